What follows belongs to an exercise in optimizing a design on an open flow for small area; a production flow would make more cautious choices. RTL that was checked went through simulation tests only; none was proved equivalent to the original. The runs stand in the order in which they began. Some may have run side by side, so a run need not build on the results above it, and the first need not be the original design. Not every run is shown, and edits may drop behaviour that the tests do not exercise. The RTL of runs 15, 17 and 24 was laid out without a check of its function. No activity file was given, so power comes from the tool's default toggle rates. The flow treats the clock pin as an ideal source, which a real chip does not have.

==> design.v <==
module ospi_flash(
    input wire clk,
    output wire [7:0] OSPI_IO_out,
    output wire OSPI_IO_oe,
    input wire OSPI_CS,
    input wire reset_n,
    input wire write_enable,
    input wire read_enable,
    input wire erase_enable,
    input wire [7:0] data_in,
    input wire [23:0] address,
    output reg [7:0] data_out,
    input wire HOLD_N,
    input wire [1:0] mode 
);
    reg [7:0] memory [0:255];
    reg hold_active;  
    reg [7:0] ospi_io_out;  
    always @(posedge clk or negedge reset_n) begin
        if (!reset_n) begin
            data_out <= 8'hFF;  
            hold_active <= 1'b0;  
        end else begin
            if (!HOLD_N) begin
                hold_active <= 1'b1;  
            end else begin
                hold_active <= 1'b0;  
            end
            if (!hold_active) begin
                if (write_enable && !OSPI_CS) begin
                    memory[address[7:0]] <= data_in;  
                end
                if (read_enable && !OSPI_CS) begin
                    data_out <= memory[address[7:0]];  
                end
                if (erase_enable && !OSPI_CS) begin
                    memory[address[7:0]] <= 8'hFF;  
                end
            end
        end
    end
    always @(*) begin
        if (!hold_active && read_enable && !OSPI_CS) begin
            case (mode)
                2'b00: begin  
                    ospi_io_out = memory[address[7:0]];
                end
                2'b01: begin  
                    ospi_io_out[7:4] = memory[address[7:0]][3:0];  
                    ospi_io_out[3:0] = memory[address[7:0]][7:4];
                end
                2'b10: begin  
                    ospi_io_out[7:6] = memory[address[7:0]][1:0];  
                    ospi_io_out[5:4] = memory[address[7:0]][3:2];
                    ospi_io_out[3:2] = memory[address[7:0]][5:4];
                    ospi_io_out[1:0] = memory[address[7:0]][7:6];
                end
                2'b11: begin  
                    ospi_io_out = {memory[address[7:0]][0], memory[address[7:0]][1], memory[address[7:0]][2], memory[address[7:0]][3], memory[address[7:0]][4], memory[address[7:0]][5], memory[address[7:0]][6], memory[address[7:0]][7]};
                end
                default: begin
                    ospi_io_out = 8'h00;
                end
            endcase
        end else begin
            ospi_io_out = 8'h00;
        end
    end
    assign OSPI_IO_oe = !(OSPI_CS || hold_active) && !hold_active && read_enable && !OSPI_CS;
    assign OSPI_IO_out = ospi_io_out;
endmodule
==> run.sh <==
#!/bin/bash
# synth_recipe.tcl (not shown) runs the flow's synth.tcl, then flattens the netlist and writes it again
# the make line also repeats each setting of config.mk as NAME=value (left out here)
make -C /OpenROAD-flow-scripts/flow DESIGN_CONFIG=/design/flow/config.mk WORK_HOME=/design/flow/orfs CLKGATE_MAP_FILE= SYNTH_SCRIPT=/design/flow/synth_recipe.tcl finish
==> config.mk <==
export PLATFORM = sky130hd
export DESIGN_NAME = ospi_flash
export DESIGN_NICKNAME = ospi_flash
export VERILOG_FILES = /design/flow/design.v
export SDC_FILE = /design/flow/constraint.sdc
export NUM_CORES = 8
export LEC_CHECK = 0
export CAP_MARGIN = 40
export CORE_MARGIN = 2
export CORE_UTILIZATION = 35
export SLEW_MARGIN = 40
==> constraint.sdc <==
create_clock -name core_clock -period 14.0 [get_ports {clk}]
set_input_delay 2.8000 -clock core_clock [delete_from_list [all_inputs] [get_ports {clk}]]
set_output_delay 2.8000 -clock core_clock [all_outputs]
set_load 0.01 [all_outputs]
==> results.toml, run 1 <==
[outcome]
outcome = "complete, no violations"

[global_routing]
grt_max_degree = 147
grt_overflow = 0
grt_use_total = 0.518
antenna_found_initial = 154
grt_pass1_wl_microns = 971000
first_global_vias = 83500

[drt]
met1_length_microns = 267000
wire_per_inst_microns = 61.2
wl_met2_microns = 300000
routed.top_layer = "met5"
viasPerCell = 7.77
antenna_left = 0
drc_errors = 0
wl_microns = 783000
wl_met3_microns = 133000
drtIter0Drc = 22800
drtPass1Iterations = 9
via_count = 99300

[place]
dp_hpwl_microns = 566000
dp_slack_ns = 2.49
portBuffers = 41
gp_congestion = 1.14

[hold_path]
hold_path.class = "flip-flop to flip-flop"
hold_depth = 2
hold_end = "data_out[7]"
min_from = "data_out[7]"

[synthesis]
yosysTopAreaCell = "edfxtp_1"
synth_cell_types = 86
synthTopCellsByCount = "2,048 x edfxtp_1, 1,384 x a22o_1, 1,072 x nor2_1, 848 x a21oi_1, 648 x a22oi_1"
synthArstFlopShare = 0.00438
ys_dominant_reg_cell = "edfxtp_1"
synth-edff-count = 2048
synth_top_area_frac = 0.612
synth_fp_nets = 8501
synth-seq-area-share = 0.614
avgSynthCellArea_sq_um = 11.9
synth_most_common_cell = "edfxtp_1"
ys_top_cells_by_area = "edfxtp_1 61%, a22o_1 12%, a22oi_1 4.8%"
yosys_warnings = 2
ys_ff_latch = 2057
syn_inst = 8460
netlist_area_sq_mm = 0.100

[timing]
hold_violations = 0
report.final.slew_viol_count = 0
relSlewSlack = 0.204
rsz0062_at_grt = "no"
timing.setup.tns_ns = 0
setup_violations = 0
fmax_ghz = 0.0835
finalWorstSetupSlack_ns = 2.03
min_period_ns = 11.97
skew_ns = 0.0571
fin_crit_sh = 0.855
worst_pin_slew_ns = 1.18

[clocking]
cts_buffers = 244
cts_hold_buf = 0
clock-root-buffer = "clkbuf_16"
cts_htree_levels = 4
cts-resized-gates = 0
clockBufferDepth = 4
cts_setup_buffers = 0
cts_tree = "built"
clkTransAtPathRegs_ns = 0.06
cts.sink_count = 2057
clk_latency_ns = 1.00

[floorplan]
die_w_microns = 540
fp.coreArea_sq_mm = 0.285
io_pins = 58
row_count = 196
initial_core_util = 0.352
die_h_microns = 540
die-area_sq_mm = 0.291

[setup_path]
reg2reg_from = "memory[134][1]"
crit_path_end_kind = "output port"
cp_data_arrival_time_ns = 9.17
ff2ff_setup_slack_ns = 9.49
cp_max_fo = 43
critPathRequiredTime_ns = 11.20
reg2reg_depth = 9
timing.rr.end = "data_out[1]"
cp-start-kind = "primary input"
critPathKind = "primary input to output port"

[cells_and_area]
layout.nets = 8701
drive_gt1_frac = 0.155
fillers = 27000
syn2layout_area_growth_pct = 17.6

[run]
drv_cap = 0

[power_and_ir_drop]
powerDensity_mw_per_mm2 = 129
max-vdd-ir-drop_mv = 0.113
power.leakage_nw = 41.7
stage by stage:
stage	hold slack, ns	instance area, sq um	instances	utilization	total power [mW]
final	0.527	118000	12800	0.414	15.2
after global routing	0.565	118000	12600	0.413	15.3
after CTS	0.525	117000	12600	0.411	15.0
after detailed placement	0.513	110000	12200	0.385	8.65
after global placement	0.507	108000	12100	0.380	8.62
after floorplan	0.506	100000	8460	-	8.11
worst max-delay path, stage by stage:
cell	delay, ns
buf_4	0.58
buf_4	0.59
or4b_2	0.27
buf_12	0.28
nor2_1	0.33
buf_4	0.31
a22oi_1	0.21
nand3_1	0.57
or4_1	0.82
nor4_1	0.79
nand4_1	0.24
buf_4	0.26
nor2_1	0.18
o22ai_1	0.14
clkdlybuf4s50_1	0.50
cell type report:
cell class / instances / area [sq um] / share of cell area
clock buffer: 311 / 6470 / 0.0548
sequential: 2057 / 61700 / 0.522
multi-input combinational: 5585 / 36700 / 0.311
antenna: 157 / 393 / 0.00332
timing repair buffer: 764 / 6960 / 0.0589
clock inverter: 141 / 1130 / 0.00955
tap: 3762 / 4710 / 0.0398
inverter: 8 / 32.5 / 0.000275
layer usage:
layer / up-vias / global-route usage
met4: 42 / 0.437
met5: - / 0.00575
met1: 50500 / 0.610
li1: 34700 / -
met2: 11500 / 0.679
met3: 2637 / 0.282
flip-flops by register name (all words and copies together), names as in the netlist:
| name | cells |
|---|---|
| hold_active | 1 |
| data_out | 8 |
| memory | 2048 |
how the worst max path moves through the flow:
stage	start	endpoint	slack, ns
2_1_floorplan	reset_n	memory[0][0]	-19.77
3_3_place_gp	address[6]	OSPI_IO_out[4]	2.27
3_5_place_dp	address[6]	OSPI_IO_out[0]	2.49
4_1_cts	address[6]	OSPI_IO_out[0]	2.48
5_1_grt	address[6]	OSPI_IO_out[0]	2.36
6_report	address[6]	OSPI_IO_out[0]	2.03
cells in the final DEF, fill, tap and decap left out, types with 59 or more instances in the layout:
master     count
clkbuf_1      59
nand4_1      106
nor2_1      1013
a22o_1      1384
nand3_1      166
nand2_1      365
nor3_1       254
a21oi_1      838
edfxtp_1    2048
o22ai_1       79
diode_2      157
a22oi_1      635
clkinv_1      69
buf_4        617
clkbuf_16    247
logic make-up (layout without fill, tap and decap cells):
family	Yosys count	in the layout	share of synthesized area
muxes	46	46	0.00496
AOI/OAI and AO/OA	3218	3218	0.238
and+or+nand+nor	2321	2321	0.108
buffers and inverters	818	1224	0.0347
other	0	157	0
DFF	2057	2057	0.614
power by group:
part | internal [mW] | leakage [nW] | switching (mW)
sequential | 7.06 | 19.3 | 0.240
combinational | 0.338 | 18.6 | 1.03
clock | 3.57 | 3.73 | 2.96
==> run 2: changes to the inputs <==
==> design.v (replaced) <==
module ospi_flash(
    input wire clk,
    output wire [7:0] OSPI_IO_out,
    output wire OSPI_IO_oe,
    input wire OSPI_CS,
    input wire reset_n,
    input wire write_enable,
    input wire read_enable,
    input wire erase_enable,
    input wire [7:0] data_in,
    input wire [23:0] address,
    output reg [7:0] data_out,
    input wire HOLD_N,
    input wire [1:0] mode
);
    reg hold_active;
    reg ph;                        
    reg [7:0] st [0:255];          
    wire [7:0] a = address[7:0];
    wire act = !hold_active && !OSPI_CS;
    wire we  = reset_n && act && (write_enable || erase_enable);
    wire [7:0] wd = we ? ((erase_enable ? 8'hFF : data_in) ^ {8{ph}}) : 8'hFF;
    wire [15:0] pa, pb, pan, pbwn;
    genvar i, j, b;
    generate
        for (i = 0; i < 16; i = i + 1) begin : g_pre
            assign pa[i]   = (a[3:0] == i);
            assign pb[i]   = (a[7:4] == i);
            assign pan[i]  = ~pa[i];
            assign pbwn[i] = ~(we & pb[i]);
        end
    endgenerate
    wire [255:0] sn, w;
    wire [7:0] nx [0:255];
    wire [7:0] hit [0:127];
    generate
        for (j = 0; j < 16; j = j + 1) begin : g_hi
            for (i = 0; i < 16; i = i + 1) begin : g_lo
                localparam integer R = 16 * j + i;
                ospi_nand2 u_sn (.a(pa[i]), .b(pb[j]), .y(sn[R]));
                ospi_nor2  u_w  (.a(pan[i]), .b(pbwn[j]), .y(w[R]));
                for (b = 0; b < 8; b = b + 1) begin : g_bit
                    ospi_oai22 u_nx (.a1(st[R][b]), .a2(w[R]), .b1(wd[b]), .b2(sn[R]), .y(nx[R][b]));
                end
                always @(posedge clk)
                    st[R] <= nx[R];
            end
        end
        for (i = 0; i < 128; i = i + 1) begin : g_pair
            for (b = 0; b < 8; b = b + 1) begin : g_bit
                ospi_oai22 u_hit (.a1(st[2*i][b]), .a2(sn[2*i]), .b1(st[2*i+1][b]), .b2(sn[2*i+1]), .y(hit[i][b]));
            end
        end
    endgenerate
    wire [7:0] l2 [0:7];
    wire [7:0] sel;
    generate
        for (b = 0; b < 8; b = b + 1) begin : g_or
            for (i = 0; i < 8; i = i + 1) begin : g_l2
                ospi_or16 u (.x({hit[16*i+15][b], hit[16*i+14][b], hit[16*i+13][b], hit[16*i+12][b],
                                 hit[16*i+11][b], hit[16*i+10][b], hit[16*i+9][b],  hit[16*i+8][b],
                                 hit[16*i+7][b],  hit[16*i+6][b],  hit[16*i+5][b],  hit[16*i+4][b],
                                 hit[16*i+3][b],  hit[16*i+2][b],  hit[16*i+1][b],  hit[16*i][b]}),
                             .y(l2[i][b]));
            end
            ospi_or8 u_l3 (.x({l2[7][b], l2[6][b], l2[5][b], l2[4][b], l2[3][b], l2[2][b], l2[1][b], l2[0][b]}),
                           .y(sel[b]));
        end
    endgenerate
    wire [7:0] d = sel ^ {8{~ph}};
    always @(posedge clk)
        ph <= ~ph;
    always @(posedge clk or negedge reset_n) begin
        if (!reset_n) begin
            data_out <= 8'hFF;
            hold_active <= 1'b0;
        end else begin
            hold_active <= !HOLD_N;
            if (act && read_enable)
                data_out <= d;
        end
    end
    assign OSPI_IO_oe = act && read_enable;
    reg [7:0] perm;
    always @(*) begin
        case (mode)
            2'b00: perm = d;
            2'b01: perm = {d[3:0], d[7:4]};
            2'b10: perm = {d[1:0], d[3:2], d[5:4], d[7:6]};
            default: perm = {d[0], d[1], d[2], d[3], d[4], d[5], d[6], d[7]};
        endcase
    end
    assign OSPI_IO_out = OSPI_IO_oe ? perm : 8'h00;
endmodule
module ospi_oai22(input wire a1, input wire a2, input wire b1, input wire b2, output wire y);
    assign y = ~((a1 | a2) & (b1 | b2));
endmodule
module ospi_nand2(input wire a, input wire b, output wire y);
    assign y = ~(a & b);
endmodule
module ospi_nor2(input wire a, input wire b, output wire y);
    assign y = ~(a | b);
endmodule
module ospi_or16(input wire [15:0] x, output wire y);
    assign y = |x;
endmodule
module ospi_or8(input wire [7:0] x, output wire y);
    assign y = |x;
endmodule
--- a/config.mk
+++ b/config.mk
@@ -7,5 +7,7 @@
 export LEC_CHECK = 0
 export CAP_MARGIN = 40
 export CORE_MARGIN = 2
-export CORE_UTILIZATION = 35
+export CORE_UTILIZATION = 60
 export SLEW_MARGIN = 40
+export SYNTH_HIERARCHICAL = 1
+export SYNTH_MINIMUM_KEEP_SIZE = 0
==> results.toml, run 2 <==
[outcome]
outcome = "complete, no violations"

[cells_and_area]
fin_cells = 8062
largest_reg_flops = 2048
layout_commonest_cell = "o22ai_1"
seq_area_sq_mm = 0.0413
final_cell_mix = "3,072 x o22ai_1, 2,049 x dfxtp_1, 269 x nand2_1, 269 x nor2_1, 261 x nor4_1"
drive_gt1_frac = 0.0726
multi_input_area_sq_mm = 0.0246
syn2layout_area_growth_pct = 15.5
fillers = 8287
layout.nets = 6527

[clocking]
cts.sink_count = 2058
cts_buffers = 194
cts_tree = "built"
clock-root-buffer = "clkbuf_16"
cts_htree_levels = 4
cts_setup_buffers = 0
cts-resized-gates = 0
clk_latency_ns = 0.80
clkTransAtPathRegs_ns = 0.06
clockBufferDepth = 3
cts_hold_buf = 0

[synthesis]
syn_inst = 6161
ys_top_cells_by_area = "dfxtp_1 62%, o22ai_1 29%, nor4_1 2.6%"
synth_cell_types = 28
synth-seq-area-share = 0.628
synthArstFlopShare = 0.00437
synth-edff-count = 0
avgSynthCellArea_sq_um = 10.7
synth_most_common_cell = "o22ai_1"
ys_dominant_reg_cell = "dfxtp_1"
yosysTopAreaCell = "dfxtp_1"
ys_ff_latch = 2058
netlist_area_sq_mm = 0.0657
synth_top_area_frac = 0.624
yosys_warnings = 9
synth_fp_nets = 6202
synthTopCellsByCount = "3,072 x o22ai_1, 2,049 x dfxtp_1, 278 x nor2_1, 276 x nand2_1, 274 x nor4_1"

[timing]
timing.setup.tns_ns = 0
worst_pin_slew_ns = 0.922
min_period_ns = 11.51
fin_hold_ws_ns = 0.441
fin_crit_sh = 0.822
hold_violations = 0
skew_ns = 0.0217
relSlewSlack = 0.384
report.final.slew_viol_count = 0
setup_violations = 0
rsz0062_at_grt = "no"
fmax_ghz = 0.0869

[drt]
wl_microns = 223000
antenna_left = 0
wire_per_inst_microns = 27.7
drc_errors = 0
drtPass1Iterations = 6
drtIter0Drc = 7068
via_count = 59100
viasPerCell = 7.34

[setup_path]
critPathMaxStageDelay_ns = 0.92
cp_max_fo = 16
ff2ff_setup_slack_ns = 10.94
cp-start-kind = "primary input"
crit_end = "OSPI_IO_out[5]"
reg2reg_from = "st[86][3]"
reg2reg_depth = 8
slowest_stage = "clkdlybuf4s50_1"
critPathKind = "primary input to output port"
critPathRequiredTime_ns = 11.20
crit_path_end_kind = "output port"
cp_data_arrival_time_ns = 8.71
cp-startpoint = "address[2]"
timing.rr.end = "data_out[3]"
path_cells = "clkdlybuf4s50_1 > nand2b_1 > nor2_4 > buf_4 > nand2_1 > o22ai_1 > nor4_1 > nand4_1 > nor4_1 > buf_4 > nand2_1 > mux4_2 > mux2i_1 > clkdlybuf4s50_1"

[floorplan]
die-area_sq_mm = 0.112
die_w_microns = 335
io_pins = 58
initial_core_util = 0.604
fp.coreArea_sq_mm = 0.109
die_h_microns = 335
row_count = 121

[power_and_ir_drop]
power.share.clock = 0.455
p_switching_mw = 2.49
power.leakage_nw = 28.8
seqPwrFrac = 0.512
powerDensity_mw_per_mm2 = 155
max-vdd-ir-drop_mv = 0.132
internal_power_mw = 9.24
p_sw_frac = 0.212
combinationalPowerShare = 0.033

[hold_path]
hold_depth = 1
hold_path.class = "flip-flop to flip-flop"

[place]
portBuffers = 41
dp_hpwl_microns = 139000
gp_congestion = 0.903
placed_cells = 7702

[global_routing]
grt_overflow = 0
antenna_found_initial = 9
grt_max_degree = 145
grt_use_total = 0.381
first_global_vias = 53200
grt_pass1_wl_microns = 330000

[run]
drv_cap = 0
[run 2: cell types whose count changed in the layout (fill, tap and decap cells not counted), sizes merged, moves of 160 or more]
cell / before / now
a21oi: 848 / 0
buf: 725 / 110
edfxtp: 2048 / 0
a22oi: 648 / 0
nor2: 1080 / 278
dfxtp: 0 / 2049
nand3: 166 / 6
a22o: 1384 / 0
o22ai: 88 / 3072
nor3: 294 / 20
nor4: 58 / 274
[run 2: logic make-up (layout without fill, tap and decap cells)]
kind of cell              count (synthesis)  after routing  synth area share
AOI/OAI and AO/OA                      3089           3089             0.294
DFF                                    2058           2058             0.628
and+or+nand+nor                         956            956            0.0696
buffers and inverters                    26            508           0.00173
muxes                                    24             24           0.00533
xor gates and xnor gates                  8              8           0.00107
other                                     0              5                 0
[run 2: final cells by class]
cell class                      count  area share
Inverter                            4    0.000198
Clock buffer                      297      0.0776
Clock inverter                     56     0.00859
Timing Repair Buffer              151      0.0219
Tap cell                         1414      0.0233
Sequential cell                  2058       0.543
Multi-Input combinational cell   4077       0.325
Antenna cell                        5    0.000165
[run 2: how the worst min path moves through the flow]
stage	start	endpoint	slack, ns
final	st[217][7]	st[217][7]	0.44
after global placement	st[137][4]	st[137][4]	0.43
after floorplan	st[101][0]	st[101][0]	0.42
after detailed placement	st[197][2]	st[197][2]	0.44
after global routing	st[111][2]	st[111][2]	0.45
after CTS	st[239][1]	st[239][1]	0.45
[run 2: Yosys stat by module, one instance, submodules excluded]
module	flops+latches	copies in the design	cell area (sq um)
ospi_flash	2058	1	42400
ospi_or16	0	64	31.3
ospi_or8	0	8	16.3
ospi_oai22	0	3072	6.26
ospi_nand2	0	256	3.75
ospi_nor2	0	256	3.75
[run 2: critical path: cells and delay by family]
family	cells	cell delay, ns
buf+inv	4	2.02
compound gates	1	0.24
simple gates	7	2.90
mux	2	0.70
[run 2: metrics by stage]
step	utilization	area, sq um	total power, mW	worst slack [ns]
2_1_floorplan	-	65700	6.32	1.33
3_3_place_gp	0.632	68600	6.48	2.72
3_5_place_dp	0.637	69300	6.50	2.72
4_1_cts	0.697	75800	11.8	2.67
5_1_grt	0.698	75900	12.0	2.47
6_report	0.698	75900	11.7	2.49
[run 2: power by group through the flow]
stage / clock network (mW) / logic [mW] / registers [mW]
5_1_grt: 5.62 / 0.391 / 6.01
2_1_floorplan: 0 / 0.190 / 6.13
4_1_cts: 5.38 / 0.367 / 6.01
3_3_place_gp: 0 / 0.354 / 6.13
6_report: 5.35 / 0.383 / 6.01
3_5_place_dp: 0 / 0.365 / 6.13
[run 2: metal layers]
| layer | global-route usage | vias to the layer above | wire length (microns) |
|---|---|---|---|
| met2 | 0.556 | 3064 | 95600 |
| met5 | 0 | - | 46 |
| met4 | 0.197 | 8 | 12600 |
| met3 | 0.0884 | 629 | 23200 |
| met1 | 0.528 | 28700 | 91700 |
| li1 | - | 26800 | - |
==> run 3: changes to the inputs <==
--- a/config.mk
+++ b/config.mk
@@ -7,7 +7,8 @@
 export LEC_CHECK = 0
 export CAP_MARGIN = 40
 export CORE_MARGIN = 2
-export CORE_UTILIZATION = 60
+export CORE_UTILIZATION = 75
+export PLACE_DENSITY = 0.85
 export SLEW_MARGIN = 40
 export SYNTH_HIERARCHICAL = 1
 export SYNTH_MINIMUM_KEEP_SIZE = 0
==> results.toml, run 3 <==
[outcome]
outcome = "complete, no violations"

[place]
portBuffers = 41
gp_congestion = 0.940
dpl-instance-area_sq_mm = 0.0686
placed_cells = 7429
dp_hpwl_microns = 131000

[synthesis]
synth_most_common_cell = "o22ai_1"
ys_top_cells_by_area = "dfxtp_1 62%, o22ai_1 29%, nor4_1 2.6%"
ys_ff_latch = 2058
synth_cell_types = 28
yosysTopAreaCell = "dfxtp_1"
synth-seq-area-share = 0.628
netlist_area_sq_mm = 0.0657
synth-edff-count = 0
synthArstFlopShare = 0.00437
ys_dominant_reg_cell = "dfxtp_1"
synth_fp_nets = 6202
synthTopCellsByCount = "3,072 x o22ai_1, 2,049 x dfxtp_1, 278 x nor2_1, 276 x nand2_1, 274 x nor4_1"
synth_top_area_frac = 0.624
syn_inst = 6161
avgSynthCellArea_sq_um = 10.7
yosys_warnings = 9

[drt]
wl_microns = 223000
drtPass1Iterations = 9
via_count = 62100
wire_per_inst_microns = 28.7
drc_errors = 0
viasPerCell = 7.99
drtIter0Drc = 9329
antenna_left = 0

[timing]
fin_crit_sh = 0.860
report.final.slew_viol_count = 0
rsz0062_at_grt = "no"
relSlewSlack = 0.347
timing.setup.tns_ns = 0
hold_violations = 0
worst_pin_slew_ns = 0.970
setup_violations = 0
skew_ns = 0.0151
min_period_ns = 12.04
fmax_ghz = 0.0830

[cells_and_area]
fillers = 4471
drive_gt1_frac = 0.0679
fin_area_sq_mm = 0.0750
largest_reg_flops = 2048
fin_cells = 7777
layout.nets = 6505
syn2layout_area_growth_pct = 14.2
layout_commonest_cell = "o22ai_1"
final_cell_mix = "3,072 x o22ai_1, 2,049 x dfxtp_1, 274 x nand2_1"

[hold_path]
hold_path.class = "flip-flop to flip-flop"

[setup_path]
critPathKind = "primary input to output port"
cp_max_fo = 16
critPathRequiredTime_ns = 11.20
cp-start-kind = "primary input"
cp_data_arrival_time_ns = 9.24
crit_path_end_kind = "output port"

[clocking]
cts-resized-gates = 0
cts.sink_count = 2058
clkTransAtPathRegs_ns = 0.06
clk_latency_ns = 0.79
cts_tree = "built"
cts_buffers = 185
cts_hold_buf = 0
cts_setup_buffers = 0
cts_htree_levels = 4
clockBufferDepth = 3
clock-root-buffer = "clkbuf_16"

[power_and_ir_drop]
p_sw_frac = 0.212
power_mw = 11.6
p_switching_mw = 2.46
power.leakage_nw = 28.4
combinationalPowerShare = 0.033
powerDensity_mw_per_mm2 = 154
max-vdd-ir-drop_mv = 0.171
seqPwrFrac = 0.519
power.share.clock = 0.448
internal_power_mw = 9.13

[global_routing]
first_global_vias = 57700
grt_max_degree = 179
antenna_found_initial = 14
grt_overflow = 0
grt_pass1_wl_microns = 334000
grt_use_total = 0.474

[floorplan]
die-area_sq_mm = 0.0900
die_w_microns = 300
io_pins = 58
initial_core_util = 0.757
die_h_microns = 300
fp.coreArea_sq_mm = 0.0868
row_count = 108

[run]
drv_cap = 0
## run 3: layer usage
layer | part of all wire | wire length (microns) | track usage | up-vias
li1 | - | - | - | 26700
met1 | 0.35 | 78700 | 0.607 | 29500
met2 | 0.42 | 94600 | 0.691 | 4765
met3 | 0.14 | 31900 | 0.140 | 1204
met4 | 0.080 | 17900 | 0.334 | 16
met5 | 0.00049 | 109 | 0 | -
## run 3: final timing paths
kind | cells after the start | from | to | slack, ns
max | 13 | address[2] | OSPI_IO_out[1] | 1.96
min | 1 | st[88][7] | st[88][7] | 0.44
max reg2reg | 7 | st[117][6] | data_out[6] | 10.48
min reg2reg | 1 | st[88][7] | st[88][7] | 0.44
max in group asynchronous | 1 | reset_n | data_out[3] | 11.35
min in group asynchronous | 1 | reset_n | hold_active | 2.32
## run 3: worst max-delay path: stages
cell and delay, ns:
clkdlybuf4s50_1 0.98, nand2b_1 0.45, nor2_4 0.19, buf_4 0.32
nand2_1 0.49, o22ai_1 0.21, nor4_1 0.72, nand4_1 0.45
nor4_2 0.81, nand2_1 0.44, mux4_2 0.60, mux2i_1 0.18
clkdlybuf4s50_1 0.56
## run 3: area by class of cell
cell class	instances	area (sq um)	share of cell area
diodes	11	27.5	0.000367
clock buffers	290	5690	0.0759
clock inverters	44	594	0.00792
inverters	4	15.0	0.000200
multi-input cells	4077	24600	0.329
flip-flops and latches	2058	41300	0.550
well taps	1155	1450	0.0193
repair buffers	138	1330	0.0178
## run 3: modules after synthesis (local to each module, per instance)
module	cell area, sq um	cells inside	flops+latches	copies in the design
ospi_nor2	3.75	1	0	256
ospi_or8	16.3	3	0	8
ospi_oai22	6.26	1	0	3072
ospi_flash	42400	2233	2058	1
ospi_or16	31.3	5	0	64
ospi_nand2	3.75	1	0	256
## run 3: logic make-up after synthesis
group | share of synthesized area
mux | 0.00533
simple gates | 0.0696
flops | 0.628
xor+xnor | 0.00107
compound gates | 0.294
buf+inv | 0.00173
## run 3: power by group through the flow
stage / sequential, mW / clock (mW) / combinational (mW)
floorplan: 6.13 / 0 / 0.190
global placement: 6.13 / 0 / 0.335
detailed placement: 6.14 / 0 / 0.350
CTS: 6.01 / 5.17 / 0.355
global route: 6.02 / 5.42 / 0.381
finish: 6.01 / 5.20 / 0.382
## run 3: per-stage QoR
stage / worst slack, ns / hold WS [ns] / util
2_1_floorplan: 1.33 / 0.422 / -
3_3_place_gp: 2.32 / 0.430 / 0.787
3_5_place_dp: 2.51 / 0.438 / 0.791
4_1_cts: 2.41 / 0.445 / 0.863
5_1_grt: 2.07 / 0.450 / 0.864
6_report: 1.96 / 0.443 / 0.865
==> run 4: changes to the inputs <==
--- a/config.mk
+++ b/config.mk
@@ -8,6 +8,7 @@
 export CAP_MARGIN = 40
 export CORE_MARGIN = 2
 export CORE_UTILIZATION = 75
+export CTS_BUF_LIST = sky130_fd_sc_hd__clkbuf_4 sky130_fd_sc_hd__clkbuf_8
 export PLACE_DENSITY = 0.85
 export SLEW_MARGIN = 40
 export SYNTH_HIERARCHICAL = 1
==> results.toml, run 4 <==
[synthesis]
synth_top_area_frac = 0.624
ys_dominant_reg_cell = "dfxtp_1"
synth_cell_types = 28
synthTopCellsByCount = "3,072 x o22ai_1, 2,049 x dfxtp_1, 278 x nor2_1, 276 x nand2_1, 274 x nor4_1"
syn_inst = 6161
yosysTopAreaCell = "dfxtp_1"
ys_ff_latch = 2058
synth_most_common_cell = "o22ai_1"
synth-edff-count = 0
synth-seq-area-share = 0.628
yosys_warnings = 9
netlist_area_sq_mm = 0.0657
synth_fp_nets = 6202
synthArstFlopShare = 0.00437
ys_top_cells_by_area = "dfxtp_1 62%, o22ai_1 29%, nor4_1 2.6%"
avgSynthCellArea_sq_um = 10.7

[place]
gp_congestion = 0.940
dp_hpwl_microns = 131000
portBuffers = 41

[floorplan]
initial_core_util = 0.757
die_w_microns = 300
row_count = 108
io_pins = 58
fp.coreArea_sq_mm = 0.0868
die_h_microns = 300
die-area_sq_mm = 0.0900

[setup_path]
cp_data_arrival_time_ns = 9.17
cp_max_fo = 16
cp-start-kind = "primary input"
critPathRequiredTime_ns = 11.20
slowest_stage = "clkdlybuf4s50_1"
critPathMaxStageDelay_ns = 0.97
cp.buffers_inverters = 3
crit_path_end_kind = "output port"
crit_family = "simple AND/OR/NAND/NOR gates"
ff2ff_setup_slack_ns = 10.45
path_cells = "clkdlybuf4s50_1 > nand2b_1 > nor2_4 > buf_4 > nand2_1 > o22ai_1 > nor4_1 > nand4_1 > nor4_2 > nand2_1 > mux4_2 > mux2i_1 > clkdlybuf4s50_1"
critPathKind = "primary input to output port"

[clocking]
cts_setup_buffers = 0
cts-resized-gates = 0
cts_tree = "built"
clk_latency_ns = 0.95
cts_buffers = 313
cts_htree_levels = 5
cts.sink_count = 2058
clkTransAtPathRegs_ns = 0.06
cts_hold_buf = 0
clock-root-buffer = "clkbuf_8"
clockBufferDepth = 4

[timing]
fin_crit_sh = 0.855
skew_ns = 0.0292
report.final.slew_viol_count = 0
worst_pin_slew_ns = 1.02
relSlewSlack = 0.318
timing.setup.tns_ns = 0
setup_violations = 0
hold_violations = 0
min_period_ns = 11.97
fmax_ghz = 0.0836
rsz0062_at_grt = "no"
fin_hold_ws_ns = 0.443

[cells_and_area]
layout_commonest_cell = "o22ai_1"
postLayoutCoreUtil = 0.866
layout.nets = 6632
largest_reg_flops = 2048
final_cell_mix = "3,072 x o22ai_1, 2,049 x dfxtp_1, 390 x clkbuf_8"
fillers = 4525
syn2layout_area_growth_pct = 14.3
drive_gt1_frac = 0.101

[drt]
drtIter0Drc = 8756
wire_per_inst_microns = 27.7
via_count = 62300
drc_errors = 0
antenna_left = 0
drtPass1Iterations = 14
viasPerCell = 7.82
wl_microns = 221000

[power_and_ir_drop]
max-vdd-ir-drop_mv = 0.191
power.leakage_nw = 28.7
powerDensity_mw_per_mm2 = 152

[global_routing]
antenna_found_initial = 15
grt_use_total = 0.470
grt_max_degree = 179
grt_pass1_wl_microns = 332000
grt_overflow = 0
first_global_vias = 57900

[outcome]
outcome = "complete, no violations"

[hold_path]
hold_path.class = "flip-flop to flip-flop"

[run]
drv_cap = 0
-- run 4: worst reg2reg max path: stages (launching register included) --
cell and delay (ns):
dfxtp_1 0.33, o22ai_1 0.11, nor4_1 0.78, nand4_1 0.37
nor4_2 0.93, nand2_1 0.43, xnor2_1 0.23, mux2_1 0.30
-- run 4: modules after synthesis, one instance, submodules excluded --
module	copies in the design	flip-flops and latches	cells inside
ospi_nor2	256	0	1
ospi_or8	8	0	3
ospi_nand2	256	0	1
ospi_flash	1	2058	2233
ospi_or16	64	0	5
ospi_oai22	3072	0	1
-- run 4: kinds of logic (layout without fill, tap and decap cells) --
kind of cell           count (synthesis)  count (layout)  share of synthesized area
buffers and inverters                 26             670                    0.00173
XOR/XNOR                               8               8                    0.00107
flip-flops                          2058            2058                      0.628
AO/OA/AOI/OAI                       3089            3089                      0.294
multiplexers                          24              24                    0.00533
other                                  0               9                          0
AND/OR/NAND/NOR                      956             956                     0.0696
-- run 4: power breakdown --
part	internal (mW)	switching [mW]	leakage (nW)
logic	0.135	0.244	6.42
clock network	2.83	2.22	3.43
registers	5.96	0.0533	18.8
total	8.93	2.52	28.7
-- run 4: per-stage QoR --
| stage | worst slack [ns] | area [sq um] | cells | total power [mW] |
|---|---|---|---|---|
| floorplan | 1.33 | 65700 | 6161 | 6.32 |
| global placement | 2.32 | 68300 | 7410 | 6.46 |
| detailed placement | 2.51 | 68600 | 7429 | 6.49 |
| CTS | 2.48 | 75000 | 7958 | 11.4 |
| global route | 2.12 | 75100 | 7963 | 11.7 |
| finish | 2.03 | 75100 | 7969 | 11.4 |
-- run 4: metal layers --
metal,routed length [microns],up-vias,global-route usage
met4,17500,18,0.335
met1,79400,29500,0.602
li1,-,27000,-
met2,93500,4644,0.679
met3,30600,1166,0.144
met5,118,-,0
-- run 4: final timing paths --
path	from	depth (start not counted)	to
max in group asynchronous	reset_n	1	data_out[1]
min in group asynchronous	reset_n	1	hold_active
worst max-delay path	address[2]	13	OSPI_IO_out[0]
worst max register to register	st[214][7]	7	data_out[7]
worst min register to register	st[115][6]	1	st[115][6]
worst min-delay path	st[115][6]	1	st[115][6]
-- run 4: area by class of cell --
class / instances / area (sq um) / share of cell area
tap: 1155 / 1450 / 0.0192
antenna: 9 / 22.5 / 0.000300
timing repair buffer: 137 / 1310 / 0.0175
sequential: 2058 / 41300 / 0.549
clock buffer: 496 / 6160 / 0.0821
clock inverter: 33 / 264 / 0.00351
multi-input combinational: 4077 / 24600 / 0.328
inverter: 4 / 15.0 / 0.000200
==> run 5: changes to the inputs <==
--- a/config.mk
+++ b/config.mk
@@ -8,7 +8,9 @@
 export CAP_MARGIN = 40
 export CORE_MARGIN = 2
 export CORE_UTILIZATION = 75
-export CTS_BUF_LIST = sky130_fd_sc_hd__clkbuf_4 sky130_fd_sc_hd__clkbuf_8
+export CTS_BUF_LIST = sky130_fd_sc_hd__clkbuf_8
+export CTS_CLUSTER_DIAMETER = 60
+export CTS_CLUSTER_SIZE = 20
 export PLACE_DENSITY = 0.85
 export SLEW_MARGIN = 40
 export SYNTH_HIERARCHICAL = 1
==> results.toml, run 5 <==
[timing]
rsz0062_at_grt = "no"
fin_crit_sh = 0.855
skew_ns = 0.0313
worst_pin_slew_ns = 0.976
min_period_ns = 11.97
fmax_ghz = 0.0836
report.final.slew_viol_count = 0
hold_violations = 0
finalWorstSetupSlack_ns = 2.03
setup_violations = 0
fin_hold_ws_ns = 0.450
timing.setup.tns_ns = 0
relSlewSlack = 0.344

[cells_and_area]
postLayoutCoreUtil = 0.817
fin_area_sq_mm = 0.0709
syn2layout_area_growth_pct = 7.92
layout.nets = 6441
fin_cells = 7608
drive_gt1_frac = 0.0501
fillers = 5348
largest_reg_flops = 2048
final_cell_mix = "3,072 x o22ai_1, 2,049 x dfxtp_1, 274 x nand2_1"
layout_commonest_cell = "o22ai_1"

[setup_path]
cp-start-kind = "primary input"
reg2reg_from = "st[117][6]"
slowest_stage = "clkdlybuf4s50_1"
crit_path_end_kind = "output port"
cp.buffers_inverters = 3
critPathMaxStageDelay_ns = 0.97
timing.rr.end = "data_out[6]"
cp_data_arrival_time_ns = 9.17
ff2ff_setup_slack_ns = 10.48
critPathKind = "primary input to output port"
cp_max_fo = 16
path_cells = "clkdlybuf4s50_1 > nand2b_1 > nor2_4 > buf_4 > nand2_1 > o22ai_1 > nor4_1 > nand4_1 > nor4_2 > nand2_1 > mux4_2 > mux2i_1 > clkdlybuf4s50_1"
critPathRequiredTime_ns = 11.20
crit_family = "simple AND/OR/NAND/NOR gates"
reg2reg_depth = 7

[clocking]
cts-resized-gates = 0
cts.sink_count = 2058
clk_latency_ns = 0.86
cts_buffers = 120
clock-root-buffer = "clkbuf_8"
clockBufferDepth = 3
cts_setup_buffers = 0
cts_htree_levels = 3
cts_tree = "built"
clkTransAtPathRegs_ns = 0.11
cts_hold_buf = 0

[power_and_ir_drop]
power_mw = 9.14
powerDensity_mw_per_mm2 = 129
max-vdd-ir-drop_mv = 0.114
power.leakage_nw = 26.4

[place]
dp_slack_ns = 2.51
dpl-instance-area_sq_mm = 0.0686
portBuffers = 41
placed_cells = 7429
dp_hpwl_microns = 131000
gp_congestion = 0.940

[drt]
wire_per_inst_microns = 27.5
drc_errors = 0
wl_microns = 209000
drtIter0Drc = 8271
drtPass1Iterations = 9
via_count = 59500
antenna_left = 0
viasPerCell = 7.82

[floorplan]
io_pins = 58
die_w_microns = 300
die-area_sq_mm = 0.0900
initial_core_util = 0.757
row_count = 108
die_h_microns = 300
fp.coreArea_sq_mm = 0.0868

[synthesis]
syn_inst = 6161
yosys_warnings = 9
ys_top_cells_by_area = "dfxtp_1 62%, o22ai_1 29%, nor4_1 2.6%"
synthArstFlopShare = 0.00437
yosysTopAreaCell = "dfxtp_1"
synthTopCellsByCount = "3,072 x o22ai_1, 2,049 x dfxtp_1, 278 x nor2_1, 276 x nand2_1, 274 x nor4_1"
ys_dominant_reg_cell = "dfxtp_1"
synth_most_common_cell = "o22ai_1"
avgSynthCellArea_sq_um = 10.7
ys_ff_latch = 2058
synth_fp_nets = 6202
synth_cell_types = 28
synth-seq-area-share = 0.628
netlist_area_sq_mm = 0.0657
synth-edff-count = 0
synth_top_area_frac = 0.624

[hold_path]
hold_path.class = "flip-flop to flip-flop"
hold_end = "st[75][6]"
min_from = "st[75][6]"
hold_depth = 1

[global_routing]
grt_overflow = 0
antenna_found_initial = 10
grt_pass1_wl_microns = 314000
first_global_vias = 54100
grt_use_total = 0.445
grt_max_degree = 179

[outcome]
outcome = "complete, no violations"

[run]
drv_cap = 0
## run 5: per-layer routing
layer | vias to the layer above | track usage | part of all wire
met5 | - | 0 | 0.00022
met4 | 6 | 0.267 | 0.072
met3 | 915 | 0.119 | 0.13
met2 | 3958 | 0.650 | 0.42
met1 | 28200 | 0.595 | 0.37
li1 | 26400 | - | -
## run 5: kinds of logic after synthesis
| family | Yosys count | synth area share |
|---|---|---|
| AO/OA/AOI/OAI | 3089 | 0.294 |
| flip-flops | 2058 | 0.628 |
| AND/OR/NAND/NOR | 956 | 0.0696 |
| buffers and inverters | 26 | 0.00173 |
| multiplexers | 24 | 0.00533 |
| XOR/XNOR | 8 | 0.00107 |
## run 5: layout make-up
type	instances	area, sq um	area share
Sequential cell	2058	41300	0.582
Multi-Input combinational cell	4077	24600	0.347
Clock buffer	135	1860	0.0262
Tap cell	1155	1450	0.0204
Timing Repair Buffer	139	1350	0.0190
Clock inverter	37	359	0.00506
Inverter	4	15.0	0.000212
Antenna cell	3	7.51	0.000106
## run 5: power breakdown
part           total, mW  switching (mW)  leakage (nW)  internal [mW]
clock               2.76            1.78          1.15          0.978
combinational      0.374           0.239          6.44          0.134
sequential          6.01          0.0514          18.8           5.95
total               9.14            2.07          26.4           7.07
## run 5: how the worst max path moves through the flow
stage | from | to | slack [ns] | depth (start not counted)
floorplan | erase_enable | st[0][0] | 1.33 | 5
global placement | address[2] | OSPI_IO_out[1] | 2.32 | 13
detailed placement | address[2] | OSPI_IO_out[0] | 2.51 | 13
CTS | address[0] | OSPI_IO_out[0] | 2.49 | 13
global route | address[2] | OSPI_IO_out[0] | 2.10 | 13
finish | address[2] | OSPI_IO_out[0] | 2.03 | 13
## run 5: modules after synthesis (local to each module, per instance)
module      times used  area [sq um]  flip-flops and latches  cells
ospi_oai22        3072          6.26                       0      1
ospi_or8             8          16.3                       0      3
ospi_nor2          256          3.75                       0      1
ospi_flash           1         42400                    2058   2233
ospi_nand2         256          3.75                       0      1
ospi_or16           64          31.3                       0      5
## run 5: worst register-to-register path, stage by stage (launching register included)
cell     delay [ns]
dfxtp_1        0.36
o22ai_1        0.10
nor4_1         0.62
nand4_1        0.52
nor4_2         0.91
nand2_1        0.43
xnor2_1        0.24
mux2_2         0.27
==> run 6: changes to the inputs <==
--- a/config.mk
+++ b/config.mk
@@ -8,8 +8,8 @@
 export CAP_MARGIN = 40
 export CORE_MARGIN = 2
 export CORE_UTILIZATION = 75
-export CTS_BUF_LIST = sky130_fd_sc_hd__clkbuf_8
-export CTS_CLUSTER_DIAMETER = 60
+export CTS_BUF_LIST = sky130_fd_sc_hd__clkbuf_16
+export CTS_CLUSTER_DIAMETER = 50
 export CTS_CLUSTER_SIZE = 20
 export PLACE_DENSITY = 0.85
 export SLEW_MARGIN = 40
==> results.toml, run 6 <==
[synthesis]
synthTopCellsByCount = "3,072 x o22ai_1, 2,049 x dfxtp_1, 278 x nor2_1, 276 x nand2_1, 274 x nor4_1"
yosysTopAreaCell = "dfxtp_1"
netlist_area_sq_mm = 0.0657
synth-edff-count = 0
synthArstFlopShare = 0.00437
avgSynthCellArea_sq_um = 10.7
ys_ff_latch = 2058
ys_top_cells_by_area = "dfxtp_1 62%, o22ai_1 29%, nor4_1 2.6%"
ys_dominant_reg_cell = "dfxtp_1"
synth-seq-area-share = 0.628
syn_inst = 6161
yosys_warnings = 9
synth_most_common_cell = "o22ai_1"
synth_cell_types = 28
synth_top_area_frac = 0.624
synth_fp_nets = 6202

[timing]
timing.setup.tns_ns = 0
hold_violations = 0
setup_violations = 0
rsz0062_at_grt = "no"
fin_hold_ws_ns = 0.445
fin_crit_sh = 0.855
skew_ns = 0.0178
report.final.slew_viol_count = 0
finalWorstSetupSlack_ns = 2.03
fmax_ghz = 0.0835
relSlewSlack = 0.355
worst_pin_slew_ns = 0.959
min_period_ns = 11.97

[cells_and_area]
syn2layout_area_growth_pct = 12.3
final_cell_mix = "3,072 x o22ai_1, 2,049 x dfxtp_1, 274 x nand2_1"
layout_commonest_cell = "o22ai_1"
layout.nets = 6464
fin_cells = 7698
largest_reg_flops = 2048
fillers = 4773
drive_gt1_frac = 0.0602

[clocking]
clock-root-buffer = "clkbuf_16"
clkTransAtPathRegs_ns = 0.08
clockBufferDepth = 3
cts_buffers = 143
clk_latency_ns = 0.77
cts-resized-gates = 0
cts_htree_levels = 4
cts_hold_buf = 0
cts.sink_count = 2058
cts_setup_buffers = 0
cts_tree = "built"

[setup_path]
crit_path_end_kind = "output port"
cp-start-kind = "primary input"
path_cells = "clkdlybuf4s50_1 > nand2b_1 > nor2_4 > buf_4 > nand2_1 > o22ai_1 > nor4_1 > nand4_1 > nor4_2 > nand2_1 > mux4_2 > mux2i_1 > clkdlybuf4s50_1"
slowest_stage = "clkdlybuf4s50_1"
cp_max_fo = 16
timing.rr.end = "data_out[2]"
reg2reg_from = "st[88][2]"
critPathRequiredTime_ns = 11.20
cp_data_arrival_time_ns = 9.17
critPathMaxStageDelay_ns = 0.98
reg2reg_depth = 7
critPathKind = "primary input to output port"
ff2ff_setup_slack_ns = 10.57

[hold_path]
hold_path.class = "flip-flop to flip-flop"
hold_end = "st[153][6]"
hold_depth = 1
min_from = "st[153][6]"

[global_routing]
antenna_found_initial = 12
first_global_vias = 56200
grt_max_degree = 179
grt_pass1_wl_microns = 326000
grt_use_total = 0.463
grt_overflow = 0

[floorplan]
die_w_microns = 300
io_pins = 58
die-area_sq_mm = 0.0900
row_count = 108
initial_core_util = 0.757
die_h_microns = 300
fp.coreArea_sq_mm = 0.0868

[drt]
viasPerCell = 7.95
wl_microns = 219000
drtIter0Drc = 8686
wire_per_inst_microns = 28.5
via_count = 61200
drtPass1Iterations = 9
antenna_left = 0
drc_errors = 0

[place]
dp_slack_ns = 2.51
gp_congestion = 0.940
portBuffers = 41
dp_hpwl_microns = 131000
placed_cells = 7429

[outcome]
outcome = "complete, no violations"

[power_and_ir_drop]
power.leakage_nw = 27.8
powerDensity_mw_per_mm2 = 148
max-vdd-ir-drop_mv = 0.152
power_mw = 10.9

[run]
drv_cap = 0
[run 6: layer usage]
layer | wire (microns) | track usage | part of all wire
met4 | 16900 | 0.309 | 0.077
met1 | 78400 | 0.596 | 0.36
met2 | 93300 | 0.674 | 0.43
met3 | 30700 | 0.146 | 0.14
met5 | 55 | 0 | 0.00025
[run 6: logic make-up (layout without fill, tap and decap cells)]
kind of cell,Yosys count,after routing,share of synthesized area
other,0,10,0
muxes,24,24,0.00533
AOI/OAI and AO/OA,3089,3089,0.294
xor gates and xnor gates,8,8,0.00107
buffers and inverters,26,398,0.00173
and+or+nand+nor,956,956,0.0696
DFF,2058,2058,0.628
[run 6: worst max-delay path by stage]
stage | endpoint | cells after the start | start
5_1_grt | OSPI_IO_out[6] | 13 | address[2]
3_3_place_gp | OSPI_IO_out[1] | 13 | address[2]
3_5_place_dp | OSPI_IO_out[0] | 13 | address[2]
2_1_floorplan | st[0][0] | 5 | erase_enable
4_1_cts | OSPI_IO_out[0] | 13 | address[2]
6_report | OSPI_IO_out[5] | 13 | address[2]
[run 6: modules after synthesis, one instance, submodules excluded]
| module | area (sq um) | cells | flip-flops and latches |
|---|---|---|---|
| ospi_flash | 42400 | 2233 | 2058 |
| ospi_nand2 | 3.75 | 1 | 0 |
| ospi_nor2 | 3.75 | 1 | 0 |
| ospi_oai22 | 6.26 | 1 | 0 |
| ospi_or16 | 31.3 | 5 | 0 |
| ospi_or8 | 16.3 | 3 | 0 |
[run 6: cell type report]
class                           count  area [sq um]  area share
Clock inverter                    100          1160      0.0157
Multi-Input combinational cell   4077         24600       0.334
Clock buffer                      155          3880      0.0526
Tap cell                         1155          1450      0.0196
Sequential cell                  2058         41300       0.559
Timing Repair Buffer              139          1350      0.0184
Inverter                            4          15.0    0.000204
Antenna cell                       10          25.0    0.000339
[run 6: where the power goes]
part	leakage (nW)	internal (mW)	switching, mW
combinational	6.44	0.135	0.244
sequential	18.8	5.95	0.0533
clock	2.49	2.41	2.11
total	27.8	8.50	2.41
[run 6: worst max-delay path: cells and delay by family]
family / cells / cell delay, ns
compound gates: 1 / 0.22
buf+inv: 3 / 1.88
mux: 2 / 0.78
simple gates: 7 / 3.46
[run 6: stage by stage]
stage	area (sq um)	util
floorplan	65700	-
global placement	68300	0.787
detailed placement	68600	0.791
CTS	73600	0.849
global route	73800	0.850
finish	73800	0.850
==> run 7: changes to the inputs <==
--- a/config.mk
+++ b/config.mk
@@ -10,7 +10,7 @@
 export CORE_UTILIZATION = 75
 export CTS_BUF_LIST = sky130_fd_sc_hd__clkbuf_16
 export CTS_CLUSTER_DIAMETER = 50
-export CTS_CLUSTER_SIZE = 20
+export CTS_CLUSTER_SIZE = 30
 export PLACE_DENSITY = 0.85
 export SLEW_MARGIN = 40
 export SYNTH_HIERARCHICAL = 1
==> results.toml, run 7 <==
[cells_and_area]
postLayoutCoreUtil = 0.851
drive_gt1_frac = 0.0634
fin_area_sq_mm = 0.0738
largest_reg_flops = 2048
layout.nets = 6462
final_cell_mix = "3,072 x o22ai_1, 2,049 x dfxtp_1, 274 x nand2_1"
syn2layout_area_growth_pct = 12.3
fillers = 4768
layout_commonest_cell = "o22ai_1"

[global_routing]
antenna_found_initial = 10
grt_overflow = 0
grt_use_total = 0.464
grt_max_degree = 179
grt_pass1_wl_microns = 327000
first_global_vias = 55900

[hold_path]
hold_depth = 1
hold_end = "st[178][0]"
min_from = "st[178][0]"
hold_path.class = "flip-flop to flip-flop"

[synthesis]
ys_dominant_reg_cell = "dfxtp_1"
synth_compound_area_frac = 0.294
synth_top_area_frac = 0.624
netlist_area_sq_mm = 0.0657
synth_cell_types = 28
synth_top_family_by_area = "compound AO/OA/AOI/OAI gates"
synth-seq-area-share = 0.628
synthTopCellsByCount = "3,072 x o22ai_1, 2,049 x dfxtp_1, 278 x nor2_1, 276 x nand2_1, 274 x nor4_1"
yosys_warnings = 9
synth_fp_nets = 6202
yosysTopAreaCell = "dfxtp_1"
ys_top_cells_by_area = "dfxtp_1 62%, o22ai_1 29%, nor4_1 2.6%"
synth_adder_area_share = 0
synthMuxAreaShare = 0.00533
synth-edff-count = 0
synthXorXnorAreaFrac = 0.00107
ys_ff_latch = 2058
synthArstFlopShare = 0.00437
synthSimpleGateAreaFrac = 0.0696
avgSynthCellArea_sq_um = 10.7
synth_most_common_cell = "o22ai_1"
syn_inst = 6161

[power_and_ir_drop]
max-vdd-ir-drop_mv = 0.158
power.leakage_nw = 27.8
powerDensity_mw_per_mm2 = 147

[timing]
relSlewSlack = 0.361
setup_violations = 0
report.final.slew_viol_count = 0
min_period_ns = 11.89
fin_crit_sh = 0.850
fmax_ghz = 0.0841
fin_hold_ws_ns = 0.445
worst_pin_slew_ns = 0.950
timing.setup.tns_ns = 0
skew_ns = 0.0251
hold_violations = 0
rsz0062_at_grt = "no"

[outcome]
outcome = "complete, no violations"

[drt]
drtPass1Iterations = 9
via_count = 61400
drtIter0Drc = 8922
wire_per_inst_microns = 28.4
antenna_left = 0
drc_errors = 0
viasPerCell = 7.96
wl_microns = 219000

[setup_path]
critPathKind = "primary input to output port"
crit_path_end_kind = "output port"
reg2reg_depth = 7
cp_max_fo = 16
path_cells = "clkdlybuf4s50_1 > nand2b_1 > nor2_4 > buf_4 > nand2_1 > o22ai_1 > nor4_1 > nand4_1 > nor4_2 > nand2_1 > mux4_2 > mux2i_1 > clkdlybuf4s50_1"
timing.rr.end = "data_out[7]"
reg2reg_from = "st[214][7]"
critPathRequiredTime_ns = 11.20
crit_family = "simple AND/OR/NAND/NOR gates"
critPathMaxStageDelay_ns = 0.97
cp.buffers_inverters = 3
slowest_stage = "clkdlybuf4s50_1"
cp_data_arrival_time_ns = 9.09
cp-start-kind = "primary input"
ff2ff_setup_slack_ns = 10.58

[floorplan]
row_count = 108
die-area_sq_mm = 0.0900
io_pins = 58
initial_core_util = 0.757
fp.coreArea_sq_mm = 0.0868
die_h_microns = 300
die_w_microns = 300

[run]
drv_cap = 0

[place]
portBuffers = 41
gp_congestion = 0.940
dp_hpwl_microns = 131000
dpl-instance-area_sq_mm = 0.0686

[clocking]
cts_setup_buffers = 0
cts_hold_buf = 0
clockBufferDepth = 3
clkTransAtPathRegs_ns = 0.08
cts_buffers = 142
cts.sink_count = 2058
cts-resized-gates = 0
clk_latency_ns = 0.79
cts_htree_levels = 4
cts_tree = "built"
clock-root-buffer = "clkbuf_16"
[run 7: changes by cell type in the layout (fill, tap and decap cells not counted), moves of 3 or more]
cell / previous run / this run
bufinv_16: 20 / 9
clkinv_1: 10 / 5
clkinv_2: 17 / 8
clkinv_4: 7 / 16
clkinv_8: 4 / 12
diode_2: 10 / 13
inv_1: 15 / 6
inv_12: 1 / 4
inv_6: 14 / 30
inv_8: 4 / 11
[run 7: routing by layer]
metal | GRT usage | vias up | share of wire
met3 | 0.134 | 1033 | 0.13
met1 | 0.603 | 29400 | 0.36
met5 | 0 | - | 0.00042
li1 | - | 26600 | -
met4 | 0.307 | 10 | 0.077
met2 | 0.679 | 4325 | 0.43
[run 7: report_power, final]
part | internal (mW) | total, mW | switching, mW
registers | 5.95 | 6.00 | 0.0533
clock network | 2.26 | 4.49 | 2.23
logic | 0.134 | 0.380 | 0.245
total | 8.34 | 10.9 | 2.53
[run 7: how the worst max path moves through the flow]
stage,start,slack [ns],cells after the start,to
floorplan,erase_enable,1.33,5,st[0][0]
global placement,address[2],2.32,13,OSPI_IO_out[1]
detailed placement,address[2],2.51,13,OSPI_IO_out[0]
CTS,address[2],2.49,13,OSPI_IO_out[0]
global route,address[2],2.09,13,OSPI_IO_out[4]
finish,address[2],2.11,13,OSPI_IO_out[4]
[run 7: final cells by class]
cell class                      count  area [sq um]  share of cell area
Timing Repair Buffer              138          1330              0.0181
Clock inverter                    111          1250              0.0169
Sequential cell                  2058         41300               0.559
Clock buffer                      153          3830              0.0519
Multi-Input combinational cell   4077         24600               0.334
Antenna cell                       13          32.5            0.000441
Tap cell                         1155          1450              0.0196
Inverter                            4          15.0            0.000203
[run 7: cells by family (layout without fill, tap and decap cells)]
family	after synthesis	after routing
other	0	13
muxes	24	24
and+or+nand+nor	956	956
xor gates and xnor gates	8	8
AOI/OAI and AO/OA	3089	3089
DFF	2058	2058
buffers and inverters	26	406
[run 7: modules after synthesis (local to each module, per instance)]
| module | cells inside | flip-flops and latches |
|---|---|---|
| ospi_flash | 2233 | 2058 |
| ospi_or16 | 5 | 0 |
| ospi_or8 | 3 | 0 |
| ospi_oai22 | 1 | 0 |
| ospi_nand2 | 1 | 0 |
| ospi_nor2 | 1 | 0 |
[run 7: through the flow]
| stage | cells | total power [mW] | setup slack (ns) |
|---|---|---|---|
| after floorplan | 6161 | 6.32 | 1.33 |
| after global placement | 7410 | 6.46 | 2.32 |
| after detailed placement | 7429 | 6.49 | 2.51 |
| after CTS | 7693 | 10.8 | 2.49 |
| after global routing | 7699 | 11.1 | 2.09 |
| final | 7709 | 10.9 | 2.11 |
[run 7: worst reg2reg max path: stages, from the launching register on]
cell,delay [ns]
dfxtp_1,0.34
o22ai_1,0.10
nor4_1,0.78
nand4_1,0.35
nor4_2,0.85
nand2_1,0.41
xnor2_1,0.22
mux2_1,0.31
==> run 8: changes to the inputs <==
--- a/config.mk
+++ b/config.mk
@@ -9,8 +9,8 @@
 export CORE_MARGIN = 2
 export CORE_UTILIZATION = 75
 export CTS_BUF_LIST = sky130_fd_sc_hd__clkbuf_16
-export CTS_CLUSTER_DIAMETER = 50
-export CTS_CLUSTER_SIZE = 30
+export CTS_CLUSTER_DIAMETER = 60
+export CTS_CLUSTER_SIZE = 40
 export PLACE_DENSITY = 0.85
 export SLEW_MARGIN = 40
 export SYNTH_HIERARCHICAL = 1
==> results.toml, run 8 <==
[clocking]
cts_hold_buf = 0
clockBufferDepth = 3
clock-root-buffer = "clkbuf_16"
cts.sink_count = 2058
cts-resized-gates = 0
cts_htree_levels = 3
clkTransAtPathRegs_ns = 0.09
cts_buffers = 111
cts_tree = "built"
cts_setup_buffers = 0
clk_latency_ns = 0.76

[drt]
drtIter0Drc = 8694
wl_microns = 217000
drc_errors = 0
drtPass1Iterations = 9
antenna_left = 0
wire_per_inst_microns = 28.4
via_count = 60900
viasPerCell = 7.96

[floorplan]
io_pins = 58
initial_core_util = 0.757
die_h_microns = 300
row_count = 108
fp.coreArea_sq_mm = 0.0868
die_w_microns = 300
die-area_sq_mm = 0.0900

[cells_and_area]
largest_reg_flops = 2048
fin_area_sq_mm = 0.0731
layout_commonest_cell = "o22ai_1"
layout.nets = 6432
drive_gt1_frac = 0.0570
final_cell_mix = "3,072 x o22ai_1, 2,049 x dfxtp_1, 274 x nand2_1"
syn2layout_area_growth_pct = 11.3

[setup_path]
slowest_stage = "clkdlybuf4s50_1"
crit_path_end_kind = "output port"
path_cells = "clkdlybuf4s50_1 > nand2b_1 > nor2_4 > buf_4 > nand2_1 > o22ai_1 > nor4_1 > nand4_1 > nor4_2 > nand2_1 > mux4_2 > mux2i_1 > clkdlybuf4s50_1"
critPathMaxStageDelay_ns = 0.98
cp-start-kind = "primary input"
critPathKind = "primary input to output port"
reg2reg_from = "st[215][7]"
timing.rr.end = "data_out[7]"
ff2ff_setup_slack_ns = 10.52
reg2reg_depth = 7
cp_max_fo = 16
cp_data_arrival_time_ns = 9.09
critPathRequiredTime_ns = 11.20
crit_family = "simple AND/OR/NAND/NOR gates"
cp.buffers_inverters = 3

[timing]
min_period_ns = 11.89
finalWorstSetupSlack_ns = 2.11
fmax_ghz = 0.0841
rsz0062_at_grt = "no"
fin_crit_sh = 0.850
setup_violations = 0
report.final.slew_viol_count = 0
skew_ns = 0.0264
hold_violations = 0
relSlewSlack = 0.352
worst_pin_slew_ns = 0.964
timing.setup.tns_ns = 0

[place]
gp_congestion = 0.940
dp_slack_ns = 2.51
portBuffers = 41
dp_hpwl_microns = 131000
dpl-instance-area_sq_mm = 0.0686

[global_routing]
grt_max_degree = 179
grt_use_total = 0.459
grt_pass1_wl_microns = 324000
grt_use_met3 = 0.124
grt_overflow = 0
grt_busiest_layer = "met2"
met2_usage = 0.671
grtUsageMet1 = 0.605
first_global_vias = 55500
antenna_found_initial = 8

[power_and_ir_drop]
max-vdd-ir-drop_mv = 0.147
powerDensity_mw_per_mm2 = 143
power_mw = 10.5
power.share.clock = 0.391
p_switching_mw = 2.64
p_sw_frac = 0.252
seqPwrFrac = 0.573
internal_power_mw = 7.84
power.leakage_nw = 27.4
combinationalPowerShare = 0.036

[synthesis]
synth-edff-count = 0
ys_dominant_reg_cell = "dfxtp_1"
ys_ff_latch = 2058
synthArstFlopShare = 0.00437
synth_top_area_frac = 0.624
synth_fp_nets = 6202
ys_top_cells_by_area = "dfxtp_1 62%, o22ai_1 29%, nor4_1 2.6%"
yosys_warnings = 9
synthTopCellsByCount = "3,072 x o22ai_1, 2,049 x dfxtp_1, 278 x nor2_1, 276 x nand2_1, 274 x nor4_1"
synth_cell_types = 28
netlist_area_sq_mm = 0.0657
syn_inst = 6161
synth_most_common_cell = "o22ai_1"
synth-seq-area-share = 0.628
avgSynthCellArea_sq_um = 10.7
yosysTopAreaCell = "dfxtp_1"

[hold_path]
hold_end = "st[39][2]"
hold_path.class = "flip-flop to flip-flop"
min_from = "st[39][2]"
hold_depth = 1

[outcome]
outcome = "complete, no violations"

[run]
drv_cap = 0
run 8: cell counts after synthesis:
No cell type changed its count.
run 8: power groups by stage:
stage | clock (mW) | combinational, mW | sequential (mW)
after global routing | 4.31 | 0.380 | 6.02
final | 4.10 | 0.378 | 6.01
after floorplan | 0 | 0.190 | 6.13
after detailed placement | 0 | 0.350 | 6.14
after global placement | 0 | 0.335 | 6.13
after CTS | 4.08 | 0.353 | 6.00
run 8: how the worst max path moves through the flow:
stage,from,slack [ns],depth (start not counted),endpoint
floorplan,erase_enable,1.33,5,st[0][0]
global placement,address[2],2.32,13,OSPI_IO_out[1]
detailed placement,address[2],2.51,13,OSPI_IO_out[0]
CTS,address[0],2.47,13,OSPI_IO_out[0]
global route,address[2],2.11,13,OSPI_IO_out[0]
finish,address[3],2.11,13,OSPI_IO_out[0]
run 8: layout make-up:
| class | instances | area, sq um |
|---|---|---|
| sequential | 2058 | 41300 |
| multi-input combinational | 4077 | 24600 |
| fill | 4863 | 13600 |
| clock buffer | 112 | 2800 |
| clock inverter | 100 | 1600 |
| tap | 1155 | 1450 |
| timing repair buffer | 139 | 1350 |
| antenna | 10 | 25.0 |
| inverter | 4 | 15.0 |
run 8: cells by family after synthesis:
kind of cell,after synthesis,synth area share
AO/OA/AOI/OAI,3089,0.294
XOR/XNOR,8,0.00107
flip-flops,2058,0.628
buffers and inverters,26,0.00173
AND/OR/NAND/NOR,956,0.0696
multiplexers,24,0.00533
run 8: per-stage QoR:
stage               hold WS (ns)  std cells   util
finish                     0.448       7655  0.843
global route               0.457       7647  0.843
CTS                        0.451       7641  0.841
detailed placement         0.438       7429  0.791
global placement           0.430       7410  0.787
floorplan                  0.422       6161      -
run 8: worst register-to-register path: cells and delay by family (launching register included):
family                    cells  cell delay, ns
DFF                           1            0.36
xor gates and xnor gates      1            0.22
AOI/OAI and AO/OA             1            0.11
and+or+nand+nor               4            2.42
muxes                         1            0.31
run 8: per-layer routing:
layer  wire [microns]  share of wire  vias to the layer above
met5               26        0.00012                        -
met2            92300           0.43                     4326
met1            78800           0.36                    29000
met3            28900           0.13                     1038
li1                 -              -                    26500
met4            17100          0.079                        4
run 8: modules after synthesis (local to each module, per instance):
module	flops+latches	area [sq um]	cells
ospi_nor2	0	3.75	1
ospi_flash	2058	42400	2233
ospi_or8	0	16.3	3
ospi_or16	0	31.3	5
ospi_nand2	0	3.75	1
ospi_oai22	0	6.26	1
==> run 9: changes to the inputs <==
--- a/config.mk
+++ b/config.mk
@@ -9,8 +9,8 @@
 export CORE_MARGIN = 2
 export CORE_UTILIZATION = 75
 export CTS_BUF_LIST = sky130_fd_sc_hd__clkbuf_16
-export CTS_CLUSTER_DIAMETER = 60
-export CTS_CLUSTER_SIZE = 40
+export CTS_CLUSTER_DIAMETER = 40
+export CTS_CLUSTER_SIZE = 25
 export PLACE_DENSITY = 0.85
 export SLEW_MARGIN = 40
 export SYNTH_HIERARCHICAL = 1
==> results.toml, run 9 <==
[drt]
wl_microns = 221000
via_count = 61700
wire_per_inst_microns = 28.4
drtPass1Iterations = 8
drc_errors = 0
viasPerCell = 7.94
drtIter0Drc = 8973
antenna_left = 0

[global_routing]
antenna_found_initial = 13
grt_max_degree = 179
grt_overflow = 0
grt_pass1_wl_microns = 331000
grt_use_total = 0.470
first_global_vias = 56400

[cells_and_area]
fillers = 4593
layout_commonest_cell = "o22ai_1"
layout.nets = 6495
largest_reg_flops = 2048
drive_gt1_frac = 0.0702
seq_area_sq_mm = 0.0413
final_cell_mix = "3,072 x o22ai_1, 2,049 x dfxtp_1, 274 x nand2_1"
multi_input_area_sq_mm = 0.0246
syn2layout_area_growth_pct = 13.7

[synthesis]
synth_cell_types = 28
synthTopCellsByCount = "3,072 x o22ai_1, 2,049 x dfxtp_1, 278 x nor2_1, 276 x nand2_1, 274 x nor4_1"
yosysTopAreaCell = "dfxtp_1"
syn_inst = 6161
netlist_area_sq_mm = 0.0657
synth_most_common_cell = "o22ai_1"
synth_top_area_frac = 0.624
ys_dominant_reg_cell = "dfxtp_1"
ys_ff_latch = 2058
synth-edff-count = 0
synthArstFlopShare = 0.00437
ys_top_cells_by_area = "dfxtp_1 62%, o22ai_1 29%, nor4_1 2.6%"
avgSynthCellArea_sq_um = 10.7
synth_fp_nets = 6202
synth-seq-area-share = 0.628
yosys_warnings = 9

[timing]
timing.setup.tns_ns = 0
skew_ns = 0.0304
worst_pin_slew_ns = 0.958
fin_crit_sh = 0.852
rsz0062_at_grt = "no"
report.final.slew_viol_count = 0
fmax_ghz = 0.0839
fin_hold_ws_ns = 0.444
relSlewSlack = 0.356
min_period_ns = 11.92
setup_violations = 0
hold_violations = 0

[place]
dp_hpwl_microns = 131000
gp_congestion = 0.940
portBuffers = 41

[setup_path]
cp_data_arrival_time_ns = 9.12
path_cells = "clkdlybuf4s50_1 > nand2b_1 > nor2_4 > buf_4 > nand2_1 > o22ai_1 > nor4_1 > nand4_1 > nor4_2 > nand2_1 > mux4_2 > mux2i_1 > clkdlybuf4s50_1"
critPathKind = "primary input to output port"
cp.buffers_inverters = 3
slowest_stage = "clkdlybuf4s50_1"
critPathMaxStageDelay_ns = 0.98
crit_family = "simple AND/OR/NAND/NOR gates"
cp_max_fo = 16
cp-start-kind = "primary input"
crit_path_end_kind = "output port"
critPathRequiredTime_ns = 11.20

[floorplan]
io_pins = 58
row_count = 108
fp.coreArea_sq_mm = 0.0868
die_w_microns = 300
die-area_sq_mm = 0.0900
die_h_microns = 300
initial_core_util = 0.757

[clocking]
cts_htree_levels = 4
clock-root-buffer = "clkbuf_16"
cts_buffers = 174
clockBufferDepth = 3
cts_setup_buffers = 0
clkTransAtPathRegs_ns = 0.07
cts_tree = "built"
cts-resized-gates = 0
cts.sink_count = 2058
cts_hold_buf = 0
clk_latency_ns = 0.80

[run]
drv_cap = 0

[hold_path]
hold_path.class = "flip-flop to flip-flop"

[outcome]
outcome = "complete, no violations"

[power_and_ir_drop]
max-vdd-ir-drop_mv = 0.143
power.leakage_nw = 28.2
power_mw = 11.4
powerDensity_mw_per_mm2 = 152
==> run 9: cell counts after synthesis <==
Identical to the previous run, type by type.
==> run 9: area by class of cell <==
type / count / share of cell area
Sequential cell: 2058 / 0.552
Multi-Input combinational cell: 4077 / 0.330
Inverter: 4 / 0.000201
Antenna cell: 11 / 0.000369
Clock buffer: 175 / 0.0586
Tap cell: 1155 / 0.0193
Timing Repair Buffer: 139 / 0.0181
Clock inverter: 155 / 0.0214
==> run 9: stage by stage <==
stage          std cells  setup WS, ns  utilization  cell area (sq um)
2_1_floorplan       6161          1.33            -              65700
6_report            7774          2.08        0.861              74700
4_1_cts             7759          2.48        0.859              74600
3_5_place_dp        7429          2.51        0.791              68600
3_3_place_gp        7410          2.32        0.787              68300
5_1_grt             7765          2.17        0.861              74700
==> run 9: final timing paths <==
kind | from | endpoint | slack [ns] | depth (start not counted)
worst max-delay path | address[2] | OSPI_IO_out[0] | 2.08 | 13
worst min-delay path | st[153][6] | st[153][6] | 0.44 | 1
worst max register to register | st[105][6] | data_out[6] | 10.47 | 7
worst min register to register | st[153][6] | st[153][6] | 0.44 | 1
max in group asynchronous | reset_n | data_out[7] | 11.34 | 1
min in group asynchronous | reset_n | hold_active | 2.33 | 1
==> run 9: layer usage <==
layer  vias up  GRT usage  wire [microns]
met2      4642      0.685           94100
met4        12      0.318           17100
met3      1100      0.139           30400
met1     29200      0.608           79400
met5         -          0              85
li1      26700          -               -
==> run 9: worst register-to-register path, cell delays in order (launching register included) <==
cell     delay (ns)
dfxtp_1        0.35
o22ai_1        0.12
nor4_1         0.59
nand4_1        0.45
nor4_2         0.92
nand2_1        0.45
xnor2_1        0.28
mux2_2         0.30
==> run 9: where the power goes <==
| part | switching, mW | leakage, nW | internal, mW |
|---|---|---|---|
| Clock | 2.39 | 2.91 | 2.61 |
| Combinational | 0.247 | 6.44 | 0.134 |
| Sequential | 0.0537 | 18.8 | 5.95 |
| Total | 2.69 | 28.2 | 8.69 |
==> run 9: per-module statistics from Yosys (local to each module, per instance) <==
module      cells inside  times used  area [sq um]  flip-flops and latches
ospi_flash          2233           1         42400                    2058
ospi_nand2             1         256          3.75                       0
ospi_nor2              1         256          3.75                       0
ospi_oai22             1        3072          6.26                       0
ospi_or16              5          64          31.3                       0
ospi_or8               3           8          16.3                       0
==> run 9: logic make-up after synthesis <==
logic type             synth area share
AO/OA/AOI/OAI                     0.294
XOR/XNOR                        0.00107
flip-flops                        0.628
multiplexers                    0.00533
buffers and inverters           0.00173
AND/OR/NAND/NOR                  0.0696
==> run 10: changes to the inputs <==
==> flow/run.sh (new file) <==
#!/bin/bash
# The standard layout, with two changes: port buffers use the smallest
# buffer cell, and clock tree synthesis inserts no dummy loads.
set -euo pipefail
export BUFFER_PORTS_ARGS="-buffer_cell sky130_fd_sc_hd__buf_1"
export CTS_ARGS="-sink_clustering_enable -repair_clock_nets -dont_use_dummy_load -buf_list sky130_fd_sc_hd__clkbuf_16 -sink_clustering_size 30 -sink_clustering_max_diameter 60"
bash standard.sh > standard.log 2>&1
==> standard.sh (new file) <==
#!/bin/bash
# synth_recipe.tcl (not shown) runs the flow's synth.tcl, then flattens the netlist and writes it again
# the make line also repeats each setting of config.mk as NAME=value (left out here)
make -C /OpenROAD-flow-scripts/flow DESIGN_CONFIG=/design/flow/config.mk WORK_HOME=/design/flow/orfs CLKGATE_MAP_FILE= SYNTH_SCRIPT=/design/flow/synth_recipe.tcl "${@:-finish}"
--- a/config.mk
+++ b/config.mk
@@ -9,8 +9,8 @@
 export CORE_MARGIN = 2
 export CORE_UTILIZATION = 75
 export CTS_BUF_LIST = sky130_fd_sc_hd__clkbuf_16
-export CTS_CLUSTER_DIAMETER = 40
-export CTS_CLUSTER_SIZE = 25
+export CTS_CLUSTER_DIAMETER = 80
+export CTS_CLUSTER_SIZE = 30
 export PLACE_DENSITY = 0.85
 export SLEW_MARGIN = 40
 export SYNTH_HIERARCHICAL = 1
removed: run.sh
==> results.toml, run 10 <==
[synthesis]
ys_dominant_reg_cell = "dfxtp_1"
syn_inst = 6161
synth-seq-area-share = 0.628
netlist_area_sq_mm = 0.0657
synth-edff-count = 0
synth_adder_area_share = 0
synthSimpleGateAreaFrac = 0.0696
synthXorXnorAreaFrac = 0.00107
ys_top_cells_by_area = "dfxtp_1 62%, o22ai_1 29%, nor4_1 2.6%"
synth_top_area_frac = 0.624
yosys_warnings = 9
synth_cell_types = 28
synthTopCellsByCount = "3,072 x o22ai_1, 2,049 x dfxtp_1, 278 x nor2_1, 276 x nand2_1, 274 x nor4_1"
synth_compound_area_frac = 0.294
avgSynthCellArea_sq_um = 10.7
yosysTopAreaCell = "dfxtp_1"
ys_ff_latch = 2058
synth_most_common_cell = "o22ai_1"
synthArstFlopShare = 0.00437
synth_top_family_by_area = "compound AO/OA/AOI/OAI gates"
synthMuxAreaShare = 0.00533
synth_fp_nets = 6202

[global_routing]
first_global_vias = 54700
grt_overflow = 0
grt_max_degree = 167
grt_pass1_wl_microns = 318000
grt_use_total = 0.452
antenna_found_initial = 12

[run]
drv_cap = 0

[power_and_ir_drop]
p_sw_frac = 0.217
p_switching_mw = 2.06
max-vdd-ir-drop_mv = 0.120
combinationalPowerShare = 0.038
internal_power_mw = 7.45
power.leakage_nw = 26.5
seqPwrFrac = 0.631
power.share.clock = 0.331
powerDensity_mw_per_mm2 = 134

[place]
portBuffers = 41
placed_cells = 7424
gp_congestion = 0.950
dp_hpwl_microns = 131000

[cells_and_area]
final_cell_mix = "3,072 x o22ai_1, 2,049 x dfxtp_1, 273 x nand2_1"
layout_commonest_cell = "o22ai_1"
drive_gt1_frac = 0.0423
layout.nets = 6428
fin_cells = 7551
syn2layout_area_growth_pct = 8.39
largest_reg_flops = 2048

[timing]
timing.setup.tns_ns = 0
fmax_ghz = 0.0908
rsz0062_at_grt = "no"
hold_violations = 0
relSlewSlack = 0.284
skew_ns = 0.0644
fin_hold_ws_ns = 0.444
min_period_ns = 11.01
worst_pin_slew_ns = 1.07
fin_crit_sh = 0.786
setup_violations = 0
report.final.slew_viol_count = 0

[clocking]
cts_buffers = 109
cts_htree_levels = 3
clk_latency_ns = 0.72
cts-resized-gates = 0
clkTransAtPathRegs_ns = 0.06
cts_tree = "built"
clock-root-buffer = "clkbuf_16"
cts.sink_count = 2058
clockBufferDepth = 3
cts_setup_buffers = 0
cts_hold_buf = 0

[setup_path]
cp_data_arrival_time_ns = 8.21
cp_max_fo = 16
cp-start-kind = "primary input"
critPathKind = "primary input to output port"
critPathRequiredTime_ns = 11.20
ff2ff_setup_slack_ns = 10.32
crit_path_end_kind = "output port"

[hold_path]
hold_path.class = "flip-flop to flip-flop"

[drt]
wire_per_inst_microns = 28.2
drtIter0Drc = 8602
drtPass1Iterations = 6
wl_microns = 213000
viasPerCell = 7.98
antenna_left = 0
via_count = 60300
drc_errors = 0

[outcome]
outcome = "complete, no violations"

[floorplan]
die-area_sq_mm = 0.0900
initial_core_util = 0.757
fp.coreArea_sq_mm = 0.0868
die_w_microns = 300
die_h_microns = 300
io_pins = 58
row_count = 108
[run 10: changes by cell type in the layout (fill, tap and decap cells not counted), sizes merged]
cell           previous run  this run
inv                      69         4
clkinvlp                 20         0
buf                      98       132
clkinv                   59         0
clkdlybuf4s50            41         0
bufinv                   11         0
clkbuf                  175       114
[run 10: final cells by class]
type	count	area [sq um]
Sequential cell	2058	41300
Multi-Input combinational cell	4077	24600
Fill cell	5324	15500
Clock buffer	109	2730
Tap cell	1155	1450
Timing Repair Buffer	137	1120
Antenna cell	11	27.5
Inverter	4	15.0
[run 10: worst max-delay path: stages]
cell and delay [ns]:
clkbuf_2 0.35, nand2b_1 0.42, nor3_4 0.19, buf_4 0.30, nand2_1 0.48, o22ai_1 0.21, nor4_1 0.62, nand4_1 0.43
nor4_2 0.98, nand2_1 0.44, mux4_2 0.60, mux2i_1 0.18, buf_1 0.17
[run 10: kinds of logic (layout without fill, tap and decap cells)]
| kind of cell | after synthesis | in the layout |
|---|---|---|
| compound gates | 3089 | 3089 |
| xor+xnor | 8 | 8 |
| other cells | 0 | 11 |
| buf+inv | 26 | 250 |
| simple gates | 956 | 956 |
| flops | 2058 | 2058 |
| mux | 24 | 24 |
[run 10: through the flow]
| stage | setup WS, ns | utilization | instance area, sq um | total power, mW |
|---|---|---|---|---|
| after floorplan | 1.33 | - | 65700 | 6.32 |
| after global placement | 3.03 | 0.783 | 67900 | 6.45 |
| after detailed placement | 3.11 | 0.787 | 68300 | 6.47 |
| after CTS | 3.10 | 0.819 | 71000 | 9.47 |
| after global routing | 3.08 | 0.821 | 71200 | 9.72 |
| final | 2.99 | 0.821 | 71200 | 9.51 |
[run 10: routing by layer]
layer  global-route usage  part of all wire  vias to the layer above
li1                     -                 -                    26400
met1                0.594              0.36                    28700
met2                0.669              0.43                     4132
met3                0.117              0.13                      993
met4                0.291             0.075                       12
met5                    0           0.00039                        -
[run 10: final timing paths]
| path | startpoint | end | cells past startpoint |
|---|---|---|---|
| hold reg to reg | st[237][4] | st[237][4] | 1 |
| min in group asynchronous | reset_n | hold_active | 1 |
| setup / recovery | address[0] | OSPI_IO_out[4] | 13 |
| setup reg to reg | ph | st[197][4] | 7 |
| hold / removal | st[237][4] | st[237][4] | 1 |
| max in group asynchronous | reset_n | data_out[5] | 1 |
[run 10: power by group through the flow]
stage	logic (mW)	clock network, mW	registers [mW]
2_1_floorplan	0.190	0	6.13
3_3_place_gp	0.319	0	6.13
3_5_place_dp	0.335	0	6.14
4_1_cts	0.336	3.13	6.00
5_1_grt	0.364	3.34	6.01
6_report	0.360	3.15	6.00
[run 10: Yosys stat by module, one instance, submodules excluded]
module | times used | area [sq um] | cells
ospi_flash | 1 | 42400 | 2233
ospi_or16 | 64 | 31.3 | 5
ospi_or8 | 8 | 16.3 | 3
ospi_oai22 | 3072 | 6.26 | 1
ospi_nand2 | 256 | 3.75 | 1
ospi_nor2 | 256 | 3.75 | 1
==> run 11: changes to the inputs <==
==> flow/run.sh (replaced) <==
#!/bin/bash
# The standard layout, with two changes: port buffers use the smallest
# buffer cell, and clock tree synthesis inserts no dummy loads.
set -euo pipefail
export BUFFER_PORTS_ARGS="-buffer_cell sky130_fd_sc_hd__buf_1"
export CTS_ARGS="-sink_clustering_enable -repair_clock_nets -dont_use_dummy_load -buf_list sky130_fd_sc_hd__clkbuf_8 -sink_clustering_size 20 -sink_clustering_max_diameter 60"
bash standard.sh > standard.log 2>&1
==> results.toml, run 11 <==
[outcome]
outcome = "complete, no violations"

[global_routing]
grt_overflow = 0
grt_max_degree = 167
grt_use_total = 0.447
first_global_vias = 54000
antenna_found_initial = 15
grt_pass1_wl_microns = 314000

[place]
portBuffers = 41
gp_congestion = 0.950
dpl-instance-area_sq_mm = 0.0683
dp_hpwl_microns = 131000

[clocking]
clkTransAtPathRegs_ns = 0.08
cts_htree_levels = 3
clock-root-buffer = "clkbuf_8"
cts_setup_buffers = 0
cts_buffers = 120
cts_tree = "built"
cts-resized-gates = 0
clockBufferDepth = 3
clk_latency_ns = 0.84
cts_hold_buf = 0
cts.sink_count = 2058

[run]
drv_cap = 0

[timing]
rsz0062_at_grt = "no"
hold_violations = 0
setup_violations = 0
timing.setup.tns_ns = 0
fin_crit_sh = 0.781
fmax_ghz = 0.0914
skew_ns = 0.0499
worst_pin_slew_ns = 1.04
report.final.slew_viol_count = 0
relSlewSlack = 0.306
fin_hold_ws_ns = 0.448
min_period_ns = 10.94

[power_and_ir_drop]
powerDensity_mw_per_mm2 = 126
power.leakage_nw = 26.0
max-vdd-ir-drop_mv = 0.107

[cells_and_area]
layout.nets = 6436
fillers = 5597
layout_commonest_cell = "o22ai_1"
final_cell_mix = "3,072 x o22ai_1, 2,049 x dfxtp_1, 274 x nand2_1"
drive_gt1_frac = 0.0430
fin_area_sq_mm = 0.0701
multi_input_area_sq_mm = 0.0246
seq_area_sq_mm = 0.0413
syn2layout_area_growth_pct = 6.70
largest_reg_flops = 2048
postLayoutCoreUtil = 0.808

[drt]
antenna_left = 0
drc_errors = 0
drtIter0Drc = 8489
wl_microns = 210000
via_count = 59700
drtPass1Iterations = 8
viasPerCell = 7.90
wire_per_inst_microns = 27.8

[setup_path]
cp_data_arrival_time_ns = 8.14
cp.buffers_inverters = 3
slowest_stage = "nor4_1"
cp_common_cell = "nand2_1"
crit_family = "simple AND/OR/NAND/NOR gates"
crit_path_end_kind = "output port"
critPathKind = "primary input to output port"
path_cells = "clkbuf_2 > nand2b_1 > nor3_2 > buf_4 > nand2_1 > o22ai_1 > nor4_1 > nand4_1 > nor4_2 > nand2_1 > mux4_2 > mux2i_1 > buf_1"
critPathMaxStageDelay_ns = 0.78
cp-start-kind = "primary input"
ff2ff_setup_slack_ns = 10.37
critPathRequiredTime_ns = 11.20
cp_max_fo = 16

[synthesis]
synth_cell_types = 28
syn_inst = 6161
yosysTopAreaCell = "dfxtp_1"
netlist_area_sq_mm = 0.0657
avgSynthCellArea_sq_um = 10.7
ys_dominant_reg_cell = "dfxtp_1"
synth-seq-area-share = 0.628
synth-edff-count = 0
synth_most_common_cell = "o22ai_1"
yosys_warnings = 9
ys_top_cells_by_area = "dfxtp_1 62%, o22ai_1 29%, nor4_1 2.6%"
synthTopCellsByCount = "3,072 x o22ai_1, 2,049 x dfxtp_1, 278 x nor2_1, 276 x nand2_1, 274 x nor4_1"
ys_ff_latch = 2058
synth_fp_nets = 6202
synth_top_area_frac = 0.624
synthArstFlopShare = 0.00437

[hold_path]
hold_path.class = "flip-flop to flip-flop"

[floorplan]
die-area_sq_mm = 0.0900
initial_core_util = 0.757
row_count = 108
die_w_microns = 300
fp.coreArea_sq_mm = 0.0868
die_h_microns = 300
io_pins = 58
run 11: cell counts after synthesis:
Identical to the previous run, type by type.
run 11: worst paths after layout:
check / from / endpoint / cells after the start
worst max-delay path: address[2] / OSPI_IO_out[5] / 13
worst min-delay path: st[24][6] / st[24][6] / 1
worst max register to register: ph / st[197][4] / 7
worst min register to register: st[24][6] / st[24][6] / 1
max in group asynchronous: reset_n / data_out[1] / 1
min in group asynchronous: reset_n / hold_active / 1
run 11: per-layer routing:
| layer | up-vias | track usage | part of all wire |
|---|---|---|---|
| met2 | 3965 | 0.661 | 0.43 |
| met5 | - | 0 | 0.00031 |
| li1 | 26400 | - | - |
| met1 | 28400 | 0.601 | 0.37 |
| met4 | 6 | 0.267 | 0.073 |
| met3 | 976 | 0.105 | 0.13 |
run 11: where the power goes:
group	internal, mW	switching (mW)	total, mW
sequential	5.95	0.0514	6.00
clock	0.768	1.70	2.47
combinational	0.121	0.239	0.359
total	6.84	1.99	8.83
run 11: kinds of logic after synthesis:
kind of cell           after synthesis  share of synthesized area
AO/OA/AOI/OAI                     3089                      0.294
flip-flops                        2058                      0.628
AND/OR/NAND/NOR                    956                     0.0696
buffers and inverters               26                    0.00173
multiplexers                        24                    0.00533
XOR/XNOR                             8                    0.00107
run 11: final cells by class:
| class | instances | area share |
|---|---|---|
| Sequential cell | 2058 | 0.588 |
| Multi-Input combinational cell | 4077 | 0.351 |
| Timing Repair Buffer | 134 | 0.0156 |
| Tap cell | 1155 | 0.0206 |
| Antenna cell | 15 | 0.000535 |
| Inverter | 4 | 0.000214 |
| Clock buffer | 120 | 0.0236 |
run 11: through the flow:
step	instances	setup WS [ns]	power (mW)
after CTS	7544	3.10	8.79
after global routing	7552	3.11	9.04
after floorplan	6161	1.33	6.32
after detailed placement	7424	3.11	6.47
final	7563	3.06	8.83
after global placement	7403	3.03	6.45
run 11: modules after synthesis, one instance, submodules excluded:
module	cells inside	flip-flops and latches	times used
ospi_flash	2233	2058	1
ospi_or8	3	0	8
ospi_nand2	1	0	256
ospi_oai22	1	0	3072
ospi_nor2	1	0	256
ospi_or16	5	0	64
==> run 12: changes to the inputs <==
==> flow/run.sh (replaced) <==
#!/bin/bash
# The standard layout, with two changes: port buffers use the smallest
# buffer cell, and clock tree synthesis inserts no dummy loads.
set -euo pipefail
export BUFFER_PORTS_ARGS="-buffer_cell sky130_fd_sc_hd__buf_1"
export CTS_ARGS="-sink_clustering_enable -repair_clock_nets -dont_use_dummy_load -buf_list sky130_fd_sc_hd__clkbuf_16 -sink_clustering_size 30 -sink_clustering_max_diameter 80"
bash standard.sh > standard.log 2>&1
==> results.toml, run 12 <==
[global_routing]
antenna_found_initial = 17
grt_pass1_wl_microns = 315000
grt_max_degree = 167
grt_overflow = 0
grt_use_total = 0.448
first_global_vias = 54200

[synthesis]
synth_top_area_frac = 0.624
synth_cell_types = 28
yosys_warnings = 9
synth_most_common_cell = "o22ai_1"
ys_top_cells_by_area = "dfxtp_1 62%, o22ai_1 29%, nor4_1 2.6%"
netlist_area_sq_mm = 0.0657
syn_inst = 6161
yosysTopAreaCell = "dfxtp_1"
ys_ff_latch = 2058
synth-edff-count = 0
synth_fp_nets = 6202
avgSynthCellArea_sq_um = 10.7
synthArstFlopShare = 0.00437
synthTopCellsByCount = "3,072 x o22ai_1, 2,049 x dfxtp_1, 278 x nor2_1, 276 x nand2_1, 274 x nor4_1"
ys_dominant_reg_cell = "dfxtp_1"
synth-seq-area-share = 0.628

[hold_path]
hold_path.class = "flip-flop to flip-flop"
hold_depth = 1
min_from = "st[129][3]"
hold_end = "st[129][3]"

[setup_path]
critPathMaxStageDelay_ns = 0.80
cp-start-kind = "primary input"
reg2reg_depth = 7
critPathKind = "primary input to output port"
cp_common_cell = "nand2_1"
path_cells = "clkbuf_2 > nand2b_1 > nor3_2 > buf_4 > nand2_1 > o22ai_1 > nor4_1 > nand4_1 > nor4_2 > nand2_1 > mux4_2 > mux2i_1 > buf_1"
reg2reg_from = "ph"
crit_path_end_kind = "output port"
critPathRequiredTime_ns = 11.20
ff2ff_setup_slack_ns = 10.36
cp_data_arrival_time_ns = 8.15
cp_max_fo = 16
slowest_stage = "nor4_1"
timing.rr.end = "st[197][4]"

[clocking]
cts_buffers = 78
cts.sink_count = 2058
cts_htree_levels = 3
cts_setup_buffers = 0
clk_latency_ns = 0.69
clkTransAtPathRegs_ns = 0.07
cts_tree = "built"
cts_hold_buf = 0
clock-root-buffer = "clkbuf_16"
clockBufferDepth = 3
cts-resized-gates = 0

[floorplan]
row_count = 108
die_h_microns = 300
initial_core_util = 0.757
io_pins = 58
die-area_sq_mm = 0.0900
fp.coreArea_sq_mm = 0.0868
die_w_microns = 300

[drt]
wl_microns = 211000
wl_met3_microns = 26500
routed.top_layer = "met5"
drc_errors = 0
wire_per_inst_microns = 28.0
via_count = 59700
met1_length_microns = 77700
drtIter0Drc = 8152
antenna_left = 0
viasPerCell = 7.93
wl_met2_microns = 90500
drtPass1Iterations = 8

[timing]
worst_pin_slew_ns = 1.04
setup_violations = 0
timing.setup.tns_ns = 0
relSlewSlack = 0.302
hold_violations = 0
report.final.slew_viol_count = 0
fmax_ghz = 0.0913
min_period_ns = 10.95
fin_crit_sh = 0.782
skew_ns = 0.0326
rsz0062_at_grt = "no"

[cells_and_area]
fin_cells = 7525
largest_reg_flops = 2048
postLayoutCoreUtil = 0.812
layout.nets = 6396
layout_commonest_cell = "o22ai_1"
syn2layout_area_growth_pct = 7.25
final_cell_mix = "3,072 x o22ai_1, 2,049 x dfxtp_1, 272 x nand2_1"
drive_gt1_frac = 0.0375

[run]
drv_cap = 0

[outcome]
outcome = "complete, no violations"

[place]
placed_cells = 7424
dp_hpwl_microns = 131000
gp_congestion = 0.950
portBuffers = 41

[power_and_ir_drop]
p_sw_frac = 0.219
max-vdd-ir-drop_mv = 0.142
power.leakage_nw = 26.2
seqPwrFrac = 0.662
power.share.clock = 0.299
internal_power_mw = 7.09
combinationalPowerShare = 0.040
powerDensity_mw_per_mm2 = 129
p_switching_mw = 1.99
[run 12: cell types whose count changed in the layout (fill, tap and decap cells not counted)]
cell / before / now
nor4_2: 6 / 8
nand2_2: 0 / 2
clkbuf_16: 0 / 78
clkbuf_2: 4 / 3
nand2_1: 274 / 272
buf_16: 6 / 7
diode_2: 15 / 17
buf_1: 37 / 38
buf_4: 66 / 67
nor4_1: 267 / 265
clkbuf_8: 121 / 1
[run 12: critical path, delay by kind of cell]
kind | cells | cell delay (ns)
simple gates | 7 | 3.50
buf+inv | 3 | 0.84
mux | 2 | 0.76
compound gates | 1 | 0.19
[run 12: layout make-up]
cell class	instances	area [sq um]
Fill cell	5460	16300
Multi-Input combinational cell	4077	24600
Clock buffer	78	1950
Sequential cell	2058	41300
Inverter	4	15.0
Tap cell	1155	1450
Antenna cell	17	42.5
Timing Repair Buffer	136	1130
[run 12: cells by family after synthesis]
kind of cell	synth area share
muxes	0.00533
buffers and inverters	0.00173
DFF	0.628
and+or+nand+nor	0.0696
AOI/OAI and AO/OA	0.294
xor gates and xnor gates	0.00107
[run 12: how the worst max path moves through the flow]
stage / startpoint / end / slack [ns] / depth (start not counted)
2_1_floorplan: erase_enable / st[0][0] / 1.33 / 5
3_3_place_gp: address[0] / OSPI_IO_out[7] / 3.03 / 13
3_5_place_dp: address[2] / OSPI_IO_out[5] / 3.11 / 13
4_1_cts: address[2] / OSPI_IO_out[5] / 3.09 / 13
5_1_grt: address[0] / OSPI_IO_out[4] / 3.07 / 13
6_report: address[2] / OSPI_IO_out[5] / 3.05 / 13
[run 12: per-stage QoR]
| stage | setup WS [ns] | instance area [sq um] | hold WS [ns] | power (mW) |
|---|---|---|---|---|
| after floorplan | 1.33 | 65700 | 0.422 | 6.32 |
| after global placement | 3.03 | 67900 | 0.429 | 6.45 |
| after detailed placement | 3.11 | 68300 | 0.438 | 6.47 |
| after CTS | 3.09 | 70300 | 0.448 | 9.04 |
| after global routing | 3.07 | 70400 | 0.457 | 9.28 |
| final | 3.05 | 70500 | 0.447 | 9.08 |
[run 12: metal layers]
metal,up-vias,GRT usage
met3,982,0.121
met5,-,0
met4,20,0.290
li1,26300,-
met1,28500,0.591
met2,3881,0.654
[run 12: per-module statistics from Yosys (local to each module, per instance)]
module / times used / area [sq um] / cells / flops+latches
ospi_nor2: 256 / 3.75 / 1 / 0
ospi_nand2: 256 / 3.75 / 1 / 0
ospi_or16: 64 / 31.3 / 5 / 0
ospi_flash: 1 / 42400 / 2233 / 2058
ospi_oai22: 3072 / 6.26 / 1 / 0
ospi_or8: 8 / 16.3 / 3 / 0
[run 12: power groups by stage]
| stage | sequential [mW] | combinational [mW] | clock, mW |
|---|---|---|---|
| global placement | 6.13 | 0.319 | 0 |
| detailed placement | 6.14 | 0.335 | 0 |
| finish | 6.00 | 0.360 | 2.71 |
| CTS | 6.00 | 0.336 | 2.70 |
| floorplan | 6.13 | 0.190 | 0 |
| global route | 6.02 | 0.365 | 2.90 |
==> run 13: changes to the inputs <==
==> run.sh (new file) <==
#!/bin/bash
# synth_recipe.tcl (not shown) runs the flow's synth.tcl, then flattens the netlist and writes it again
# the make line also repeats each setting of config.mk as NAME=value (left out here)
make -C /OpenROAD-flow-scripts/flow DESIGN_CONFIG=/design/flow/config.mk WORK_HOME=/design/flow/orfs CLKGATE_MAP_FILE= SYNTH_SCRIPT=/design/flow/synth_recipe.tcl finish
removed: flow/run.sh
removed: standard.sh
==> results.toml, run 13 <==
[run]
drv_cap = 0

[drt]
drtPass1Iterations = 9
wire_per_inst_microns = 27.9
wl_microns = 210000
viasPerCell = 7.92
drc_errors = 0
antenna_left = 0
drtIter0Drc = 8001
via_count = 59600

[floorplan]
die_h_microns = 300
die-area_sq_mm = 0.0900
row_count = 108
die_w_microns = 300
fp.coreArea_sq_mm = 0.0868
initial_core_util = 0.757
io_pins = 58

[synthesis]
yosysTopAreaCell = "dfxtp_1"
ys_dominant_reg_cell = "dfxtp_1"
synth-edff-count = 0
synthTopCellsByCount = "3,072 x o22ai_1, 2,049 x dfxtp_1, 278 x nor2_1, 276 x nand2_1, 274 x nor4_1"
ys_ff_latch = 2058
yosys_warnings = 9
syn_inst = 6161
avgSynthCellArea_sq_um = 10.7
ys_top_cells_by_area = "dfxtp_1 62%, o22ai_1 29%, nor4_1 2.6%"
synth_top_area_frac = 0.624
synth-seq-area-share = 0.628
synthArstFlopShare = 0.00437
synth_most_common_cell = "o22ai_1"
synth_fp_nets = 6202
netlist_area_sq_mm = 0.0657
synth_cell_types = 28

[clocking]
cts-resized-gates = 0
cts.sink_count = 2058
clkTransAtPathRegs_ns = 0.10
clk_latency_ns = 0.70
clock-root-buffer = "clkbuf_16"
cts_htree_levels = 3
cts_tree = "built"
clockBufferDepth = 3
cts_hold_buf = 0
cts_setup_buffers = 0
cts_buffers = 78

[cells_and_area]
seq_area_sq_mm = 0.0413
largest_reg_flops = 2048
fin_cells = 7527
drive_gt1_frac = 0.0382
layout.nets = 6397
postLayoutCoreUtil = 0.816
layout_commonest_cell = "o22ai_1"
final_cell_mix = "3,072 x o22ai_1, 2,049 x dfxtp_1, 274 x nand2_1"
multi_input_area_sq_mm = 0.0246
fillers = 5345
syn2layout_area_growth_pct = 7.69

[setup_path]
critPathKind = "primary input to output port"
cp-start-kind = "primary input"
cp_max_fo = 16
reg2reg_depth = 7
critPathRequiredTime_ns = 11.20
crit_path_end_kind = "output port"
cp_data_arrival_time_ns = 9.13

[timing]
fin_crit_sh = 0.852
worst_pin_slew_ns = 0.925
fmax_ghz = 0.0838
hold_violations = 0
min_period_ns = 11.93
timing.setup.tns_ns = 0
setup_violations = 0
report.final.slew_viol_count = 0
fin_hold_ws_ns = 0.449
rsz0062_at_grt = "no"
skew_ns = 0.0303
relSlewSlack = 0.378

[place]
portBuffers = 41
dp_hpwl_microns = 131000
placed_cells = 7429
gp_congestion = 0.940

[global_routing]
first_global_vias = 54000
grt_pass1_wl_microns = 315000
antenna_found_initial = 9
grt_max_degree = 179
grt_overflow = 0
grt_use_total = 0.446

[hold_path]
hold_depth = 1
hold_path.class = "flip-flop to flip-flop"

[power_and_ir_drop]
max-vdd-ir-drop_mv = 0.131
power.leakage_nw = 26.3
powerDensity_mw_per_mm2 = 129

[outcome]
outcome = "complete, no violations"
run 13: cell counts after synthesis:
Identical to the previous run, type by type.
run 13: final timing paths:
check / endpoint / slack (ns) / start
worst max register to register: data_out[3] / 10.60 / st[214][3]
min in group asynchronous: hold_active / 2.38 / reset_n
worst min-delay path: st[163][0] / 0.45 / st[163][0]
worst min register to register: st[163][0] / 0.45 / st[163][0]
max in group asynchronous: data_out[1] / 11.29 / reset_n
worst max-delay path: OSPI_IO_out[1] / 2.07 / address[2]
run 13: metrics by stage:
step           instance area (sq um)  setup WS (ns)  power [mW]
2_1_floorplan                  65700           1.33        6.32
3_3_place_gp                   68300           2.32        6.46
6_report                       70800           2.07        9.15
5_1_grt                        70700           2.09        9.36
3_5_place_dp                   68600           2.51        6.49
4_1_cts                        70700           2.48        9.11
run 13: power by group:
group | internal, mW | switching [mW] | total (mW)
clock | 1.04 | 1.73 | 2.77
combinational | 0.135 | 0.240 | 0.375
sequential | 5.95 | 0.0519 | 6.01
run 13: area by class of cell:
type / instances / share of cell area
sequential: 2058 / 0.583
multi-input combinational: 4077 / 0.348
clock buffer: 80 / 0.0283
tap: 1155 / 0.0204
timing repair buffer: 137 / 0.0186
clock inverter: 7 / 0.000937
antenna: 9 / 0.000318
inverter: 4 / 0.000212
run 13: kinds of logic (layout without fill, tap and decap cells):
group | Yosys count | after routing | synth area share
AOI/OAI and AO/OA | 3089 | 3089 | 0.294
xor gates and xnor gates | 8 | 8 | 0.00107
buffers and inverters | 26 | 228 | 0.00173
DFF | 2058 | 2058 | 0.628
muxes | 24 | 24 | 0.00533
other | 0 | 9 | 0
and+or+nand+nor | 956 | 956 | 0.0696
run 13: critical path, cell delays in order:
cell and delay [ns]:
clkdlybuf4s50_1 0.99, nand2b_1 0.43, nor2_4 0.19, buf_4 0.32, nand2_1 0.50, o22ai_1 0.21
nor4_1 0.69, nand4_1 0.44, nor4_2 0.79, nand2_1 0.42, mux4_2 0.59, mux2i_1 0.18
clkdlybuf4s50_1 0.56
run 13: metal layers:
layer  track usage  part of all wire  wire, microns  vias up
met3         0.123              0.13          27900      875
met5             0           0.00018             37        -
met1         0.595              0.37          77900    28400
li1              -                 -              -    26400
met4         0.270             0.069          14600        6
met2         0.651              0.43          89800     3952
run 13: modules after synthesis (local to each module, per instance):
module,flip-flops and latches,cells
ospi_nor2,0,1
ospi_or8,0,3
ospi_flash,2058,2233
ospi_or16,0,5
ospi_oai22,0,1
ospi_nand2,0,1
==> run 14: changes to the inputs <==
--- a/config.mk
+++ b/config.mk
@@ -11,6 +11,7 @@
 export CTS_BUF_LIST = sky130_fd_sc_hd__clkbuf_16
 export CTS_CLUSTER_DIAMETER = 80
 export CTS_CLUSTER_SIZE = 30
+export GPL_TIMING_DRIVEN = 0
 export PLACE_DENSITY = 0.85
 export SLEW_MARGIN = 40
 export SYNTH_HIERARCHICAL = 1
==> results.toml, run 14 <==
[global_routing]
grt_pass1_wl_microns = 338000
grt_use_total = 0.481
grt_overflow = 0
first_global_vias = 57700
antenna_found_initial = 13
grt_max_degree = 32

[setup_path]
crit_path_end_kind = "output port"
crit_end = "OSPI_IO_out[1]"
timing.rr.end = "st[213][5]"
cp-start-kind = "primary input"
critPathRequiredTime_ns = 11.20
ff2ff_setup_slack_ns = 9.66
reg2reg_from = "hold_active"
cp_max_fo = 16
cp-startpoint = "address[1]"
reg2reg_depth = 14
cp_data_arrival_time_ns = 9.52
critPathKind = "primary input to output port"

[clocking]
clockBufferDepth = 3
cts_buffers = 78
cts_hold_buf = 0
cts.sink_count = 2058
clock-root-buffer = "clkbuf_16"
clkTransAtPathRegs_ns = 0.10
clk_latency_ns = 0.69
cts-resized-gates = 0
cts_htree_levels = 3
cts_setup_buffers = 0
cts_tree = "built"

[cells_and_area]
final_cell_mix = "3,072 x o22ai_1, 2,049 x dfxtp_1, 347 x buf_2"
syn2layout_area_growth_pct = 11.2
layout.nets = 6781
layout_commonest_cell = "o22ai_1"
fillers = 4992
drive_gt1_frac = 0.0935
fin_cells = 7921
largest_reg_flops = 2048

[synthesis]
synth-seq-area-share = 0.628
synthArstFlopShare = 0.00437
yosysTopAreaCell = "dfxtp_1"
avgSynthCellArea_sq_um = 10.7
synth_top_area_frac = 0.624
synth_cell_types = 28
netlist_area_sq_mm = 0.0657
synth-edff-count = 0
ys_dominant_reg_cell = "dfxtp_1"
syn_inst = 6161
synth_fp_nets = 6202
synth_most_common_cell = "o22ai_1"
yosys_warnings = 9
ys_ff_latch = 2058
ys_top_cells_by_area = "dfxtp_1 62%, o22ai_1 29%, nor4_1 2.6%"
synthTopCellsByCount = "3,072 x o22ai_1, 2,049 x dfxtp_1, 278 x nor2_1, 276 x nand2_1, 274 x nor4_1"

[floorplan]
die-area_sq_mm = 0.0900
row_count = 108
die_h_microns = 300
die_w_microns = 300
io_pins = 58
initial_core_util = 0.757
fp.coreArea_sq_mm = 0.0868

[timing]
min_period_ns = 12.32
timing.setup.tns_ns = 0
fmax_ghz = 0.0812
setup_violations = 0
fin_hold_ws_ns = 0.449
report.final.slew_viol_count = 0
rsz0062_at_grt = "no"
finalWorstSetupSlack_ns = 1.68
fin_crit_sh = 0.880
relSlewSlack = 0.298
hold_violations = 0
skew_ns = 0.0205
worst_pin_slew_ns = 1.04

[place]
dp_hpwl_microns = 156000
portBuffers = 38
placed_cells = 7815
gp_congestion = 0.914
dp_slack_ns = 2.29

[drt]
met1_length_microns = 79900
wl_met2_microns = 94000
routed.top_layer = "met5"
wl_microns = 225000
wl_met3_microns = 32600
wire_per_inst_microns = 28.5
viasPerCell = 7.91
via_count = 62700
drtPass1Iterations = 9
drtIter0Drc = 9375
antenna_left = 0
drc_errors = 0

[hold_path]
min_from = "st[18][4]"
hold_depth = 1
hold_path.class = "flip-flop to flip-flop"

[power_and_ir_drop]
powerDensity_mw_per_mm2 = 126
power_mw = 9.20
max-vdd-ir-drop_mv = 0.124
power.leakage_nw = 27.4

[outcome]
outcome = "complete, no violations"

[run]
drv_cap = 0
-- run 14: cell types whose count changed in the layout (fill, tap and decap cells not counted), sizes merged --
cell           delta
buf             +374
clkbuf           +13
diode            +10
clkdlybuf4s50     -3
-- run 14: cell families (layout without fill, tap and decap cells) --
group	after synthesis	count (layout)	synth area share
compound gates	3089	3089	0.294
xor+xnor	8	8	0.00107
simple gates	956	956	0.0696
buf+inv	26	612	0.00173
other cells	0	19	0
mux	24	24	0.00533
flops	2058	2058	0.628
-- run 14: worst max-delay path, stage by stage --
cell,delay [ns]
clkdlybuf4s50_1,0.63
clkbuf_1,0.71
nor3_2,0.31
buf_4,0.26
buf_2,0.17
buf_4,0.19
nand2_1,0.40
o22ai_1,0.18
nor4_1,0.60
nand4_1,0.39
nor4_2,0.98
nand2_1,0.46
mux4_2,0.62
mux2i_1,0.21
clkdlybuf4s50_1,0.58
-- run 14: cell type report --
class	count	area [sq um]	share of cell area
antenna	19	47.5	0.000651
buffer	22	100	0.00137
clock buffer	80	2000	0.0274
clock inverter	7	66.3	0.000908
inverter	4	20.0	0.000274
multi-input combinational	4077	24700	0.339
sequential	2058	41300	0.565
tap	1155	1450	0.0198
timing repair buffer	499	3370	0.0462
-- run 14: through the flow --
| stage | util | area, sq um |
|---|---|---|
| after global routing | 0.841 | 73000 |
| after CTS | 0.841 | 73000 |
| after floorplan | - | 65700 |
| after detailed placement | 0.817 | 70900 |
| after global placement | 0.778 | 67500 |
| final | 0.842 | 73000 |
-- run 14: metal layers --
layer	vias up	GRT usage
li1	27100	-
met1	29600	0.615
met2	4630	0.693
met3	1287	0.165
met4	8	0.319
met5	-	0.00476
-- run 14: power breakdown --
group / internal, mW / total (mW) / switching, mW
registers: 5.95 / 6.01 / 0.0537
logic: 0.148 / 0.412 / 0.264
clock network: 1.04 / 2.79 / 1.74
-- run 14: modules after synthesis (local to each module, per instance) --
module      cells  times used  cell area (sq um)  flip-flops and latches
ospi_or16       5          64               31.3                       0
ospi_oai22      1        3072               6.26                       0
ospi_or8        3           8               16.3                       0
ospi_nor2       1         256               3.75                       0
ospi_flash   2233           1              42400                    2058
ospi_nand2      1         256               3.75                       0
-- run 14: worst min path at each step --
stage                 end
2_1_floorplan  st[101][0]
3_3_place_gp   st[213][4]
3_5_place_dp   st[117][4]
4_1_cts        st[129][4]
5_1_grt        st[129][1]
6_report        st[18][4]
==> run 15: changes to the inputs <==
==> design.v (replaced) <==
module ospi_flash(
    input wire clk,
    output wire [7:0] OSPI_IO_out,
    output wire OSPI_IO_oe,
    input wire OSPI_CS,
    input wire reset_n,
    input wire write_enable,
    input wire read_enable,
    input wire erase_enable,
    input wire [7:0] data_in,
    input wire [23:0] address,
    output reg [7:0] data_out,
    input wire HOLD_N,
    input wire [1:0] mode
);
    reg hold_active;
    reg ph;                        
    reg [7:0] st [0:255];          
    wire [7:0] a = address[7:0];
    wire act = !hold_active && !OSPI_CS;
    wire we  = reset_n && act && (write_enable || erase_enable);
    wire [7:0] wv = (erase_enable ? 8'hFF : data_in) ^ {8{ph}};
    wire [7:0] c0 = (we && !a[0]) ? wv : 8'hFF;
    wire [7:0] c1 = (we &&  a[0]) ? wv : 8'hFF;
    wire [15:0] pan16, pbwn, pb16;
    wire [7:0] pa8;
    genvar i, j, b;
    generate
        for (i = 0; i < 16; i = i + 1) begin : g_pre16
            assign pan16[i] = ~(a[3:0] == i);
            assign pb16[i]  = (a[7:4] == i);
            assign pbwn[i]  = ~(we & pb16[i]);
        end
        for (i = 0; i < 8; i = i + 1) begin : g_pre8
            assign pa8[i] = (a[3:1] == i);
        end
    endgenerate
    wire [127:0] sn;
    wire [255:0] w;
    wire [7:0] nx [0:255];
    generate
        for (j = 0; j < 16; j = j + 1) begin : g_hi
            for (i = 0; i < 8; i = i + 1) begin : g_row
                ospi_nand2 u_sn (.a(pa8[i]), .b(pb16[j]), .y(sn[8*j+i]));
            end
            for (i = 0; i < 16; i = i + 1) begin : g_byte
                localparam integer R = 16 * j + i;
                ospi_nor2 u_w (.a(pan16[i]), .b(pbwn[j]), .y(w[R]));
                for (b = 0; b < 8; b = b + 1) begin : g_bit
                    ospi_oai22 u_nx (.a1(st[R][b]), .a2(w[R]), .b1(R % 2 ? c1[b] : c0[b]), .b2(sn[R/2]),
                                     .y(nx[R][b]));
                end
                always @(posedge clk)
                    st[R] <= nx[R];
            end
        end
    endgenerate
    wire [7:0] hit0 [0:63];
    wire [7:0] hit1 [0:63];
    generate
        for (i = 0; i < 64; i = i + 1) begin : g_pair
            for (b = 0; b < 8; b = b + 1) begin : g_bit
                ospi_oai22 u_h0 (.a1(st[4*i][b]),   .a2(sn[2*i]), .b1(st[4*i+2][b]), .b2(sn[2*i+1]), .y(hit0[i][b]));
                ospi_oai22 u_h1 (.a1(st[4*i+1][b]), .a2(sn[2*i]), .b1(st[4*i+3][b]), .b2(sn[2*i+1]), .y(hit1[i][b]));
            end
        end
    endgenerate
    wire [3:0] q0 [0:7];
    wire [3:0] q1 [0:7];
    wire [7:0] rd;
    generate
        for (b = 0; b < 8; b = b + 1) begin : g_or
            for (i = 0; i < 4; i = i + 1) begin : g_grp
                ospi_or16 u0 (.x({hit0[16*i+15][b], hit0[16*i+14][b], hit0[16*i+13][b], hit0[16*i+12][b],
                                  hit0[16*i+11][b], hit0[16*i+10][b], hit0[16*i+9][b],  hit0[16*i+8][b],
                                  hit0[16*i+7][b],  hit0[16*i+6][b],  hit0[16*i+5][b],  hit0[16*i+4][b],
                                  hit0[16*i+3][b],  hit0[16*i+2][b],  hit0[16*i+1][b],  hit0[16*i][b]}),
                              .y(q0[b][i]));
                ospi_or16 u1 (.x({hit1[16*i+15][b], hit1[16*i+14][b], hit1[16*i+13][b], hit1[16*i+12][b],
                                  hit1[16*i+11][b], hit1[16*i+10][b], hit1[16*i+9][b],  hit1[16*i+8][b],
                                  hit1[16*i+7][b],  hit1[16*i+6][b],  hit1[16*i+5][b],  hit1[16*i+4][b],
                                  hit1[16*i+3][b],  hit1[16*i+2][b],  hit1[16*i+1][b],  hit1[16*i][b]}),
                              .y(q1[b][i]));
            end
            ospi_pick u_pick (.x0(q0[b]), .x1(q1[b]), .s(a[0]), .y(rd[b]));
        end
    endgenerate
    wire [7:0] d = rd ^ {8{ph}};
    always @(posedge clk)
        ph <= ~ph;
    always @(posedge clk or negedge reset_n) begin
        if (!reset_n) begin
            data_out <= 8'hFF;
            hold_active <= 1'b0;
        end else begin
            hold_active <= !HOLD_N;
            if (act && read_enable)
                data_out <= d;
        end
    end
    assign OSPI_IO_oe = act && read_enable;
    wire [3:0] m;
    generate
        for (i = 0; i < 4; i = i + 1) begin : g_mode
            assign m[i] = OSPI_IO_oe && (mode == i);
        end
    endgenerate
    wire [7:0] p1 = {d[3:0], d[7:4]};
    wire [7:0] p2 = {d[1:0], d[3:2], d[5:4], d[7:6]};
    wire [7:0] p3 = {d[0], d[1], d[2], d[3], d[4], d[5], d[6], d[7]};
    generate
        for (b = 0; b < 8; b = b + 1) begin : g_out
            ospi_ao4 u_o (.d({p3[b], p2[b], p1[b], d[b]}), .e(m), .y(OSPI_IO_out[b]));
        end
    endgenerate
endmodule
module ospi_oai22(input wire a1, input wire a2, input wire b1, input wire b2, output wire y);
    assign y = ~((a1 | a2) & (b1 | b2));
endmodule
module ospi_nand2(input wire a, input wire b, output wire y);
    assign y = ~(a & b);
endmodule
module ospi_nor2(input wire a, input wire b, output wire y);
    assign y = ~(a | b);
endmodule
module ospi_or16(input wire [15:0] x, output wire y);
    assign y = |x;
endmodule
module ospi_pick(input wire [3:0] x0, input wire [3:0] x1, input wire s, output wire y);
    assign y = s ? ~|x1 : ~|x0;
endmodule
module ospi_ao4(input wire [3:0] d, input wire [3:0] e, output wire y);
    assign y = |(d & e);
endmodule
--- a/config.mk
+++ b/config.mk
@@ -11,7 +11,6 @@
 export CTS_BUF_LIST = sky130_fd_sc_hd__clkbuf_16
 export CTS_CLUSTER_DIAMETER = 80
 export CTS_CLUSTER_SIZE = 30
-export GPL_TIMING_DRIVEN = 0
 export PLACE_DENSITY = 0.85
 export SLEW_MARGIN = 40
 export SYNTH_HIERARCHICAL = 1
==> results.toml, run 15 <==
[synthesis]
synth_most_common_cell = "o22ai_1"
yosysTopAreaCell = "dfxtp_1"
avgSynthCellArea_sq_um = 10.8
synthTopCellsByCount = "3,080 x o22ai_1, 2,049 x dfxtp_1, 268 x nor2_1, 257 x nor4_1, 146 x nand2_1"
netlist_area_sq_mm = 0.0652
synth-seq-area-share = 0.633
synth_top_area_frac = 0.629
ys_ff_latch = 2058
ys_top_cells_by_area = "dfxtp_1 63%, o22ai_1 30%, nor4_1 2.5%"
synth_cell_types = 32
ys_dominant_reg_cell = "dfxtp_1"
syn_inst = 6027
synth_fp_nets = 6068
synthArstFlopShare = 0.00437
synth-edff-count = 0
yosys_warnings = 9

[setup_path]
critPathRequiredTime_ns = 11.20
cp_max_fo = 17
crit_path_end_kind = "output port"
cp-startpoint = "address[5]"
reg2reg_from = "st[215][1]"
reg2reg_depth = 7
cp_data_arrival_time_ns = 9.08
timing.rr.end = "data_out[1]"
critPathKind = "primary input to output port"
ff2ff_setup_slack_ns = 10.31
cp-start-kind = "primary input"

[global_routing]
grt_max_degree = 129
grt_use_total = 0.451
first_global_vias = 53700
antenna_found_initial = 16
grt_overflow = 0
grt_pass1_wl_microns = 316000

[clocking]
clkTransAtPathRegs_ns = 0.11
clock-root-buffer = "clkbuf_16"
cts_setup_buffers = 0
cts_hold_buf = 0
cts_buffers = 78
cts.sink_count = 2058
cts-resized-gates = 0
clk_latency_ns = 0.69
clockBufferDepth = 3
cts_htree_levels = 3
cts_tree = "built"

[place]
dp_slack_ns = 2.48
dp_hpwl_microns = 136000
gp_congestion = 0.952
portBuffers = 41
placed_cells = 7356
dpl-instance-area_sq_mm = 0.0685

[floorplan]
row_count = 108
die_h_microns = 299
fp.coreArea_sq_mm = 0.0865
die_w_microns = 299
initial_core_util = 0.754
io_pins = 58
die-area_sq_mm = 0.0893

[power_and_ir_drop]
power.leakage_nw = 26.5
max-vdd-ir-drop_mv = 0.134
powerDensity_mw_per_mm2 = 129

[drt]
drtPass1Iterations = 18
via_count = 59200
wl_microns = 212000
antenna_left = 0
viasPerCell = 7.95
wire_per_inst_microns = 28.4
drc_errors = 0
drtIter0Drc = 8243

[cells_and_area]
fin_cells = 7450
largest_reg_flops = 2048
fillers = 5324
drive_gt1_frac = 0.0588
fin_area_sq_mm = 0.0708
multi_input_area_sq_mm = 0.0243
final_cell_mix = "3,080 x o22ai_1, 2,048 x dfxtp_1, 264 x nor2_1"
layout_commonest_cell = "o22ai_1"
layout.nets = 6326
syn2layout_area_growth_pct = 8.53
seq_area_sq_mm = 0.0413
postLayoutCoreUtil = 0.818

[hold_path]
hold_depth = 1
min_from = "st[203][4]"
hold_end = "st[203][4]"
hold_path.class = "flip-flop to flip-flop"

[timing]
skew_ns = 0.0261
relSlewSlack = 0.297
setup_violations = 0
report.final.slew_viol_count = 0
finalWorstSetupSlack_ns = 2.12
fin_crit_sh = 0.848
rsz0062_at_grt = "no"
timing.setup.tns_ns = 0
fmax_ghz = 0.0842
min_period_ns = 11.88
worst_pin_slew_ns = 1.05
hold_violations = 0

[run]
drv_cap = 0

[outcome]
outcome = "complete, no violations"
-- run 15: changes by cell type after synthesis, moves of 10 or more --
cell,delta
a22oi_1,+16
nand2_1,-130
nor2_1,-10
nor4_1,-17
-- run 15: layer usage --
layer | up-vias | GRT usage | wire, microns
met2 | 3889 | 0.637 | 87500
met5 | - | 0.00582 | 182
li1 | 26000 | - | -
met3 | 855 | 0.129 | 28700
met1 | 28400 | 0.612 | 79600
met4 | 20 | 0.286 | 15900
-- run 15: worst max-delay path by stage --
stage,to
after floorplan,OSPI_IO_out[0]
after global placement,OSPI_IO_out[2]
after detailed placement,OSPI_IO_out[7]
after CTS,OSPI_IO_out[7]
after global routing,OSPI_IO_out[2]
final,OSPI_IO_out[7]
-- run 15: logic make-up after synthesis --
group                     share of synthesized area
AOI/OAI and AO/OA                             0.300
muxes                                       0.00184
DFF                                           0.633
buffers and inverters                       0.00148
and+or+nand+nor                              0.0630
xor gates and xnor gates                    0.00107
-- run 15: final cells by class --
type	count	share of cell area
clock inverter	5	0.000866
clock buffer	81	0.0286
inverter	3	0.000336
tap	1155	0.0204
antenna	4	0.000141
timing repair buffer	193	0.0237
multi-input combinational	3951	0.343
sequential	2058	0.583
-- run 15: per-stage QoR --
| step | hold WS [ns] | power, mW |
|---|---|---|
| final | 0.449 | 9.16 |
| after CTS | 0.452 | 9.12 |
| after global routing | 0.458 | 9.36 |
| after floorplan | 0.422 | 6.31 |
| after global placement | 0.430 | 6.48 |
| after detailed placement | 0.438 | 6.50 |
-- run 15: report_power, final --
part	leakage [nW]	internal [mW]	switching, mW
registers	18.8	5.95	0.0525
clock network	1.03	1.05	1.71
logic	6.66	0.133	0.256
-- run 15: critical path, cell delays in order --
cell and delay (ns):
clkdlybuf4s50_1 0.83, nand2b_1 0.46, nor2_1 0.29, nand2_1 0.48
buf_4 0.33, o22ai_1 0.14, nor4_1 0.78, nand4_1 0.60
or4b_1 0.68, o22ai_1 0.45, xor2_1 0.39, a22oi_1 0.15
nand2_1 0.13, clkdlybuf4s50_1 0.54
-- run 15: modules after synthesis (local to each module, per instance) --
module      cells  flip-flops and latches
ospi_pick       3                       0
ospi_oai22      1                       0
ospi_or16       5                       0
ospi_nor2       1                       0
ospi_flash   2203                    2058
ospi_nand2      1                       0
ospi_ao4        3                       0
==> run 16: changes to the inputs <==
==> design.v: back to that of run 2 <==
--- a/config.mk
+++ b/config.mk
@@ -5,13 +5,13 @@
 export SDC_FILE = /design/flow/constraint.sdc
 export NUM_CORES = 8
 export LEC_CHECK = 0
-export CAP_MARGIN = 40
+export CAP_MARGIN = 25
 export CORE_MARGIN = 2
 export CORE_UTILIZATION = 75
 export CTS_BUF_LIST = sky130_fd_sc_hd__clkbuf_16
 export CTS_CLUSTER_DIAMETER = 80
 export CTS_CLUSTER_SIZE = 30
 export PLACE_DENSITY = 0.85
-export SLEW_MARGIN = 40
+export SLEW_MARGIN = 25
 export SYNTH_HIERARCHICAL = 1
 export SYNTH_MINIMUM_KEEP_SIZE = 0
==> results.toml, run 16 <==
[power_and_ir_drop]
p_sw_frac = 0.220
power.share.clock = 0.303
p_switching_mw = 2.02
max-vdd-ir-drop_mv = 0.135
seqPwrFrac = 0.656
power.leakage_nw = 26.2
power_mw = 9.15
powerDensity_mw_per_mm2 = 130
internal_power_mw = 7.13
combinationalPowerShare = 0.041

[synthesis]
yosys_warnings = 9
synth_most_common_cell = "o22ai_1"
synthSimpleGateAreaFrac = 0.0696
syn_inst = 6161
synth_top_family_by_area = "compound AO/OA/AOI/OAI gates"
synthMuxAreaShare = 0.00533
synth_cell_types = 28
synth_top_area_frac = 0.624
synth-edff-count = 0
synth-seq-area-share = 0.628
netlist_area_sq_mm = 0.0657
ys_top_cells_by_area = "dfxtp_1 62%, o22ai_1 29%, nor4_1 2.6%"
synthArstFlopShare = 0.00437
synth_fp_nets = 6202
synthXorXnorAreaFrac = 0.00107
ys_dominant_reg_cell = "dfxtp_1"
synth_adder_area_share = 0
synth_compound_area_frac = 0.294
synthTopCellsByCount = "3,072 x o22ai_1, 2,049 x dfxtp_1, 278 x nor2_1, 276 x nand2_1, 274 x nor4_1"
ys_ff_latch = 2058
yosysTopAreaCell = "dfxtp_1"
avgSynthCellArea_sq_um = 10.7

[clocking]
clockBufferDepth = 3
clkTransAtPathRegs_ns = 0.10
cts.sink_count = 2058
cts_tree = "built"
cts_hold_buf = 0
cts-resized-gates = 0
clock-root-buffer = "clkbuf_16"
cts_setup_buffers = 0
cts_buffers = 78
cts_htree_levels = 3
clk_latency_ns = 0.69

[cells_and_area]
layout_commonest_cell = "o22ai_1"
fillers = 5405
final_cell_mix = "3,072 x o22ai_1, 2,049 x dfxtp_1, 274 x nand2_1"
fin_area_sq_mm = 0.0706
drive_gt1_frac = 0.0357
fin_cells = 7513
largest_reg_flops = 2048
layout.nets = 6387
postLayoutCoreUtil = 0.813
syn2layout_area_growth_pct = 7.38

[timing]
min_period_ns = 11.81
fin_hold_ws_ns = 0.449
fmax_ghz = 0.0847
hold_violations = 0
worst_pin_slew_ns = 1.21
setup_violations = 0
report.final.slew_viol_count = 0
rsz0062_at_grt = "no"
fin_crit_sh = 0.843
relSlewSlack = 0.191
timing.setup.tns_ns = 0
finalWorstSetupSlack_ns = 2.19
skew_ns = 0.0253

[setup_path]
reg2reg_depth = 7
cp_data_arrival_time_ns = 9.01
critPathKind = "primary input to output port"
slowest_stage = "clkdlybuf4s50_1"
critPathMaxStageDelay_ns = 0.90
critPathRequiredTime_ns = 11.20
path_cells = "clkdlybuf4s50_1 > nand2b_1 > nor2_4 > buf_4 > nand2_1 > o22ai_1 > nor4_1 > nand4_1 > nor4_2 > nand2_1 > mux4_2 > mux2i_1 > clkdlybuf4s50_1"
crit_path_end_kind = "output port"
timing.rr.end = "data_out[7]"
cp-start-kind = "primary input"
cp_max_fo = 16
ff2ff_setup_slack_ns = 10.56
reg2reg_from = "st[214][7]"

[global_routing]
grt_max_degree = 197
antenna_found_initial = 10
grt_overflow = 0
grt_use_total = 0.445
grt_pass1_wl_microns = 314000
first_global_vias = 53800

[hold_path]
hold_path.class = "flip-flop to flip-flop"
hold_end = "st[153][6]"
hold_depth = 1
min_from = "st[153][6]"

[drt]
wl_microns = 210000
viasPerCell = 7.92
antenna_left = 0
drtIter0Drc = 8216
drc_errors = 0
drtPass1Iterations = 8
via_count = 59500
wire_per_inst_microns = 28.0

[floorplan]
die_h_microns = 300
io_pins = 58
row_count = 108
fp.coreArea_sq_mm = 0.0868
initial_core_util = 0.757
die_w_microns = 300
die-area_sq_mm = 0.0900

[place]
gp_congestion = 0.940
placed_cells = 7414
dp_hpwl_microns = 130000
portBuffers = 41
dp_slack_ns = 2.31
dpl-instance-area_sq_mm = 0.0683

[outcome]
outcome = "complete, no violations"

[run]
drv_cap = 0
## run 16: per-layer routing
metal	track usage	vias to the layer above	wire (microns)
met2	0.649	3950	89600
met4	0.268	14	14400
met3	0.114	868	27800
li1	-	26300	-
met1	0.600	28300	78200
met5	0	-	95
## run 16: worst max path at each step
stage	startpoint	endpoint	slack (ns)	depth (start not counted)
2_1_floorplan	erase_enable	st[0][0]	1.33	5
3_3_place_gp	address[2]	OSPI_IO_out[1]	2.32	13
6_report	address[0]	OSPI_IO_out[0]	2.19	13
4_1_cts	address[2]	OSPI_IO_out[4]	2.31	13
5_1_grt	address[1]	OSPI_IO_out[1]	2.11	13
3_5_place_dp	address[2]	OSPI_IO_out[4]	2.31	13
## run 16: cell families (layout without fill, tap and decap cells)
family,count (synthesis),after routing
compound gates,3089,3089
flops,2058,2058
simple gates,956,956
buf+inv,26,217
mux,24,24
xor+xnor,8,8
other cells,0,6
## run 16: critical path, delay by kind of cell
family | cells | cell delay [ns]
compound gates | 1 | 0.23
buf+inv | 3 | 1.80
mux | 2 | 0.79
simple gates | 7 | 3.36
## run 16: cell type report
class / instances / area (sq um) / area share
Sequential cell: 2058 / 41300 / 0.585
Multi-Input combinational cell: 4077 / 24600 / 0.348
Clock buffer: 80 / 2000 / 0.0284
Tap cell: 1155 / 1450 / 0.0205
Timing Repair Buffer: 127 / 1190 / 0.0169
Clock inverter: 6 / 62.6 / 0.000887
Inverter: 4 / 15.0 / 0.000213
Antenna cell: 6 / 15.0 / 0.000213
## run 16: Yosys stat by module, one instance, submodules excluded
module | cells | copies in the design | area (sq um) | flip-flops and latches
ospi_nand2 | 1 | 256 | 3.75 | 0
ospi_or16 | 5 | 64 | 31.3 | 0
ospi_flash | 2233 | 1 | 42400 | 2058
ospi_oai22 | 1 | 3072 | 6.26 | 0
ospi_nor2 | 1 | 256 | 3.75 | 0
ospi_or8 | 3 | 8 | 16.3 | 0
## run 16: power by group through the flow
stage / registers [mW] / logic (mW) / clock network, mW
final: 6.00 / 0.373 / 2.77
after global routing: 6.02 / 0.377 / 2.96
after CTS: 6.00 / 0.349 / 2.75
after detailed placement: 6.14 / 0.347 / 0
after global placement: 6.13 / 0.335 / 0
after floorplan: 6.13 / 0.190 / 0
==> run 17: changes to the inputs <==
==> design.v: back to that of run 15 <==
==> results.toml, run 17 <==
[synthesis]
netlist_area_sq_mm = 0.0652
synth_most_common_cell = "o22ai_1"
synthTopCellsByCount = "3,080 x o22ai_1, 2,049 x dfxtp_1, 268 x nor2_1, 257 x nor4_1, 146 x nand2_1"
synth_top_family_by_area = "compound AO/OA/AOI/OAI gates"
synthXorXnorAreaFrac = 0.00107
synthMuxAreaShare = 0.00184
yosysTopAreaCell = "dfxtp_1"
synthArstFlopShare = 0.00437
ys_dominant_reg_cell = "dfxtp_1"
synthSimpleGateAreaFrac = 0.0630
synth_compound_area_frac = 0.300
synth_fp_nets = 6068
ys_ff_latch = 2058
synth_cell_types = 32
avgSynthCellArea_sq_um = 10.8
synth-edff-count = 0
yosys_warnings = 9
ys_top_cells_by_area = "dfxtp_1 63%, o22ai_1 30%, nor4_1 2.5%"
synth-seq-area-share = 0.633
synth_top_area_frac = 0.629
synth_adder_area_share = 0
syn_inst = 6027

[global_routing]
grt_pass1_wl_microns = 315000
antenna_found_initial = 13
grt_max_degree = 129
grt_overflow = 0
first_global_vias = 53600
grt_use_total = 0.450

[drt]
wl_microns = 211000
wire_per_inst_microns = 28.4
viasPerCell = 7.94
drc_errors = 0
drtPass1Iterations = 7
antenna_left = 0
via_count = 59200
drtIter0Drc = 8514

[timing]
report.final.slew_viol_count = 0
relSlewSlack = 0.132
min_period_ns = 11.85
worst_pin_slew_ns = 1.29
fmax_ghz = 0.0844
fin_crit_sh = 0.846
rsz0062_at_grt = "no"
skew_ns = 0.0271
setup_violations = 0
timing.setup.tns_ns = 0
hold_violations = 0

[clocking]
clock-root-buffer = "clkbuf_16"
cts-resized-gates = 0
clk_latency_ns = 0.70
cts_hold_buf = 0
cts_setup_buffers = 0
cts_tree = "built"
cts.sink_count = 2058
clockBufferDepth = 3
cts_buffers = 78
cts_htree_levels = 3
clkTransAtPathRegs_ns = 0.10

[run]
drv_cap = 0

[floorplan]
die-area_sq_mm = 0.0893
fp.coreArea_sq_mm = 0.0865
row_count = 108
die_w_microns = 299
initial_core_util = 0.754
die_h_microns = 299
io_pins = 58

[cells_and_area]
fillers = 5367
syn2layout_area_growth_pct = 8.25
largest_reg_flops = 2048
fin_cells = 7452
layout.nets = 6323
seq_area_sq_mm = 0.0413
layout_commonest_cell = "o22ai_1"
multi_input_area_sq_mm = 0.0241
final_cell_mix = "3,080 x o22ai_1, 2,049 x dfxtp_1, 266 x nor2_1"
drive_gt1_frac = 0.0518

[power_and_ir_drop]
p_switching_mw = 2.02
p_sw_frac = 0.221
combinationalPowerShare = 0.042
seqPwrFrac = 0.655
power.leakage_nw = 26.5
powerDensity_mw_per_mm2 = 130
max-vdd-ir-drop_mv = 0.123
internal_power_mw = 7.15
power.share.clock = 0.303
power_mw = 9.17

[setup_path]
cp-start-kind = "primary input"
critPathKind = "primary input to output port"
crit_path_end_kind = "output port"
reg2reg_depth = 7
cp_data_arrival_time_ns = 9.05
critPathMaxStageDelay_ns = 0.78
slowest_stage = "nor4_1"
path_cells = "clkdlybuf4s50_1 > and3b_1 > buf_4 > nand2_1 > buf_4 > o22ai_1 > nor4_1 > nand4_1 > or4b_1 > o22ai_1 > xor2_1 > a22oi_1 > nand2_1 > clkdlybuf4s50_1"
cp_max_fo = 17
critPathRequiredTime_ns = 11.20

[hold_path]
hold_depth = 1
hold_path.class = "flip-flop to flip-flop"

[place]
gp_congestion = 0.952
dp_hpwl_microns = 135000
placed_cells = 7341
portBuffers = 41

[outcome]
outcome = "complete, no violations"
[run 17: final timing paths]
| kind | slack (ns) | from | to |
|---|---|---|---|
| max in group asynchronous | 11.27 | reset_n | data_out[4] |
| hold / removal | 0.45 | st[116][2] | st[116][2] |
| min in group asynchronous | 2.41 | reset_n | hold_active |
| setup / recovery | 2.15 | address[1] | OSPI_IO_out[7] |
| setup reg to reg | 10.14 | st[222][4] | data_out[4] |
| hold reg to reg | 0.45 | st[116][2] | st[116][2] |
[run 17: kinds of logic (layout without fill, tap and decap cells)]
family | count (synthesis) | after routing
and+or+nand+nor | 814 | 814
muxes | 8 | 8
DFF | 2058 | 2058
AOI/OAI and AO/OA | 3121 | 3121
buffers and inverters | 18 | 281
other | 0 | 7
xor gates and xnor gates | 8 | 8
[run 17: critical path: cells and delay by family]
kind | cells | cell delay (ns)
xor gates and xnor gates | 1 | 0.41
and+or+nand+nor | 6 | 3.16
buffers and inverters | 4 | 1.92
AOI/OAI and AO/OA | 3 | 0.72
[run 17: stage by stage]
step | instance area (sq um) | hold WS [ns] | utilization | setup slack [ns]
global placement | 68000 | 0.430 | 0.786 | 2.41
global route | 70600 | 0.459 | 0.816 | 2.19
CTS | 70200 | 0.452 | 0.812 | 2.29
floorplan | 65200 | 0.422 | - | 5.38
finish | 70600 | 0.449 | 0.816 | 2.15
detailed placement | 68100 | 0.438 | 0.787 | 2.35
[run 17: routing by layer]
metal  track usage  part of all wire  up-vias  wire length, microns
li1              -                 -    26000                     -
met1         0.614              0.38    28300                 79400
met2         0.642              0.42     3984                 88000
met3         0.130              0.14      840                 29100
met4         0.254             0.069       10                 14700
met5             0           0.00032        -                    68
[run 17: power by group through the flow]
stage	logic, mW	clock network (mW)	registers [mW]
after floorplan	0.184	0	6.13
after global placement	0.344	0	6.13
after detailed placement	0.354	0	6.14
after CTS	0.355	2.76	6.00
after global routing	0.386	2.96	6.02
final	0.385	2.78	6.01
[run 17: modules after synthesis (local to each module, per instance)]
module	flip-flops and latches	area, sq um	copies in the design	cells inside
ospi_flash	2058	42200	1	2203
ospi_or16	0	31.3	64	5
ospi_nor2	0	3.75	256	1
ospi_pick	0	23.8	8	3
ospi_nand2	0	3.75	128	1
ospi_oai22	0	6.26	3072	1
ospi_ao4	0	18.8	8	3
[run 17: cell type report]
cell class	count	share of cell area
multi-input cells	3951	0.341
flip-flops and latches	2058	0.584
inverters	3	0.000337
well taps	1155	0.0205
clock inverters	6	0.000762
repair buffers	190	0.0236
diodes	7	0.000248
clock buffers	82	0.0291
==> run 18: changes to the inputs <==
==> design.v: back to that of run 2 <==
==> config.mk (replaced) <==
export PLATFORM = sky130hd
export DESIGN_NAME = ospi_flash
export DESIGN_NICKNAME = ospi_flash
export VERILOG_FILES = /design/flow/design.v
export SDC_FILE = /design/flow/constraint.sdc
export NUM_CORES = 8
export LEC_CHECK = 0
export CAP_MARGIN = 40
export CORE_MARGIN = 2
export CORE_UTILIZATION = 75
export CTS_BUF_LIST = sky130_fd_sc_hd__clkbuf_8
export CTS_CLUSTER_DIAMETER = 60
export CTS_CLUSTER_SIZE = 16
export PLACE_DENSITY = 0.85
export SLEW_MARGIN = 40
export SYNTH_HIERARCHICAL = 1
export SYNTH_MINIMUM_KEEP_SIZE = 0
==> results.toml, run 18 <==
[clocking]
cts_setup_buffers = 0
cts_hold_buf = 0
clk_latency_ns = 0.89
cts_htree_levels = 4
cts_buffers = 147
cts-resized-gates = 0
cts_tree = "built"
clockBufferDepth = 3
cts.sink_count = 2058
clock-root-buffer = "clkbuf_8"
clkTransAtPathRegs_ns = 0.09

[timing]
hold_violations = 0
fin_crit_sh = 0.851
setup_violations = 0
timing.setup.tns_ns = 0
fmax_ghz = 0.0839
report.final.slew_viol_count = 0
rsz0062_at_grt = "no"
relSlewSlack = 0.361
skew_ns = 0.0307
min_period_ns = 11.92
worst_pin_slew_ns = 0.950

[setup_path]
slowest_stage = "clkdlybuf4s50_1"
cp_data_arrival_time_ns = 9.12
path_cells = "clkdlybuf4s50_1 > nand2b_1 > nor2_4 > buf_4 > nand2_1 > o22ai_1 > nor4_1 > nand4_1 > nor4_2 > nand2_1 > mux4_2 > mux2i_1 > clkdlybuf4s50_1"
cp_max_fo = 16
ff2ff_setup_slack_ns = 10.53
critPathMaxStageDelay_ns = 0.98
critPathRequiredTime_ns = 11.20
cp-start-kind = "primary input"
critPathKind = "primary input to output port"
crit_path_end_kind = "output port"

[power_and_ir_drop]
combinationalPowerShare = 0.041
seqPwrFrac = 0.652
powerDensity_mw_per_mm2 = 130
power.leakage_nw = 26.5
power.share.clock = 0.308
p_switching_mw = 2.06
internal_power_mw = 7.15
max-vdd-ir-drop_mv = 0.128
p_sw_frac = 0.224

[floorplan]
initial_core_util = 0.757
fp.coreArea_sq_mm = 0.0868
io_pins = 58
row_count = 108
die-area_sq_mm = 0.0900
die_w_microns = 300
die_h_microns = 300

[synthesis]
yosysTopAreaCell = "dfxtp_1"
ys_dominant_reg_cell = "dfxtp_1"
synth-edff-count = 0
syn_inst = 6161
yosys_warnings = 9
synth_fp_nets = 6202
synth_top_area_frac = 0.624
ys_top_cells_by_area = "dfxtp_1 62%, o22ai_1 29%, nor4_1 2.6%"
avgSynthCellArea_sq_um = 10.7
synthTopCellsByCount = "3,072 x o22ai_1, 2,049 x dfxtp_1, 278 x nor2_1, 276 x nand2_1, 274 x nor4_1"
ys_ff_latch = 2058
synthArstFlopShare = 0.00437
synth_most_common_cell = "o22ai_1"
netlist_area_sq_mm = 0.0657
synth-seq-area-share = 0.628
synth_cell_types = 28

[global_routing]
grt_use_total = 0.446
first_global_vias = 53900
grt_pass1_wl_microns = 314000
grt_max_degree = 179
antenna_found_initial = 13
grt_overflow = 0

[drt]
drc_errors = 0
wl_microns = 211000
viasPerCell = 7.86
via_count = 59800
wire_per_inst_microns = 27.7
drtPass1Iterations = 9
antenna_left = 0
drtIter0Drc = 8221

[cells_and_area]
syn2layout_area_growth_pct = 8.06
layout.nets = 6467
final_cell_mix = "3,072 x o22ai_1, 2,049 x dfxtp_1, 274 x nand2_1"
layout_commonest_cell = "o22ai_1"
drive_gt1_frac = 0.0498
fin_cells = 7612
fin_area_sq_mm = 0.0710
largest_reg_flops = 2048

[place]
gp_congestion = 0.940
portBuffers = 41
placed_cells = 7429
dpl-instance-area_sq_mm = 0.0686
dp_hpwl_microns = 131000

[hold_path]
hold_path.class = "flip-flop to flip-flop"

[outcome]
outcome = "complete, no violations"

[run]
drv_cap = 0
==> run 18: cell types whose count changed after synthesis, moves of 7 or more <==
| cell | before | now |
|---|---|---|
| nand2_1 | 146 | 276 |
| nor4_1 | 257 | 274 |
| a22oi_1 | 16 | 0 |
| nor2_1 | 268 | 278 |
| mux2_4 | 8 | 0 |
| mux2i_1 | 0 | 8 |
| mux4_2 | 0 | 8 |
| o211ai_1 | 16 | 8 |
| o22ai_1 | 3080 | 3072 |
| or4_1 | 8 | 0 |
| xnor2_1 | 0 | 8 |
| xor2_1 | 8 | 0 |
| clkbuf_1 | 6 | 13 |
| or4b_1 | 8 | 1 |
==> run 18: logic make-up after synthesis <==
group           Yosys count  synth area share
compound gates         3089             0.294
buf+inv                  26           0.00173
xor+xnor                  8           0.00107
flops                  2058             0.628
mux                      24           0.00533
simple gates            956            0.0696
==> run 18: power groups by stage <==
| stage | Combinational, mW | Sequential, mW | Clock (mW) |
|---|---|---|---|
| after floorplan | 0.190 | 6.13 | 0 |
| after global placement | 0.335 | 6.13 | 0 |
| after detailed placement | 0.350 | 6.14 | 0 |
| after CTS | 0.352 | 6.00 | 2.83 |
| after global routing | 0.378 | 6.01 | 3.05 |
| final | 0.375 | 6.00 | 2.84 |
==> run 18: worst paths after layout <==
kind	to	depth (start not counted)	startpoint
min in group asynchronous	hold_active	1	reset_n
worst max-delay path	OSPI_IO_out[0]	13	address[2]
worst min-delay path	st[179][5]	1	st[179][5]
max in group asynchronous	data_out[5]	1	reset_n
worst min register to register	st[179][5]	1	st[179][5]
worst max register to register	data_out[3]	7	st[214][3]
==> run 18: worst max-delay path: cells and delay by family <==
| kind | cells | cell delay (ns) |
|---|---|---|
| and+or+nand+nor | 7 | 3.43 |
| buffers and inverters | 3 | 1.85 |
| muxes | 2 | 0.77 |
| AOI/OAI and AO/OA | 1 | 0.21 |
==> run 18: per-layer routing <==
metal,up-vias,routed length [microns],part of all wire,track usage
li1,26500,-,-,-
met1,28500,78900,0.37,0.595
met2,3991,90100,0.43,0.649
met3,887,27200,0.13,0.122
met4,8,14300,0.068,0.270
met5,-,55,0.00026,0
==> run 18: metrics by stage <==
stage / utilization / hold WS (ns) / power [mW] / worst slack (ns)
2_1_floorplan: - / 0.422 / 6.32 / 1.33
3_3_place_gp: 0.787 / 0.430 / 6.46 / 2.32
3_5_place_dp: 0.791 / 0.438 / 6.49 / 2.51
4_1_cts: 0.817 / 0.450 / 9.18 / 2.46
5_1_grt: 0.818 / 0.456 / 9.45 / 2.09
6_report: 0.818 / 0.447 / 9.21 / 2.08
==> run 18: layout make-up <==
cell class	count	area [sq um]
Tap cell	1155	1450
Sequential cell	2058	41300
Timing Repair Buffer	138	1330
Clock buffer	157	2160
Clock inverter	11	133
Multi-Input combinational cell	4077	24600
Inverter	4	15.0
Antenna cell	12	30.0
Fill cell	5337	15800
==> run 18: modules after synthesis (local to each module, per instance) <==
| module | area [sq um] | cells |
|---|---|---|
| ospi_flash | 42400 | 2233 |
| ospi_nor2 | 3.75 | 1 |
| ospi_nand2 | 3.75 | 1 |
| ospi_oai22 | 6.26 | 1 |
| ospi_or16 | 31.3 | 5 |
| ospi_or8 | 16.3 | 3 |
==> run 19: changes to the inputs <==
==> flow/run.sh (new file) <==
#!/bin/bash
# The standard layout, with three changes: port buffers use the smallest
# buffer cell, clock tree synthesis inserts no dummy loads, and power
# recovery downsizes gates that have timing slack to spare.
set -euo pipefail
export BUFFER_PORTS_ARGS="-buffer_cell sky130_fd_sc_hd__buf_1"
export CTS_ARGS="-sink_clustering_enable -repair_clock_nets -dont_use_dummy_load -buf_list sky130_fd_sc_hd__clkbuf_16 -sink_clustering_size 30 -sink_clustering_max_diameter 80"
export RECOVER_POWER=100
bash standard.sh > standard.log 2>&1
==> standard.sh (new file) <==
#!/bin/bash
# synth_recipe.tcl (not shown) runs the flow's synth.tcl, then flattens the netlist and writes it again
# the make line also repeats each setting of config.mk as NAME=value (left out here)
make -C /OpenROAD-flow-scripts/flow DESIGN_CONFIG=/design/flow/config.mk WORK_HOME=/design/flow/orfs CLKGATE_MAP_FILE= SYNTH_SCRIPT=/design/flow/synth_recipe.tcl "${@:-finish}"
==> config.mk (replaced) <==
export PLATFORM = sky130hd
export DESIGN_NAME = ospi_flash
export DESIGN_NICKNAME = ospi_flash
export VERILOG_FILES = /design/flow/design.v
export SDC_FILE = /design/flow/constraint.sdc
export NUM_CORES = 8
export LEC_CHECK = 0
export CAP_MARGIN = 25
export CORE_MARGIN = 2
export CORE_UTILIZATION = 75
export CTS_BUF_LIST = sky130_fd_sc_hd__clkbuf_16
export CTS_CLUSTER_DIAMETER = 80
export CTS_CLUSTER_SIZE = 30
export PLACE_DENSITY = 0.85
export SLEW_MARGIN = 25
export SYNTH_HIERARCHICAL = 1
export SYNTH_MINIMUM_KEEP_SIZE = 0
removed: run.sh
==> results.toml, run 19 <==
[floorplan]
die-area_sq_mm = 0.0900
row_count = 108
io_pins = 58
die_h_microns = 300
die_w_microns = 300
initial_core_util = 0.757
fp.coreArea_sq_mm = 0.0868

[cells_and_area]
fin_cells = 7507
fin_area_sq_mm = 0.0699
final_cell_mix = "3,072 x o22ai_1, 2,049 x dfxtp_1, 274 x nand2_1"
layout.nets = 6380
fillers = 5569
seq_area_sq_mm = 0.0413
syn2layout_area_growth_pct = 6.40
largest_reg_flops = 2048
layout_commonest_cell = "o22ai_1"
drive_gt1_frac = 0.0275
multi_input_area_sq_mm = 0.0245
postLayoutCoreUtil = 0.806

[drt]
wl_microns = 211000
drtPass1Iterations = 10
viasPerCell = 7.94
antenna_left = 0
wire_per_inst_microns = 28.2
drtIter0Drc = 8072
via_count = 59600
drc_errors = 0

[synthesis]
synth-edff-count = 0
synth_fp_nets = 6202
synth-seq-area-share = 0.628
yosysTopAreaCell = "dfxtp_1"
yosys_warnings = 9
netlist_area_sq_mm = 0.0657
syn_inst = 6161
avgSynthCellArea_sq_um = 10.7
synthArstFlopShare = 0.00437
synth_cell_types = 28
ys_top_cells_by_area = "dfxtp_1 62%, o22ai_1 29%, nor4_1 2.6%"
synth_most_common_cell = "o22ai_1"
ys_ff_latch = 2058
ys_dominant_reg_cell = "dfxtp_1"
synth_top_area_frac = 0.624
synthTopCellsByCount = "3,072 x o22ai_1, 2,049 x dfxtp_1, 278 x nor2_1, 276 x nand2_1, 274 x nor4_1"

[place]
dpl-instance-area_sq_mm = 0.0681
portBuffers = 41
placed_cells = 7409
gp_congestion = 0.950
dp_hpwl_microns = 130000

[power_and_ir_drop]
p_switching_mw = 1.99
powerDensity_mw_per_mm2 = 130
seqPwrFrac = 0.662
power.leakage_nw = 25.9
power.share.clock = 0.299
max-vdd-ir-drop_mv = 0.132
combinationalPowerShare = 0.039
p_sw_frac = 0.220
internal_power_mw = 7.08

[clocking]
cts-resized-gates = 0
clockBufferDepth = 3
cts.sink_count = 2058
cts_htree_levels = 3
cts_setup_buffers = 0
clkTransAtPathRegs_ns = 0.10
cts_tree = "built"
cts_hold_buf = 0
clock-root-buffer = "clkbuf_16"
cts_buffers = 78
clk_latency_ns = 0.69

[setup_path]
crit_path_end_kind = "flip-flop"
cp_max_fo = 87
reg2reg_from = "ph"
cp-start-kind = "primary input"
critPathRequiredTime_ns = 14.53
reg2reg_depth = 8
critPathKind = "primary input to flip-flop"
cp-startpoint = "erase_enable"
cp_data_arrival_time_ns = 13.07

[timing]
hold_violations = 0
relSlewSlack = -5.43
fmax_ghz = 0.0798
setup_violations = 0
worst_pin_slew_ns = 9.64
fin_crit_sh = 0.896
min_period_ns = 12.54
report.final.slew_viol_count = 1853
rsz0062_at_grt = "no"
skew_ns = 0.0246
timing.setup.tns_ns = 0

[hold_path]
min_from = "st[130][5]"
hold_depth = 1
hold_path.class = "flip-flop to flip-flop"

[global_routing]
grt_max_degree = 196
grt_pass1_wl_microns = 316000
grt_overflow = 0
antenna_found_initial = 15
grt_use_total = 0.449
first_global_vias = 53900

[outcome]
outcome = "finished with violations"
violations = "capacitance limit, slew limit"

[run]
drv_cap = 24
## run 19: area by class of cell
type	instances	share of cell area
multi-input combinational	4077	0.351
clock buffer	78	0.0279
tap	1155	0.0207
sequential	2058	0.590
antenna	15	0.000537
inverter	4	0.000215
timing repair buffer	120	0.00997
## run 19: power groups by stage
| stage | Clock (mW) | Sequential [mW] | Combinational (mW) |
|---|---|---|---|
| floorplan | 0 | 6.13 | 0.190 |
| global placement | 0 | 6.13 | 0.319 |
| detailed placement | 0 | 6.14 | 0.331 |
| CTS | 2.69 | 6.00 | 0.333 |
| global route | 2.91 | 6.02 | 0.357 |
| finish | 2.71 | 6.01 | 0.356 |
## run 19: kinds of logic (layout without fill, tap and decap cells)
| logic type | after synthesis | in the layout | share of synthesized area |
|---|---|---|---|
| flops | 2058 | 2058 | 0.628 |
| xor+xnor | 8 | 8 | 0.00107 |
| compound gates | 3089 | 3089 | 0.294 |
| mux | 24 | 24 | 0.00533 |
| other cells | 0 | 15 | 0 |
| buf+inv | 26 | 202 | 0.00173 |
| simple gates | 956 | 956 | 0.0696 |
## run 19: routing by layer
metal  track usage  share of wire  vias to the layer above
met1         0.586           0.36                    28400
met2         0.665           0.43                     3908
li1              -              -                    26300
met5             0        0.00026                        -
met4         0.276          0.072                       10
met3         0.126           0.13                      951
## run 19: critical path, stage by stage
cell and delay [ns]:
clkbuf_1 0.32, o21a_1 0.69, o211ai_1 0.24, clkbuf_1 3.27, clkbuf_1 3.31, clkbuf_1 1.85
buf_16 0.32, o22ai_1 0.13
## run 19: final timing paths
check                              end  slack, ns
max in group asynchronous  data_out[1]      11.58
setup / recovery             st[89][0]       1.46
setup reg to reg             st[89][0]       3.22
hold reg to reg             st[130][5]       0.45
min in group asynchronous  hold_active       2.06
hold / removal              st[130][5]       0.45
## run 19: Yosys stat by module, one instance, submodules excluded
module      cell area [sq um]  cells inside
ospi_flash              42400          2233
ospi_nand2               3.75             1
ospi_nor2                3.75             1
ospi_oai22               6.26             1
ospi_or16                31.3             5
ospi_or8                 16.3             3
## run 19: stage by stage
| step | setup WS, ns | power (mW) | hold WS [ns] |
|---|---|---|---|
| 5_1_grt | 1.41 | 9.28 | 0.454 |
| 4_1_cts | 2.75 | 9.03 | 0.448 |
| 6_report | 1.46 | 9.07 | 0.445 |
| 3_5_place_dp | 2.78 | 6.47 | 0.438 |
| 2_1_floorplan | 1.33 | 6.32 | 0.422 |
| 3_3_place_gp | 3.03 | 6.45 | 0.429 |
==> run 20: changes to the inputs <==
==> flow/run.sh (replaced) <==
#!/bin/bash
# The standard layout, with two changes: port buffers use the smallest
# buffer cell, and clock tree synthesis inserts no dummy loads.
set -euo pipefail
export BUFFER_PORTS_ARGS="-buffer_cell sky130_fd_sc_hd__buf_1"
export CTS_ARGS="-sink_clustering_enable -repair_clock_nets -dont_use_dummy_load -buf_list sky130_fd_sc_hd__clkbuf_16 -sink_clustering_size 30 -sink_clustering_max_diameter 80"
bash standard.sh > standard.log 2>&1
==> results.toml, run 20 <==
[synthesis]
synth_adder_area_share = 0
synth_compound_area_frac = 0.294
synth_cell_types = 28
synth-edff-count = 0
synthSimpleGateAreaFrac = 0.0696
synthTopCellsByCount = "3,072 x o22ai_1, 2,049 x dfxtp_1, 278 x nor2_1, 276 x nand2_1, 274 x nor4_1"
ys_ff_latch = 2058
synth_top_family_by_area = "compound AO/OA/AOI/OAI gates"
yosysTopAreaCell = "dfxtp_1"
ys_top_cells_by_area = "dfxtp_1 62%, o22ai_1 29%, nor4_1 2.6%"
ys_dominant_reg_cell = "dfxtp_1"
avgSynthCellArea_sq_um = 10.7
yosys_warnings = 9
syn_inst = 6161
synthXorXnorAreaFrac = 0.00107
synthMuxAreaShare = 0.00533
synthArstFlopShare = 0.00437
synth_most_common_cell = "o22ai_1"
synth-seq-area-share = 0.628
synth_top_area_frac = 0.624
netlist_area_sq_mm = 0.0657
synth_fp_nets = 6202

[timing]
setup_violations = 0
finalWorstSetupSlack_ns = 2.62
skew_ns = 0.0282
min_period_ns = 11.38
hold_violations = 0
worst_pin_slew_ns = 1.22
report.final.slew_viol_count = 0
rsz0062_at_grt = "no"
timing.setup.tns_ns = 0
relSlewSlack = 0.187
fmax_ghz = 0.0879
fin_crit_sh = 0.813

[clocking]
cts_buffers = 78
cts.sink_count = 2058
clk_latency_ns = 0.69
clock-root-buffer = "clkbuf_16"
cts-resized-gates = 0
clockBufferDepth = 3
cts_tree = "built"
cts_htree_levels = 3
cts_hold_buf = 0
cts_setup_buffers = 0
clkTransAtPathRegs_ns = 0.08

[cells_and_area]
seq_area_sq_mm = 0.0413
fillers = 5508
syn2layout_area_growth_pct = 6.76
postLayoutCoreUtil = 0.809
multi_input_area_sq_mm = 0.0246
largest_reg_flops = 2048
layout_commonest_cell = "o22ai_1"
final_cell_mix = "3,072 x o22ai_1, 2,049 x dfxtp_1, 274 x nand2_1"
drive_gt1_frac = 0.0336
layout.nets = 6380

[global_routing]
grt_use_total = 0.449
grt_max_degree = 196
antenna_found_initial = 16
grt_overflow = 0
grt_pass1_wl_microns = 316000
first_global_vias = 53900

[power_and_ir_drop]
power.leakage_nw = 26.0
powerDensity_mw_per_mm2 = 129
max-vdd-ir-drop_mv = 0.132
power_mw = 9.08

[floorplan]
die_h_microns = 300
io_pins = 58
die_w_microns = 300
initial_core_util = 0.757
row_count = 108
fp.coreArea_sq_mm = 0.0868
die-area_sq_mm = 0.0900

[drt]
wl_met3_microns = 27500
wl_microns = 212000
antenna_left = 0
wire_per_inst_microns = 28.2
via_count = 59700
routed.top_layer = "met5"
drtIter0Drc = 7998
met1_length_microns = 77600
wl_met2_microns = 90500
drc_errors = 0
viasPerCell = 7.95
drtPass1Iterations = 8

[hold_path]
hold_path.class = "flip-flop to flip-flop"

[setup_path]
critPathRequiredTime_ns = 11.20
path_cells = "buf_1 > nand2b_1 > nor3_2 > buf_4 > nand2_1 > o22ai_1 > nor4_1 > nand4_1 > nor4_2 > nand2_1 > mux4_2 > mux2i_1 > buf_1"
cp_data_arrival_time_ns = 8.58
critPathMaxStageDelay_ns = 0.82
cp_max_fo = 17
slowest_stage = "nor4_2"
critPathKind = "primary input to output port"
cp-start-kind = "primary input"
crit_path_end_kind = "output port"

[run]
drv_cap = 0

[place]
dp_slack_ns = 2.78
dp_hpwl_microns = 130000
gp_congestion = 0.950
portBuffers = 41

[outcome]
outcome = "complete, no violations"
==> run 20: cell counts after synthesis <==
No cell type changed its count.
==> run 20: metrics by stage <==
step                hold slack [ns]  std cells  area [sq um]
floorplan                     0.422       6161         65700
global route                  0.454       7496         70100
detailed placement            0.438       7409         68100
global placement              0.429       7403         67900
finish                        0.445       7505         70200
CTS                           0.448       7487         70000
==> run 20: final cells by class <==
class	count	share of cell area
Sequential cell	2058	0.588
Multi-Input combinational cell	4077	0.350
Clock buffer	78	0.0278
Tap cell	1155	0.0206
Timing Repair Buffer	120	0.0128
Antenna cell	13	0.000464
Inverter	4	0.000214
==> run 20: worst max-delay path: cells and delay by family <==
kind	cells	cell delay (ns)
and+or+nand+nor	7	3.64
buffers and inverters	3	1.15
AOI/OAI and AO/OA	1	0.19
muxes	2	0.76
==> run 20: final timing paths <==
check / startpoint / endpoint / slack (ns) / cells after the start
max: address[2] / OSPI_IO_out[5] / 2.62 / 13
min: st[131][6] / st[131][6] / 0.45 / 1
max reg2reg: ph / st[89][0] / 9.88 / 8
min reg2reg: st[131][6] / st[131][6] / 0.45 / 1
max in group asynchronous: reset_n / data_out[6] / 11.58 / 1
min in group asynchronous: reset_n / hold_active / 2.06 / 1
==> run 20: cell families (layout without fill, tap and decap cells) <==
family,Yosys count,count (layout)
mux,24,24
buf+inv,26,202
other cells,0,13
flops,2058,2058
xor+xnor,8,8
simple gates,956,956
compound gates,3089,3089
==> run 20: Yosys stat by module (local to each module, per instance) <==
module      times used  flops+latches  cells inside  cell area, sq um
ospi_nand2         256              0             1              3.75
ospi_flash           1           2058          2233             42400
ospi_or16           64              0             5              31.3
ospi_or8             8              0             3              16.3
ospi_oai22        3072              0             1              6.26
ospi_nor2          256              0             1              3.75
==> run 20: layer usage <==
metal  vias to the layer above  GRT usage
li1                      26300          -
met5                         -          0
met1                     28500      0.586
met3                       976      0.126
met2                      3911      0.665
met4                        20      0.276
==> run 20: where the power goes <==
part,leakage [nW],internal [mW],total [mW],switching (mW)
logic,6.19,0.119,0.358,0.239
registers,18.8,5.95,6.01,0.0518
clock network,0.961,1.01,2.72,1.71
total,26.0,7.08,9.08,2.00
==> run 21: changes to the inputs <==
--- a/config.mk
+++ b/config.mk
@@ -11,6 +11,7 @@
 export CTS_BUF_LIST = sky130_fd_sc_hd__clkbuf_16
 export CTS_CLUSTER_DIAMETER = 80
 export CTS_CLUSTER_SIZE = 30
+export GPL_ROUTABILITY_DRIVEN = 0
 export PLACE_DENSITY = 0.85
 export SLEW_MARGIN = 25
 export SYNTH_HIERARCHICAL = 1
==> results.toml, run 21 <==
[power_and_ir_drop]
max-vdd-ir-drop_mv = 0.151
p_switching_mw = 1.98
combinationalPowerShare = 0.039
p_sw_frac = 0.218
power.share.clock = 0.298
seqPwrFrac = 0.663
powerDensity_mw_per_mm2 = 129
power.leakage_nw = 26.1
internal_power_mw = 7.08

[synthesis]
ys_dominant_reg_cell = "dfxtp_1"
synthArstFlopShare = 0.00437
netlist_area_sq_mm = 0.0657
synth-seq-area-share = 0.628
synthTopCellsByCount = "3,072 x o22ai_1, 2,049 x dfxtp_1, 278 x nor2_1, 276 x nand2_1, 274 x nor4_1"
ys_ff_latch = 2058
synth_top_area_frac = 0.624
syn_inst = 6161
yosysTopAreaCell = "dfxtp_1"
yosys_warnings = 9
avgSynthCellArea_sq_um = 10.7
synth_most_common_cell = "o22ai_1"
synth_fp_nets = 6202
ys_top_cells_by_area = "dfxtp_1 62%, o22ai_1 29%, nor4_1 2.6%"
synth_cell_types = 28
synth-edff-count = 0

[timing]
rsz0062_at_grt = "no"
setup_violations = 0
fin_crit_sh = 0.830
hold_violations = 0
fmax_ghz = 0.0860
relSlewSlack = 0.152
timing.setup.tns_ns = 0
report.final.slew_viol_count = 0
worst_pin_slew_ns = 1.26
min_period_ns = 11.63
skew_ns = 0.0307
finalWorstSetupSlack_ns = 2.37

[clocking]
cts_htree_levels = 3
clk_latency_ns = 0.69
cts_buffers = 78
cts.sink_count = 2058
cts-resized-gates = 0
cts_setup_buffers = 0
cts_tree = "built"
cts_hold_buf = 0
clockBufferDepth = 3
clkTransAtPathRegs_ns = 0.10
clock-root-buffer = "clkbuf_16"

[cells_and_area]
final_cell_mix = "3,072 x o22ai_1, 2,049 x dfxtp_1, 274 x nand2_1"
drive_gt1_frac = 0.0347
fillers = 5451
layout.nets = 6388
layout_commonest_cell = "o22ai_1"
postLayoutCoreUtil = 0.811
largest_reg_flops = 2048
syn2layout_area_growth_pct = 7.03
fin_area_sq_mm = 0.0703

[global_routing]
grt_pass1_wl_microns = 319000
grtUsageMet1 = 0.593
met2_usage = 0.670
grt_use_total = 0.452
first_global_vias = 55100
grt_busiest_layer = "met2"
grt_use_met3 = 0.115
grt_overflow = 0
antenna_found_initial = 14
grt_max_degree = 203

[drt]
wl_microns = 212000
wire_per_inst_microns = 28.3
antenna_left = 0
drc_errors = 0
drtPass1Iterations = 8
viasPerCell = 7.96
via_count = 59800
drtIter0Drc = 8258

[setup_path]
critPathKind = "primary input to output port"
crit_family = "simple AND/OR/NAND/NOR gates"
crit_path_end_kind = "output port"
critPathMaxStageDelay_ns = 1.07
critPathRequiredTime_ns = 11.20
cp_max_fo = 16
cp_data_arrival_time_ns = 8.83
cp.buffers_inverters = 3
path_cells = "buf_1 > nand2b_1 > nor3_2 > buf_4 > nand2_1 > o22ai_1 > nor4_1 > nand4_1 > nor4_1 > nand2_1 > mux4_2 > mux2i_1 > buf_1"
slowest_stage = "nor4_1"
cp-start-kind = "primary input"

[place]
dp_slack_ns = 2.97
portBuffers = 41
dpl-instance-area_sq_mm = 0.0682
dp_hpwl_microns = 131000

[floorplan]
initial_core_util = 0.757
die_h_microns = 300
die_w_microns = 300
fp.coreArea_sq_mm = 0.0868
io_pins = 58
row_count = 108
die-area_sq_mm = 0.0900

[run]
drv_cap = 0

[outcome]
outcome = "complete, no violations"

[hold_path]
hold_path.class = "flip-flop to flip-flop"
==> run 21: area by class of cell <==
cell class              instances  area (sq um)  area share
inverters                       4          15.0    0.000214
clock buffers                  78          1950      0.0278
multi-input cells            4077         24500       0.349
well taps                    1155          1450      0.0205
repair buffers                128          1080      0.0153
flip-flops and latches       2058         41300       0.587
diodes                         17          42.5    0.000605
==> run 21: stage by stage <==
stage	total power, mW	hold slack, ns	cells
floorplan	6.32	0.422	6161
global placement	6.45	0.429	7403
detailed placement	6.47	0.438	7413
CTS	9.02	0.450	7491
global route	9.27	0.460	7505
finish	9.06	0.449	7517
==> run 21: cells by family (layout without fill, tap and decap cells) <==
logic type                count (synthesis)  count (layout)  share of synthesized area
AOI/OAI and AO/OA                      3089            3089                      0.294
DFF                                    2058            2058                      0.628
and+or+nand+nor                         956             956                     0.0696
buffers and inverters                    26             210                    0.00173
muxes                                    24              24                    0.00533
xor gates and xnor gates                  8               8                    0.00107
other                                     0              17                          0
==> run 21: path summary, 6_finish.rpt <==
kind	end	start	cells past startpoint	slack [ns]
min reg2reg	st[180][7]	st[180][7]	1	0.45
max	OSPI_IO_out[6]	address[2]	13	2.37
max in group asynchronous	data_out[7]	reset_n	1	11.60
min	st[180][7]	st[180][7]	1	0.45
max reg2reg	st[122][4]	ph	7	10.10
min in group asynchronous	hold_active	reset_n	1	2.05
==> run 21: layer usage <==
metal  wire (microns)  part of all wire  vias up
li1                 -                 -    26300
met1            77800              0.37    28500
met2            91400              0.43     3990
met3            27600              0.13      976
met4            15600             0.074        6
met5               36           0.00017        -
==> run 21: Yosys stat by module (local to each module, per instance) <==
module	times used	cells
ospi_nand2	256	1
ospi_or8	8	3
ospi_nor2	256	1
ospi_or16	64	5
ospi_oai22	3072	1
ospi_flash	1	2233
==> run 21: power groups by stage <==
stage               registers (mW)  logic [mW]  clock network, mW
floorplan                     6.13       0.190                  0
global placement              6.13       0.319                  0
detailed placement            6.14       0.333                  0
CTS                           6.00       0.334               2.69
global route                  6.02       0.360               2.89
finish                        6.01       0.357               2.70
==> run 22: changes to the inputs <==
--- a/config.mk
+++ b/config.mk
@@ -7,12 +7,11 @@
 export LEC_CHECK = 0
 export CAP_MARGIN = 25
 export CORE_MARGIN = 2
-export CORE_UTILIZATION = 75
+export CORE_UTILIZATION = 80
 export CTS_BUF_LIST = sky130_fd_sc_hd__clkbuf_16
 export CTS_CLUSTER_DIAMETER = 80
 export CTS_CLUSTER_SIZE = 30
-export GPL_ROUTABILITY_DRIVEN = 0
-export PLACE_DENSITY = 0.85
+export PLACE_DENSITY = 0.9
 export SLEW_MARGIN = 25
 export SYNTH_HIERARCHICAL = 1
 export SYNTH_MINIMUM_KEEP_SIZE = 0
==> results.toml, run 22 <==
[outcome]
outcome = "complete, no violations"

[setup_path]
cp_max_fo = 16
cp_data_arrival_time_ns = 8.64
critPathKind = "primary input to output port"
critPathRequiredTime_ns = 11.20
crit_path_end_kind = "output port"
cp-start-kind = "primary input"

[synthesis]
synth_top_area_frac = 0.624
yosysTopAreaCell = "dfxtp_1"
synthSimpleGateAreaFrac = 0.0696
synth_adder_area_share = 0
synthXorXnorAreaFrac = 0.00107
ys_ff_latch = 2058
ys_dominant_reg_cell = "dfxtp_1"
synth_compound_area_frac = 0.294
netlist_area_sq_mm = 0.0657
synthTopCellsByCount = "3,072 x o22ai_1, 2,049 x dfxtp_1, 278 x nor2_1, 276 x nand2_1, 274 x nor4_1"
synth-seq-area-share = 0.628
yosys_warnings = 9
synth_fp_nets = 6202
avgSynthCellArea_sq_um = 10.7
synthArstFlopShare = 0.00437
syn_inst = 6161
synth_top_family_by_area = "compound AO/OA/AOI/OAI gates"
synth_cell_types = 28
synthMuxAreaShare = 0.00533
ys_top_cells_by_area = "dfxtp_1 62%, o22ai_1 29%, nor4_1 2.6%"
synth_most_common_cell = "o22ai_1"
synth-edff-count = 0

[cells_and_area]
largest_reg_flops = 2048
fillers = 4371
drive_gt1_frac = 0.0325
syn2layout_area_growth_pct = 6.55
multi_input_area_sq_mm = 0.0246
seq_area_sq_mm = 0.0413
layout_commonest_cell = "o22ai_1"
layout.nets = 6374
final_cell_mix = "3,072 x o22ai_1, 2,049 x dfxtp_1, 276 x nand2_1"
postLayoutCoreUtil = 0.857

[timing]
skew_ns = 0.0419
min_period_ns = 11.44
fin_crit_sh = 0.817
relSlewSlack = 0.132
setup_violations = 0
timing.setup.tns_ns = 0
rsz0062_at_grt = "no"
worst_pin_slew_ns = 1.30
fmax_ghz = 0.0874
fin_hold_ws_ns = 0.448
hold_violations = 0
report.final.slew_viol_count = 0

[global_routing]
grt_use_total = 0.486
grt_pass1_wl_microns = 324000
grt_overflow = 0
first_global_vias = 56100
antenna_found_initial = 7
grt_max_degree = 199

[floorplan]
initial_core_util = 0.804
die_h_microns = 291
io_pins = 58
row_count = 105
die_w_microns = 291
die-area_sq_mm = 0.0844
fp.coreArea_sq_mm = 0.0817

[clocking]
cts_tree = "built"
clock-root-buffer = "clkbuf_16"
cts_setup_buffers = 0
cts_buffers = 78
cts.sink_count = 2058
clkTransAtPathRegs_ns = 0.07
clk_latency_ns = 0.69
cts-resized-gates = 0
clockBufferDepth = 3
cts_hold_buf = 0
cts_htree_levels = 3

[power_and_ir_drop]
power.leakage_nw = 26.0
max-vdd-ir-drop_mv = 0.127
powerDensity_mw_per_mm2 = 130

[drt]
wire_per_inst_microns = 29.0
wl_microns = 215000
drtPass1Iterations = 8
antenna_left = 0
via_count = 61000
drtIter0Drc = 8278
viasPerCell = 8.23
drc_errors = 0

[hold_path]
hold_path.class = "flip-flop to flip-flop"

[run]
drv_cap = 0

[place]
dp_hpwl_microns = 129000
portBuffers = 41
gp_congestion = 0.988
-- run 22: cell counts after synthesis --
Identical to the previous run, type by type.
-- run 22: logic make-up after synthesis --
kind of cell / after synthesis
xor gates and xnor gates: 8
and+or+nand+nor: 956
buffers and inverters: 26
muxes: 24
AOI/OAI and AO/OA: 3089
DFF: 2058
-- run 22: modules after synthesis, one instance, submodules excluded --
module	copies in the design	flops+latches
ospi_flash	1	2058
ospi_nand2	256	0
ospi_or8	8	0
ospi_nor2	256	0
ospi_or16	64	0
ospi_oai22	3072	0
-- run 22: report_power, final --
group | switching [mW] | total, mW | internal [mW]
sequential | 0.0542 | 6.01 | 5.95
clock | 1.70 | 2.71 | 1.01
combinational | 0.242 | 0.359 | 0.117
total | 1.99 | 9.07 | 7.08
-- run 22: worst paths after layout --
kind | start | to | depth (start not counted) | slack [ns]
min in group asynchronous | reset_n | hold_active | 1 | 2.06
max in group asynchronous | reset_n | data_out[7] | 1 | 11.57
worst min-delay path | st[144][5] | st[144][5] | 1 | 0.45
worst max register to register | ph | st[24][0] | 6 | 10.24
worst max-delay path | address[2] | OSPI_IO_out[6] | 13 | 2.56
worst min register to register | st[144][5] | st[144][5] | 1 | 0.45
-- run 22: metal layers --
| layer | global-route usage | up-vias | share of wire |
|---|---|---|---|
| met4 | 0.350 | 8 | 0.087 |
| met5 | 0.00510 | - | 0.00041 |
| li1 | - | 26200 | - |
| met2 | 0.706 | 4696 | 0.42 |
| met3 | 0.156 | 1215 | 0.14 |
| met1 | 0.614 | 28800 | 0.35 |
-- run 22: cell type report --
type	count	area share
Clock buffer	78	0.0279
Timing Repair Buffer	114	0.0123
Antenna cell	11	0.000393
Inverter	4	0.000214
Multi-Input combinational cell	4077	0.351
Tap cell	1070	0.0191
Sequential cell	2058	0.589
-- run 22: critical path: stages --
cell      delay [ns]
buf_1           0.73
nand2b_1        0.41
nor3_2          0.21
buf_4           0.36
nand2_1         0.47
o22ai_1         0.19
nor4_1          0.79
nand4_1         0.45
nor4_2          0.75
nand2_1         0.42
mux4_2          0.59
mux2i_1         0.22
buf_1           0.18
-- run 22: stage by stage --
stage,instances,worst slack (ns),cell area [sq um],power [mW]
floorplan,6161,1.33,65700,6.32
global placement,7312,2.95,67800,6.44
detailed placement,7313,2.71,67800,6.46
CTS,7391,2.73,69800,9.01
global route,7403,2.74,70000,9.25
finish,7412,2.56,70000,9.07
==> run 23: changes to the inputs <==
==> config.mk (replaced) <==
export PLATFORM = sky130hd
export DESIGN_NAME = ospi_flash
export DESIGN_NICKNAME = ospi_flash
export VERILOG_FILES = /design/flow/design.v
export SDC_FILE = /design/flow/constraint.sdc
export NUM_CORES = 8
export LEC_CHECK = 0
export CAP_MARGIN = 18
export CORE_MARGIN = 2
export CORE_UTILIZATION = 75
export CTS_BUF_LIST = sky130_fd_sc_hd__clkbuf_16
export CTS_CLUSTER_DIAMETER = 80
export CTS_CLUSTER_SIZE = 30
export PLACE_DENSITY = 0.85
export SLEW_MARGIN = 18
export SYNTH_HIERARCHICAL = 1
export SYNTH_MINIMUM_KEEP_SIZE = 0
==> results.toml, run 23 <==
[clocking]
cts_setup_buffers = 0
cts_buffers = 78
clock-root-buffer = "clkbuf_16"
cts_htree_levels = 3
cts.sink_count = 2058
clkTransAtPathRegs_ns = 0.07
cts_tree = "built"
clk_latency_ns = 0.69
cts-resized-gates = 0
cts_hold_buf = 0
clockBufferDepth = 3

[timing]
fmax_ghz = 0.0851
rsz0062_at_grt = "no"
report.final.slew_viol_count = 0
skew_ns = 0.0525
fin_crit_sh = 0.839
hold_violations = 0
timing.setup.tns_ns = 0
relSlewSlack = 0.0784
setup_violations = 0
min_period_ns = 11.75
worst_pin_slew_ns = 1.37

[drt]
drtPass1Iterations = 9
drtIter0Drc = 8489
antenna_left = 0
via_count = 59500
viasPerCell = 7.92
wire_per_inst_microns = 28.1
drc_errors = 0
wl_microns = 211000

[hold_path]
hold_end = "st[129][4]"
min_from = "st[129][4]"
hold_depth = 1
hold_path.class = "flip-flop to flip-flop"

[setup_path]
cp_data_arrival_time_ns = 8.95
cp_max_fo = 16
reg2reg_from = "ph"
ff2ff_setup_slack_ns = 9.81
reg2reg_depth = 7
slowest_stage = "nor4_1"
timing.rr.end = "st[255][4]"
critPathKind = "primary input to output port"
crit_path_end_kind = "output port"
cp-start-kind = "primary input"
critPathMaxStageDelay_ns = 1.12
path_cells = "buf_1 > nand2b_1 > nor3_2 > buf_4 > nand2_1 > o22ai_1 > nor4_1 > nand4_1 > nor4_1 > nand2_1 > mux4_2 > mux2i_1 > buf_1"
critPathRequiredTime_ns = 11.20

[place]
dp_hpwl_microns = 129000
dpl-instance-area_sq_mm = 0.0679
gp_congestion = 0.950
portBuffers = 41
placed_cells = 7403

[floorplan]
die_h_microns = 300
die-area_sq_mm = 0.0900
io_pins = 58
fp.coreArea_sq_mm = 0.0868
initial_core_util = 0.757
die_w_microns = 300
row_count = 108

[synthesis]
yosys_warnings = 9
synth_most_common_cell = "o22ai_1"
ys_ff_latch = 2058
synth-edff-count = 0
netlist_area_sq_mm = 0.0657
avgSynthCellArea_sq_um = 10.7
synth_cell_types = 28
synth-seq-area-share = 0.628
ys_dominant_reg_cell = "dfxtp_1"
ys_top_cells_by_area = "dfxtp_1 62%, o22ai_1 29%, nor4_1 2.6%"
synthTopCellsByCount = "3,072 x o22ai_1, 2,049 x dfxtp_1, 278 x nor2_1, 276 x nand2_1, 274 x nor4_1"
yosysTopAreaCell = "dfxtp_1"
synthArstFlopShare = 0.00437
synth_fp_nets = 6202
synth_top_area_frac = 0.624
syn_inst = 6161

[cells_and_area]
fin_area_sq_mm = 0.0700
layout.nets = 6372
fin_cells = 7502
largest_reg_flops = 2048
seq_area_sq_mm = 0.0413
layout_commonest_cell = "o22ai_1"
syn2layout_area_growth_pct = 6.58
multi_input_area_sq_mm = 0.0245
drive_gt1_frac = 0.0319
final_cell_mix = "3,072 x o22ai_1, 2,049 x dfxtp_1, 274 x nand2_1"
fillers = 5546

[global_routing]
grt_pass1_wl_microns = 316000
grt_max_degree = 196
first_global_vias = 54200
grt_overflow = 0
antenna_found_initial = 18
grt_use_total = 0.448

[power_and_ir_drop]
p_sw_frac = 0.218
power.share.clock = 0.298
power.leakage_nw = 25.9
max-vdd-ir-drop_mv = 0.128
seqPwrFrac = 0.663
powerDensity_mw_per_mm2 = 129
p_switching_mw = 1.98
combinationalPowerShare = 0.039
internal_power_mw = 7.08

[outcome]
outcome = "complete, no violations"

[run]
drv_cap = 0
## run 23: cell count changes in the layout (fill, tap and decap cells not counted), sizes merged
cell and change:
diode +7, clkbuf -2
## run 23: cells by family (layout without fill, tap and decap cells)
group | after synthesis | in the layout | synth area share
compound gates | 3089 | 3089 | 0.294
flops | 2058 | 2058 | 0.628
simple gates | 956 | 956 | 0.0696
buf+inv | 26 | 194 | 0.00173
mux | 24 | 24 | 0.00533
xor+xnor | 8 | 8 | 0.00107
other cells | 0 | 18 | 0
## run 23: cell type report
type / count / share of cell area
inverters: 4 / 0.000214
diodes: 18 / 0.000643
repair buffers: 112 / 0.0112
well taps: 1155 / 0.0206
clock buffers: 78 / 0.0279
flip-flops and latches: 2058 / 0.589
multi-input cells: 4077 / 0.350
## run 23: worst max path at each step
stage,startpoint,to,slack [ns],cells after the start
5_1_grt,address[2],OSPI_IO_out[6],2.50,13
6_report,address[2],OSPI_IO_out[5],2.25,13
3_5_place_dp,address[2],OSPI_IO_out[5],2.75,13
4_1_cts,address[2],OSPI_IO_out[5],2.72,13
2_1_floorplan,erase_enable,st[0][0],1.33,5
3_3_place_gp,address[0],OSPI_IO_out[7],3.03,13
## run 23: worst max-delay path: cells and delay by family
| kind | cells | cell delay (ns) |
|---|---|---|
| AND/OR/NAND/NOR | 7 | 3.99 |
| buffers and inverters | 3 | 1.14 |
| multiplexers | 2 | 0.77 |
| AO/OA/AOI/OAI | 1 | 0.18 |
## run 23: layer usage
layer | GRT usage | vias up | share of wire
li1 | - | 26300 | -
met5 | 0 | - | 0.00054
met1 | 0.590 | 28400 | 0.37
met4 | 0.268 | 16 | 0.069
met3 | 0.123 | 902 | 0.13
met2 | 0.662 | 3832 | 0.43
## run 23: power groups by stage
stage / sequential (mW) / clock [mW] / combinational [mW]
final: 6.01 / 2.70 / 0.354
after global routing: 6.02 / 2.90 / 0.357
after floorplan: 6.13 / 0 / 0.190
after global placement: 6.13 / 0 / 0.319
after CTS: 6.00 / 2.69 / 0.331
after detailed placement: 6.14 / 0 / 0.330
## run 23: stage by stage
step	util	power, mW	hold slack [ns]	setup WS [ns]
finish	0.807	9.06	0.447	2.25
global route	0.807	9.27	0.459	2.50
CTS	0.806	9.02	0.448	2.72
detailed placement	0.783	6.47	0.438	2.75
global placement	0.783	6.45	0.429	3.03
floorplan	-	6.32	0.422	1.33
## run 23: modules after synthesis (local to each module, per instance)
module,cells inside,flip-flops and latches,cell area (sq um),times used
ospi_oai22,1,0,6.26,3072
ospi_flash,2233,2058,42400,1
ospi_nor2,1,0,3.75,256
ospi_or8,3,0,16.3,8
ospi_nand2,1,0,3.75,256
ospi_or16,5,0,31.3,64
==> run 24: changes to the inputs <==
--- a/design.v
+++ b/design.v
@@ -81,16 +81,18 @@
         end
     end
     assign OSPI_IO_oe = act && read_enable;
-    reg [7:0] perm;
-    always @(*) begin
-        case (mode)
-            2'b00: perm = d;
-            2'b01: perm = {d[3:0], d[7:4]};
-            2'b10: perm = {d[1:0], d[3:2], d[5:4], d[7:6]};
-            default: perm = {d[0], d[1], d[2], d[3], d[4], d[5], d[6], d[7]};
-        endcase
-    end
-    assign OSPI_IO_out = OSPI_IO_oe ? perm : 8'h00;
+    wire [3:0] m;
+    wire [7:0] p1 = {d[3:0], d[7:4]};
+    wire [7:0] p2 = {d[1:0], d[3:2], d[5:4], d[7:6]};
+    wire [7:0] p3 = {d[0], d[1], d[2], d[3], d[4], d[5], d[6], d[7]};
+    generate
+        for (i = 0; i < 4; i = i + 1) begin : g_mode
+            assign m[i] = OSPI_IO_oe && (mode == i);
+        end
+        for (b = 0; b < 8; b = b + 1) begin : g_out
+            ospi_ao4 u_o (.d({p3[b], p2[b], p1[b], d[b]}), .e(m), .y(OSPI_IO_out[b]));
+        end
+    endgenerate
 endmodule
 module ospi_oai22(input wire a1, input wire a2, input wire b1, input wire b2, output wire y);
     assign y = ~((a1 | a2) & (b1 | b2));
@@ -107,3 +109,6 @@
 module ospi_or8(input wire [7:0] x, output wire y);
     assign y = |x;
 endmodule
+module ospi_ao4(input wire [3:0] d, input wire [3:0] e, output wire y);
+    assign y = |(d & e);
+endmodule
--- a/config.mk
+++ b/config.mk
@@ -7,11 +7,11 @@
 export LEC_CHECK = 0
 export CAP_MARGIN = 18
 export CORE_MARGIN = 2
-export CORE_UTILIZATION = 75
+export CORE_UTILIZATION = 80
 export CTS_BUF_LIST = sky130_fd_sc_hd__clkbuf_16
 export CTS_CLUSTER_DIAMETER = 80
 export CTS_CLUSTER_SIZE = 30
-export PLACE_DENSITY = 0.85
+export PLACE_DENSITY = 0.9
 export SLEW_MARGIN = 18
 export SYNTH_HIERARCHICAL = 1
 export SYNTH_MINIMUM_KEEP_SIZE = 0
==> results.toml, run 24 <==
[clocking]
cts_tree = "built"
cts-resized-gates = 0
clk_latency_ns = 0.69
clockBufferDepth = 3
clkTransAtPathRegs_ns = 0.08
cts_buffers = 78
cts_htree_levels = 3
clock-root-buffer = "clkbuf_16"
cts_setup_buffers = 0
cts_hold_buf = 0
cts.sink_count = 2058

[floorplan]
die_h_microns = 290
row_count = 105
io_pins = 58
die-area_sq_mm = 0.0844
fp.coreArea_sq_mm = 0.0817
die_w_microns = 290
initial_core_util = 0.804

[timing]
hold_violations = 0
min_period_ns = 11.30
setup_violations = 0
rsz0062_at_grt = "no"
fmax_ghz = 0.0885
fin_crit_sh = 0.807
finalWorstSetupSlack_ns = 2.70
relSlewSlack = 0.120
worst_pin_slew_ns = 1.31
timing.setup.tns_ns = 0
report.final.slew_viol_count = 0
skew_ns = 0.0328

[global_routing]
grt_pass1_wl_microns = 321000
grt_use_total = 0.482
first_global_vias = 55200
grt_overflow = 0
antenna_found_initial = 15
grt_max_degree = 197

[drt]
drtPass1Iterations = 12
wl_microns = 212000
viasPerCell = 8.16
drc_errors = 0
via_count = 60600
antenna_left = 0
drtIter0Drc = 8547
wire_per_inst_microns = 28.6

[setup_path]
critPathRequiredTime_ns = 11.20
cp_data_arrival_time_ns = 8.50
crit_family = "simple AND/OR/NAND/NOR gates"
critPathMaxStageDelay_ns = 0.93
slowest_stage = "nor4_1"
cp-start-kind = "primary input"
cp_max_fo = 16
cp.buffers_inverters = 3
crit_path_end_kind = "output port"
path_depth = 14
cp_common_cell = "nand2_1"
critPathKind = "primary input to output port"
path_cells = "buf_1 > nand2b_1 > nor3_2 > buf_4 > nand2_1 > o22ai_1 > nor4_1 > nand4_1 > nor4_1 > nand2_1 > xnor2_1 > a22oi_1 > nand2_1 > buf_1"
reg2reg_depth = 7

[synthesis]
synth-seq-area-share = 0.628
yosys_warnings = 9
ys_top_cells_by_area = "dfxtp_1 62%, o22ai_1 29%, nor4_1 2.6%"
yosysTopAreaCell = "dfxtp_1"
avgSynthCellArea_sq_um = 10.6
synth_top_area_frac = 0.625
ys_ff_latch = 2058
synth_fp_nets = 6208
synth_cell_types = 30
syn_inst = 6167
synthTopCellsByCount = "3,072 x o22ai_1, 2,049 x dfxtp_1, 284 x nand2_1, 277 x nor2_1, 275 x nor4_1"
synth_most_common_cell = "o22ai_1"
ys_dominant_reg_cell = "dfxtp_1"
synth-edff-count = 0
netlist_area_sq_mm = 0.0657
synthArstFlopShare = 0.00437

[hold_path]
hold_path.class = "flip-flop to flip-flop"
hold_depth = 1

[cells_and_area]
syn2layout_area_growth_pct = 6.33
layout.nets = 6376
largest_reg_flops = 2048
drive_gt1_frac = 0.0308
layout_commonest_cell = "o22ai_1"
final_cell_mix = "3,072 x o22ai_1, 2,049 x dfxtp_1, 282 x nand2_1"
fillers = 4547

[power_and_ir_drop]
max-vdd-ir-drop_mv = 0.150
power.leakage_nw = 25.9
powerDensity_mw_per_mm2 = 130

[place]
portBuffers = 41
dp_hpwl_microns = 128000
dp_slack_ns = 3.28
gp_congestion = 0.976

[outcome]
outcome = "complete, no violations"

[run]
drv_cap = 0
run 24: final timing paths:
check	startpoint	end	slack, ns
min reg2reg	st[18][4]	st[18][4]	0.45
max in group asynchronous	reset_n	data_out[5]	11.53
min	st[18][4]	st[18][4]	0.45
max	address[2]	OSPI_IO_out[6]	2.70
max reg2reg	st[214][3]	data_out[3]	10.22
min in group asynchronous	reset_n	hold_active	2.10
run 24: final cells by class:
| class | count | area (sq um) | share of cell area |
|---|---|---|---|
| Sequential cell | 2058 | 41300 | 0.591 |
| Multi-Input combinational cell | 4089 | 24500 | 0.351 |
| Clock buffer | 78 | 1950 | 0.0280 |
| Tap cell | 1070 | 1340 | 0.0192 |
| Timing Repair Buffer | 104 | 734 | 0.0105 |
| Antenna cell | 18 | 45.0 | 0.000645 |
| Inverter | 4 | 15.0 | 0.000215 |
run 24: worst reg2reg max path, delay by kind of cell (launching register included):
| family | cells | cell delay (ns) |
|---|---|---|
| AO/OA/AOI/OAI | 1 | 0.10 |
| XOR/XNOR | 1 | 0.48 |
| flip-flops | 1 | 0.36 |
| multiplexers | 1 | 0.24 |
| AND/OR/NAND/NOR | 4 | 2.53 |
run 24: logic make-up (layout without fill, tap and decap cells):
logic type      Yosys count  after routing  synth area share
other cells               0             18                 0
buf+inv                  20            186           0.00166
mux                       8              8           0.00166
flops                  2058           2058             0.628
compound gates         3105           3105             0.296
xor+xnor                  8              8           0.00107
simple gates            968            968            0.0708
run 24: stage by stage:
stage                     utilization  std cells  power (mW)  area, sq um  hold WS [ns]
final                           0.854       7421        9.05        69800         0.448
after detailed placement        0.829       7322        6.45        67800         0.438
after floorplan                     -       6167        6.31        65700         0.422
after CTS                       0.853       7400        8.99        69700         0.449
after global routing            0.854       7403        9.22        69800         0.460
after global placement          0.829       7322        6.43        67800         0.429
run 24: power by group:
| group | internal, mW | switching [mW] | leakage, nW |
|---|---|---|---|
| Sequential | 5.95 | 0.0540 | 18.8 |
| Clock | 1.01 | 1.69 | 0.961 |
| Combinational | 0.103 | 0.231 | 6.11 |
| Total | 7.07 | 1.98 | 25.9 |
run 24: routing by layer:
metal | part of all wire | global-route usage | vias to the layer above | routed length (microns)
met5 | 0.00098 | 0 | - | 209
met4 | 0.084 | 0.333 | 12 | 17800
met3 | 0.14 | 0.140 | 1168 | 30200
met2 | 0.42 | 0.695 | 4644 | 88800
met1 | 0.35 | 0.631 | 28400 | 75200
li1 | - | - | 26300 | -
run 24: per-module statistics from Yosys (local to each module, per instance), a selection:
module	cells	times used	flops+latches
ospi_or8	3	8	0
ospi_or16	5	64	0
ospi_nand2	1	256	0
ospi_nor2	1	256	0
ospi_ao4	3	8	0
ospi_oai22	1	3072	0
==> run 25: changes to the inputs <==
--- a/design.v
+++ b/design.v
@@ -20,16 +20,15 @@
     wire act = !hold_active && !OSPI_CS;
     wire we  = reset_n && act && (write_enable || erase_enable);
     wire [7:0] wd = we ? ((erase_enable ? 8'hFF : data_in) ^ {8{ph}}) : 8'hFF;
-    wire [15:0] pa, pb, pan, pbwn;
+    wire [15:0] pa, pb;
     genvar i, j, b;
     generate
         for (i = 0; i < 16; i = i + 1) begin : g_pre
-            assign pa[i]   = (a[3:0] == i);
-            assign pb[i]   = (a[7:4] == i);
-            assign pan[i]  = ~pa[i];
-            assign pbwn[i] = ~(we & pb[i]);
+            assign pa[i] = (a[3:0] == i);
+            assign pb[i] = (a[7:4] == i);
         end
     endgenerate
+    wire wen = ~we;
     wire [255:0] sn, w;
     wire [7:0] nx [0:255];
     wire [7:0] hit [0:127];
@@ -38,7 +37,7 @@
             for (i = 0; i < 16; i = i + 1) begin : g_lo
                 localparam integer R = 16 * j + i;
                 ospi_nand2 u_sn (.a(pa[i]), .b(pb[j]), .y(sn[R]));
-                ospi_nor2  u_w  (.a(pan[i]), .b(pbwn[j]), .y(w[R]));
+                ospi_nor2  u_w  (.a(sn[R]), .b(wen), .y(w[R]));
                 for (b = 0; b < 8; b = b + 1) begin : g_bit
                     ospi_oai22 u_nx (.a1(st[R][b]), .a2(w[R]), .b1(wd[b]), .b2(sn[R]), .y(nx[R][b]));
                 end
@@ -53,6 +52,7 @@
         end
     endgenerate
     wire [7:0] l2 [0:7];
+    wire [7:0] l3 [0:3];
     wire [7:0] sel;
     generate
         for (b = 0; b < 8; b = b + 1) begin : g_or
@@ -63,8 +63,10 @@
                                  hit[16*i+3][b],  hit[16*i+2][b],  hit[16*i+1][b],  hit[16*i][b]}),
                              .y(l2[i][b]));
             end
-            ospi_or8 u_l3 (.x({l2[7][b], l2[6][b], l2[5][b], l2[4][b], l2[3][b], l2[2][b], l2[1][b], l2[0][b]}),
-                           .y(sel[b]));
+            for (i = 0; i < 4; i = i + 1) begin : g_l3
+                ospi_nor2 u (.a(l2[2*i][b]), .b(l2[2*i+1][b]), .y(l3[i][b]));
+            end
+            ospi_nand4 u_l4 (.a(l3[0][b]), .b(l3[1][b]), .c(l3[2][b]), .d(l3[3][b]), .y(sel[b]));
         end
     endgenerate
     wire [7:0] d = sel ^ {8{~ph}};
@@ -106,8 +108,8 @@
 module ospi_or16(input wire [15:0] x, output wire y);
     assign y = |x;
 endmodule
-module ospi_or8(input wire [7:0] x, output wire y);
-    assign y = |x;
+module ospi_nand4(input wire a, input wire b, input wire c, input wire d, output wire y);
+    assign y = ~(a & b & c & d);
 endmodule
 module ospi_ao4(input wire [3:0] d, input wire [3:0] e, output wire y);
     assign y = |(d & e);
--- a/config.mk
+++ b/config.mk
@@ -5,13 +5,13 @@
 export SDC_FILE = /design/flow/constraint.sdc
 export NUM_CORES = 8
 export LEC_CHECK = 0
-export CAP_MARGIN = 18
+export CAP_MARGIN = 25
 export CORE_MARGIN = 2
 export CORE_UTILIZATION = 80
 export CTS_BUF_LIST = sky130_fd_sc_hd__clkbuf_16
 export CTS_CLUSTER_DIAMETER = 80
 export CTS_CLUSTER_SIZE = 30
 export PLACE_DENSITY = 0.9
-export SLEW_MARGIN = 18
+export SLEW_MARGIN = 25
 export SYNTH_HIERARCHICAL = 1
 export SYNTH_MINIMUM_KEEP_SIZE = 0
==> results.toml, run 25 <==
[drt]
viasPerCell = 8.04
wl_microns = 197000
via_count = 59200
antenna_left = 0
drtIter0Drc = 8117
wire_per_inst_microns = 26.8
drc_errors = 0
drtPass1Iterations = 7

[clocking]
cts_tree = "built"
clock-root-buffer = "clkbuf_16"
clkTransAtPathRegs_ns = 0.08
cts-resized-gates = 0
cts.sink_count = 2058
cts_setup_buffers = 0
cts_hold_buf = 0
clockBufferDepth = 3
clk_latency_ns = 0.70
cts_buffers = 78
cts_htree_levels = 3

[synthesis]
synth_top_area_frac = 0.627
synth_most_common_cell = "o22ai_1"
synth-edff-count = 0
synthArstFlopShare = 0.00437
synth_cell_types = 27
yosys_warnings = 9
avgSynthCellArea_sq_um = 10.7
ys_top_cells_by_area = "dfxtp_1 63%, o22ai_1 29%, nor4_1 2.5%"
ys_ff_latch = 2058
syn_inst = 6127
synthTopCellsByCount = "3,072 x o22ai_1, 2,049 x dfxtp_1, 306 x nor2_1, 268 x nand2_1, 258 x nor4_1"
yosysTopAreaCell = "dfxtp_1"
synth_fp_nets = 6168
ys_dominant_reg_cell = "dfxtp_1"
synth-seq-area-share = 0.631
netlist_area_sq_mm = 0.0654

[timing]
timing.setup.tns_ns = 0
report.final.slew_viol_count = 0
fin_hold_ws_ns = 0.448
worst_pin_slew_ns = 1.23
relSlewSlack = 0.178
setup_violations = 0
finalWorstSetupSlack_ns = 3.24
fin_crit_sh = 0.768
hold_violations = 0
skew_ns = 0.0565
fmax_ghz = 0.0930
min_period_ns = 10.76
rsz0062_at_grt = "no"

[place]
portBuffers = 41
dp_slack_ns = 3.73
dpl-instance-area_sq_mm = 0.0676
dp_hpwl_microns = 117000
placed_cells = 7272
gp_congestion = 0.903

[power_and_ir_drop]
power_mw = 9.01
power.leakage_nw = 25.9
max-vdd-ir-drop_mv = 0.135
powerDensity_mw_per_mm2 = 130

[setup_path]
crit_path_end_kind = "output port"
cp-start-kind = "primary input"
cp_max_fo = 17
cp_data_arrival_time_ns = 7.96
critPathKind = "primary input to output port"
critPathRequiredTime_ns = 11.20

[cells_and_area]
syn2layout_area_growth_pct = 6.38
fin_area_sq_mm = 0.0696
seq_area_sq_mm = 0.0413
postLayoutCoreUtil = 0.861
fin_cells = 7358
layout.nets = 6334
drive_gt1_frac = 0.0299
fillers = 4365
layout_commonest_cell = "o22ai_1"
multi_input_area_sq_mm = 0.0244
largest_reg_flops = 2048
final_cell_mix = "3,072 x o22ai_1, 2,049 x dfxtp_1, 294 x nor2_1"

[hold_path]
hold_path.class = "flip-flop to flip-flop"

[global_routing]
grt_overflow = 0
grt_pass1_wl_microns = 302000
grt_max_degree = 197
grt_use_total = 0.447
first_global_vias = 54200
antenna_found_initial = 4

[floorplan]
row_count = 104
fp.coreArea_sq_mm = 0.0808
die_w_microns = 290
die_h_microns = 290
io_pins = 58
initial_core_util = 0.810
die-area_sq_mm = 0.0841

[outcome]
outcome = "complete, no violations"

[run]
drv_cap = 0
run 25: changes by cell type after synthesis, moves of 2 or more:
cell,change
and2_1,-2
nor2b_1,-7
nor2_1,+29
o211ai_1,-8
nand3_1,-14
clkbuf_1,-2
buf_2,-6
nand2_1,-16
o221ai_1,+8
nor4_1,-17
buf_4,-2
inv_1,-2
run 25: area by class of cell:
| type | count | share of cell area |
|---|---|---|
| Tap cell | 1060 | 0.0191 |
| Sequential cell | 2058 | 0.593 |
| Inverter | 2 | 0.000108 |
| Multi-Input combinational cell | 4059 | 0.350 |
| Antenna cell | 7 | 0.000252 |
| Timing Repair Buffer | 94 | 0.00983 |
| Clock buffer | 78 | 0.0280 |
run 25: cell families after synthesis:
family                 Yosys count  share of synthesized area
AO/OA/AOI/OAI                 3105                      0.298
flip-flops                    2058                      0.631
AND/OR/NAND/NOR                938                     0.0679
buffers and inverters           10                    0.00111
XOR/XNOR                         8                    0.00107
multiplexers                     8                    0.00166
run 25: where the power goes:
part	switching [mW]	internal [mW]	total (mW)
Sequential	0.0525	5.95	6.01
Clock	1.67	1.01	2.68
Combinational	0.223	0.101	0.325
Total	1.95	7.07	9.01
run 25: worst max-delay path: stages:
cell      delay (ns)
buf_1           0.35
nand2b_1        0.32
nor2_2          0.16
buf_4           0.35
nand2_1         0.50
o22ai_1         0.19
nor4_1          0.72
nand4_1         0.36
nor2_1          0.53
nand4_1         0.45
xnor2_1         0.51
a22oi_1         0.13
nand2_1         0.28
buf_1           0.29
run 25: routing by layer:
layer / part of all wire / track usage / wire [microns]
met4: 0.065 / 0.272 / 12700
met2: 0.44 / 0.670 / 86200
met1: 0.37 / 0.594 / 73000
met3: 0.13 / 0.102 / 25000
met5: 0.00014 / 0 / 27
run 25: Yosys stat by module (local to each module, per instance):
module,flops+latches,area (sq um),cells inside,copies in the design
ospi_oai22,0,6.26,1,3072
ospi_nand4,0,6.26,1,8
ospi_flash,2058,42000,2159,1
ospi_nand2,0,3.75,1,256
ospi_nor2,0,3.75,1,288
ospi_ao4,0,18.8,3,8
ospi_or16,0,31.3,5,64
run 25: final timing paths:
path / slack (ns) / cells after the start / startpoint / endpoint
min in group asynchronous: 2.08 / 1 / reset_n / hold_active
hold / removal: 0.45 / 1 / st[208][2] / st[208][2]
setup reg to reg: 10.34 / 5 / ph / st[17][7]
setup / recovery: 3.24 / 14 / address[3] / OSPI_IO_out[1]
max in group asynchronous: 11.56 / 1 / reset_n / data_out[6]
hold reg to reg: 0.45 / 1 / st[208][2] / st[208][2]
==> run 26: changes to the inputs <==
==> flow/run.sh (replaced) <==
#!/bin/bash
# The standard layout, with two changes: port buffers use the smallest
# buffer cell, and clock tree synthesis inserts no dummy loads.
set -euo pipefail
export BUFFER_PORTS_ARGS="-buffer_cell sky130_fd_sc_hd__buf_1"
export CTS_ARGS="-sink_clustering_enable -repair_clock_nets -dont_use_dummy_load -buf_list sky130_fd_sc_hd__clkbuf_16 -sink_clustering_size 33 -sink_clustering_max_diameter 80"
bash standard.sh > standard.log 2>&1
==> results.toml, run 26 <==
[outcome]
outcome = "complete, no violations"

[floorplan]
die-area_sq_mm = 0.0841
initial_core_util = 0.810
row_count = 104
die_h_microns = 290
fp.coreArea_sq_mm = 0.0808
io_pins = 58
die_w_microns = 290

[place]
portBuffers = 41
gp_congestion = 0.903
dp_hpwl_microns = 117000

[power_and_ir_drop]
max-vdd-ir-drop_mv = 0.119
p_sw_frac = 0.216
internal_power_mw = 6.99
powerDensity_mw_per_mm2 = 129
power.leakage_nw = 25.8
seqPwrFrac = 0.673
p_switching_mw = 1.93
combinationalPowerShare = 0.036
power.share.clock = 0.291

[synthesis]
netlist_area_sq_mm = 0.0654
ys_dominant_reg_cell = "dfxtp_1"
yosysTopAreaCell = "dfxtp_1"
syn_inst = 6127
synth-seq-area-share = 0.631
ys_ff_latch = 2058
avgSynthCellArea_sq_um = 10.7
yosys_warnings = 9
synth_most_common_cell = "o22ai_1"
synth-edff-count = 0
synthTopCellsByCount = "3,072 x o22ai_1, 2,049 x dfxtp_1, 306 x nor2_1, 268 x nand2_1, 258 x nor4_1"
ys_top_cells_by_area = "dfxtp_1 63%, o22ai_1 29%, nor4_1 2.5%"
synth_fp_nets = 6168
synthArstFlopShare = 0.00437
synth_top_area_frac = 0.627
synth_cell_types = 27

[timing]
report.final.slew_viol_count = 0
rsz0062_at_grt = "no"
fmax_ghz = 0.0937
hold_violations = 0
fin_crit_sh = 0.762
relSlewSlack = 0.219
setup_violations = 0
worst_pin_slew_ns = 1.17
min_period_ns = 10.67
skew_ns = 0.0410
timing.setup.tns_ns = 0

[global_routing]
grt_max_degree = 197
grt_pass1_wl_microns = 300000
grt_overflow = 0
first_global_vias = 53700
antenna_found_initial = 3
grt_use_total = 0.443

[setup_path]
cp_max_fo = 17
critPathRequiredTime_ns = 11.20
slowest_stage = "nor4_1"
crit_path_end_kind = "output port"
cp-start-kind = "primary input"
critPathMaxStageDelay_ns = 0.59
crit_family = "simple AND/OR/NAND/NOR gates"
path_cells = "buf_1 > nand2b_1 > nor2_2 > buf_4 > nand2_1 > o22ai_1 > nor4_1 > nand4_1 > nor2_1 > nand4_1 > xnor2_1 > a22oi_1 > nand2_1 > buf_1"
cp.buffers_inverters = 3
cp-startpoint = "address[3]"
critPathKind = "primary input to output port"
cp_data_arrival_time_ns = 7.87
reg2reg_from = "ph"

[cells_and_area]
syn2layout_area_growth_pct = 6.13
postLayoutCoreUtil = 0.859
layout_commonest_cell = "o22ai_1"
drive_gt1_frac = 0.0290
largest_reg_flops = 2048
final_cell_mix = "3,072 x o22ai_1, 2,049 x dfxtp_1, 294 x nor2_1"
layout.nets = 6328

[hold_path]
min_from = "st[207][3]"
hold_path.class = "flip-flop to flip-flop"

[drt]
wl_microns = 196000
drtIter0Drc = 8732
drc_errors = 0
viasPerCell = 8.04
drtPass1Iterations = 9
wire_per_inst_microns = 26.6
antenna_left = 0
via_count = 59100

[clocking]
clockBufferDepth = 3
cts.sink_count = 2058
cts_setup_buffers = 0
clk_latency_ns = 0.69
cts_buffers = 72
clock-root-buffer = "clkbuf_16"
cts_tree = "built"
cts_hold_buf = 0
clkTransAtPathRegs_ns = 0.11
cts_htree_levels = 3
cts-resized-gates = 0

[run]
drv_cap = 0
run 26: cell types whose count changed in the layout (fill, tap and decap cells not counted), sizes merged:
cell,delta
clkbuf,-6
diode,-4
run 26: modules after synthesis (local to each module, per instance):
module	cell area, sq um	flip-flops and latches	cells inside
ospi_nor2	3.75	0	1
ospi_flash	42000	2058	2159
ospi_oai22	6.26	0	1
ospi_nand4	6.26	0	1
ospi_ao4	18.8	0	3
ospi_nand2	3.75	0	1
ospi_or16	31.3	0	5
run 26: metrics by stage:
stage               cell area [sq um]  hold slack [ns]  worst slack [ns]  power (mW)  std cells
CTS                             69400            0.451              3.70        8.89       7344
global route                    69400            0.459              3.33        9.12       7345
floorplan                       65400            0.422             0.674        6.30       6127
global placement                67600            0.430              3.86        6.42       7272
detailed placement              67600            0.438              3.73        6.44       7272
finish                          69400            0.450              3.33        8.93       7348
run 26: path summary, 6_finish.rpt:
path                                   to  slack, ns  depth (start not counted)
max in group asynchronous     data_out[6]      11.57                          1
setup / recovery           OSPI_IO_out[2]       3.33                         14
min in group asynchronous     hold_active       2.07                          1
hold reg to reg                st[207][3]       0.45                          1
hold / removal                 st[207][3]       0.45                          1
setup reg to reg                 st[0][5]      10.39                          5
run 26: logic make-up after synthesis:
kind of cell              Yosys count  share of synthesized area
DFF                              2058                      0.631
xor gates and xnor gates            8                    0.00107
and+or+nand+nor                   938                     0.0679
AOI/OAI and AO/OA                3105                      0.298
buffers and inverters              10                    0.00111
muxes                               8                    0.00166
run 26: cell type report:
| type | instances | area (sq um) |
|---|---|---|
| fillers | 4395 | 11400 |
| multi-input cells | 4059 | 24400 |
| clock buffers | 72 | 1800 |
| repair buffers | 94 | 677 |
| diodes | 3 | 7.51 |
| inverters | 2 | 7.51 |
| flip-flops and latches | 2058 | 41300 |
| well taps | 1060 | 1330 |
run 26: power groups by stage:
stage	sequential (mW)	combinational (mW)	clock [mW]
6_report	6.01	0.323	2.60
3_3_place_gp	6.13	0.291	0
2_1_floorplan	6.13	0.173	0
5_1_grt	6.02	0.327	2.78
3_5_place_dp	6.14	0.302	0
4_1_cts	6.00	0.303	2.58
run 26: routing by layer:
| metal | vias up | part of all wire | track usage |
|---|---|---|---|
| li1 | 26100 | - | - |
| met1 | 27800 | 0.37 | 0.597 |
| met2 | 4097 | 0.43 | 0.668 |
| met3 | 971 | 0.13 | 0.0913 |
| met4 | 4 | 0.070 | 0.263 |
| met5 | - | 0.00012 | 0 |
==> run 27: changes to the inputs <==
==> flow/run.sh (replaced) <==
#!/bin/bash
# The standard layout, with two changes: port buffers use the smallest
# buffer cell, and clock tree synthesis inserts no dummy loads.
set -euo pipefail
export BUFFER_PORTS_ARGS="-buffer_cell sky130_fd_sc_hd__buf_1"
export CTS_ARGS="-sink_clustering_enable -repair_clock_nets -dont_use_dummy_load -buf_list sky130_fd_sc_hd__clkbuf_16 -sink_clustering_size 30 -sink_clustering_max_diameter 60"
bash standard.sh > standard.log 2>&1
==> results.toml, run 27 <==
[outcome]
outcome = "complete, no violations"

[setup_path]
critPathMaxStageDelay_ns = 0.74
reg2reg_from = "ph"
crit_family = "simple AND/OR/NAND/NOR gates"
critPathRequiredTime_ns = 11.20
reg2reg_depth = 5
crit_path_end_kind = "output port"
slowest_stage = "nor2_1"
ff2ff_setup_slack_ns = 10.33
cp_data_arrival_time_ns = 8.22
critPathKind = "primary input to output port"
path_depth = 14
timing.rr.end = "st[200][7]"
cp-startpoint = "address[3]"
crit_end = "OSPI_IO_out[1]"
cp_max_fo = 17
path_cells = "buf_1 > nand2b_1 > nor2_2 > buf_4 > nand2_1 > o22ai_1 > nor4_1 > nand4_1 > nor2_1 > nand4_1 > xnor2_1 > a22oi_1 > nand2_1 > buf_1"
cp.buffers_inverters = 3
cp-start-kind = "primary input"

[synthesis]
synth_cell_types = 27
synth_top_area_frac = 0.627
avgSynthCellArea_sq_um = 10.7
synth-edff-count = 0
synth-seq-area-share = 0.631
synth_compound_area_frac = 0.298
synth_top_family_by_area = "compound AO/OA/AOI/OAI gates"
ys_dominant_reg_cell = "dfxtp_1"
synthSimpleGateAreaFrac = 0.0679
ys_top_cells_by_area = "dfxtp_1 63%, o22ai_1 29%, nor4_1 2.5%"
synthMuxAreaShare = 0.00166
yosysTopAreaCell = "dfxtp_1"
synthXorXnorAreaFrac = 0.00107
syn_inst = 6127
synth_adder_area_share = 0
ys_ff_latch = 2058
synthTopCellsByCount = "3,072 x o22ai_1, 2,049 x dfxtp_1, 306 x nor2_1, 268 x nand2_1, 258 x nor4_1"
yosys_warnings = 9
synth_most_common_cell = "o22ai_1"
netlist_area_sq_mm = 0.0654
synth_fp_nets = 6168
synthArstFlopShare = 0.00437

[cells_and_area]
postLayoutCoreUtil = 0.868
largest_reg_flops = 2048
layout_commonest_cell = "o22ai_1"
final_cell_mix = "3,072 x o22ai_1, 2,049 x dfxtp_1, 294 x nor2_1"
drive_gt1_frac = 0.0331
layout.nets = 6355
syn2layout_area_growth_pct = 7.17

[floorplan]
fp.coreArea_sq_mm = 0.0808
initial_core_util = 0.810
die-area_sq_mm = 0.0841
row_count = 104
die_h_microns = 290
die_w_microns = 290
io_pins = 58

[power_and_ir_drop]
max-vdd-ir-drop_mv = 0.131
power_mw = 9.32
power.leakage_nw = 26.2
powerDensity_mw_per_mm2 = 133

[timing]
rsz0062_at_grt = "no"
fin_crit_sh = 0.787
report.final.slew_viol_count = 0
fmax_ghz = 0.0908
fin_hold_ws_ns = 0.444
relSlewSlack = 0.234
setup_violations = 0
timing.setup.tns_ns = 0
hold_violations = 0
worst_pin_slew_ns = 1.15
min_period_ns = 11.02
skew_ns = 0.0545

[clocking]
clock-root-buffer = "clkbuf_16"
cts-resized-gates = 0
cts_setup_buffers = 0
cts.sink_count = 2058
clockBufferDepth = 3
cts_hold_buf = 0
cts_tree = "built"
cts_htree_levels = 3
clkTransAtPathRegs_ns = 0.08
clk_latency_ns = 0.71
cts_buffers = 99

[drt]
viasPerCell = 8.06
drc_errors = 0
drtPass1Iterations = 8
wl_microns = 199000
via_count = 59400
wire_per_inst_microns = 27.0
antenna_left = 0
drtIter0Drc = 8388

[global_routing]
grt_overflow = 0
grt_max_degree = 197
first_global_vias = 54400
grt_use_total = 0.451
antenna_found_initial = 3
grt_pass1_wl_microns = 305000

[hold_path]
hold_path.class = "flip-flop to flip-flop"

[run]
drv_cap = 0

[place]
gp_congestion = 0.903
portBuffers = 41
dp_hpwl_microns = 117000
run 27: cell counts after synthesis:
No cell type changed its count.
run 27: area by class of cell:
| class | count | area, sq um |
|---|---|---|
| multi-input cells | 4059 | 24400 |
| clock buffers | 99 | 2480 |
| repair buffers | 94 | 684 |
| diodes | 3 | 7.51 |
| flip-flops and latches | 2058 | 41300 |
| fillers | 4164 | 10700 |
| well taps | 1060 | 1330 |
| inverters | 2 | 7.51 |
run 27: cells by family (layout without fill, tap and decap cells):
logic type / Yosys count / in the layout
muxes: 8 / 8
xor gates and xnor gates: 8 / 8
AOI/OAI and AO/OA: 3105 / 3105
and+or+nand+nor: 938 / 938
DFF: 2058 / 2058
buffers and inverters: 10 / 195
other: 0 / 3
run 27: worst min path at each step:
stage	startpoint	to	slack, ns	depth (start not counted)
after floorplan	st[101][0]	st[101][0]	0.42	1
after global placement	st[79][1]	st[79][1]	0.43	1
after detailed placement	st[137][7]	st[137][7]	0.44	1
after CTS	st[70][3]	st[70][3]	0.45	1
after global routing	st[51][7]	st[51][7]	0.46	1
final	st[146][1]	st[146][1]	0.44	1
run 27: per-stage QoR:
stage               worst slack, ns  instances  area (sq um)
finish                         2.98       7375         70100
global route                   3.10       7372         70100
CTS                            3.54       7371         70100
detailed placement             3.73       7272         67600
global placement               3.86       7272         67600
floorplan                     0.674       6127         65400
run 27: routing by layer:
metal	vias up	wire (microns)	track usage	share of wire
li1	26200	-	-	-
met1	28100	72700	0.596	0.36
met2	4173	87400	0.684	0.44
met3	964	25700	0.107	0.13
met4	4	13600	0.264	0.068
met5	-	22	0	0.00011
run 27: per-module statistics from Yosys (local to each module, per instance):
module      times used  flip-flops and latches
ospi_ao4             8                       0
ospi_flash           1                    2058
ospi_nand2         256                       0
ospi_nand4           8                       0
ospi_nor2          288                       0
ospi_oai22        3072                       0
ospi_or16           64                       0
run 27: power breakdown:
part           total, mW  switching, mW  internal [mW]
Combinational      0.326          0.225          0.101
Sequential          6.00         0.0528           5.95
Clock               2.98           1.72           1.26
Total               9.32           2.00           7.31
==> run 28: changes to the inputs <==
==> flow/run.sh (replaced) <==
#!/bin/bash
# The standard layout, with two changes: port buffers use the smallest
# buffer cell, and clock tree synthesis inserts no dummy loads.
set -euo pipefail
export BUFFER_PORTS_ARGS="-buffer_cell sky130_fd_sc_hd__buf_1"
export CTS_ARGS="-sink_clustering_enable -repair_clock_nets -dont_use_dummy_load -buf_list sky130_fd_sc_hd__clkbuf_8 -sink_clustering_size 18 -sink_clustering_max_diameter 60"
bash standard.sh > standard.log 2>&1
==> results.toml, run 28 <==
[setup_path]
cp-start-kind = "primary input"
critPathRequiredTime_ns = 11.20
path_cells = "buf_1 > nand2b_1 > nor2_2 > buf_4 > nand2_1 > o22ai_1 > nor4_1 > nand4_1 > nor2_1 > nand4_1 > xnor2_1 > a22oi_1 > nand2_1 > buf_1"
crit_path_end_kind = "output port"
cp_max_fo = 17
cp_data_arrival_time_ns = 7.98
critPathKind = "primary input to output port"
slowest_stage = "nor4_1"
critPathMaxStageDelay_ns = 0.70

[timing]
report.final.slew_viol_count = 0
skew_ns = 0.0474
rsz0062_at_grt = "no"
worst_pin_slew_ns = 1.37
setup_violations = 0
min_period_ns = 10.78
fin_hold_ws_ns = 0.448
fin_crit_sh = 0.770
relSlewSlack = 0.0864
fmax_ghz = 0.0928
timing.setup.tns_ns = 0
hold_violations = 0

[cells_and_area]
multi_input_area_sq_mm = 0.0244
largest_reg_flops = 2048
layout_commonest_cell = "o22ai_1"
seq_area_sq_mm = 0.0413
postLayoutCoreUtil = 0.860
fillers = 4380
syn2layout_area_growth_pct = 6.22
fin_cells = 7415
layout.nets = 6390
drive_gt1_frac = 0.0384
final_cell_mix = "3,072 x o22ai_1, 2,049 x dfxtp_1, 294 x nor2_1"

[clocking]
cts_setup_buffers = 0
clk_latency_ns = 0.85
cts_tree = "built"
clkTransAtPathRegs_ns = 0.09
cts_htree_levels = 4
cts_buffers = 134
cts-resized-gates = 0
cts.sink_count = 2058
clockBufferDepth = 3
cts_hold_buf = 0
clock-root-buffer = "clkbuf_8"

[drt]
drtPass1Iterations = 9
antenna_left = 0
wire_per_inst_microns = 26.3
wl_microns = 195000
drtIter0Drc = 8096
via_count = 59300
viasPerCell = 7.99
drc_errors = 0

[synthesis]
avgSynthCellArea_sq_um = 10.7
yosysTopAreaCell = "dfxtp_1"
netlist_area_sq_mm = 0.0654
synth_cell_types = 27
synthArstFlopShare = 0.00437
synth_fp_nets = 6168
synth-edff-count = 0
synth_most_common_cell = "o22ai_1"
synth_top_area_frac = 0.627
synthTopCellsByCount = "3,072 x o22ai_1, 2,049 x dfxtp_1, 306 x nor2_1, 268 x nand2_1, 258 x nor4_1"
syn_inst = 6127
synth-seq-area-share = 0.631
ys_ff_latch = 2058
yosys_warnings = 9
ys_top_cells_by_area = "dfxtp_1 63%, o22ai_1 29%, nor4_1 2.5%"
ys_dominant_reg_cell = "dfxtp_1"

[hold_path]
hold_path.class = "flip-flop to flip-flop"

[power_and_ir_drop]
internal_power_mw = 6.92
max-vdd-ir-drop_mv = 0.114
power_mw = 8.88
p_switching_mw = 1.97
p_sw_frac = 0.221
powerDensity_mw_per_mm2 = 128
power.leakage_nw = 25.9
power.share.clock = 0.288
combinationalPowerShare = 0.036
seqPwrFrac = 0.676

[floorplan]
die_h_microns = 290
io_pins = 58
row_count = 104
die_w_microns = 290
fp.coreArea_sq_mm = 0.0808
die-area_sq_mm = 0.0841
initial_core_util = 0.810

[global_routing]
grt_use_total = 0.444
first_global_vias = 53900
grt_max_degree = 197
grt_pass1_wl_microns = 300000
antenna_found_initial = 6
grt_overflow = 0

[place]
gp_congestion = 0.903
dp_hpwl_microns = 117000
placed_cells = 7272
portBuffers = 41

[outcome]
outcome = "complete, no violations"

[run]
drv_cap = 0
run 28: cell types whose count changed in the layout (fill, tap and decap cells not counted), sizes merged:
cell	change
clkbuf	+35
diode	+5
run 28: per-layer routing:
metal,global-route usage,wire (microns),vias to the layer above
met5,0,25,-
met3,0.105,24900,932
li1,-,-,26300
met1,0.595,72600,28000
met4,0.262,12700,6
met2,0.661,84800,4025
run 28: critical path: cells and delay by family:
| kind | cells | cell delay [ns] |
|---|---|---|
| AOI/OAI and AO/OA | 2 | 0.31 |
| xor gates and xnor gates | 1 | 0.50 |
| buffers and inverters | 3 | 0.97 |
| and+or+nand+nor | 8 | 3.37 |
run 28: kinds of logic after synthesis:
group | Yosys count | share of synthesized area
AO/OA/AOI/OAI | 3105 | 0.298
XOR/XNOR | 8 | 0.00107
buffers and inverters | 10 | 0.00111
flip-flops | 2058 | 0.631
multiplexers | 8 | 0.00166
AND/OR/NAND/NOR | 938 | 0.0679
run 28: worst paths after layout:
check	from	to	slack [ns]	depth (start not counted)
max	address[3]	OSPI_IO_out[2]	3.22	14
min	st[198][0]	st[198][0]	0.45	1
max reg2reg	ph	st[231][7]	10.34	5
min reg2reg	st[198][0]	st[198][0]	0.45	1
max in group asynchronous	reset_n	data_out[6]	11.72	1
min in group asynchronous	reset_n	hold_active	1.92	1
run 28: cell type report:
cell class	count	area share
antenna	8	0.000288
clock buffer	134	0.0265
sequential	2058	0.594
multi-input combinational	4059	0.350
tap	1060	0.0191
timing repair buffer	94	0.00985
inverter	2	0.000108
run 28: per-module statistics from Yosys (local to each module, per instance):
module	flops+latches	times used	area [sq um]	cells inside
ospi_ao4	0	8	18.8	3
ospi_flash	2058	1	42000	2159
ospi_nand2	0	256	3.75	1
ospi_nand4	0	8	6.26	1
ospi_nor2	0	288	3.75	1
ospi_oai22	0	3072	6.26	1
ospi_or16	0	64	31.3	5
run 28: power by group through the flow:
stage	combinational, mW	sequential (mW)	clock [mW]
after global placement	0.291	6.13	0
after global routing	0.327	6.02	2.76
final	0.321	6.00	2.56
after floorplan	0.173	6.13	0
after detailed placement	0.302	6.14	0
after CTS	0.303	6.00	2.55
run 28: through the flow:
step	instance area [sq um]	setup slack [ns]
3_5_place_dp	67600	3.73
5_1_grt	69500	3.21
2_1_floorplan	65400	0.674
6_report	69500	3.22
3_3_place_gp	67600	3.86
4_1_cts	69400	3.69
==> run 29: changes to the inputs <==
==> flow/run.sh (replaced) <==
#!/bin/bash
# The standard layout, with two changes: port buffers use the smallest
# buffer cell, and clock tree synthesis inserts no dummy loads.
set -euo pipefail
export BUFFER_PORTS_ARGS="-buffer_cell sky130_fd_sc_hd__buf_1"
export CTS_ARGS="-sink_clustering_enable -repair_clock_nets -dont_use_dummy_load -buf_list sky130_fd_sc_hd__clkbuf_16 -sink_clustering_buffer sky130_fd_sc_hd__clkbuf_8 -sink_clustering_size 18 -sink_clustering_max_diameter 60"
bash standard.sh > standard.log 2>&1
==> results.toml, run 29 <==
[synthesis]
synth_top_area_frac = 0.627
yosysTopAreaCell = "dfxtp_1"
synth_most_common_cell = "o22ai_1"
synth-edff-count = 0
yosys_warnings = 9
ys_ff_latch = 2058
netlist_area_sq_mm = 0.0654
synth_cell_types = 27
ys_top_cells_by_area = "dfxtp_1 63%, o22ai_1 29%, nor4_1 2.5%"
synthTopCellsByCount = "3,072 x o22ai_1, 2,049 x dfxtp_1, 306 x nor2_1, 268 x nand2_1, 258 x nor4_1"
ys_dominant_reg_cell = "dfxtp_1"
synth-seq-area-share = 0.631
synthArstFlopShare = 0.00437
syn_inst = 6127
synth_fp_nets = 6168
avgSynthCellArea_sq_um = 10.7

[drt]
drtIter0Drc = 8471
routed.top_layer = "met5"
wl_microns = 196000
via_count = 59300
antenna_left = 0
drtPass1Iterations = 8
wl_met3_microns = 25700
viasPerCell = 7.99
wl_met2_microns = 85500
wire_per_inst_microns = 26.5
met1_length_microns = 72500
drc_errors = 0

[setup_path]
crit_path_end_kind = "output port"
cp-start-kind = "primary input"
cp_data_arrival_time_ns = 7.95
critPathKind = "primary input to output port"
critPathRequiredTime_ns = 11.20
cp_max_fo = 17

[timing]
finalWorstSetupSlack_ns = 3.25
report.final.slew_viol_count = 0
fin_crit_sh = 0.768
fmax_ghz = 0.0930
worst_pin_slew_ns = 1.24
rsz0062_at_grt = "no"
fin_hold_ws_ns = 0.447
hold_violations = 0
setup_violations = 0
timing.setup.tns_ns = 0
relSlewSlack = 0.175
skew_ns = 0.0393
min_period_ns = 10.75

[power_and_ir_drop]
power_mw = 9.02
powerDensity_mw_per_mm2 = 129
power.leakage_nw = 26.0
max-vdd-ir-drop_mv = 0.124

[cells_and_area]
fin_area_sq_mm = 0.0697
layout_commonest_cell = "o22ai_1"
fin_cells = 7418
syn2layout_area_growth_pct = 6.53
postLayoutCoreUtil = 0.862
drive_gt1_frac = 0.0384
layout.nets = 6390
largest_reg_flops = 2048
final_cell_mix = "3,072 x o22ai_1, 2,049 x dfxtp_1, 294 x nor2_1"

[clocking]
cts_hold_buf = 0
cts_setup_buffers = 0
cts.sink_count = 2058
cts_htree_levels = 4
clock-root-buffer = "clkbuf_16"
clk_latency_ns = 0.71
clkTransAtPathRegs_ns = 0.06
cts_buffers = 134
cts_tree = "built"
clockBufferDepth = 3
cts-resized-gates = 0

[global_routing]
grt_pass1_wl_microns = 301000
grt_use_total = 0.446
antenna_found_initial = 4
grt_overflow = 0
grt_max_degree = 197
first_global_vias = 54100

[floorplan]
initial_core_util = 0.810
row_count = 104
fp.coreArea_sq_mm = 0.0808
die-area_sq_mm = 0.0841
io_pins = 58
die_h_microns = 290
die_w_microns = 290

[hold_path]
hold_path.class = "flip-flop to flip-flop"

[place]
portBuffers = 41
dpl-instance-area_sq_mm = 0.0676
gp_congestion = 0.903
dp_hpwl_microns = 117000
placed_cells = 7272
dp_slack_ns = 3.73

[outcome]
outcome = "complete, no violations"

[run]
drv_cap = 0
-- run 29: cell count changes in the layout (fill, tap and decap cells not counted), sizes merged --
cell	delta
diode	+3
-- run 29: cell families (layout without fill, tap and decap cells) --
| logic type | after synthesis | in the layout | share of synthesized area |
|---|---|---|---|
| AO/OA/AOI/OAI | 3105 | 3105 | 0.298 |
| flip-flops | 2058 | 2058 | 0.631 |
| AND/OR/NAND/NOR | 938 | 938 | 0.0679 |
| buffers and inverters | 10 | 230 | 0.00111 |
| XOR/XNOR | 8 | 8 | 0.00107 |
| multiplexers | 8 | 8 | 0.00166 |
| other | 0 | 11 | 0 |
-- run 29: critical path: stages --
cell and delay (ns):
buf_1 0.34, nand2b_1 0.33, nor2_2 0.15, buf_4 0.34
nand2_1 0.50, o22ai_1 0.18, nor4_1 0.69, nand4_1 0.44
nor2_1 0.53, nand4_1 0.43, xnor2_1 0.52, a22oi_1 0.13
nand2_1 0.27, buf_1 0.27
-- run 29: final cells by class --
| class | count | area [sq um] |
|---|---|---|
| Multi-Input combinational cell | 4059 | 24400 |
| Antenna cell | 11 | 27.5 |
| Clock buffer | 134 | 2040 |
| Fill cell | 4327 | 11100 |
| Sequential cell | 2058 | 41300 |
| Inverter | 2 | 7.51 |
| Timing Repair Buffer | 94 | 684 |
| Tap cell | 1060 | 1330 |
-- run 29: metal layers --
| metal | track usage | vias to the layer above |
|---|---|---|
| met2 | 0.663 | 4148 |
| met1 | 0.597 | 27900 |
| li1 | - | 26300 |
| met5 | 0 | - |
| met3 | 0.105 | 951 |
| met4 | 0.265 | 4 |
-- run 29: modules after synthesis (local to each module, per instance) --
module      flops+latches  times used
ospi_nor2               0         288
ospi_flash           2058           1
ospi_or16               0          64
ospi_oai22              0        3072
ospi_nand2              0         256
ospi_nand4              0           8
ospi_ao4                0           8
-- run 29: worst paths after layout --
check	startpoint	to	slack (ns)	depth (start not counted)
max	address[3]	OSPI_IO_out[2]	3.25	14
max in group asynchronous	reset_n	data_out[6]	11.62	1
min reg2reg	st[208][0]	st[208][0]	0.45	1
max reg2reg	ph	st[231][7]	10.36	5
min in group asynchronous	reset_n	hold_active	2.02	1
min	st[208][0]	st[208][0]	0.45	1
-- run 29: power by group --
part,internal (mW),switching [mW]
Combinational,0.101,0.223
Sequential,5.95,0.0520
Clock,0.976,1.71
==> run 30: changes to the inputs <==
--- a/design.v
+++ b/design.v
@@ -19,7 +19,14 @@
     wire [7:0] a = address[7:0];
     wire act = !hold_active && !OSPI_CS;
     wire we  = reset_n && act && (write_enable || erase_enable);
-    wire [7:0] wd = we ? ((erase_enable ? 8'hFF : data_in) ^ {8{ph}}) : 8'hFF;
+    wire [7:0] wdn = ~((erase_enable ? 8'hFF : data_in) ^ {8{ph}});
+    wire [7:0] wd;
+    genvar k;
+    generate
+        for (k = 0; k < 8; k = k + 1) begin : g_wd
+            ospi_nand2 u_wd (.a(we), .b(wdn[k]), .y(wd[k]));
+        end
+    endgenerate
     wire [15:0] pa, pb;
     genvar i, j, b;
     generate
==> flow/run.sh (replaced) <==
#!/bin/bash
# The standard layout, with two changes: port buffers use the smallest
# buffer cell, and clock tree synthesis inserts no dummy loads.
set -euo pipefail
export BUFFER_PORTS_ARGS="-buffer_cell sky130_fd_sc_hd__buf_1"
export CTS_ARGS="-sink_clustering_enable -repair_clock_nets -dont_use_dummy_load -buf_list sky130_fd_sc_hd__clkbuf_8 -sink_clustering_size 18 -sink_clustering_max_diameter 60"
bash standard.sh > standard.log 2>&1
==> results.toml, run 30 <==
[global_routing]
grt_pass1_wl_microns = 292000
grt_use_total = 0.440
first_global_vias = 52800
antenna_found_initial = 7
grt_max_degree = 213
grt_overflow = 0

[power_and_ir_drop]
power.leakage_nw = 25.9
p_sw_frac = 0.225
p_switching_mw = 2.03
max-vdd-ir-drop_mv = 0.115
power.share.clock = 0.284
powerDensity_mw_per_mm2 = 130
seqPwrFrac = 0.672
combinationalPowerShare = 0.043
internal_power_mw = 6.98

[floorplan]
initial_core_util = 0.810
die-area_sq_mm = 0.0840
fp.coreArea_sq_mm = 0.0807
io_pins = 58
die_h_microns = 290
row_count = 104
die_w_microns = 290

[synthesis]
synthTopCellsByCount = "3,072 x o22ai_1, 2,049 x dfxtp_1, 315 x nor2_1, 276 x nand2_1, 258 x nor4_1"
netlist_area_sq_mm = 0.0653
synthArstFlopShare = 0.00437
yosysTopAreaCell = "dfxtp_1"
syn_inst = 6123
synth_cell_types = 25
synth-seq-area-share = 0.631
yosys_warnings = 9
synth_top_area_frac = 0.628
ys_ff_latch = 2058
synth-edff-count = 0
ys_dominant_reg_cell = "dfxtp_1"
avgSynthCellArea_sq_um = 10.7
synth_fp_nets = 6164
ys_top_cells_by_area = "dfxtp_1 63%, o22ai_1 29%, nor4_1 2.5%"
synth_most_common_cell = "o22ai_1"

[clocking]
cts_buffers = 134
cts.sink_count = 2058
cts_hold_buf = 0
clkTransAtPathRegs_ns = 0.07
cts-resized-gates = 0
cts_htree_levels = 4
cts_setup_buffers = 0
clock-root-buffer = "clkbuf_8"
clockBufferDepth = 3
clk_latency_ns = 0.81
cts_tree = "built"

[hold_path]
hold_path.class = "flip-flop to flip-flop"

[timing]
fmax_ghz = 0.0945
fin_hold_ws_ns = 0.445
relSlewSlack = 0.120
timing.setup.tns_ns = 0
setup_violations = 0
report.final.slew_viol_count = 0
skew_ns = 0.0424
fin_crit_sh = 0.756
rsz0062_at_grt = "no"
min_period_ns = 10.59
hold_violations = 0
worst_pin_slew_ns = 1.32

[drt]
via_count = 59000
drtPass1Iterations = 8
drtIter0Drc = 7125
antenna_left = 0
wire_per_inst_microns = 26.1
viasPerCell = 7.95
wl_microns = 193000
drc_errors = 0

[setup_path]
crit_path_end_kind = "output port"
slowest_stage = "nor4_1"
critPathKind = "primary input to output port"
timing.rr.end = "st[10][5]"
cp-start-kind = "primary input"
cp-startpoint = "address[2]"
path_cells = "buf_1 > nand2b_1 > nor2_4 > buf_4 > nand2_1 > o22ai_1 > nor4_1 > nand4_1 > nor2_1 > nand4_1 > xnor2_1 > a22oi_1 > nand2_1 > buf_1"
ff2ff_setup_slack_ns = 10.27
cp_max_fo = 17
cp_data_arrival_time_ns = 7.79
critPathRequiredTime_ns = 11.20
reg2reg_from = "ph"
critPathMaxStageDelay_ns = 0.61
crit_end = "OSPI_IO_out[0]"
reg2reg_depth = 6

[cells_and_area]
drive_gt1_frac = 0.0380
largest_reg_flops = 2048
syn2layout_area_growth_pct = 6.26
layout.nets = 6392
layout_commonest_cell = "o22ai_1"
final_cell_mix = "3,072 x o22ai_1, 2,049 x dfxtp_1, 306 x nor2_1"

[place]
dp_hpwl_microns = 116000
portBuffers = 41
gp_congestion = 0.920

[outcome]
outcome = "complete, no violations"

[run]
drv_cap = 0
==> run 30: per-stage QoR <==
stage                      util  total power [mW]  setup slack [ns]  area [sq um]  cells
after floorplan               -              6.39             0.194         65300   6123
after global placement    0.836              6.53              3.86         67400   7271
after detailed placement  0.836              6.55              3.83         67400   7271
after CTS                 0.859              8.96              3.79         69300   7405
after global routing      0.860              9.23              3.43         69400   7413
final                     0.861              9.01              3.41         69400   7420
==> run 30: per-module statistics from Yosys (local to each module, per instance) <==
module | cell area [sq um] | cells | flip-flops and latches | copies in the design
ospi_nor2 | 3.75 | 1 | 0 | 288
ospi_oai22 | 6.26 | 1 | 0 | 3072
ospi_nand2 | 3.75 | 1 | 0 | 264
ospi_flash | 41800 | 2147 | 2058 | 1
ospi_or16 | 31.3 | 5 | 0 | 64
ospi_ao4 | 18.8 | 3 | 0 | 8
ospi_nand4 | 6.26 | 1 | 0 | 8
==> run 30: critical path, delay by kind of cell <==
| family | cells | cell delay, ns |
|---|---|---|
| and+or+nand+nor | 8 | 3.12 |
| xor gates and xnor gates | 1 | 0.47 |
| buffers and inverters | 3 | 0.98 |
| AOI/OAI and AO/OA | 2 | 0.36 |
==> run 30: area by class of cell <==
cell class | instances | area, sq um
clock buffers | 134 | 1840
fillers | 4372 | 11200
multi-input cells | 4060 | 24200
flip-flops and latches | 2058 | 41300
well taps | 1060 | 1330
inverters | 2 | 7.51
diodes | 11 | 27.5
repair buffers | 95 | 734
==> run 30: per-layer routing <==
metal / up-vias / part of all wire / GRT usage
li1: 26200 / - / -
met1: 27900 / 0.37 / 0.583
met4: 4 / 0.072 / 0.279
met2: 3983 / 0.44 / 0.664
met5: - / 0.00022 / 0
met3: 926 / 0.12 / 0.0878
==> run 30: kinds of logic after synthesis <==
kind of cell | count (synthesis) | synth area share
compound gates | 3090 | 0.296
xor+xnor | 16 | 0.00214
buf+inv | 5 | 0.000459
flops | 2058 | 0.631
mux | 8 | 0.00167
simple gates | 946 | 0.0681
==> run 30: worst min-delay path by stage <==
stage,start,endpoint,slack [ns],cells after the start
after global routing,st[227][7],st[227][7],0.46,1
after detailed placement,st[207][2],st[207][2],0.44,1
after CTS,st[202][1],st[202][1],0.45,1
after global placement,st[147][6],st[147][6],0.43,1
after floorplan,st[101][0],st[101][0],0.42,1
final,st[202][1],st[202][1],0.44,1
==> run 30: power by group through the flow <==
stage          Sequential [mW]  Clock (mW)  Combinational, mW
2_1_floorplan             6.17           0              0.220
3_3_place_gp              6.18           0              0.353
3_5_place_dp              6.19           0              0.367
4_1_cts                   6.05        2.54              0.368
5_1_grt                   6.07        2.76              0.397
6_report                  6.06        2.56              0.391
==> run 31: changes to the inputs <==
==> flow/run.sh (replaced) <==
#!/bin/bash
# The standard layout, with two changes: port buffers use the smallest
# buffer cell, and clock tree synthesis inserts no dummy loads.
set -euo pipefail
export BUFFER_PORTS_ARGS="-buffer_cell sky130_fd_sc_hd__buf_1"
export CTS_ARGS="-sink_clustering_enable -repair_clock_nets -dont_use_dummy_load -buf_list sky130_fd_sc_hd__clkbuf_4 -sink_clustering_buffer sky130_fd_sc_hd__clkbuf_8 -sink_clustering_size 18 -sink_clustering_max_diameter 60"
bash standard.sh > standard.log 2>&1
==> results.toml, run 31 <==
[clocking]
cts_hold_buf = 0
cts_htree_levels = 4
cts.sink_count = 2058
cts_setup_buffers = 0
clk_latency_ns = 1.01
clockBufferDepth = 3
clkTransAtPathRegs_ns = 0.08
cts-resized-gates = 0
cts_buffers = 134
clock-root-buffer = "clkbuf_4"
cts_tree = "built"

[synthesis]
netlist_area_sq_mm = 0.0653
ys_ff_latch = 2058
synth_cell_types = 25
synth_most_common_cell = "o22ai_1"
synth-seq-area-share = 0.631
synthArstFlopShare = 0.00437
ys_top_cells_by_area = "dfxtp_1 63%, o22ai_1 29%, nor4_1 2.5%"
synthTopCellsByCount = "3,072 x o22ai_1, 2,049 x dfxtp_1, 315 x nor2_1, 276 x nand2_1, 258 x nor4_1"
avgSynthCellArea_sq_um = 10.7
syn_inst = 6123
synth-edff-count = 0
synth_fp_nets = 6164
yosys_warnings = 9
yosysTopAreaCell = "dfxtp_1"
synth_top_area_frac = 0.628
ys_dominant_reg_cell = "dfxtp_1"

[setup_path]
cp_max_fo = 17
cp_data_arrival_time_ns = 7.74
critPathKind = "primary input to output port"
cp-start-kind = "primary input"
critPathRequiredTime_ns = 11.20
crit_path_end_kind = "output port"

[outcome]
outcome = "complete, no violations"

[drt]
viasPerCell = 7.95
wire_per_inst_microns = 26.0
drtIter0Drc = 7338
routed.top_layer = "met5"
drc_errors = 0
via_count = 59000
drtPass1Iterations = 8
wl_met2_microns = 84900
wl_microns = 193000
met1_length_microns = 71300
antenna_left = 0
wl_met3_microns = 23200

[floorplan]
row_count = 104
die_w_microns = 290
initial_core_util = 0.810
die_h_microns = 290
die-area_sq_mm = 0.0840
io_pins = 58
fp.coreArea_sq_mm = 0.0807

[timing]
report.final.slew_viol_count = 0
rsz0062_at_grt = "no"
relSlewSlack = 0.0892
worst_pin_slew_ns = 1.37
fmax_ghz = 0.0949
setup_violations = 0
timing.setup.tns_ns = 0
fin_crit_sh = 0.753
skew_ns = 0.0783
min_period_ns = 10.54
hold_violations = 0

[global_routing]
first_global_vias = 52800
grt_pass1_wl_microns = 292000
grt_overflow = 0
grt_use_total = 0.439
antenna_found_initial = 8
grt_max_degree = 213

[place]
portBuffers = 41
dpl-instance-area_sq_mm = 0.0674
dp_hpwl_microns = 116000
gp_congestion = 0.920
placed_cells = 7271

[cells_and_area]
syn2layout_area_growth_pct = 6.09
postLayoutCoreUtil = 0.859
layout_commonest_cell = "o22ai_1"
fin_cells = 7418
largest_reg_flops = 2048
final_cell_mix = "3,072 x o22ai_1, 2,049 x dfxtp_1, 306 x nor2_1"
layout.nets = 6392
fin_area_sq_mm = 0.0693
drive_gt1_frac = 0.0380

[power_and_ir_drop]
max-vdd-ir-drop_mv = 0.116
power.leakage_nw = 25.9
power_mw = 8.93
powerDensity_mw_per_mm2 = 129

[hold_path]
hold_path.class = "flip-flop to flip-flop"

[run]
drv_cap = 0
==> run 31: path summary, 6_finish.rpt <==
path                                   to  slack, ns        from  cells past startpoint
min in group asynchronous     hold_active       1.77     reset_n                      1
max in group asynchronous     hold_active      11.84     reset_n                      1
max                        OSPI_IO_out[4]       3.46  address[2]                     14
max reg2reg                     st[28][5]      10.26          ph                      6
min                            st[202][1]       0.45  st[202][1]                      1
min reg2reg                    st[202][1]       0.45  st[202][1]                      1
==> run 31: through the flow <==
step	setup slack, ns	hold WS [ns]
3_5_place_dp	3.83	0.438
3_3_place_gp	3.86	0.429
6_report	3.46	0.446
5_1_grt	3.47	0.459
2_1_floorplan	0.194	0.422
4_1_cts	3.79	0.449
==> run 31: per-module statistics from Yosys, one instance, submodules excluded <==
module      flops+latches  copies in the design  area, sq um
ospi_flash           2058                     1        41800
ospi_or16               0                    64         31.3
ospi_nor2               0                   288         3.75
ospi_oai22              0                  3072         6.26
ospi_ao4                0                     8         18.8
ospi_nand2              0                   264         3.75
ospi_nand4              0                     8         6.26
==> run 31: cell type report <==
cell class / instances / area (sq um)
repair buffers: 95 / 734
inverters: 2 / 7.51
diodes: 9 / 22.5
fillers: 4416 / 11400
well taps: 1060 / 1330
clock buffers: 134 / 1740
flip-flops and latches: 2058 / 41300
multi-input cells: 4060 / 24200
==> run 31: power by group <==
part	total (mW)	switching [mW]	leakage, nW	internal [mW]
registers	6.06	0.0708	18.8	5.99
clock network	2.48	1.68	0.919	0.803
logic	0.390	0.262	6.14	0.128
total	8.93	2.01	25.9	6.92
==> run 31: layer usage <==
| metal | vias up | track usage |
|---|---|---|
| met1 | 27900 | 0.583 |
| met5 | - | 0 |
| met4 | 4 | 0.269 |
| met3 | 885 | 0.0879 |
| met2 | 3968 | 0.666 |
| li1 | 26200 | - |
==> run 31: logic make-up after synthesis <==
kind of cell	after synthesis	share of synthesized area
XOR/XNOR	16	0.00214
AO/OA/AOI/OAI	3090	0.296
multiplexers	8	0.00167
AND/OR/NAND/NOR	946	0.0681
flip-flops	2058	0.631
buffers and inverters	5	0.000459
==> run 31: worst max-delay path: stages <==
cell,delay [ns]
buf_1,0.30
nand2b_1,0.37
nor3_2,0.06
buf_4,0.36
nand2_1,0.48
o22ai_1,0.17
nor4_1,0.65
nand4_1,0.30
nor2_1,0.60
nand4_1,0.31
xnor2_1,0.50
a22oi_1,0.16
nand2_1,0.24
buf_1,0.39
==> run 32: changes to the inputs <==
==> flow/run.sh (replaced) <==
#!/bin/bash
# The standard layout, with two changes: port buffers use the smallest
# buffer cell, and clock tree synthesis inserts no dummy loads.
set -euo pipefail
export BUFFER_PORTS_ARGS="-buffer_cell sky130_fd_sc_hd__buf_1"
export CTS_ARGS="-sink_clustering_enable -repair_clock_nets -dont_use_dummy_load -buf_list sky130_fd_sc_hd__clkbuf_4 -sink_clustering_size 10 -sink_clustering_max_diameter 40"
bash standard.sh > standard.log 2>&1
==> results.toml, run 32 <==
[timing]
min_period_ns = 10.59
fmax_ghz = 0.0944
report.final.slew_viol_count = 0
hold_violations = 0
timing.setup.tns_ns = 0
skew_ns = 0.109
relSlewSlack = 0.0513
worst_pin_slew_ns = 1.42
rsz0062_at_grt = "no"
fin_crit_sh = 0.756
setup_violations = 0

[drt]
via_count = 59500
drtPass1Iterations = 7
antenna_left = 0
viasPerCell = 7.91
drc_errors = 0
wire_per_inst_microns = 25.8
wl_microns = 194000
drtIter0Drc = 7141

[setup_path]
crit_path_end_kind = "output port"
cp.buffers_inverters = 3
crit_family = "simple AND/OR/NAND/NOR gates"
path_cells = "buf_1 > nand2b_1 > nor3_2 > buf_4 > nand2_1 > o22ai_1 > nor4_1 > nand4_1 > nor2_1 > nand4_1 > xnor2_1 > a22oi_1 > nand2_1 > buf_1"
critPathMaxStageDelay_ns = 0.68
cp_max_fo = 17
slowest_stage = "nor2_1"
cp_data_arrival_time_ns = 7.79
critPathRequiredTime_ns = 11.20
cp-start-kind = "primary input"
critPathKind = "primary input to output port"

[clocking]
cts_setup_buffers = 0
cts_tree = "built"
cts_hold_buf = 0
cts_htree_levels = 4
cts.sink_count = 2058
clockBufferDepth = 3
clkTransAtPathRegs_ns = 0.08
cts-resized-gates = 0
clock-root-buffer = "clkbuf_4"
cts_buffers = 226
clk_latency_ns = 1.17

[synthesis]
synth_cell_types = 25
yosys_warnings = 9
synth_fp_nets = 6164
avgSynthCellArea_sq_um = 10.7
synth_most_common_cell = "o22ai_1"
ys_top_cells_by_area = "dfxtp_1 63%, o22ai_1 29%, nor4_1 2.5%"
synthTopCellsByCount = "3,072 x o22ai_1, 2,049 x dfxtp_1, 315 x nor2_1, 276 x nand2_1, 258 x nor4_1"
synthArstFlopShare = 0.00437
yosysTopAreaCell = "dfxtp_1"
synth-seq-area-share = 0.631
netlist_area_sq_mm = 0.0653
synth-edff-count = 0
ys_ff_latch = 2058
synth_top_area_frac = 0.628
syn_inst = 6123
ys_dominant_reg_cell = "dfxtp_1"

[place]
dp_hpwl_microns = 116000
dpl-instance-area_sq_mm = 0.0674
placed_cells = 7271
portBuffers = 41
gp_congestion = 0.920

[floorplan]
fp.coreArea_sq_mm = 0.0807
die-area_sq_mm = 0.0840
initial_core_util = 0.810
die_h_microns = 290
die_w_microns = 290
row_count = 104
io_pins = 58

[cells_and_area]
fillers = 4468
fin_area_sq_mm = 0.0693
fin_cells = 7514
layout.nets = 6484
final_cell_mix = "3,072 x o22ai_1, 2,049 x dfxtp_1, 306 x nor2_1"
syn2layout_area_growth_pct = 6.03
drive_gt1_frac = 0.0517
seq_area_sq_mm = 0.0413
layout_commonest_cell = "o22ai_1"
multi_input_area_sq_mm = 0.0242
largest_reg_flops = 2048

[run]
drv_cap = 0

[power_and_ir_drop]
powerDensity_mw_per_mm2 = 129
p_switching_mw = 2.08
p_sw_frac = 0.233
internal_power_mw = 6.85
combinationalPowerShare = 0.044
power.share.clock = 0.278
seqPwrFrac = 0.678
power.leakage_nw = 26.0
max-vdd-ir-drop_mv = 0.104

[global_routing]
antenna_found_initial = 6
grt_pass1_wl_microns = 294000
grt_use_total = 0.442
first_global_vias = 53700
grt_max_degree = 213
grt_overflow = 0

[hold_path]
hold_path.class = "flip-flop to flip-flop"

[outcome]
outcome = "complete, no violations"
==> run 32: cell count changes in the layout (fill, tap and decap cells not counted), sizes merged <==
cell    previous run  this run
clkbuf           134       226
diode              9        13
==> run 32: path summary, 6_finish.rpt <==
check	from	to	slack [ns]	depth (start not counted)
max in group asynchronous	reset_n	data_out[3]	11.98	1
min reg2reg	st[108][0]	st[108][0]	0.45	1
max	address[2]	OSPI_IO_out[1]	3.41	14
min	st[108][0]	st[108][0]	0.45	1
min in group asynchronous	reset_n	hold_active	1.64	1
max reg2reg	ph	st[190][5]	10.18	6
==> run 32: modules after synthesis (local to each module, per instance) <==
module,times used,flops+latches
ospi_nand2,264,0
ospi_flash,1,2058
ospi_or16,64,0
ospi_nor2,288,0
ospi_ao4,8,0
ospi_nand4,8,0
ospi_oai22,3072,0
==> run 32: cell families after synthesis <==
| logic type | Yosys count | share of synthesized area |
|---|---|---|
| muxes | 8 | 0.00167 |
| xor gates and xnor gates | 16 | 0.00214 |
| DFF | 2058 | 0.631 |
| buffers and inverters | 5 | 0.000459 |
| and+or+nand+nor | 946 | 0.0681 |
| AOI/OAI and AO/OA | 3090 | 0.296 |
==> run 32: layout make-up <==
| cell class | count | share of cell area |
|---|---|---|
| antenna | 13 | 0.000470 |
| clock buffer | 226 | 0.0245 |
| inverter | 2 | 0.000108 |
| multi-input combinational | 4060 | 0.350 |
| sequential | 2058 | 0.595 |
| tap | 1060 | 0.0191 |
| timing repair buffer | 95 | 0.0105 |
==> run 32: worst register-to-register path: cells and delay by family (launching register included) <==
family          cells  cell delay [ns]
xor+xnor            1             0.23
simple gates        1             0.77
compound gates      1             0.20
flops               1             0.65
buf+inv             3             1.78
==> run 32: power groups by stage <==
stage	Sequential (mW)	Clock, mW	Combinational [mW]
2_1_floorplan	6.17	0	0.220
3_3_place_gp	6.18	0	0.353
3_5_place_dp	6.19	0	0.367
4_1_cts	6.05	2.47	0.368
5_1_grt	6.07	2.70	0.397
6_report	6.06	2.48	0.390
==> run 32: layer usage <==
layer,vias up,share of wire,track usage
li1,26500,-,-
met1,28100,0.37,0.581
met2,3920,0.44,0.668
met3,932,0.12,0.0934
met4,2,0.073,0.286
met5,-,0.000088,0
==> run 32: metrics by stage <==
stage           util  setup slack, ns  total power, mW  hold slack, ns
2_1_floorplan      -            0.194             6.39           0.422
3_3_place_gp   0.836             3.86             6.53           0.429
3_5_place_dp   0.836             3.83             6.55           0.438
4_1_cts        0.857             3.79             8.90           0.448
5_1_grt        0.858             3.40             9.17           0.458
6_report       0.859             3.41             8.93           0.445
==> run 33: changes to the inputs <==
--- a/design.v
+++ b/design.v
@@ -27,12 +27,17 @@
             ospi_nand2 u_wd (.a(we), .b(wdn[k]), .y(wd[k]));
         end
     endgenerate
-    wire [15:0] pa, pb;
+    wire [7:0] an = ~a;
+    wire [15:0] pan, pbn, pa, pb;
     genvar i, j, b;
     generate
         for (i = 0; i < 16; i = i + 1) begin : g_pre
-            assign pa[i] = (a[3:0] == i);
-            assign pb[i] = (a[7:4] == i);
+            ospi_nand4 u_pan (.a(i & 1 ? a[0] : an[0]), .b(i & 2 ? a[1] : an[1]),
+                              .c(i & 4 ? a[2] : an[2]), .d(i & 8 ? a[3] : an[3]), .y(pan[i]));
+            ospi_nand4 u_pbn (.a(i & 1 ? a[4] : an[4]), .b(i & 2 ? a[5] : an[5]),
+                              .c(i & 4 ? a[6] : an[6]), .d(i & 8 ? a[7] : an[7]), .y(pbn[i]));
+            ospi_inv u_pa (.a(pan[i]), .y(pa[i]));
+            ospi_inv u_pb (.a(pbn[i]), .y(pb[i]));
         end
     endgenerate
     wire wen = ~we;
@@ -121,3 +126,6 @@
 module ospi_ao4(input wire [3:0] d, input wire [3:0] e, output wire y);
     assign y = |(d & e);
 endmodule
+module ospi_inv(input wire a, output wire y);
+    assign y = ~a;
+endmodule
==> results.toml, run 33 <==
[outcome]
outcome = "complete, no violations"

[synthesis]
syn_inst = 6151
synth_most_common_cell = "o22ai_1"
synth_cell_types = 23
ys_ff_latch = 2058
synth_top_area_frac = 0.626
synth_fp_nets = 6192
synth-edff-count = 0
yosysTopAreaCell = "dfxtp_1"
avgSynthCellArea_sq_um = 10.6
ys_top_cells_by_area = "dfxtp_1 63%, o22ai_1 29%, nor4_1 2.4%"
netlist_area_sq_mm = 0.0655
synth-seq-area-share = 0.630
synthTopCellsByCount = "3,072 x o22ai_1, 2,049 x dfxtp_1, 296 x nor2_1, 272 x nand2_1, 256 x nor4_1"
yosys_warnings = 9
synthArstFlopShare = 0.00437
ys_dominant_reg_cell = "dfxtp_1"

[cells_and_area]
multi_input_area_sq_mm = 0.0241
fin_area_sq_mm = 0.0691
fin_cells = 7525
largest_reg_flops = 2048
final_cell_mix = "3,072 x o22ai_1, 2,049 x dfxtp_1, 296 x nor2_1"
postLayoutCoreUtil = 0.855
drive_gt1_frac = 0.0469
syn2layout_area_growth_pct = 5.54
fillers = 4571
layout.nets = 6499
layout_commonest_cell = "o22ai_1"
seq_area_sq_mm = 0.0413

[drt]
wire_per_inst_microns = 26.3
drtIter0Drc = 7493
via_count = 59800
drc_errors = 0
antenna_left = 0
viasPerCell = 7.95
drtPass1Iterations = 9
wl_microns = 198000

[setup_path]
slowest_stage = "nor4_1"
cp.buffers_inverters = 5
critPathMaxStageDelay_ns = 0.74
cp_common_cell = "nand4_1"
critPathRequiredTime_ns = 11.20
cp-start-kind = "primary input"
critPathKind = "primary input to output port"
crit_path_end_kind = "output port"
reg2reg_from = "ph"
crit_family = "simple AND/OR/NAND/NOR gates"
ff2ff_setup_slack_ns = 9.77
timing.rr.end = "st[78][7]"
cp_max_fo = 17
reg2reg_depth = 6
cp_data_arrival_time_ns = 8.13
path_cells = "buf_1 > inv_1 > nand4_1 > inv_1 > buf_4 > nand2_1 > o22ai_1 > nor4_1 > nand4_1 > nor2_1 > nand4_1 > xnor2_1 > a22oi_1 > nand2_1 > buf_1"

[timing]
worst_pin_slew_ns = 1.15
rsz0062_at_grt = "no"
min_period_ns = 10.93
fmax_ghz = 0.0915
hold_violations = 0
relSlewSlack = 0.231
setup_violations = 0
report.final.slew_viol_count = 0
skew_ns = 0.107
timing.setup.tns_ns = 0
fin_crit_sh = 0.781

[place]
portBuffers = 41
dp_hpwl_microns = 120000
gp_congestion = 1.00
placed_cells = 7287
dpl-instance-area_sq_mm = 0.0673

[hold_path]
hold_end = "st[79][1]"
min_from = "st[79][1]"
hold_path.class = "flip-flop to flip-flop"
hold_depth = 1

[clocking]
cts_hold_buf = 0
clk_latency_ns = 1.20
clkTransAtPathRegs_ns = 0.09
cts_buffers = 227
cts_tree = "built"
cts.sink_count = 2058
clockBufferDepth = 3
cts_setup_buffers = 0
cts_htree_levels = 4
clock-root-buffer = "clkbuf_4"
cts-resized-gates = 0

[global_routing]
antenna_found_initial = 4
first_global_vias = 54800
grt_use_total = 0.448
grt_max_degree = 185
grt_overflow = 0
grt_pass1_wl_microns = 302000

[run]
drv_cap = 0

[floorplan]
die_h_microns = 290
die_w_microns = 290
io_pins = 58
initial_core_util = 0.810
die-area_sq_mm = 0.0842
fp.coreArea_sq_mm = 0.0808
row_count = 104

[power_and_ir_drop]
max-vdd-ir-drop_mv = 0.110
powerDensity_mw_per_mm2 = 129
power.leakage_nw = 26.2
power_mw = 8.94
## run 33: cell types whose count changed after synthesis, sizes merged, moves of 2 or more
cell and change:
nand2b -8, nor4 -2, nand4 +32, nand2 -4
inv +40, nor2 -19, nor3 -11
## run 33: per-module statistics from Yosys (local to each module, per instance)
module      area [sq um]  flip-flops and latches  cells  copies in the design
ospi_ao4            18.8                       0      3                     8
ospi_flash         41700                    2058   2111                     1
ospi_inv            3.75                       0      1                    32
ospi_nand2          3.75                       0      1                   264
ospi_nand4          6.26                       0      1                    40
ospi_nor2           3.75                       0      1                   288
ospi_oai22          6.26                       0      1                  3072
ospi_or16           31.3                       0      5                    64
## run 33: worst max path at each step
| stage | from | end | slack [ns] | cells after the start |
|---|---|---|---|---|
| finish | address[2] | OSPI_IO_out[0] | 3.07 | 15 |
| global route | address[2] | OSPI_IO_out[4] | 3.09 | 15 |
| CTS | address[0] | OSPI_IO_out[2] | 3.76 | 15 |
| detailed placement | address[0] | OSPI_IO_out[2] | 3.77 | 15 |
| global placement | address[0] | OSPI_IO_out[2] | 3.84 | 15 |
| floorplan | erase_enable | st[0][0] | 6.36 | 5 |
## run 33: area by class of cell
class,instances,share of cell area
sequential,2058,0.597
multi-input combinational,4048,0.349
clock buffer,227,0.0247
tap,1060,0.0192
timing repair buffer,81,0.00769
inverter,42,0.00228
antenna,9,0.000326
## run 33: metrics by stage
step	hold WS (ns)	setup slack [ns]
after floorplan	0.422	6.36
after global placement	0.429	3.84
after detailed placement	0.438	3.77
after CTS	0.449	3.76
after global routing	0.458	3.09
final	0.448	3.07
## run 33: kinds of logic after synthesis
kind of cell           Yosys count  share of synthesized area
AND/OR/NAND/NOR                935                     0.0680
multiplexers                     8                    0.00166
AO/OA/AOI/OAI                 3089                      0.295
flip-flops                    2058                      0.630
buffers and inverters           45                    0.00281
XOR/XNOR                        16                    0.00214
## run 33: worst reg2reg max path: cells and delay by family, from the launching register on
family,cells,cell delay [ns]
buffers and inverters,3,2.18
and+or+nand+nor,1,0.66
DFF,1,0.64
xor gates and xnor gates,1,0.26
AOI/OAI and AO/OA,1,0.29
## run 33: where the power goes
group / internal, mW / total [mW] / leakage [nW] / switching (mW)
registers: 5.99 / 6.06 / 18.8 / 0.0704
clock network: 0.740 / 2.49 / 1.04 / 1.75
logic: 0.125 / 0.393 / 6.29 / 0.269
total: 6.85 / 8.94 / 26.2 / 2.09
## run 33: per-layer routing
| metal | wire [microns] | vias to the layer above | global-route usage |
|---|---|---|---|
| li1 | - | 26600 | - |
| met1 | 72800 | 28200 | 0.586 |
| met2 | 87200 | 4155 | 0.673 |
| met3 | 24000 | 921 | 0.0980 |
| met4 | 13700 | 2 | 0.297 |
| met5 | 16 | - | 0 |
==> run 34: changes to the inputs <==
==> flow/run.sh (replaced) <==
#!/bin/bash
# The standard layout, with two changes: port buffers use the smallest
# buffer cell, and clock tree synthesis inserts no dummy loads.
set -euo pipefail
export BUFFER_PORTS_ARGS="-buffer_cell sky130_fd_sc_hd__buf_1"
export CTS_ARGS="-sink_clustering_enable -repair_clock_nets -dont_use_dummy_load -buf_list sky130_fd_sc_hd__clkbuf_4 -sink_clustering_buffer sky130_fd_sc_hd__clkbuf_8 -sink_clustering_size 18 -sink_clustering_max_diameter 60"
bash standard.sh > standard.log 2>&1
==> results.toml, run 34 <==
[clocking]
clock-root-buffer = "clkbuf_4"
cts_htree_levels = 4
cts_tree = "built"
cts_setup_buffers = 0
clkTransAtPathRegs_ns = 0.10
cts_hold_buf = 0
clk_latency_ns = 1.09
cts.sink_count = 2058
clockBufferDepth = 3
cts_buffers = 133
cts-resized-gates = 0

[floorplan]
initial_core_util = 0.810
fp.coreArea_sq_mm = 0.0808
row_count = 104
io_pins = 58
die-area_sq_mm = 0.0842
die_h_microns = 290
die_w_microns = 290

[setup_path]
critPathRequiredTime_ns = 11.20
cp-start-kind = "primary input"
cp_common_cell = "nand4_1"
cp.buffers_inverters = 5
crit_path_end_kind = "output port"
slowest_stage = "nor4_1"
cp_data_arrival_time_ns = 8.37
cp_max_fo = 17
crit_family = "simple AND/OR/NAND/NOR gates"
reg2reg_from = "ph"
path_cells = "buf_1 > inv_1 > nand4_1 > inv_1 > buf_4 > nand2_1 > o22ai_1 > nor4_1 > nand4_1 > nor2_1 > nand4_1 > xnor2_1 > a22oi_1 > nand2_1 > buf_1"
critPathKind = "primary input to output port"
critPathMaxStageDelay_ns = 0.76
cp-startpoint = "address[0]"

[synthesis]
ys_top_cells_by_area = "dfxtp_1 63%, o22ai_1 29%, nor4_1 2.4%"
yosysTopAreaCell = "dfxtp_1"
synthTopCellsByCount = "3,072 x o22ai_1, 2,049 x dfxtp_1, 296 x nor2_1, 272 x nand2_1, 256 x nor4_1"
synth_fp_nets = 6192
ys_ff_latch = 2058
ys_dominant_reg_cell = "dfxtp_1"
avgSynthCellArea_sq_um = 10.6
synth_cell_types = 23
syn_inst = 6151
synth_most_common_cell = "o22ai_1"
synth-edff-count = 0
netlist_area_sq_mm = 0.0655
synth_top_area_frac = 0.626
synthArstFlopShare = 0.00437
yosys_warnings = 9
synth-seq-area-share = 0.630

[drt]
drtIter0Drc = 7745
antenna_left = 0
drc_errors = 0
wire_per_inst_microns = 26.7
drtPass1Iterations = 9
wl_microns = 198000
via_count = 59200
viasPerCell = 7.96

[hold_path]
min_from = "st[198][3]"
hold_path.class = "flip-flop to flip-flop"

[cells_and_area]
syn2layout_area_growth_pct = 5.59
layout_commonest_cell = "o22ai_1"
seq_area_sq_mm = 0.0413
multi_input_area_sq_mm = 0.0241
postLayoutCoreUtil = 0.856
final_cell_mix = "3,072 x o22ai_1, 2,049 x dfxtp_1, 296 x nor2_1"
drive_gt1_frac = 0.0330
fillers = 4523
fin_cells = 7435
layout.nets = 6405
largest_reg_flops = 2048

[timing]
finalWorstSetupSlack_ns = 2.83
hold_violations = 0
rsz0062_at_grt = "no"
min_period_ns = 11.17
fin_hold_ws_ns = 0.448
worst_pin_slew_ns = 1.12
timing.setup.tns_ns = 0
fmax_ghz = 0.0896
skew_ns = 0.0776
report.final.slew_viol_count = 0
fin_crit_sh = 0.798
setup_violations = 0
relSlewSlack = 0.256

[global_routing]
first_global_vias = 54100
grt_max_degree = 185
antenna_found_initial = 8
grt_pass1_wl_microns = 302000
grt_overflow = 0
grt_use_total = 0.448

[place]
dp_hpwl_microns = 120000
placed_cells = 7287
portBuffers = 41
dp_slack_ns = 3.77
gp_congestion = 1.00

[power_and_ir_drop]
max-vdd-ir-drop_mv = 0.120
power.leakage_nw = 26.0
powerDensity_mw_per_mm2 = 129

[outcome]
outcome = "complete, no violations"

[run]
drv_cap = 0
run 34: cell counts after synthesis:
Identical to the previous run, type by type.
run 34: final cells by class:
type / instances / share of cell area
Multi-Input combinational cell: 4048 / 0.349
Tap cell: 1060 / 0.0192
Timing Repair Buffer: 81 / 0.00764
Inverter: 42 / 0.00228
Sequential cell: 2058 / 0.597
Clock buffer: 133 / 0.0249
Antenna cell: 13 / 0.000470
run 34: path summary, 6_finish.rpt:
kind,endpoint,cells after the start,slack [ns]
max,OSPI_IO_out[1],15,2.83
max in group asynchronous,data_out[1],1,11.98
min reg2reg,st[198][3],1,0.45
min in group asynchronous,hold_active,1,1.66
min,st[198][3],1,0.45
max reg2reg,st[9][7],6,9.86
run 34: report_power, final:
group / switching [mW] / internal (mW)
sequential: 0.0708 / 5.99
clock: 1.70 / 0.797
combinational: 0.272 / 0.125
total: 2.04 / 6.91
run 34: Yosys stat by module, one instance, submodules excluded:
module,flops+latches,cell area (sq um),cells inside,copies in the design
ospi_oai22,0,6.26,1,3072
ospi_nand2,0,3.75,1,264
ospi_nor2,0,3.75,1,288
ospi_nand4,0,6.26,1,40
ospi_flash,2058,41700,2111,1
ospi_or16,0,31.3,5,64
ospi_ao4,0,18.8,3,8
ospi_inv,0,3.75,1,32
run 34: metrics by stage:
| stage | cell area [sq um] | total power [mW] |
|---|---|---|
| final | 69100 | 8.95 |
| after global routing | 69100 | 9.16 |
| after CTS | 69100 | 8.89 |
| after detailed placement | 67300 | 6.55 |
| after global placement | 67300 | 6.53 |
| after floorplan | 65500 | 6.40 |
run 34: cell families after synthesis:
kind of cell           after synthesis  share of synthesized area
AO/OA/AOI/OAI                     3089                      0.295
flip-flops                        2058                      0.630
AND/OR/NAND/NOR                    935                     0.0680
XOR/XNOR                            16                    0.00214
buffers and inverters               45                    0.00281
multiplexers                         8                    0.00166
run 34: per-layer routing:
layer  vias to the layer above  wire (microns)  track usage
li1                      26300               -            -
met1                     28000           73100        0.593
met2                      3985           86700        0.669
met3                       906           24000       0.0951
met4                         8           14300        0.298
met5                         -              54            0
run 34: worst reg2reg max path: cells and delay by family (launching register included):
family,cells,cell delay (ns)
XOR/XNOR,1,0.25
AND/OR/NAND/NOR,1,0.67
buffers and inverters,3,2.12
flip-flops,1,0.61
AO/OA/AOI/OAI,1,0.32
==> run 35: changes to the inputs <==
--- a/design.v
+++ b/design.v
@@ -28,7 +28,7 @@
         end
     endgenerate
     wire [7:0] an = ~a;
-    wire [15:0] pan, pbn, pa, pb;
+    wire [15:0] pan, pbn, pa0, pa1, pb;
     genvar i, j, b;
     generate
         for (i = 0; i < 16; i = i + 1) begin : g_pre
@@ -36,7 +36,8 @@
                               .c(i & 4 ? a[2] : an[2]), .d(i & 8 ? a[3] : an[3]), .y(pan[i]));
             ospi_nand4 u_pbn (.a(i & 1 ? a[4] : an[4]), .b(i & 2 ? a[5] : an[5]),
                               .c(i & 4 ? a[6] : an[6]), .d(i & 8 ? a[7] : an[7]), .y(pbn[i]));
-            ospi_inv u_pa (.a(pan[i]), .y(pa[i]));
+            ospi_inv u_pa0 (.a(pan[i]), .y(pa0[i]));
+            ospi_inv u_pa1 (.a(pan[i]), .y(pa1[i]));
             ospi_inv u_pb (.a(pbn[i]), .y(pb[i]));
         end
     endgenerate
@@ -48,7 +49,7 @@
         for (j = 0; j < 16; j = j + 1) begin : g_hi
             for (i = 0; i < 16; i = i + 1) begin : g_lo
                 localparam integer R = 16 * j + i;
-                ospi_nand2 u_sn (.a(pa[i]), .b(pb[j]), .y(sn[R]));
+                ospi_nand2 u_sn (.a(j < 8 ? pa0[i] : pa1[i]), .b(pb[j]), .y(sn[R]));
                 ospi_nor2  u_w  (.a(sn[R]), .b(wen), .y(w[R]));
                 for (b = 0; b < 8; b = b + 1) begin : g_bit
                     ospi_oai22 u_nx (.a1(st[R][b]), .a2(w[R]), .b1(wd[b]), .b2(sn[R]), .y(nx[R][b]));
==> results.toml, run 35 <==
[synthesis]
yosysTopAreaCell = "dfxtp_1"
synth_cell_types = 23
synth-seq-area-share = 0.629
synth-edff-count = 0
ys_top_cells_by_area = "dfxtp_1 63%, o22ai_1 29%, nor4_1 2.4%"
yosys_warnings = 9
ys_ff_latch = 2058
synth_most_common_cell = "o22ai_1"
avgSynthCellArea_sq_um = 10.6
synth_top_area_frac = 0.626
synthArstFlopShare = 0.00437
ys_dominant_reg_cell = "dfxtp_1"
synth_fp_nets = 6208
netlist_area_sq_mm = 0.0655
synthTopCellsByCount = "3,072 x o22ai_1, 2,049 x dfxtp_1, 296 x nor2_1, 272 x nand2_1, 256 x nor4_1"
syn_inst = 6167

[timing]
fmax_ghz = 0.0927
min_period_ns = 10.79
setup_violations = 0
fin_crit_sh = 0.771
skew_ns = 0.106
worst_pin_slew_ns = 1.20
relSlewSlack = 0.203
timing.setup.tns_ns = 0
hold_violations = 0
report.final.slew_viol_count = 0
rsz0062_at_grt = "no"
fin_hold_ws_ns = 0.443

[setup_path]
crit_family = "simple AND/OR/NAND/NOR gates"
path_cells = "buf_1 > inv_1 > nand4_1 > inv_1 > nand2_1 > o22ai_1 > nor4_1 > nand4_1 > nor2_1 > nand4_1 > xnor2_1 > a22oi_1 > nand2_1 > buf_1"
critPathMaxStageDelay_ns = 0.72
critPathRequiredTime_ns = 11.20
critPathKind = "primary input to output port"
reg2reg_from = "ph"
timing.rr.end = "st[85][4]"
reg2reg_depth = 7
slowest_stage = "nor4_1"
cp-start-kind = "primary input"
cp.buffers_inverters = 4
cp_common_cell = "nand4_1"
crit_path_end_kind = "output port"
cp_max_fo = 17
cp_data_arrival_time_ns = 7.99
ff2ff_setup_slack_ns = 9.13

[clocking]
cts-resized-gates = 0
cts_hold_buf = 0
clkTransAtPathRegs_ns = 0.06
cts_tree = "built"
cts_htree_levels = 4
cts_buffers = 133
cts.sink_count = 2058
clock-root-buffer = "clkbuf_4"
clk_latency_ns = 1.12
clockBufferDepth = 3
cts_setup_buffers = 0

[global_routing]
grt_overflow = 0
grt_max_degree = 195
antenna_found_initial = 12
grt_use_total = 0.441
grt_pass1_wl_microns = 298000
first_global_vias = 54000

[hold_path]
hold_path.class = "flip-flop to flip-flop"
min_from = "st[202][1]"
hold_end = "st[202][1]"
hold_depth = 1

[floorplan]
fp.coreArea_sq_mm = 0.0808
die_w_microns = 290
die_h_microns = 290
die-area_sq_mm = 0.0842
initial_core_util = 0.811
row_count = 104
io_pins = 58

[power_and_ir_drop]
power.share.clock = 0.278
powerDensity_mw_per_mm2 = 129
power.leakage_nw = 26.1
seqPwrFrac = 0.678
p_sw_frac = 0.227
internal_power_mw = 6.91
combinationalPowerShare = 0.044
max-vdd-ir-drop_mv = 0.117
p_switching_mw = 2.03

[drt]
wl_microns = 195000
viasPerCell = 7.98
antenna_left = 0
drtPass1Iterations = 10
drtIter0Drc = 9027
via_count = 59300
drc_errors = 0
wire_per_inst_microns = 26.3

[outcome]
outcome = "complete, no violations"

[cells_and_area]
fillers = 4472
layout.nets = 6410
syn2layout_area_growth_pct = 5.42
largest_reg_flops = 2048
final_cell_mix = "3,072 x o22ai_1, 2,049 x dfxtp_1, 296 x nor2_1"
layout_commonest_cell = "o22ai_1"
drive_gt1_frac = 0.0305

[run]
drv_cap = 0

[place]
gp_congestion = 0.928
portBuffers = 41
dp_hpwl_microns = 121000
-- run 35: cell count changes after synthesis --
cell	change
inv_1	+16
-- run 35: metal layers --
| metal | GRT usage | share of wire | vias to the layer above |
|---|---|---|---|
| met5 | 0 | 0.00048 | - |
| met2 | 0.650 | 0.43 | 4033 |
| met3 | 0.112 | 0.13 | 954 |
| met1 | 0.589 | 0.37 | 28100 |
| li1 | - | - | 26300 |
| met4 | 0.268 | 0.069 | 18 |
-- run 35: worst max path at each step --
stage               depth (start not counted)              to  slack, ns    startpoint
floorplan                                   5        st[0][0]       6.36  erase_enable
global placement                           14  OSPI_IO_out[0]       3.92    address[4]
detailed placement                         14  OSPI_IO_out[7]       3.81    address[4]
CTS                                        14  OSPI_IO_out[0]       3.76    address[4]
global route                               14  OSPI_IO_out[0]       3.27    address[4]
finish                                     14  OSPI_IO_out[0]       3.21    address[4]
-- run 35: stage by stage --
stage	cell area (sq um)	util	cells	power, mW	worst slack, ns
final	69100	0.855	7434	8.93	3.21
after global routing	69100	0.855	7433	9.15	3.27
after CTS	69000	0.854	7425	8.89	3.76
after detailed placement	67300	0.833	7292	6.55	3.81
after global placement	67300	0.833	7292	6.53	3.92
after floorplan	65500	-	6167	6.40	6.36
-- run 35: logic make-up after synthesis --
logic type	after synthesis	synth area share
compound gates	3089	0.295
xor+xnor	16	0.00214
buf+inv	61	0.00372
flops	2058	0.629
mux	8	0.00166
simple gates	935	0.0680
-- run 35: final cells by class --
class	instances	area [sq um]	area share
clock buffers	133	1720	0.0250
multi-input cells	4048	24100	0.349
flip-flops and latches	2058	41300	0.597
well taps	1060	1330	0.0192
repair buffers	70	443	0.00641
diodes	7	17.5	0.000253
inverters	58	218	0.00315
-- run 35: modules after synthesis, one instance, submodules excluded, excerpt --
module,times used,cell area (sq um),cells,flip-flops and latches
ospi_oai22,3072,6.26,1,0
ospi_nand4,40,6.26,1,0
ospi_ao4,8,18.8,3,0
ospi_inv,48,3.75,1,0
ospi_or16,64,31.3,5,0
ospi_nand2,264,3.75,1,0
ospi_nor2,288,3.75,1,0
-- run 35: power by group through the flow --
stage,Combinational (mW),Clock (mW),Sequential [mW]
after floorplan,0.221,0,6.17
after global placement,0.351,0,6.18
after detailed placement,0.365,0,6.19
after CTS,0.366,2.47,6.05
after global routing,0.396,2.68,6.07
final,0.390,2.49,6.06

[afterwards: timing with drivers on the ports]
The flow's constraints put no driver on any port. The routed layouts listed below were extracted and timed again, unchanged, in two steps. Step 1: set_driving_cell puts a clkbuf_16 on clk and a buf_2 on each other input, an assumption about the parent block. Step 2 moves the port delays by t, midway between the first and last clock arrival at a register: inputs arrive t later, outputs are due t later. That takes back most of the time a late clock gives input paths. Three values: ideal ports, drivers, drivers and shift; two values: the first two.
run | t, ns | slack for setup (ns) | worst setup path after step 2 | clock arrival spread, ns | cell pins on the clock port's net
run 1 | 1.079 | 2.029 / 1.969 / 1.969 | input to output | 0.066 / 0.066 | 1
run 2 | 0.858 | 2.492 / 2.388 / 2.388 | input to output | 0.028 / 0.028 | 1
run 3 | 0.853 | 1.955 / 1.884 / 1.884 | input to output | 0.018 / 0.019 | 1
run 4 | 1.012 | 2.034 / 1.958 / 1.958 | input to output | 0.044 / 0.044 | 1
run 5 | 0.909 | 2.034 / 1.953 / 1.953 | input to output | 0.040 / 0.041 | 1
run 6 | 0.845 | 2.028 / 1.963 / 1.963 | input to output | 0.029 / 0.029 | 1
run 7 | 0.842 | 2.107 / 2.033 / 2.033 | input to output | 0.036 / 0.036 | 1
run 8 | 0.817 | 2.107 / 2.027 / 2.027 | input to output | 0.041 / 0.041 | 1
run 9 | 0.859 | 2.078 / 2.010 / 2.010 | input to output | 0.033 / 0.033 | 1
run 10 | 0.762 | 2.992 / 2.876 / 2.876 | input to output | 0.076 / 0.076 | 1
run 11 | 0.888 | 3.064 / 2.936 / 2.936 | input to output | 0.052 / 0.052 | 1
run 12 | 0.760 | 3.046 / 2.940 / 2.940 | input to output | 0.048 / 0.048 | 1
run 13 | 0.768 | 2.067 / 1.989 / 1.989 | input to output | 0.035 / 0.036 | 1
run 14 | 0.762 | 1.679 / 1.646 / 1.646 | input to output | 0.033 / 0.033 | 1
run 15 | 0.751 | 2.122 / 2.034 / 2.034 | input to output | 0.027 / 0.026 | 1
run 16 | 0.752 | 2.194 / 2.122 / 2.122 | input to output | 0.030 / 0.030 | 1
run 17 | 0.757 | 2.153 / 2.092 / 2.092 | input to output | 0.033 / 0.032 | 1
run 18 | 0.946 | 2.082 / 1.994 / 1.994 | input to output | 0.033 / 0.033 | 1
run 19 | 0.750 | 1.463 / 1.362 / 0.612 | input to register | 0.044 / 0.044 | 1
run 20 | 0.750 | 2.617 / 2.490 / 2.490 | input to output | 0.042 / 0.041 | 1
run 21 | 0.750 | 2.374 / 2.234 / 2.234 | input to output | 0.034 / 0.033 | 1
run 22 | 0.750 | 2.558 / 2.458 / 2.458 | input to output | 0.042 / 0.043 | 1
run 23 | 0.750 | 2.250 / 2.132 / 2.132 | input to output | 0.057 / 0.057 | 1
run 24 | 0.742 | 2.703 / 2.640 / 2.640 | input to output | 0.038 / 0.038 | 1
run 25 | 0.742 | 3.244 / 3.184 / 3.184 | input to output | 0.061 / 0.061 | 1
run 26 | 0.742 | 3.329 / 3.277 / 3.277 | input to output | 0.046 / 0.047 | 1
run 27 | 0.757 | 2.981 / 2.923 / 2.923 | input to output | 0.068 / 0.068 | 1
run 28 | 0.885 | 3.219 / 3.161 / 3.161 | input to output | 0.080 / 0.080 | 1
run 29 | 0.778 | 3.248 / 3.197 / 3.197 | input to output | 0.058 / 0.058 | 1
run 30 | 0.881 | 3.414 / 3.359 / 3.359 | input to output | 0.075 / 0.075 | 1
run 31 | 1.062 | 3.463 / 3.408 / 3.408 | input to output | 0.120 / 0.121 | 1
run 32 | 1.188 | 3.412 / 3.358 / 3.358 | input to output | 0.126 / 0.125 | 1
run 33 | 1.239 | 3.070 / 3.019 / 3.019 | input to output | 0.148 / 0.148 | 1
run 34 | 1.143 | 2.834 / 2.771 / 2.771 | input to output | 0.114 / 0.115 | 1
run 35 | 1.137 | 3.209 / 3.097 / 3.097 | input to output | 0.112 / 0.113 | 1
The setup slack of run 19, which loses most, moves by -0.101 ns with the drivers and by -0.851 ns with both steps.
